What follows belongs to an exercise in optimizing a design on an open flow for small area; a production flow would make more cautious choices. Where RTL was checked, it was by simulation tests only, not by an equivalence proof against the original. The runs stand in the order in which they began. Some may have run side by side, so a run need not build on the results above it, and the first need not be the original design. Some runs may be left out. An edit can pass the tests and still lose a function that they never use. The RTL of runs 1 and 2 was laid out without a check of its function.

===== flow/design.v =====
`timescale 1ns / 1ps
module UART_RX(
    input clk,
    input reset,
    input rx,
    output reg [7:0] rx_data,
    output reg rx_valid
    );
   reg rx_synch1;
   reg rx_synch2;
   always @(posedge clk)
    begin
        rx_synch1 <= rx;
        rx_synch2<= rx_synch1;
    end
    parameter BAUDRATE= 115200*16;
    parameter CLK_FREQ=50000000;
    parameter CYCLES=CLK_FREQ/BAUDRATE;  
    wire baud_tick;
    reg [4:0] counter;
    always @(posedge clk)
    begin
    if(!reset)
        counter <= 5'b0;
    else
        if(counter == CYCLES-1)  
            counter <=5'd0;
        else
            counter <= counter +1;
    end
    assign baud_tick = (counter == CYCLES-1)?1'b1:1'b0;
    parameter
    IDLE =3'b000, 
    START=3'b001, 
    DATA=3'b010, 
    STOP=3'b011, 
    DONE=3'b100;  
    reg [2:0] state;
    reg [2:0] next_state;
    reg [7:0] bit_time;
    reg [2:0] pos;
    reg [3:0] read_count;
   always @(posedge clk)
        if(!reset)
            state<=IDLE;
        else
            state<=next_state;
    always @(*)
     begin
        next_state =state;  
        case(state)
            IDLE:
                if(!rx_synch2)
                    next_state=START;
            START:
                if(baud_tick && bit_time==7)  
                    begin
                       if(!rx_synch2)
                          next_state=DATA;
                       else
                          next_state=IDLE;
                    end
                else
                    next_state=START;
            DATA:
                if(baud_tick && read_count==8)
                    next_state=STOP;
                else
                    next_state=DATA;
            STOP:
                if(baud_tick && bit_time==15 && rx_synch2)
                    next_state=DONE;
                else
                    next_state=STOP;
            DONE:
                next_state=IDLE;
        endcase
     end
   always @(posedge clk)
    begin
        if(!reset)
            begin
            read_count<=0;
            pos<=0;
            bit_time<=0;
            rx_valid<=0;
            end
        else
            begin
            if(baud_tick)
                bit_time<=bit_time+1;
            case(state)
                IDLE:
                    begin
                      read_count<=0;
                      pos<=0;
                      bit_time<=0;
                      rx_valid<=0;  
                    end
                START:
                    if(baud_tick && bit_time==7)
                        bit_time<=0;
                DATA:
                    if(baud_tick && bit_time==15)
                        begin
                            rx_data[pos] <= rx_synch2;
                            pos<=pos+1;
                            read_count<=read_count +1;
                            bit_time<=0;
                        end
                STOP:
                    if(baud_tick && bit_time == 15)
                        bit_time<=0;
                DONE:
                    rx_valid<=1;          
            endcase
            end
    end
endmodule
`timescale 1ns / 1ps
module UART_TX(
    input clk,
    input reset,
    input TX_start,
    input [7:0] TX_data,
    output q_busy,
    output TX
    );
    parameter BAUDRATE= 5000000;
    parameter CLK_FREQ=50000000;
    parameter CYCLES=CLK_FREQ/BAUDRATE;
    wire enable;
    time_base_generation #(.CYCLES(CYCLES)) baud_generation(.clk(clk), .reset(reset), .q(enable));
    parameter RESET=3'b000,
              IDLE =3'b001,
              START=3'b010,
              SEND =3'b011,
              DONE =3'b100;
    reg [2:0] state, next_state;
    parameter UART_FRAME_SIZE=10;
    reg [1:0] syn_reg;
    wire start_request;
    always @(posedge clk)
        if(!reset)
            syn_reg<=2'b00;
        else
            syn_reg<={syn_reg[0], TX_start};
    assign start_request = (syn_reg == 2'b01) ? 1'b1 : 1'b0;
    reg start_request_detected;
    always @(posedge clk)
        if(!reset)
            start_request_detected <=0;
        else if(state == DONE || state == SEND)
            start_request_detected <=0;
        else if(state ==IDLE && ~start_request_detected)
            start_request_detected <= start_request;
     function [7:0] uart_bit_swap (
		 input [7:0] data
		);
		integer i;
		begin
			for (i=0; i < 8; i=i+1) begin : reverse_bits
				uart_bit_swap[7-i] = data[i]; 	
			end
		end
	endfunction
    wire STOP_BIT; assign STOP_BIT  = 1'b1;
    wire START_BIT; assign START_BIT = 1'b0;
    wire [7:0] TXD_DATA; assign TXD_DATA = uart_bit_swap(TX_data);
    wire txd_shift_reg_en; wire txd_shift_reg_init;
    assign txd_shift_reg_en = (state == SEND) & enable;
    assign txd_shift_reg_init = start_request & ~start_request_detected;
    reg [9:0] txd_shift_reg;
    always @(posedge clk)
        if(!reset)
            txd_shift_reg <=10'b1111111111;
        else if(txd_shift_reg_init)
            txd_shift_reg <= {STOP_BIT, START_BIT, TXD_DATA};
        else if(txd_shift_reg_en)
            txd_shift_reg <= {txd_shift_reg[8:0], STOP_BIT};
    assign TX = txd_shift_reg[9];
    always @(posedge clk)
        if(!reset)
            state <= RESET;
        else if(enable)
            state <= next_state;
	reg [3:0] bits_transmitted;
	always @(posedge clk)
		if(!reset)
			bits_transmitted <= 0;
		else if(enable)
			begin
				if(state == SEND)
					bits_transmitted <= bits_transmitted + 1'b1;
				else
					bits_transmitted <= 0;
			end
    always @(*)
    begin
        next_state = state;  
        case(state)
            RESET: begin
                next_state=IDLE;
                end
            IDLE: begin
                if(start_request_detected)
                    next_state = SEND;
                  end
            SEND: begin
                if(bits_transmitted != (UART_FRAME_SIZE - 1))
                    next_state = SEND;
                else
                    next_state = DONE;
                   end
            DONE:
                next_state = IDLE;
        endcase         
    end 
    assign q_busy = (state == IDLE || state == RESET) ? 1'b0 : 1'b1;
endmodule
module time_base_generation #(parameter CYCLES=50000)(
            input clk,
            input reset,
            output q);
  localparam BITWIDTH = $clog2(CYCLES);
  reg [BITWIDTH-1:0] time_base_counter;
  always @(posedge clk)
    if(!reset)
        time_base_counter <='d0;
    else 
    begin
        if(time_base_counter == CYCLES -1)
            time_base_counter <='d0;
        else
             time_base_counter<=time_base_counter +1;
    end
  assign q=(time_base_counter==(CYCLES -1))?1'b1:1'b0;
endmodule
`timescale 1ns / 1ps
module cmd_parser(
    input clk,
    input reset,
    input rx_valid,
    input [7:0] rx_data,
    output reg reg_we,
    output reg reg_re,
    output reg [5:0] r_addr,
    output reg [5:0] w_addr,
    output reg [7:0] w_data
    );
    parameter 
            IDLE = 3'b000,
            CMD_BYTE =3'b001,
            ADDR_BYTE = 3'b010,
            DATA_BYTE = 3'b011,
            EXECUTE = 3'b100,
            RESP_TX = 3'b101;
   reg [2:0] state, next_state;
   reg [7:0] cmd;  
   always @(posedge clk) begin
        if(!reset)
            state <= IDLE;
        else
            state <= next_state;
   end
   always @(*) begin
        next_state = state;  
        case(state)
            IDLE: begin
                if(rx_valid)
                    next_state = CMD_BYTE;
                else
                    next_state = IDLE;
            end
            CMD_BYTE: begin
                if(rx_valid)
                    next_state = ADDR_BYTE;
                else
                    next_state = CMD_BYTE;
            end
            ADDR_BYTE: begin  
                if(cmd[7]) begin
                    if(rx_valid)
                        next_state = DATA_BYTE;
                    else
                        next_state = ADDR_BYTE;
                end
               else
                   next_state = EXECUTE;
            end
            DATA_BYTE: begin
                 next_state = EXECUTE;
            end
            EXECUTE: 
            begin
                 if(reg_we==1 || reg_re==1)
                    next_state = RESP_TX;
                 else
                    next_state = EXECUTE;
            end
            RESP_TX: begin
                next_state = IDLE;
            end
        endcase
   end
    reg [1:0] counter;
    always @(posedge clk) begin
        if(!reset) begin
           cmd <= 0;
           w_addr <= 0;
           r_addr <= 0;
           w_data <= 0;
           reg_we <= 0;
           reg_re <= 0; 
           counter <=0;   
        end
        else 
        begin
            reg_we <= 0;
            reg_re <= 0;
            case(state)
                IDLE: begin
                   cmd <= 0;
                   w_addr <= 0;
                   r_addr <= 0;
                   w_data <= 0;
                   reg_we <= 0;
                   reg_re <= 0; 
                   counter <=0;  
                end
                CMD_BYTE: begin
                     if(counter == 0) begin
                        cmd <= rx_data; 
                        counter <= counter +1; 
                       end
                 end
                 ADDR_BYTE: begin
                    if(counter == 1) begin
                        w_addr <= rx_data[5:0];
                        r_addr <= rx_data[5:0];
                        counter <= counter +1;
                      end      
                 end  
                 DATA_BYTE: begin
                        if(counter == 2) begin
                            w_data <= rx_data;
                            counter <= counter +1;
                        end
                 end
                 EXECUTE: 
                 begin
                    if(cmd[7])
                        reg_we <= 1;  
                    else
                        reg_re <= 1'b1;  
                 end 
            endcase
        end
    end
endmodule
`timescale 1ns / 1ps
module register_file(
    input clk,
    input reset,
    input we,
    input re,
    input  [7:0] w_data,
    input  [7:0] w_addr,
    input  [7:0] r_addr,
    output reg [7:0] r_data,
    output reg adress_status,
    output  TX_start
    );
    reg start;
    reg status;
    reg [7:0] ram[0:63];
    integer i;
    reg [5:0] addr;
    reg [7:0] data;
    always @(posedge clk) begin
        if(!reset) begin
            for( i = 0; i < 64; i = i+1)
              ram[i] <= 8'b0;
           r_data <= 8'b0;
           adress_status <= 1'b0;
           start <=0;
           addr <=0;
           data <=0;
        end
        else begin
            adress_status <= 1'b0;
            if( we ) 
            begin
                addr <= w_addr;
                data <= w_data;
                if( addr < 'd64 ) 
                begin
                   ram[addr] <= data;
                   adress_status <= 1'b1;
                end
                else
                   adress_status <= 1'b0;
            end
            if( re ) 
            begin
             addr <= r_addr;
                if(addr < 'd64 )
                 begin
                    r_data <= ram[addr];
                    adress_status <= 1'b1;
                    start <= 1'b1;
                 end
                else 
                begin
                   adress_status <= 1'b0;
                   start <= 1'b0;
                 end
           end
           else
             start <= 1'b0;
        end     
    end
       assign  TX_start = start;
endmodule
`timescale 1ns / 1ps
module uart_parser_register_TOP(
    input clk,
    input reset,
    input RX,
    output TX,
    output busy
    );
    wire  [7:0] rx_data;
    wire rx_valid;
    UART_RX uart_rx(
                    .clk(clk),
                    .reset(reset),
                    .rx(RX),
                    .rx_valid(rx_valid),
                    .rx_data(rx_data));
   wire reg_we; wire reg_re; 
   wire [5:0] r_addr; wire [5:0] w_addr; 
   wire [7:0] w_data;
   cmd_parser parser(
                    .clk(clk),
                    .reset(reset),
                    .rx_valid(rx_valid),
                    .rx_data(rx_data),
                    .reg_we(reg_we),
                    .reg_re(reg_re),
                    .r_addr(r_addr),
                    .w_addr(w_addr),
                    .w_data(w_data));
    wire [7:0] r_data; 
    wire status;  
    wire TX_start;         
    register_file reg_file(
                     .clk(clk),
                     .reset(reset),
                     .we(reg_we),
                     .re(reg_re),
                     .w_addr(w_addr),
                     .r_addr(r_addr),
                     .w_data(w_data),
                     .r_data(r_data),
                     .adress_status(status),
                     .TX_start(TX_start)
                     );   
    UART_TX uart_tx(
                    .clk(clk),
                    .reset(reset),
                    .TX_start(TX_start),
                    .TX_data(r_data),
                    .TX(TX),
                    .q_busy(busy)
                    );
endmodule

===== flow/run.sh =====
#!/bin/bash
# synth_recipe.tcl (not shown) runs the flow's synth.tcl, then flattens the netlist and writes it again
# the make line also repeats each setting of config.mk as NAME=value (left out here)
make -C /OpenROAD-flow-scripts/flow DESIGN_CONFIG=/design/flow/config.mk WORK_HOME=/design/flow/orfs CLKGATE_MAP_FILE= SYNTH_SCRIPT=/design/flow/synth_recipe.tcl finish

===== flow/config.mk =====
export PLATFORM = sky130hd
export DESIGN_NAME = uart_parser_register_TOP
export DESIGN_NICKNAME = uart_parser_register_TOP
export VERILOG_FILES = /design/flow/design.v
export SDC_FILE = /design/flow/constraint.sdc
export NUM_CORES = 4
export LEC_CHECK = 0
export CAP_MARGIN = 20
export CORE_MARGIN = 2
export CORE_UTILIZATION = 40
export PLACE_DENSITY = 0.6
export SLEW_MARGIN = 20

===== flow/constraint.sdc =====
create_clock -name core_clock -period 10.0 [get_ports {clk}]
set_input_delay 2.0000 -clock core_clock [delete_from_list [all_inputs] [get_ports {clk}]]
set_output_delay 2.0000 -clock core_clock [all_outputs]
set_load 0.01 [all_outputs]

==> results of run 1 <==
-- Yosys cell counts, types with 10 or more instances --
cell and n:
and2_1 525, edfxtp_1 520, nor2_1 137, o21ai_0 135, clkbuf_1 118, dfxtp_1 95
mux2i_1 86, nand2_1 78, a21oi_1 48, nand3_1 47, a221oi_1 41, a22oi_1 36
mux2_2 36, mux4_2 32, buf_2 30, nor2b_1 29, a21boi_0 28, o22ai_1 19
a22o_1 18, buf_4 18, inv_1 17, ha_1 16, a31oi_1 14, nor3_1 12
a211oi_1 11, xor2_1 11, and3_1 10, buf_6 10
-- path summary, 6_finish.rpt --
check,startpoint,to,slack [ps]
min,uart_rx.rx_synch1,uart_rx.rx_synch2,330
max reg2reg,reg_file.addr[0],reg_file.ram[10][0],5620
max,reset,reg_file.ram[4][6],4910
min reg2reg,uart_rx.rx_synch1,uart_rx.rx_synch2,330
-- kinds of logic (layout without fill, tap and decap cells) --
| family | Yosys count | in the layout | synth area share |
|---|---|---|---|
| XOR/XNOR | 18 | 18 | 0.00554 |
| adder cells (fa/ha/maj) | 16 | 16 | 0.00704 |
| flip-flops | 615 | 615 | 0.616 |
| AND/OR/NAND/NOR | 875 | 875 | 0.172 |
| multiplexers | 158 | 158 | 0.0716 |
| AO/OA/AOI/OAI | 406 | 406 | 0.0951 |
| buffers and inverters | 198 | 163 | 0.0331 |
-- layer usage --
layer  wire length (µm)  vias up
met1              32900     8986
met5                  0        -
met4               3030        0
li1                   -     8154
met2              36300      822
met3               6380      178
-- critical path: cells and delay by family --
family | cells | cell delay [ps]
AND/OR/NAND/NOR | 2 | 1320
AO/OA/AOI/OAI | 1 | 1260
buffers and inverters | 1 | 620
-- metrics by stage --
stage / hold WS [ps] / util / instance area, µm²
after floorplan: 310 / - / 28400
after global placement: 314 / 0.413 / 29000
after detailed placement: 318 / 0.413 / 29000
after CTS: 332 / 0.441 / 31000
after global routing: 343 / 0.442 / 31100
final: 327 / 0.442 / 31100
-- placed cells by master (no fill, tap or decap), types with 12 or more instances in the layout --
| cell | instances |
|---|---|
| buf_4 | 26 |
| nor3_1 | 12 |
| o21ai_1 | 38 |
| o21ai_0 | 98 |
| a31oi_1 | 14 |
| a21oi_1 | 48 |
| nand3_1 | 45 |
| a22oi_1 | 36 |
| clkbuf_1 | 16 |
| nor2b_1 | 26 |
| dfxtp_1 | 84 |
| nand2_1 | 78 |
| mux2i_1 | 86 |
| clkbuf_16 | 69 |
| inv_1 | 17 |
| ha_1 | 16 |
| and2_1 | 526 |
| o22ai_1 | 19 |
| mux4_2 | 32 |
| a221oi_1 | 41 |
| a21boi_0 | 28 |
| a22o_1 | 18 |
| edfxtp_1 | 520 |
| nor2_1 | 136 |
| mux2_2 | 36 |
-- layout make-up --
cell class	count	share of cell area
sequential	615	0.565
multi-input combinational	1473	0.322
clock buffer	88	0.0589
tap	940	0.0379
timing repair buffer	32	0.00806
clock inverter	25	0.00512
inverter	18	0.00226
==> run notes, run 1 <==
layout cells sized above 1 0.0946; pin count of the biggest net entering global routing 76; Inserted Clock Buffers 66; max reg flops 512; final worst-path cycle share 0.509; Die X 271 µm; CTS root buffer clkbuf_16; syn nets 2305; final RePlAce weighted congestion 0.836; DR iter-0 viols 1973; RSZ-0062 raised after global routing no; Fmax 196 MHz; Mapped Cells 2286; routed vias/inst 5.68; final setup vio count 0; filler cell count 6297; # hold bufs at CTS 0; top post-synthesis cells by area edfxtp_1 55%, and2_1 12%, dfxtp_1 6.7%; leading area contributor after synthesis edfxtp_1; Least-Margin Pin Slew 1160 ps; CTS clk-pin slew, worst paths 60 ps; starting density of the core 0.405; CP endpoint kind register; most used routing layer in global routing met2; M1 GR Usage 0.285; hold path cells 0; fraction of registers with async set/reset 0; worst hold-check path type register to register; critical path peak fanout 66; total core area 70300 µm²; CTS tree built; Vias 18140; # Post-CTS Setup Buffers 0; die height 271 µm; number of synthesized flops with an enable pin 520; Critical Path Slowest Stage Cell o21ai_0; crit start category input pin; signal arrival time at the worst endpoint 5290 ps; met2 Track Usage GR 0.338; met3 Use GR 0.0384; area grow syn2layout 9.16%; cts repair resizes 0; global-route wire length before repair 116 mm; required time of the worst setup path 10200 ps; post-synth top area share 0.549; port buffer count 4; Clock Skew 30.0 ps; Congestion Overflow GR 0; # DRC 0; HPWL Detailed 47.4 mm; Tot GR Track Use 0.212; FP Rows 97; Post-Syn Area per Cell 12.4 µm²; Worst path max stage delay 1260 ps; dominant register cell in the synthesized netlist edfxtp_1; drt first pass iters 5; final hold viol count 0; Setup TNS 0 ps; Ys Warns 7; mapped cell area 28400 µm²; htree depth 3; worst reg-to-reg path cell count 4; Finished Layout Cells 3191; Unique masters post-synth 73; dpl cells 3075; clk buf depth 3; status timing/DRC/antenna clean; Max Cap Violations 0; Synth Register Bits 615; CTS sink count 615; worst skew pair latency 600 ps; vias in the first global route 18054; Routed Antenna Nets 0; Tmin final 5090 ps; pre-CTS WS 4340 ps; slew margin rel. 0.222; Routed WL 78.6 mm; critical-path cell list buf_4 -> and2_1 -> nand3_1 -> o21ai_0; crit path kind input pin to register; die area 73300 µm²; area of the multi-input gates 10000 µm²; sequential share of the synthesized area 0.616; Final WS setup 4910 ps; initial antenna violation count 0; Final Slew Violations 0; register area 17600 µm²; final net count 2225; n_diodes 0; number of I/O pins 5; Wirelength per Cell 24.6 µm
Power of run 1 is not shown: the default activity estimate is doubtful for this run.
==> inputs of run 2 (changes only) <==
==> flow/design.v (replaced) <==
module UART_RX(
    input clk,
    input reset,
    input rx,
    output rxd,           
    output smp,           
    output [2:0] pos,     
    output in_data,       
    output done,          
    output cnt6           
    );
    reg rx_synch1, rx_synch2;
    always @(posedge clk) begin
        rx_synch1 <= rx;
        rx_synch2 <= rx_synch1;
    end
    assign rxd = rx_synch2;
    reg [4:0] counter;
    wire tick = (counter == 5'd26);
    always @(posedge clk)
        if (!reset || tick) counter <= 5'd0;
        else counter <= counter + 5'd1;
    assign cnt6 = (counter == 5'd6);
    localparam DATA8 = 4'd0, IDLE = 4'd1, START = 4'd2, STOP = 4'd3, DONE = 4'd4, DATA0 = 4'd8;
    reg [3:0] state;
    reg [3:0] bt;
    always @(posedge clk) begin
        if (!reset) begin
            state <= IDLE;
        end else begin
            case (state)
                IDLE:  if (!rx_synch2) state <= START;
                START: if (tick && bt == 4'd7) state <= rx_synch2 ? IDLE : DATA0;
                DATA8: if (tick) state <= STOP;
                STOP:  if (tick && bt == 4'd15 && rx_synch2) state <= DONE;
                DONE:  state <= IDLE;
                default: if (state[3] && tick && bt == 4'd15) state <= state + 4'd1;
            endcase
        end
    end
    always @(posedge clk) begin
        if (state == IDLE || (state == START && tick && bt == 4'd7))
            bt <= 4'd0;
        else if (tick)
            bt <= bt + 4'd1;
    end
    assign in_data = state[3];
    assign pos = state[2:0];
    assign smp = state[3] && tick && bt == 4'd15;
    assign done = (state == DONE);
endmodule
module UART_TX(
    input clk,
    input reset,
    input start,
    input [7:0] tap,
    input hit,
    output busy,
    output TX
    );
    reg [3:0] tbc;
    wire enable = (tbc == 4'd9);
    always @(posedge clk)
        if (!reset || enable) tbc <= 4'd0;
        else tbc <= tbc + 4'd1;
    localparam IDLE = 4'd0, PEND = 4'd1, DONE = 4'd2, S0 = 4'd6, S1 = 4'd7;
    reg [3:0] state;
    always @(posedge clk) begin
        if (!reset) state <= IDLE;
        else if (state == IDLE) begin
            if (start) state <= PEND;
        end else if (enable) begin
            case (state)
                PEND: state <= S0;
                DONE: state <= IDLE;
                4'd15: state <= DONE;
                default: state <= state + 4'd1;
            endcase
        end
    end
    reg [7:0] buf_q;
    wire idle = (state == IDLE || state == PEND);
    always @(posedge clk)
        if (idle && hit) buf_q <= tap;
    assign busy = !idle;
    assign TX = state[3] ? buf_q[state[2:0]] : (state != S1);
endmodule
module cmd_parser(
    input clk,
    input reset,
    input rxd,
    input smp,
    input [2:0] pos,
    input in_data,
    input done,
    input cnt6,
    output wen,
    output reg [5:0] addr,
    output reg [7:0] data,
    output start
    );
    localparam CMD_R = 3'd0, CMD_W = 3'd1, ADDR_R = 3'd2, ADDR_W = 3'd3, DATA = 3'd5, RWAIT = 3'd4, RDW = 3'd6;
    reg [2:0] state;
    reg wv;  
    wire last = smp && pos == 3'd7;
    always @(posedge clk) begin
        if (!reset) begin
            state <= CMD_R;
            wv <= 1'b0;
        end else begin
            case (state)
                CMD_R, CMD_W: if (last) state <= rxd ? ADDR_W : ADDR_R;
                ADDR_W: if (last) state <= DATA;
                ADDR_R: if (last) state <= RWAIT;
                RWAIT: if (done) state <= RDW;
                DATA: if (last) begin state <= CMD_W; wv <= 1'b1; end
                RDW: if (cnt6) state <= CMD_R;
                default: state <= CMD_R;
            endcase
        end
    end
    always @(posedge clk)
        if ((state == ADDR_R || state == ADDR_W) && smp && !(pos[2] && pos[1]))
            addr <= {rxd, addr[5:1]};
    always @(posedge clk)
        if (state == DATA && smp)
            data <= {rxd, data[7:1]};
    assign wen = wv && (state == CMD_W || state == ADDR_W) && !in_data;
    assign start = (state == RDW) && cnt6;
endmodule
module register_file(
    input clk,
    input reset,
    input wen,
    input [5:0] addr,
    input [7:0] data,
    output [7:0] tap,
    output hit
    );
    reg [511:0] ring;
    reg [5:0] ptr;
    reg clr;
    wire fb = ptr[5] ^ ptr[4] ^ (ptr[4:0] == 5'd0);
    wire ptr_last = (ptr == 6'b100000);
    always @(posedge clk) begin
        if (!reset) ptr <= 6'd0;
        else ptr <= {ptr[4:0], fb};
    end
    always @(posedge clk)
        clr <= !reset || (clr && !ptr_last);
    assign tap = ring[7:0];
    assign hit = (ptr == addr);
    wire [7:0] ins = clr ? 8'd0 : (wen && hit) ? data : tap;
    always @(posedge clk)
        ring <= {ins, ring[511:8]};
endmodule
module uart_parser_register_TOP(
    input clk,
    input reset,
    input RX,
    output TX,
    output busy
    );
    wire rxd, smp, in_data, done, cnt6;
    wire [2:0] pos;
    UART_RX uart_rx(.clk(clk), .reset(reset), .rx(RX), .rxd(rxd), .smp(smp), .pos(pos),
                    .in_data(in_data), .done(done), .cnt6(cnt6));
    wire wen, start;
    wire [5:0] addr;
    wire [7:0] data;
    cmd_parser parser(.clk(clk), .reset(reset), .rxd(rxd), .smp(smp), .pos(pos),
                      .in_data(in_data), .done(done), .cnt6(cnt6), .wen(wen),
                      .addr(addr), .data(data), .start(start));
    wire [7:0] tap;
    wire hit;
    register_file reg_file(.clk(clk), .reset(reset), .wen(wen), .addr(addr), .data(data),
                           .tap(tap), .hit(hit));
    UART_TX uart_tx(.clk(clk), .reset(reset), .start(start), .tap(tap), .hit(hit),
                    .busy(busy), .TX(TX));
endmodule
==> run 2 against run 1 <==
Net effect: clock skew down 14 ps; clock-buffer cell count down 20; wire length down 82%; register-to-register slack better by 2200 ps; worst setup slack better by 770 ps; flip-flop and latch count down 47; final cell count down 59%; sequential share of layout area up 19 points; worst hold slack worse by 17 ps; global-route usage down 12 points; highest routed layer unchanged.
==> run notes, run 2 <==
commonest non-fill, non-tap cell in the layout dfxtp_1; Critical Path Slowest Stage Cell mux4_2; Synth Register Bits 568 (-7.6%); RSZ-0062 raised after global routing no; final net count 848 (-62%); signal arrival time at the worst endpoint 2320 ps (-2970 ps); worst hold-check path type register to register; htree depth 2 (-1); Ys Warns 4 (-3); CP endpoint kind output pin; leading area contributor after synthesis dfxtp_1; # DRC 0 (unchanged); top-count cell post-synth dfxtp_1; area of the multi-input gates 1320 µm² (-87%); Fmax 231 MHz (+18%); Post-Syn Area per Cell 16.6 µm² (+33%); Final Slew Violations 0 (unchanged); Final WS setup 5680 ps (+769 ps); pre-CTS WS 6250 ps (+1910 ps); final hold viol count 0 (unchanged); mapped cell area 13000 µm² (-54%); Mapped Cells 784 (-66%); Wirelength per Cell 11.1 µm (-55%); worst skew pair latency 560 ps (-40 ps); final RePlAce weighted congestion 0.800 (-4.3%); Congestion Overflow GR 0 (unchanged); slew margin rel. 0.442 (+0.220); top post-synthesis cells by area dfxtp_1 84%, edfxtp_1 5.1%, ha_1 1.4%; layout cells sized above 1 0.107 (+0.0126); clk buf depth 3 (unchanged); Largest Register reg_file.ring; FP Rows 66 (-32%); Tmin final 4320 ps (-769 ps); status timing/DRC/antenna clean; CTS tree built; required time of the worst setup path 8000 ps (-2200 ps); fraction of registers with async set/reset 0 (unchanged); n_diodes 0 (unchanged); Unique masters post-synth 52 (-29%); Worst path max stage delay 530 ps (-730 ps); sequential share of the synthesized area 0.890 (+0.275); Inserted Clock Buffers 50 (-24%); Max Cap Violations 0 (unchanged); drt first pass iters 4 (-1); Die X 184 µm (-32%); filler cell count 2745 (-56%); Routed WL 14.5 mm (-82%); initial antenna violation count 0 (unchanged); DR iter-0 viols 214 (-89%); # Post-CTS Setup Buffers 0 (unchanged); area grow syn2layout 17.8%; crit path kind register to output pin; register area 11600 µm² (-34%); die area 34000 µm² (-54%); Vias 5193 (-71%); HPWL Detailed 7.34 mm (-85%); pin count of the biggest net entering global routing 27 (-64%); final worst-path cycle share 0.432 (-0.0769); die height 184 µm (-32%); dominant register cell in the synthesized netlist dfxtp_1; Tot GR Track Use 0.0898 (-0.122); total core area 32300 µm² (-54%); final setup vio count 0 (unchanged); crit start category register; CTS sink count 568 (-7.6%); routed vias/inst 3.97 (-30%); CTS root buffer clkbuf_16; # hold bufs at CTS 0 (unchanged); most frequent cells in the layout 546 x dfxtp_1, 51 x clkbuf_16, 35 x nor2_1, 22 x edfxtp_1, 19 x nand2_1; critical-path cell list mux4_2 -> mux2i_1 -> a21oi_1 -> clkdlybuf4s50_1; Least-Margin Pin Slew 834 ps (-330 ps); max reg flops 512 (unchanged); Routed Antenna Nets 0 (unchanged); cts repair resizes 0 (unchanged); Clock Skew 15.7 ps (-14.3 ps); number of synthesized flops with an enable pin 22 (-96%); post-synth top area share 0.840 (+0.291); starting density of the core 0.403 (-0.00166); syn nets 802 (-65%); CTS clk-pin slew, worst paths 70 ps (about the same); critical path peak fanout 7 (-89%); global-route wire length before repair 24.8 mm (-79%); port buffer count 4 (unchanged); top post-synthesis cells by count 546 x dfxtp_1, 35 x nor2_1, 22 x edfxtp_1, 19 x nand2_1, 15 x ha_1; vias in the first global route 5103 (-72%); number of I/O pins 5 (unchanged); Setup TNS 0 ps (unchanged)
[run 2: cell count changes in the layout (fill, tap and decap cells not counted), moves of 76 or more]
cell / previous run / this run
mux2i_1: 86 / 10
dfxtp_1: 84 / 546
and2_1: 526 / 6
nor2_1: 136 / 35
edfxtp_1: 520 / 22
o21ai_0: 98 / 11
[run 2: logic make-up (layout without fill, tap and decap cells)]
| logic type | after synthesis | count (layout) | synth area share |
|---|---|---|---|
| flops | 568 | 568 | 0.890 |
| xor+xnor | 14 | 14 | 0.00942 |
| fa+ha+maj | 15 | 15 | 0.0144 |
| buf+inv | 25 | 108 | 0.00817 |
| compound gates | 51 | 51 | 0.0265 |
| mux | 13 | 13 | 0.0120 |
| simple gates | 98 | 98 | 0.0390 |
[run 2: per-stage QoR]
stage,utilization,instances,hold slack [ps],cell area [µm²]
2_1_floorplan,-,784,310,13000
3_3_place_gp,0.420,1220,310,13600
3_5_place_dp,0.420,1220,312,13600
4_1_cts,0.475,1309,303,15300
5_1_grt,0.475,1309,316,15300
6_report,0.475,1309,310,15300
[run 2: final timing paths]
check             cells past startpoint  slack [ps]                 end          startpoint
setup / recovery                      4        5680                  TX    uart_tx.state[0]
setup reg to reg                      6        7850      parser.addr[0]  uart_rx.counter[0]
hold / removal                        0         310  reg_file.ring[125]  reg_file.ring[133]
hold reg to reg                       0         310  reg_file.ring[125]  reg_file.ring[133]
[run 2: area by class of cell]
cell class / instances / area share
flip-flops and latches: 568 / 0.756
multi-input cells: 191 / 0.0862
well taps: 442 / 0.0361
clock buffers: 68 / 0.0933
inverters: 13 / 0.00318
clock inverters: 21 / 0.0219
repair buffers: 6 / 0.00359
[run 2: critical path: cells and delay by family, from the launching register on]
kind                   cells  cell delay (ps)
muxes                      2              680
buffers and inverters      1              500
DFF                        1              480
AOI/OAI and AO/OA          1              100
[run 2: per-layer routing]
layer | part of all wire | vias to the layer above | track usage
met1 | 0.55 | 2420 | 0.134
met4 | 0.035 | 0 | 0.0470
met3 | 0.043 | 43 | 0.0259
li1 | - | 2657 | -
met2 | 0.38 | 73 | 0.116
met5 | 0 | - | 0
Power of run 2 is not shown: the default activity estimate is doubtful for this run.
==> inputs of run 3 (changes only) <==
--- a/flow/design.v
+++ b/flow/design.v
@@ -94,6 +94,7 @@
     input in_data,
     input done,
     input cnt6,
+    output reg wv,       
     output wen,
     output reg [5:0] addr,
     output reg [7:0] data,
@@ -101,7 +102,6 @@
     );
     localparam CMD_R = 3'd0, CMD_W = 3'd1, ADDR_R = 3'd2, ADDR_W = 3'd3, DATA = 3'd5, RWAIT = 3'd4, RDW = 3'd6;
     reg [2:0] state;
-    reg wv;  
     wire last = smp && pos == 3'd7;
     always @(posedge clk) begin
         if (!reset) begin
@@ -125,12 +125,13 @@
     always @(posedge clk)
         if (state == DATA && smp)
             data <= {rxd, data[7:1]};
-    assign wen = wv && (state == CMD_W || state == ADDR_W) && !in_data;
+    assign wen = state == CMD_W || (state == ADDR_W && !in_data);
     assign start = (state == RDW) && cnt6;
 endmodule
 module register_file(
     input clk,
     input reset,
+    input wv,
     input wen,
     input [5:0] addr,
     input [7:0] data,
@@ -139,18 +140,14 @@
     );
     reg [511:0] ring;
     reg [5:0] ptr;
-    reg clr;
     wire fb = ptr[5] ^ ptr[4] ^ (ptr[4:0] == 5'd0);
-    wire ptr_last = (ptr == 6'b100000);
     always @(posedge clk) begin
         if (!reset) ptr <= 6'd0;
         else ptr <= {ptr[4:0], fb};
     end
-    always @(posedge clk)
-        clr <= !reset || (clr && !ptr_last);
     assign tap = ring[7:0];
     assign hit = (ptr == addr);
-    wire [7:0] ins = clr ? 8'd0 : (wen && hit) ? data : tap;
+    wire [7:0] ins = !wv ? 8'd0 : (wen && hit) ? data : tap;
     always @(posedge clk)
         ring <= {ins, ring[511:8]};
 endmodule
@@ -165,15 +162,15 @@
     wire [2:0] pos;
     UART_RX uart_rx(.clk(clk), .reset(reset), .rx(RX), .rxd(rxd), .smp(smp), .pos(pos),
                     .in_data(in_data), .done(done), .cnt6(cnt6));
-    wire wen, start;
+    wire wv, wen, start;
     wire [5:0] addr;
     wire [7:0] data;
     cmd_parser parser(.clk(clk), .reset(reset), .rxd(rxd), .smp(smp), .pos(pos),
-                      .in_data(in_data), .done(done), .cnt6(cnt6), .wen(wen),
+                      .in_data(in_data), .done(done), .cnt6(cnt6), .wv(wv), .wen(wen),
                       .addr(addr), .data(data), .start(start));
     wire [7:0] tap;
     wire hit;
-    register_file reg_file(.clk(clk), .reset(reset), .wen(wen), .addr(addr), .data(data),
+    register_file reg_file(.clk(clk), .reset(reset), .wv(wv), .wen(wen), .addr(addr), .data(data),
                            .tap(tap), .hit(hit));
     UART_TX uart_tx(.clk(clk), .reset(reset), .start(start), .tap(tap), .hit(hit),
                     .busy(busy), .TX(TX));
--- a/flow/config.mk
+++ b/flow/config.mk
@@ -8,5 +8,8 @@
 export CAP_MARGIN = 20
 export CORE_MARGIN = 2
 export CORE_UTILIZATION = 40
+export CTS_BUF_LIST = sky130_fd_sc_hd__clkbuf_16
+export CTS_CLUSTER_DIAMETER = 80
+export CTS_CLUSTER_SIZE = 32
 export PLACE_DENSITY = 0.6
 export SLEW_MARGIN = 20
==> run 3 against run 2 <==
Net effect: still clean on timing, DRC and antenna; synthesized cell count shrank 0.89%; worst setup slack gained 25 ps; final cell count shrank 4.8%; global-route usage shrank 0.64 points; maximum frequency grew 0.58%; sequential share of layout area grew 5.9 points; flip-flop and latch count shrank 1; non-clock buffer count is the same; clock-buffer cell count shrank 45; critical endpoint unchanged; highest routed layer unchanged.
==> run notes, run 3 <==
Largest Register reg_file.ring; final net count 815 (-3.9%); CP startpoint uart_tx.state[0]; worst skew pair latency 540 ps (-20 ps); worst reg2reg setup slack 7820 ps (-30 ps); signal arrival time at the worst endpoint 2300 ps (-20 ps); Vias 4922 (-5.2%); Mapped Cells 777 (-0.89%); cts repair resizes 0 (unchanged); final hold viol count 0 (unchanged); CTS tree built; CTS clk-pin slew, worst paths 110 ps (+40 ps); drt first pass iters 5 (+1); crit start category register; Ys Warns 4 (unchanged); initial antenna violation count 0 (unchanged); die height 184 µm (about the same); starting density of the core 0.403 (-0.000543); area grow syn2layout 9.28%; # Post-CTS Setup Buffers 0 (unchanged); reg2reg start uart_rx.counter[0]; total core area 32300 µm² (unchanged); CTS root buffer clkbuf_16; most frequent cells in the layout 545 x dfxtp_1, 24 x nor2_1, 23 x clkbuf_16, 22 x edfxtp_1, 19 x nand2_1; # DRC 0 (unchanged); final worst-path cycle share 0.430 (-0.00247); leading area contributor after synthesis dfxtp_1; vias in the first global route 4644 (-9.0%); fraction of registers with async set/reset 0 (unchanged); slew margin rel. 0.559 (+0.117); RR Endpoint parser.addr[3]; number of synthesized flops with an enable pin 22 (unchanged); Post-Syn Area per Cell 16.7 µm² (+0.77%); CTS sink count 567 (-0.18%); Fmax 233 MHz (+0.58%); Congestion Overflow GR 0 (unchanged); pin count of the biggest net entering global routing 34 (+26%); # hold bufs at CTS 0 (unchanged); layout cells sized above 1 0.0498 (-0.0575); worst reg-to-reg path cell count 6 (unchanged); Wirelength per Cell 10.9 µm (-1.7%); status timing/DRC/antenna clean; top post-synthesis cells by count 545 x dfxtp_1, 24 x nor2_1, 22 x edfxtp_1, 19 x nand2_1, 14 x ha_1; clk buf depth 3 (unchanged); Die X 184 µm (about the same); port buffer count 4 (unchanged); sequential share of the synthesized area 0.890 (about the same); crit path kind register to output pin; Unique masters post-synth 56 (+7.7%); top post-synthesis cells by area dfxtp_1 84%, edfxtp_1 5.1%, ha_1 1.3%; n_diodes 0 (unchanged); post-synth top area share 0.839 (about the same); Final Slew Violations 0 (unchanged); commonest non-fill, non-tap cell in the layout dfxtp_1; Setup TNS 0 ps (unchanged); Clock Skew 20.2 ps (+4.47 ps); worst hold-check path type register to register; routed vias/inst 3.95 (-0.43%); htree depth 1 (-1); die area 34000 µm² (-0.14%); Least-Margin Pin Slew 659 ps (-175 ps); DR iter-0 viols 223 (+4.2%); final RePlAce weighted congestion 0.750 (-6.1%); RSZ-0062 raised after global routing no; max reg flops 512 (unchanged); dominant register cell in the synthesized netlist dfxtp_1; final setup vio count 0 (unchanged); Tmin final 4300 ps (-24.7 ps); Synth Register Bits 567 (-0.18%); Routed WL 13.6 mm (-6.4%); Inserted Clock Buffers 22 (-56%); FP Rows 66 (unchanged); Max Cap Violations 0 (unchanged); syn nets 794 (-1.0%); HPWL Detailed 7.34 mm (about the same); global-route wire length before repair 23.3 mm (-6.1%); critical path peak fanout 7 (unchanged); CP endpoint kind output pin; filler cell count 2814 (+2.5%); top-count cell post-synth dfxtp_1; Tot GR Track Use 0.0834 (-0.00641); Routed Antenna Nets 0 (unchanged); number of I/O pins 5 (unchanged); critical path endpoint TX; required time of the worst setup path 8000 ps (about the same); mapped cell area 13000 µm² (-0.13%)
run 3: layer usage:
metal / track usage / wire length [µm]
met3: 0.0172 / 456
met5: 0 / 0
met2: 0.107 / 4830
met1: 0.135 / 7940
met4: 0.0291 / 381
run 3: logic make-up (layout without fill, tap and decap cells):
| logic type | Yosys count | in the layout | share of synthesized area |
|---|---|---|---|
| multiplexers | 14 | 14 | 0.0128 |
| buffers and inverters | 20 | 47 | 0.00645 |
| AO/OA/AOI/OAI | 46 | 46 | 0.0247 |
| XOR/XNOR | 14 | 14 | 0.00943 |
| adder cells (fa/ha/maj) | 14 | 14 | 0.0135 |
| AND/OR/NAND/NOR | 102 | 102 | 0.0430 |
| flip-flops | 567 | 567 | 0.890 |
run 3: worst min-delay path by stage:
| stage | from | cells after the start | slack (ps) | to |
|---|---|---|---|---|
| final | reg_file.ring[86] | 0 | 320 | reg_file.ring[78] |
| after detailed placement | reg_file.ring[311] | 0 | 310 | reg_file.ring[303] |
| after global routing | reg_file.ring[339] | 0 | 320 | reg_file.ring[331] |
| after global placement | reg_file.ring[30] | 0 | 310 | reg_file.ring[22] |
| after floorplan | reg_file.ring[8] | 0 | 310 | reg_file.ring[0] |
| after CTS | reg_file.ring[501] | 0 | 320 | reg_file.ring[493] |
run 3: critical path, cell delays in order (launching register included):
cell and delay (ps):
dfxtp_1 520, mux4_2 540, mux2i_1 140, a21oi_1 80, clkdlybuf4s50_1 490
run 3: area by class of cell:
class	instances	area, µm²	area share
inverter	11	41.3	0.00291
timing repair buffer	6	55.1	0.00388
sequential	567	11600	0.815
multi-input combinational	190	1350	0.0948
clock buffer	23	576	0.0405
tap	442	553	0.0389
clock inverter	7	63.8	0.00449
run 3: per-stage QoR:
step / cells / worst slack [ps] / cell area (µm²) / utilization / hold WS (ps)
floorplan: 777 / 6790 / 13000 / - / 310
global placement: 1216 / 6240 / 13600 / 0.420 / 310
detailed placement: 1216 / 6240 / 13600 / 0.420 / 312
CTS: 1246 / 5650 / 14200 / 0.440 / 317
global route: 1246 / 5570 / 14200 / 0.440 / 317
finish: 1246 / 5700 / 14200 / 0.440 / 319
Power of run 3 is not shown: the default activity estimate is doubtful for this run.
==> inputs of run 4 (changes only) <==
--- a/flow/config.mk
+++ b/flow/config.mk
@@ -8,8 +8,8 @@
 export CAP_MARGIN = 20
 export CORE_MARGIN = 2
 export CORE_UTILIZATION = 40
-export CTS_BUF_LIST = sky130_fd_sc_hd__clkbuf_16
-export CTS_CLUSTER_DIAMETER = 80
-export CTS_CLUSTER_SIZE = 32
+export CTS_BUF_LIST = sky130_fd_sc_hd__clkbuf_8
+export CTS_CLUSTER_DIAMETER = 60
+export CTS_CLUSTER_SIZE = 18
 export PLACE_DENSITY = 0.6
 export SLEW_MARGIN = 20
==> run 4 against run 3 <==
Net effect: critical path depth stayed put; global-route usage is 0.33 points higher; highest routed layer unchanged; register-to-register slack better by 20 ps; still clean on timing, DRC and antenna; critical path type unchanged; largest cell class unchanged; maximum frequency is 0.47% lower; area after synthesis stayed put; worst hold slack worse by 7.0 ps.
==> run notes, run 4 <==
Die X 184 µm (unchanged); CP endpoint kind output pin; # Post-CTS Setup Buffers 0 (unchanged); Wirelength per Cell 11.0 µm (+0.50%); initial antenna violation count 0 (unchanged); Util after Layout 0.439 (-0.000504); hold path cells 0 (unchanged); Fmax 232 MHz (-0.47%); CTS sink count 567 (unchanged); Max Cap Violations 0 (unchanged); number of synthesized flops with an enable pin 22 (unchanged); CTS clk-pin slew, worst paths 100 ps (about the same); worst hold-check path type register to register; crit start category register; signal arrival time at the worst endpoint 2320 ps (+20 ps); Vias 4997 (+1.5%); Unique masters post-synth 56 (unchanged); max reg flops 512 (unchanged); fraction of registers with async set/reset 0 (unchanged); Least-Margin Pin Slew 647 ps (-11.7 ps); number of I/O pins 5 (unchanged); die height 184 µm (unchanged); vias in the first global route 4867 (+4.8%); CTS root buffer clkbuf_8; leading area contributor after synthesis dfxtp_1; commonest non-fill, non-tap cell in the layout dfxtp_1; worst skew pair latency 560 ps (+20 ps); cts repair resizes 0 (unchanged); dominant register cell in the synthesized netlist dfxtp_1; Synth Register Bits 567 (unchanged); worst reg-to-reg path cell count 6 (unchanged); Mapped Cells 777 (unchanged); n_diodes 0 (unchanged); area grow syn2layout 9.15%; critical path peak fanout 7 (unchanged); post-synth top area share 0.839 (unchanged); port buffer count 4 (unchanged); layout cells sized above 1 0.0717 (+0.0219); RSZ-0062 raised after global routing no; status timing/DRC/antenna clean; crit path kind register to output pin; most frequent cells in the layout 545 x dfxtp_1, 38 x clkbuf_8, 24 x nor2_1, 22 x edfxtp_1, 19 x nand2_1; Tmin final 4320 ps (+20.2 ps); mapped cell area 13000 µm² (unchanged); Routed Antenna Nets 0 (unchanged); top post-synthesis cells by area dfxtp_1 84%, edfxtp_1 5.1%, ha_1 1.3%; top-count cell post-synth dfxtp_1; # hold bufs at CTS 0 (unchanged); final worst-path cycle share 0.432 (+0.00202); final net count 831 (+2.0%); worst reg2reg setup slack 7840 ps (+20 ps); Tot GR Track Use 0.0867 (+0.00327); Largest Register reg_file.ring; Inserted Clock Buffers 38 (+73%); Setup TNS 0 ps (unchanged); Routed WL 13.9 mm (+2.0%); Clock Skew 29.4 ps (+9.23 ps); # DRC 0 (unchanged); sequential share of the synthesized area 0.890 (unchanged); routed vias/inst 3.95 (about the same); Post-Syn Area per Cell 16.7 µm² (unchanged); HPWL Detailed 7.34 mm (unchanged); Congestion Overflow GR 0 (unchanged); starting density of the core 0.403 (unchanged); required time of the worst setup path 8000 ps (about the same); total core area 32300 µm² (unchanged); pin count of the biggest net entering global routing 20 (-41%); final setup vio count 0 (unchanged); DR iter-0 viols 262 (+17%); drt first pass iters 4 (-1); die area 34000 µm² (unchanged); slew margin rel. 0.567 (+0.00780); Ys Warns 4 (unchanged); CTS tree built; top post-synthesis cells by count 545 x dfxtp_1, 24 x nor2_1, 22 x edfxtp_1, 19 x nand2_1, 14 x ha_1; Final Slew Violations 0 (unchanged); FP Rows 66 (unchanged); htree depth 2 (+1); syn nets 794 (unchanged); final RePlAce weighted congestion 0.750 (unchanged); final hold viol count 0 (unchanged); clk buf depth 3 (unchanged); global-route wire length before repair 24.0 mm (+2.9%)
[run 4: per-layer routing]
metal,track usage,share of wire
met4,0.0387,0.027
met1,0.135,0.57
met3,0.0239,0.041
met5,0,0
met2,0.109,0.36
[run 4: stage by stage]
step / instance area [µm²] / std cells / hold slack [ps] / worst slack [ps]
floorplan: 13000 / 777 / 310 / 6790
global placement: 13600 / 1216 / 310 / 6240
detailed placement: 13600 / 1216 / 312 / 6240
CTS: 14200 / 1265 / 311 / 5630
global route: 14200 / 1265 / 337 / 5560
finish: 14200 / 1265 / 312 / 5680
[run 4: area by class of cell]
class,count,area (µm²)
Inverter,11,41.3
Multi-Input combinational cell,190,1350
Tap cell,442,553
Fill cell,2822,18100
Clock inverter,11,100
Sequential cell,567,11600
Timing Repair Buffer,6,55.1
Clock buffer,38,523
[run 4: cells by family (layout without fill, tap and decap cells)]
kind of cell    count (synthesis)  count (layout)  share of synthesized area
compound gates                 46              46                     0.0247
xor+xnor                       14              14                    0.00943
fa+ha+maj                      14              14                     0.0135
buf+inv                        20              66                    0.00645
flops                         567             567                      0.890
mux                            14              14                     0.0128
simple gates                  102             102                     0.0430
[run 4: path summary, 6_finish.rpt]
path / start / end
hold reg to reg: reg_file.ring[501] / reg_file.ring[493]
setup / recovery: uart_tx.state[0] / TX
setup reg to reg: uart_rx.counter[0] / parser.addr[1]
hold / removal: reg_file.ring[501] / reg_file.ring[493]
[run 4: critical path: stages, from the launching register on]
cell             delay [ps]
dfxtp_1                 520
mux4_2                  540
mux2i_1                 140
a21oi_1                  80
clkdlybuf4s50_1         490
Power of run 4 is not shown: the default activity estimate is doubtful for this run.
==> inputs of run 5 (changes only) <==
--- a/flow/design.v
+++ b/flow/design.v
@@ -16,37 +16,39 @@
     end
     assign rxd = rx_synch2;
     reg [4:0] counter;
-    wire tick = (counter == 5'd26);
+    wire fa = !(counter[3] || (counter[2] && counter[1]));
+    wire fb = counter[4] ? fa : !((counter[2] || counter[1]) && fa);
     always @(posedge clk)
-        if (!reset || tick) counter <= 5'd0;
-        else counter <= counter + 5'd1;
-    assign cnt6 = (counter == 5'd6);
-    localparam DATA8 = 4'd0, IDLE = 4'd1, START = 4'd2, STOP = 4'd3, DONE = 4'd4, DATA0 = 4'd8;
+        if (!reset) counter <= 5'b00001;
+        else counter <= {counter[3:0], fb};
+    wire tick = !(counter[3] || counter[2] || counter[1] || counter[0]);
+    assign cnt6 = !(counter[4] || counter[1] || counter[0]);
+    localparam STOP = 4'd0, IDLE = 4'd1, START = 4'd2, DONE = 4'd3, DATA0 = 4'd8;
     reg [3:0] state;
     reg [3:0] bt;
+    wire t15 = tick && bt == 4'd15;
     always @(posedge clk) begin
         if (!reset) begin
             state <= IDLE;
         end else begin
             case (state)
                 IDLE:  if (!rx_synch2) state <= START;
-                START: if (tick && bt == 4'd7) state <= rx_synch2 ? IDLE : DATA0;
-                DATA8: if (tick) state <= STOP;
-                STOP:  if (tick && bt == 4'd15 && rx_synch2) state <= DONE;
+                START: if (t15) state <= rx_synch2 ? IDLE : DATA0;
+                STOP:  if (t15 && rx_synch2) state <= DONE;
                 DONE:  state <= IDLE;
-                default: if (state[3] && tick && bt == 4'd15) state <= state + 4'd1;
+                default: if (t15) state <= state + 4'd1;
             endcase
         end
     end
     always @(posedge clk) begin
-        if (state == IDLE || (state == START && tick && bt == 4'd7))
-            bt <= 4'd0;
+        if (state == IDLE)
+            bt <= 4'd8;
         else if (tick)
             bt <= bt + 4'd1;
     end
     assign in_data = state[3];
     assign pos = state[2:0];
-    assign smp = state[3] && tick && bt == 4'd15;
+    assign smp = state[3] && t15;
     assign done = (state == DONE);
 endmodule
 module UART_TX(
@@ -59,11 +61,11 @@
     output TX
     );
     reg [3:0] tbc;
-    wire enable = (tbc == 4'd9);
+    wire enable = tbc[3] && tbc[0];    
     always @(posedge clk)
         if (!reset || enable) tbc <= 4'd0;
         else tbc <= tbc + 4'd1;
-    localparam IDLE = 4'd0, PEND = 4'd1, DONE = 4'd2, S0 = 4'd6, S1 = 4'd7;
+    localparam IDLE = 4'd2, PEND = 4'd3, DONE = 4'd0, S0 = 4'd6, S1 = 4'd7;
     reg [3:0] state;
     always @(posedge clk) begin
         if (!reset) state <= IDLE;
@@ -72,6 +74,8 @@
         end else if (enable) begin
             case (state)
                 PEND: state <= S0;
+                S0: state <= S1;
+                S1: state <= 4'd8;
                 DONE: state <= IDLE;
                 4'd15: state <= DONE;
                 default: state <= state + 4'd1;
@@ -147,7 +151,9 @@
     end
     assign tap = ring[7:0];
     assign hit = (ptr == addr);
-    wire [7:0] ins = !wv ? 8'd0 : (wen && hit) ? data : tap;
+    wire wr = wv && wen && hit;
+    wire keep = wv && !(wen && hit);
+    wire [7:0] ins = ({8{wr}} & data) | ({8{keep}} & tap);
     always @(posedge clk)
         ring <= {ins, ring[511:8]};
 endmodule
--- a/flow/config.mk
+++ b/flow/config.mk
@@ -7,9 +7,9 @@
 export LEC_CHECK = 0
 export CAP_MARGIN = 20
 export CORE_MARGIN = 2
-export CORE_UTILIZATION = 40
+export CORE_UTILIZATION = 70
 export CTS_BUF_LIST = sky130_fd_sc_hd__clkbuf_8
 export CTS_CLUSTER_DIAMETER = 60
 export CTS_CLUSTER_SIZE = 18
-export PLACE_DENSITY = 0.6
+export PLACE_DENSITY = 0.85
 export SLEW_MARGIN = 20
==> run 5 against run 4 <==
Net effect: area after synthesis decreased by 1.1%; still clean on timing, DRC and antenna; final cell count shrank 19%; global-route usage up 8.4 points; worst setup slack worse by 180 ps; worst hold slack gained 4.5 ps; synthesized cell count shrank 2.4%.
==> run notes, run 5 <==
HPWL Detailed 9.35 mm (+27%); Final Slew Violations 0 (unchanged); Tmin final 4500 ps (+181 ps); n_diodes 0 (unchanged); commonest non-fill, non-tap cell in the layout dfxtp_1; port buffer count 4 (unchanged); layout cells sized above 1 0.0676 (-0.00410); critical-path cell list inv_1 -> ha_1 -> o21ai_0 -> clkdlybuf4s50_1; CP startpoint uart_tx.state[0]; area grow syn2layout 6.74%; Least-Margin Pin Slew 991 ps (+343 ps); Die X 140 µm (-24%); fraction of registers with async set/reset 0 (unchanged); routed vias/inst 4.85 (+23%); post-synth top area share 0.848 (+0.00906); Ys Warns 4 (unchanged); clk buf depth 3 (unchanged); Worst path max stage delay 600 ps (+60 ps); Post-Syn Area per Cell 17.0 µm² (+1.4%); leading area contributor after synthesis dfxtp_1; die area 19500 µm² (-43%); global-route wire length before repair 26.6 mm (+11%); CTS tree built; final setup vio count 0 (unchanged); sequential share of the synthesized area 0.900 (+0.00961); area of the multi-input gates 1210 µm² (-9.8%); Clock Skew 14.4 ps (-15.0 ps); xor and xnor area share after synthesis 0.00817 (-0.00126); dpl cells 981 (-19%); Synth Area in Compound Gates 0.0200 (-0.00469); mapped cell area 12900 µm² (-1.1%); starting density of the core 0.714 (+0.311); Setup TNS 0 ps (unchanged); # DRC 0 (unchanged); CTS clk-pin slew, worst paths 100 ps (about the same); most frequent cells in the layout 545 x dfxtp_1, 37 x clkbuf_8, 29 x nand2_1, 22 x edfxtp_1; Inserted Clock Buffers 37 (-2.6%); cts repair resizes 0 (unchanged); Synth Area in Adders 0.00973 (-0.00375); mux share of post-synthesis cell area 0.0157 (+0.00286); Vias 4987 (-0.20%); pin count of the biggest net entering global routing 26 (+30%); top-count cell post-synth dfxtp_1; vias in the first global route 5212 (+7.1%); Synth Register Bits 567 (unchanged); largest family of logic cells by synthesized area simple AND/OR/NAND/NOR gates; htree depth 2 (unchanged); final RePlAce weighted congestion 0.797 (+6.2%); drt first pass iters 4 (unchanged); Mapped Cells 758 (-2.4%); crit start category register; required time of the worst setup path 8000 ps (about the same); CTS root buffer clkbuf_8; final hold viol count 0 (unchanged); # Post-CTS Setup Buffers 0 (unchanged); signal arrival time at the worst endpoint 2500 ps (+180 ps); max reg flops 512 (unchanged); Min Hold Slack 316 ps (+4.51 ps); RSZ-0062 raised after global routing no; Buf/Inv on CP 2 (+1); slew margin rel. 0.334 (-0.232); Routed WL 15.8 mm (+14%); worst hold-check path type register to register; final net count 804 (-3.2%); final worst-path cycle share 0.450 (+0.0181); initial antenna violation count 0 (unchanged); total core area 18000 µm² (-44%); Unique masters post-synth 55 (-1.8%); top post-synthesis cells by count 545 x dfxtp_1, 29 x nand2_1, 22 x edfxtp_1, 15 x nor2_1, 13 x mux2i_1; # hold bufs at CTS 0 (unchanged); die height 140 µm (-24%); Finished Layout Cells 1028 (-19%); Max Cap Violations 0 (unchanged); number of synthesized flops with an enable pin 22 (unchanged); reg2reg start uart_tx.state[0]; status timing/DRC/antenna clean; syn nets 771 (-2.9%); FP Rows 49 (-26%); Congestion Overflow GR 0 (unchanged); Largest Register reg_file.ring; crit path kind register to output pin; Tot GR Track Use 0.171 (+0.0843); top post-synthesis cells by area dfxtp_1 85%, edfxtp_1 5.1%, mux2i_1 1.0%; simple-gate share of the synthesized area 0.0404 (-0.00265); Wirelength per Cell 15.4 µm (+40%); CP delay by family, top buffers and inverters; DR iter-0 viols 338 (+29%); dominant register cell in the synthesized netlist dfxtp_1; worst skew pair latency 560 ps (about the same); register area 11600 µm² (unchanged); Fmax 222 MHz (-4.0%); critical path peak fanout 7 (unchanged); CTS sink count 567 (unchanged); filler cell count 980 (-65%); number of I/O pins 5 (unchanged); Hold Startpoint reg_file.ring[294]; Routed Antenna Nets 0 (unchanged); CP endpoint kind output pin; Critical Path Slowest Stage Cell clkdlybuf4s50_1
## run 5: cells by family (layout without fill, tap and decap cells)
family | Yosys count | count (layout)
buf+inv | 21 | 62
fa+ha+maj | 10 | 10
xor+xnor | 12 | 12
flops | 567 | 567
mux | 17 | 17
compound gates | 36 | 36
simple gates | 95 | 95
## run 5: layer usage
| metal | GRT usage | part of all wire |
|---|---|---|
| met4 | 0.0611 | 0.022 |
| met3 | 0.0365 | 0.043 |
| met5 | 0 | 0 |
| met1 | 0.238 | 0.47 |
| met2 | 0.271 | 0.46 |
## run 5: final cells by class
cell class / instances / area share
sequential: 567 / 0.843
multi-input combinational: 170 / 0.0885
clock buffer: 37 / 0.0371
tap: 229 / 0.0209
clock inverter: 10 / 0.00419
timing repair buffer: 6 / 0.00401
inverter: 9 / 0.00246
## run 5: per-stage QoR
stage	setup WS, ps	utilization	instance area [µm²]
after floorplan	6810	-	12900
after global placement	6050	0.730	13200
after detailed placement	5950	0.730	13200
after CTS	5540	0.761	13700
after global routing	5370	0.762	13700
final	5500	0.762	13700
## run 5: worst paths after layout
kind	endpoint	slack (ps)	cells after the start
min reg2reg	reg_file.ring[286]	320	0
max reg2reg	uart_tx.buf_q[3]	7700	3
min	reg_file.ring[286]	320	0
max	busy	5500	4
Power of run 5 is not shown: the default activity estimate is doubtful for this run.
==> inputs of run 6 (changes only) <==
==> flow/flow/run.sh (new file) <==
#!/bin/bash
# The standard layout (standard.sh), with two changes: clock tree synthesis
# without dummy load cells, and plain buf_1 cells as the port buffers.
# make's full output goes to standard.log; each tool's log is under orfs/logs.
set -euo pipefail
export CTS_ARGS="-sink_clustering_enable -repair_clock_nets -dont_use_dummy_load -buf_list sky130_fd_sc_hd__clkbuf_8 -sink_clustering_size 18 -sink_clustering_max_diameter 60"
export BUFFER_PORTS_ARGS="-buffer_cell sky130_fd_sc_hd__buf_1"
bash standard.sh > standard.log 2>&1
==> flow/standard.sh (new file) <==
#!/bin/bash
# synth_recipe.tcl (not shown) runs the flow's synth.tcl, then flattens the netlist and writes it again
# the make line also repeats each setting of config.mk as NAME=value (left out here)
make -C /OpenROAD-flow-scripts/flow DESIGN_CONFIG=/design/flow/config.mk WORK_HOME=/design/flow/orfs CLKGATE_MAP_FILE= SYNTH_SCRIPT=/design/flow/synth_recipe.tcl "${@:-finish}"
--- a/flow/config.mk
+++ b/flow/config.mk
@@ -7,9 +7,9 @@
 export LEC_CHECK = 0
 export CAP_MARGIN = 20
 export CORE_MARGIN = 2
-export CORE_UTILIZATION = 70
+export CORE_UTILIZATION = 40
 export CTS_BUF_LIST = sky130_fd_sc_hd__clkbuf_8
 export CTS_CLUSTER_DIAMETER = 60
 export CTS_CLUSTER_SIZE = 18
-export PLACE_DENSITY = 0.85
+export PLACE_DENSITY = 0.6
 export SLEW_MARGIN = 20
removed: flow/run.sh
==> run 6 against run 5 <==
Net effect: still clean on timing, DRC and antenna; clock skew is 12 ps higher; cell area is 1.1% higher; non-clock buffer count is 2 higher; wire length is 14% lower; final cell count is 16% higher; sequential share of layout area is 0.89 points lower; via count is 2.7% lower; critical path type unchanged; critical endpoint is now TX.
==> run notes, run 6 <==
status timing/DRC/antenna clean; top post-synthesis cells by area dfxtp_1 85%, edfxtp_1 5.1%, mux2i_1 1.0%; Vias 4854 (-2.7%); Tmin final 3940 ps (-554 ps); Ys Warns 4 (unchanged); Min Hold Slack 309 ps (-6.99 ps); required time of the worst setup path 8000 ps (about the same); mapped cell area 12900 µm² (unchanged); critical-path cell list mux4_2 -> mux2i_1 -> a21oi_1 -> buf_1; Die X 183 µm (+31%); final RePlAce weighted congestion 0.752 (-5.6%); n_diodes 0 (unchanged); max reg flops 512 (unchanged); Largest Register reg_file.ring; Mapped Cells 758 (unchanged); signal arrival time at the worst endpoint 1940 ps (-560 ps); slew margin rel. 0.480 (+0.146); Finished Cell Area 13900 µm² (+1.1%); CTS sink count 567 (unchanged); DR iter-0 viols 266 (-21%); crit path kind register to output pin; # DRC 0 (unchanged); worst hold-check path type register to register; syn nets 771 (unchanged); # hold bufs at CTS 0 (unchanged); htree depth 2 (unchanged); layout cells sized above 1 0.0657 (-0.00184); starting density of the core 0.407 (-0.307); cts repair resizes 0 (unchanged); pin count of the biggest net entering global routing 26 (unchanged); Congestion Overflow GR 0 (unchanged); top-count cell post-synth dfxtp_1; initial antenna violation count 0 (unchanged); port buffer count 4 (unchanged); critical path peak fanout 7 (unchanged); Worst path max stage delay 540 ps (-60 ps); RSZ-0062 raised after global routing no; Critical Path Stages 4 (unchanged); leading area contributor after synthesis dfxtp_1; CTS root buffer clkbuf_8; CP delay by family, top multiplexers; number of synthesized flops with an enable pin 22 (unchanged); crit start category register; final setup vio count 0 (unchanged); area grow syn2layout 7.88%; commonest non-fill, non-tap cell in the layout dfxtp_1; post-synth top area share 0.848 (unchanged); # Post-CTS Setup Buffers 0 (unchanged); total core area 31600 µm² (+76%); Final Slew Violations 0 (unchanged); Routed Antenna Nets 0 (unchanged); die height 183 µm (+31%); Post-Syn Area per Cell 17.0 µm² (unchanged); Buf/Inv on CP 1 (-1); Critical Path Slowest Stage Cell mux4_2; dominant register cell in the synthesized netlist dfxtp_1; Wirelength per Cell 11.4 µm (-26%); die area 33600 µm² (+73%); fraction of registers with async set/reset 0 (unchanged); hold path cells 0 (unchanged); Unique masters post-synth 55 (unchanged); final worst-path cycle share 0.394 (-0.0554); drt first pass iters 4 (unchanged); Clock Skew 26.7 ps (+12.3 ps); vias in the first global route 4697 (-9.9%); Routed WL 13.6 mm (-14%); Tot GR Track Use 0.0847 (-0.0863); most frequent cells in the layout 545 x dfxtp_1, 37 x clkbuf_8, 29 x nand2_1, 22 x edfxtp_1, 15 x nor2_1; Least-Margin Pin Slew 769 ps (-222 ps); HPWL Detailed 7.23 mm (-23%); worst reg-to-reg path cell count 4 (+1); top post-synthesis cells by count 545 x dfxtp_1, 29 x nand2_1, 22 x edfxtp_1, 15 x nor2_1, 13 x mux2i_1; FP Rows 65 (+33%); routed vias/inst 4.07 (-16%); Max Cap Violations 0 (unchanged); placed instance area 13400 µm² (+1.5%); CTS tree built; final hold viol count 0 (unchanged); number of I/O pins 5 (unchanged); clk buf depth 3 (unchanged); global-route wire length before repair 23.1 mm (-13%); Synth Register Bits 567 (unchanged); final net count 806 (+0.25%); CTS clk-pin slew, worst paths 100 ps (about the same); CP endpoint kind output pin; worst skew pair latency 530 ps (-30 ps); Inserted Clock Buffers 37 (unchanged); Setup TNS 0 ps (unchanged); sequential share of the synthesized area 0.900 (unchanged); Fmax 254 MHz (+14%)
==> run 6: kinds of logic (layout without fill, tap and decap cells) <==
kind of cell,Yosys count,after routing,synth area share
multiplexers,17,17,0.0157
XOR/XNOR,12,12,0.00817
AO/OA/AOI/OAI,36,36,0.0200
flip-flops,567,567,0.900
AND/OR/NAND/NOR,95,95,0.0404
buffers and inverters,21,54,0.00632
adder cells (fa/ha/maj),10,10,0.00973
==> run 6: per-layer routing <==
metal / global-route usage / part of all wire / routed length [µm]
met1: 0.130 / 0.56 / 7630
met2: 0.109 / 0.36 / 4920
met3: 0.0240 / 0.044 / 594
met4: 0.0378 / 0.035 / 470
met5: 0 / 0 / 0
==> run 6: worst paths after layout <==
kind                      startpoint  slack, ps           endpoint
setup / recovery    uart_tx.state[0]       6060                 TX
hold / removal    reg_file.ring[107]        310  reg_file.ring[99]
setup reg to reg  uart_rx.counter[3]       7880     parser.data[4]
hold reg to reg   reg_file.ring[107]        310  reg_file.ring[99]
==> run 6: through the flow <==
stage / setup WS [ps] / utilization / std cells
after floorplan: 6810 / - / 758
after global placement: 6610 / 0.422 / 1155
after detailed placement: 6630 / 0.422 / 1156
after CTS: 6020 / 0.438 / 1193
after global routing: 5850 / 0.439 / 1193
final: 6060 / 0.439 / 1193
==> run 6: cell type report <==
type / count / area, µm²
clock buffers: 37 / 509
fillers: 2780 / 17800
inverters: 9 / 33.8
multi-input cells: 170 / 1210
flip-flops and latches: 567 / 11600
well taps: 402 / 503
repair buffers: 8 / 42.5
Power of run 6 is not shown: the default activity estimate is doubtful for this run.
==> inputs of run 7 (changes only) <==
==> flow/run.sh (new file) <==
#!/bin/bash
# synth_recipe.tcl (not shown) runs the flow's synth.tcl, then flattens the netlist and writes it again
# the make line also repeats each setting of config.mk as NAME=value (left out here)
make -C /OpenROAD-flow-scripts/flow DESIGN_CONFIG=/design/flow/config.mk WORK_HOME=/design/flow/orfs CLKGATE_MAP_FILE= SYNTH_SCRIPT=/design/flow/synth_recipe.tcl finish
removed: flow/flow/run.sh
removed: flow/standard.sh
==> run 7 against run 6 <==
Net effect: global-route usage up 0.13 points; core utilization up 0.24 points; critical path depth unchanged; sequential share of layout area down 0.45 points; final cell count up 0.84%; critical path type unchanged; worst setup slack worse by 440 ps; clock skew down 2.1 ps; highest routed layer unchanged; die area unchanged; wire length up 2.0%; register-to-register slack better by 30 ps; synthesized cell count unchanged.
==> run notes, run 7 <==
Setup TNS 0 ps (unchanged); final worst-path cycle share 0.438 (+0.0437); Final Slew Violations 0 (unchanged); worst skew pair latency 540 ps (about the same); cts repair resizes 0 (unchanged); sequential share of the synthesized area 0.900 (unchanged); vias in the first global route 4766 (+1.5%); Buf/Inv on CP 2 (+1); critical path peak fanout 7 (unchanged); # Post-CTS Setup Buffers 0 (unchanged); area grow syn2layout 8.46%; Tmin final 4380 ps (+437 ps); final setup vio count 0 (unchanged); slew margin rel. 0.502 (+0.0216); Unique masters post-synth 55 (unchanged); Fmax 228 MHz (-10%); CTS tree built; final hold viol count 0 (unchanged); critical-path cell list inv_1 -> ha_1 -> o21ai_0 -> clkdlybuf4s50_1; most frequent cells in the layout 545 x dfxtp_1, 37 x clkbuf_8, 29 x nand2_1, 22 x edfxtp_1; top-count cell post-synth dfxtp_1; Critical Path Slowest Stage Cell clkdlybuf4s50_1; mapped cell area 12900 µm² (unchanged); met2 Track Usage GR 0.112 (+0.00318); post-synth top area share 0.848 (unchanged); met3 Use GR 0.0254 (+0.00139); Routed WL 13.9 mm (+2.0%); final RePlAce weighted congestion 0.758 (+0.74%); Least-Margin Pin Slew 737 ps (-32.0 ps); CTS clk-pin slew, worst paths 100 ps (about the same); Congestion Overflow GR 0 (unchanged); FP Rows 65 (unchanged); worst hold-check path type register to register; Largest Register reg_file.ring; drt first pass iters 5 (+1); M1 GR Usage 0.132 (+0.00199); Clock Skew 24.6 ps (-2.14 ps); CTS root buffer clkbuf_8; routed vias/inst 4.06 (-0.30%); leading area contributor after synthesis dfxtp_1; final net count 806 (unchanged); Post-Syn Area per Cell 17.0 µm² (unchanged); die area 33600 µm² (unchanged); Finished Cell Area 13900 µm² (+0.54%); Die X 183 µm (unchanged); CP endpoint kind output pin; fraction of registers with async set/reset 0 (unchanged); top post-synthesis cells by count 545 x dfxtp_1, 29 x nand2_1, 22 x edfxtp_1, 15 x nor2_1, 13 x mux2i_1; CTS sink count 567 (unchanged); RSZ-0062 raised after global routing no; global-route wire length before repair 23.7 mm (+2.5%); dominant register cell in the synthesized netlist dfxtp_1; total core area 31600 µm² (unchanged); Routed Antenna Nets 0 (unchanged); Max Cap Violations 0 (unchanged); Synth Register Bits 567 (unchanged); HPWL Detailed 7.20 mm (-0.44%); CP delay by family, top buffers and inverters; # hold bufs at CTS 0 (unchanged); Wirelength per Cell 11.6 µm (+1.2%); crit start category register; signal arrival time at the worst endpoint 2380 ps (+440 ps); Vias 4880 (+0.54%); clk buf depth 3 (unchanged); commonest non-fill, non-tap cell in the layout dfxtp_1; htree depth 2 (unchanged); crit path kind register to output pin; Worst path max stage delay 600 ps (+60 ps); n_diodes 0 (unchanged); Ys Warns 4 (unchanged); top post-synthesis cells by area dfxtp_1 85%, edfxtp_1 5.1%, mux2i_1 1.0%; required time of the worst setup path 8000 ps (about the same); # DRC 0 (unchanged); initial antenna violation count 0 (unchanged); port buffer count 4 (unchanged); status timing/DRC/antenna clean; Inserted Clock Buffers 37 (unchanged); layout cells sized above 1 0.0699 (+0.00417); max reg flops 512 (unchanged); number of I/O pins 5 (unchanged); most used routing layer in global routing met1; pin count of the biggest net entering global routing 26 (unchanged); DR iter-0 viols 252 (-5.3%); filler cell count 2748 (-1.2%); starting density of the core 0.407 (unchanged); Mapped Cells 758 (unchanged); Tot GR Track Use 0.0860 (+0.00126); syn nets 771 (unchanged); number of synthesized flops with an enable pin 22 (unchanged); placed instance area 13400 µm² (+0.19%); die height 183 µm (unchanged)
[run 7: cell counts after synthesis]
Identical to the previous run, type by type.
[run 7: cell type report]
cell class                 instances  area [µm²]  area share
clock buffer                      37         509      0.0365
clock inverter                    10        50.0     0.00359
inverter                           9        33.8     0.00242
multi-input combinational        170        1210      0.0871
sequential                       567       11600       0.829
tap                              402         503      0.0361
timing repair buffer               8        67.6     0.00484
[run 7: cells by family (layout without fill, tap and decap cells)]
logic type | after synthesis | in the layout | share of synthesized area
buffers and inverters | 21 | 64 | 0.00632
xor gates and xnor gates | 12 | 12 | 0.00817
AOI/OAI and AO/OA | 36 | 36 | 0.0200
and+or+nand+nor | 95 | 95 | 0.0404
adders and majority gates | 10 | 10 | 0.00973
muxes | 17 | 17 | 0.0157
DFF | 567 | 567 | 0.900
[run 7: layer usage]
layer / share of wire / up-vias
met2: 0.36 / 57
met1: 0.57 / 2288
li1: - / 2501
met3: 0.045 / 34
met4: 0.027 / 0
met5: 0 / -
[run 7: metrics by stage]
step | instances | hold WS [ps] | setup slack (ps) | utilization
floorplan | 758 | 310 | 6810 | -
global placement | 1155 | 310 | 6280 | 0.423
detailed placement | 1156 | 312 | 6240 | 0.423
CTS | 1203 | 308 | 5610 | 0.441
global route | 1203 | 324 | 5420 | 0.441
finish | 1203 | 316 | 5620 | 0.441
[run 7: final timing paths]
check	startpoint	endpoint	slack (ps)	cells after the start
setup / recovery	uart_tx.state[0]	busy	5620	4
hold / removal	reg_file.ring[98]	reg_file.ring[90]	320	0
setup reg to reg	uart_rx.counter[2]	parser.data[4]	7910	4
hold reg to reg	reg_file.ring[98]	reg_file.ring[90]	320	0
[run 7: worst reg2reg max path: cells and delay by family, from the launching register on]
family	cells	cell delay [ps]
simple gates	3	1130
buf+inv	1	290
flops	1	380
Power of run 7 is not shown: the default activity estimate is doubtful for this run.
==> inputs of run 8 (changes only) <==
==> flow/flow/run.sh (new file) <==
#!/bin/bash
# The standard layout (standard.sh), with two changes: clock tree synthesis
# without dummy load cells, and plain buf_1 cells as the port buffers.
# make's full output goes to standard.log; each tool's log is under orfs/logs.
set -euo pipefail
export CTS_ARGS="-sink_clustering_enable -repair_clock_nets -dont_use_dummy_load -buf_list sky130_fd_sc_hd__clkbuf_8 -sink_clustering_size 22 -sink_clustering_max_diameter 60"
export BUFFER_PORTS_ARGS="-buffer_cell sky130_fd_sc_hd__buf_1"
bash standard.sh > standard.log 2>&1
==> flow/standard.sh (new file) <==
#!/bin/bash
# synth_recipe.tcl (not shown) runs the flow's synth.tcl, then flattens the netlist and writes it again
# the make line also repeats each setting of config.mk as NAME=value (left out here)
make -C /OpenROAD-flow-scripts/flow DESIGN_CONFIG=/design/flow/config.mk WORK_HOME=/design/flow/orfs CLKGATE_MAP_FILE= SYNTH_SCRIPT=/design/flow/synth_recipe.tcl "${@:-finish}"
removed: flow/run.sh
==> run 8 against run 7 <==
Net effect: wire length down 1.9%; sequential share of layout area up 0.95 points; maximum frequency up 10%; final cell count down 1.3%; via count down 1.4%; die area unchanged; critical path type unchanged; largest cell class unchanged.
==> run notes, run 8 <==
vias in the first global route 4671 (-2.0%); Unique masters post-synth 55 (unchanged); Clock Skew 76.0 ps (+51.4 ps); Tmin final 3980 ps (-402 ps); n_diodes 0 (unchanged); Vias 4812 (-1.4%); slew margin rel. 0.480 (-0.0219); # DRC 0 (unchanged); Congestion Overflow GR 0 (unchanged); area grow syn2layout 7.24%; Least-Margin Pin Slew 769 ps (+32.3 ps); top post-synthesis cells by area dfxtp_1 85%, edfxtp_1 5.1%, mux2i_1 1.0%; final setup vio count 0 (unchanged); top post-synthesis cells by count 545 x dfxtp_1, 29 x nand2_1, 22 x edfxtp_1, 15 x nor2_1, 13 x mux2i_1; Routed Antenna Nets 0 (unchanged); Setup TNS 0 ps (unchanged); simple-gate share of the synthesized area 0.0404 (unchanged); CTS clk-pin slew, worst paths 120 ps (+20 ps); RSZ-0062 raised after global routing no; sequential share of the synthesized area 0.900 (unchanged); cts repair resizes 0 (unchanged); xor and xnor area share after synthesis 0.00817 (unchanged); CP delay by family, top multiplexers; post-synth top area share 0.848 (unchanged); largest family of logic cells by synthesized area simple AND/OR/NAND/NOR gates; global-route wire length before repair 23.1 mm (-2.4%); Wirelength per Cell 11.5 µm (-0.61%); DR iter-0 viols 267 (+6.0%); Fmax 251 MHz (+10%); mapped cell area 12900 µm² (unchanged); Ys Warns 4 (unchanged); required time of the worst setup path 8000 ps (about the same); Tot GR Track Use 0.0831 (-0.00290); crit start category register; CP endpoint kind output pin; number of I/O pins 5 (unchanged); die height 183 µm (unchanged); total core area 31600 µm² (unchanged); CTS sink count 567 (unchanged); routed vias/inst 4.05 (about the same); Inserted Clock Buffers 31 (-16%); htree depth 1 (-1); leading area contributor after synthesis dfxtp_1; Max Cap Violations 0 (unchanged); number of synthesized flops with an enable pin 22 (unchanged); Post-Syn Area per Cell 17.0 µm² (unchanged); Synth Register Bits 567 (unchanged); final worst-path cycle share 0.398 (-0.0402); Final Slew Violations 0 (unchanged); fraction of registers with async set/reset 0 (unchanged); critical path peak fanout 7 (unchanged); Worst path max stage delay 540 ps (-60 ps); final net count 800 (-0.74%); die area 33600 µm² (unchanged); most frequent cells in the layout 545 x dfxtp_1, 31 x clkbuf_8, 29 x nand2_1, 22 x edfxtp_1, 15 x nor2_1; drt first pass iters 4 (-1); status timing/DRC/antenna clean; Mapped Cells 758 (unchanged); worst skew pair latency 570 ps (+30 ps); worst hold-check path type register to register; Buf/Inv on CP 1 (-1); signal arrival time at the worst endpoint 1980 ps (-400 ps); dominant register cell in the synthesized netlist dfxtp_1; commonest non-fill, non-tap cell in the layout dfxtp_1; pin count of the biggest net entering global routing 26 (unchanged); final RePlAce weighted congestion 0.752 (-0.74%); mux share of post-synthesis cell area 0.0157 (unchanged); clk buf depth 3 (unchanged); FP Rows 65 (unchanged); crit path kind register to output pin; critical-path cell list mux4_2 -> mux2i_1 -> a21oi_1 -> buf_1; HPWL Detailed 7.23 mm (+0.44%); Routed WL 13.6 mm (-1.9%); CTS tree built; syn nets 771 (unchanged); port buffer count 4 (unchanged); starting density of the core 0.407 (unchanged); Die X 183 µm (unchanged); Synth Area in Compound Gates 0.0200 (unchanged); top-count cell post-synth dfxtp_1; layout cells sized above 1 0.0586 (-0.0113); initial antenna violation count 0 (unchanged); Synth Area in Adders 0.00973 (unchanged); filler cell count 2785 (+1.3%); Largest Register reg_file.ring; # Post-CTS Setup Buffers 0 (unchanged); # hold bufs at CTS 0 (unchanged); Critical Path Slowest Stage Cell mux4_2; max reg flops 512 (unchanged); final hold viol count 0 (unchanged); CTS root buffer clkbuf_8
[run 8: metal layers]
layer / up-vias / track usage / wire length (µm)
met5: - / 0 / 0
met4: 0 / 0.0294 / 377
met3: 38 / 0.0199 / 530
met2: 47 / 0.108 / 4840
met1: 2247 / 0.132 / 7880
li1: 2480 / - / -
[run 8: final cells by class]
type / count / area [µm²] / share of cell area
clock buffers: 31 / 427 / 0.0309
inverters: 9 / 33.8 / 0.00245
multi-input cells: 170 / 1210 / 0.0881
flip-flops and latches: 567 / 11600 / 0.839
well taps: 402 / 503 / 0.0365
repair buffers: 8 / 42.5 / 0.00308
[run 8: cells by family (layout without fill, tap and decap cells)]
kind of cell    Yosys count  after routing
flops                   567            567
simple gates             95             95
compound gates           36             36
buf+inv                  21             48
mux                      17             17
xor+xnor                 12             12
fa+ha+maj                10             10
[run 8: through the flow]
step / util / setup slack (ps) / cells / hold WS (ps) / cell area, µm²
2_1_floorplan: - / 6810 / 758 / 310 / 12900
3_3_place_gp: 0.422 / 6610 / 1155 / 310 / 13400
3_5_place_dp: 0.422 / 6630 / 1156 / 312 / 13400
4_1_cts: 0.436 / 5970 / 1187 / 248 / 13800
5_1_grt: 0.436 / 5830 / 1187 / 246 / 13800
6_report: 0.436 / 6020 / 1187 / 248 / 13800
[run 8: final timing paths]
check | depth (start not counted) | endpoint | slack (ps) | startpoint
hold / removal | 0 | reg_file.ring[318] | 250 | reg_file.ring[326]
setup / recovery | 4 | TX | 6020 | uart_tx.state[0]
hold reg to reg | 0 | reg_file.ring[318] | 250 | reg_file.ring[326]
setup reg to reg | 4 | parser.data[2] | 7900 | uart_rx.counter[3]
Power of run 8 is not shown: the default activity estimate is doubtful for this run.
==> inputs of run 9 (changes only) <==
==> flow/flow/run.sh (replaced) <==
#!/bin/bash
# The standard layout (standard.sh), with two changes: clock tree synthesis
# without dummy load cells, and plain buf_1 cells as the port buffers.
# make's full output goes to standard.log; each tool's log is under orfs/logs.
set -euo pipefail
export CTS_ARGS="-sink_clustering_enable -repair_clock_nets -dont_use_dummy_load -buf_list sky130_fd_sc_hd__clkbuf_8 -sink_clustering_size 20 -sink_clustering_max_diameter 50"
export BUFFER_PORTS_ARGS="-buffer_cell sky130_fd_sc_hd__buf_1"
bash standard.sh > standard.log 2>&1
--- a/flow/config.mk
+++ b/flow/config.mk
@@ -7,9 +7,9 @@
 export LEC_CHECK = 0
 export CAP_MARGIN = 20
 export CORE_MARGIN = 2
-export CORE_UTILIZATION = 40
+export CORE_UTILIZATION = 70
 export CTS_BUF_LIST = sky130_fd_sc_hd__clkbuf_8
-export CTS_CLUSTER_DIAMETER = 60
-export CTS_CLUSTER_SIZE = 18
-export PLACE_DENSITY = 0.6
+export CTS_CLUSTER_DIAMETER = 50
+export CTS_CLUSTER_SIZE = 20
+export PLACE_DENSITY = 0.85
 export SLEW_MARGIN = 20
==> run 9 against run 8 <==
Net effect: still clean on timing, DRC and antenna; synthesized cell count stayed put; clock skew fell by 17 ps; sequential share of layout area grew 0.95 points; critical path type unchanged.
==> run notes, run 9 <==
status timing/DRC/antenna clean; syn nets 771 (unchanged); FP Rows 49 (-25%); pin count of the biggest net entering global routing 26 (unchanged); RSZ-0062 raised after global routing no; layout cells sized above 1 0.0635 (+0.00485); total core area 18000 µm² (-43%); cts repair resizes 0 (unchanged); final worst-path cycle share 0.400 (+0.00218); Worst path max stage delay 550 ps (about the same); top post-synthesis cells by count 545 x dfxtp_1, 29 x nand2_1, 22 x edfxtp_1, 15 x nor2_1, 13 x mux2i_1; slew margin rel. 0.362 (-0.118); filler cell count 992 (-64%); critical path peak fanout 7 (unchanged); Finished Layout Cells 1017 (-14%); required time of the worst setup path 8000 ps (about the same); post-synth top area share 0.848 (unchanged); worst reg2reg setup slack 7860 ps (-40 ps); critical-path cell list mux4_2 -> mux2i_1 -> a21oi_1 -> buf_1; Routed Antenna Nets 0 (unchanged); routed vias/inst 4.93 (+22%); n_diodes 0 (unchanged); Synth Register Bits 567 (unchanged); Critical Path Slowest Stage Cell mux4_2; Final Slew Violations 0 (unchanged); Clock Skew 59.4 ps (-16.6 ps); final RePlAce weighted congestion 0.768 (+2.1%); vias in the first global route 5184 (+11%); crit start category register; CTS root buffer clkbuf_8; Unique masters post-synth 55 (unchanged); sequential share of the synthesized area 0.900 (unchanged); Least-Margin Pin Slew 957 ps (+188 ps); fraction of registers with async set/reset 0 (unchanged); Ys Warns 4 (unchanged); dpl cells 981 (-15%); crit path kind register to output pin; Routed WL 15.7 mm (+15%); Die X 140 µm (-24%); global-route wire length before repair 25.9 mm (+12%); # Post-CTS Setup Buffers 0 (unchanged); top-count cell post-synth dfxtp_1; Tot GR Track Use 0.168 (+0.0848); Post-Syn Area per Cell 17.0 µm² (unchanged); CTS clk-pin slew, worst paths 100 ps (-20 ps); Max Cap Violations 0 (unchanged); Vias 5015 (+4.2%); CTS sink count 567 (unchanged); signal arrival time at the worst endpoint 2000 ps (+20 ps); commonest non-fill, non-tap cell in the layout dfxtp_1; CP endpoint kind output pin; Setup TNS 0 ps (unchanged); final setup vio count 0 (unchanged); port buffer count 4 (unchanged); CTS tree built; most frequent cells in the layout 545 x dfxtp_1, 36 x clkbuf_8, 29 x nand2_1, 22 x edfxtp_1, 15 x nor2_1; Congestion Overflow GR 0 (unchanged); final hold viol count 0 (unchanged); mapped cell area 12900 µm² (unchanged); Wirelength per Cell 15.4 µm (+34%); # hold bufs at CTS 0 (unchanged); Mapped Cells 758 (unchanged); worst skew pair latency 540 ps (-30 ps); worst hold-check path type register to register; Largest Register reg_file.ring; max reg flops 512 (unchanged); number of synthesized flops with an enable pin 22 (unchanged); number of I/O pins 5 (unchanged); initial antenna violation count 0 (unchanged); HPWL Detailed 9.18 mm (+27%); htree depth 2 (+1); Fmax 250 MHz (-0.54%); # DRC 0 (unchanged); drt first pass iters 4 (unchanged); leading area contributor after synthesis dfxtp_1; Tmin final 4000 ps (+21.8 ps); clk buf depth 3 (unchanged); DR iter-0 viols 283 (+6.0%); die height 140 µm (-24%); starting density of the core 0.714 (+0.307); final net count 803 (+0.38%); die area 19500 µm² (-42%); Inserted Clock Buffers 36 (+16%); dominant register cell in the synthesized netlist dfxtp_1; top post-synthesis cells by area dfxtp_1 85%, edfxtp_1 5.1%, mux2i_1 1.0%; area grow syn2layout 6.03%
-- run 9: cell counts after synthesis --
Identical to the previous run, type by type.
-- run 9: cell families (layout without fill, tap and decap cells) --
kind of cell	count (synthesis)	after routing	synth area share
XOR/XNOR	12	12	0.00817
buffers and inverters	21	51	0.00632
flip-flops	567	567	0.900
AO/OA/AOI/OAI	36	36	0.0200
AND/OR/NAND/NOR	95	95	0.0404
multiplexers	17	17	0.0157
adder cells (fa/ha/maj)	10	10	0.00973
-- run 9: layer usage --
layer  share of wire  GRT usage  vias to the layer above
li1                -          -                     2489
met4           0.031     0.0716                        0
met1            0.48      0.230                     2378
met5               0          0                        -
met3           0.036     0.0348                       39
met2            0.46      0.265                      109
-- run 9: worst paths after layout --
path	startpoint	to	cells past startpoint
worst max-delay path	uart_tx.state[0]	TX	4
worst min-delay path	reg_file.ring[40]	reg_file.ring[32]	0
worst max register to register	uart_rx.counter[3]	parser.addr[5]	4
worst min register to register	reg_file.ring[40]	reg_file.ring[32]	0
-- run 9: worst max-delay path, delay by kind of cell, from the launching register on --
kind,cells,cell delay [ps]
buffers and inverters,1,140
AOI/OAI and AO/OA,1,100
muxes,2,740
DFF,1,500
-- run 9: metrics by stage --
step / setup slack (ps) / hold WS, ps / area, µm² / utilization
floorplan: 6810 / 310 / 12900 / -
global placement: 6330 / 310 / 13100 / 0.729
detailed placement: 6240 / 312 / 13100 / 0.729
CTS: 5960 / 278 / 13600 / 0.756
global route: 5860 / 274 / 13600 / 0.757
finish: 6000 / 275 / 13600 / 0.757
-- run 9: final cells by class --
class	count	area [µm²]	area share
sequential	567	11600	0.849
inverter	9	33.8	0.00248
clock buffer	36	495	0.0363
multi-input combinational	170	1220	0.0895
timing repair buffer	6	30.0	0.00220
tap	229	287	0.0210
Power of run 9 is not shown: the default activity estimate is doubtful for this run.
==> inputs of run 10 (changes only) <==
--- a/flow/design.v
+++ b/flow/design.v
@@ -104,33 +104,32 @@
     output reg [7:0] data,
     output start
     );
-    localparam CMD_R = 3'd0, CMD_W = 3'd1, ADDR_R = 3'd2, ADDR_W = 3'd3, DATA = 3'd5, RWAIT = 3'd4, RDW = 3'd6;
-    reg [2:0] state;
+    reg w;
+    reg [1:0] phase;
     wire last = smp && pos == 3'd7;
     always @(posedge clk) begin
         if (!reset) begin
-            state <= CMD_R;
+            w <= 1'b0;
+            phase <= 2'd0;
             wv <= 1'b0;
         end else begin
-            case (state)
-                CMD_R, CMD_W: if (last) state <= rxd ? ADDR_W : ADDR_R;
-                ADDR_W: if (last) state <= DATA;
-                ADDR_R: if (last) state <= RWAIT;
-                RWAIT: if (done) state <= RDW;
-                DATA: if (last) begin state <= CMD_W; wv <= 1'b1; end
-                RDW: if (cnt6) state <= CMD_R;
-                default: state <= CMD_R;
+            case (phase)
+                2'd0: if (last) begin phase <= 2'd1; w <= rxd; end
+                2'd1: if (last) phase <= 2'd2;
+                2'd2: if (last) begin phase <= 2'd0; wv <= 1'b1; end
+                      else if (done && !w) phase <= 2'd3;
+                2'd3: if (cnt6) phase <= 2'd0;
             endcase
         end
     end
     always @(posedge clk)
-        if ((state == ADDR_R || state == ADDR_W) && smp && !(pos[2] && pos[1]))
+        if (phase == 2'd1 && smp && !(pos[2] && pos[1]))
             addr <= {rxd, addr[5:1]};
     always @(posedge clk)
-        if (state == DATA && smp)
+        if (phase == 2'd2 && smp)
             data <= {rxd, data[7:1]};
-    assign wen = state == CMD_W || (state == ADDR_W && !in_data);
-    assign start = (state == RDW) && cnt6;
+    assign wen = w && !in_data;
+    assign start = (phase == 2'd3) && cnt6;
 endmodule
 module register_file(
     input clk,
==> flow/flow/run.sh (replaced) <==
#!/bin/bash
# The standard layout (standard.sh), with two changes: clock tree synthesis
# without dummy load cells, and plain buf_1 cells as the port buffers.
# make's full output goes to standard.log; each tool's log is under orfs/logs.
set -euo pipefail
export CTS_ARGS="-sink_clustering_enable -repair_clock_nets -dont_use_dummy_load -buf_list sky130_fd_sc_hd__clkbuf_8 -sink_clustering_size 22 -sink_clustering_max_diameter 60"
export BUFFER_PORTS_ARGS="-buffer_cell sky130_fd_sc_hd__buf_1"
bash standard.sh > standard.log 2>&1
--- a/flow/config.mk
+++ b/flow/config.mk
@@ -7,9 +7,9 @@
 export LEC_CHECK = 0
 export CAP_MARGIN = 20
 export CORE_MARGIN = 2
-export CORE_UTILIZATION = 70
+export CORE_UTILIZATION = 40
 export CTS_BUF_LIST = sky130_fd_sc_hd__clkbuf_8
-export CTS_CLUSTER_DIAMETER = 50
-export CTS_CLUSTER_SIZE = 20
-export PLACE_DENSITY = 0.85
+export CTS_CLUSTER_DIAMETER = 60
+export CTS_CLUSTER_SIZE = 18
+export PLACE_DENSITY = 0.6
 export SLEW_MARGIN = 20
==> run 10 against run 9 <==
Net effect: die area increased by 72%; core utilization decreased by 32 points; flip-flop and latch count unchanged; largest cell class unchanged; critical path depth unchanged; critical path type unchanged; sequential share of layout area decreased by 0.61 points; final cell count increased by 17%; still clean on timing, DRC and antenna; wire length decreased by 16%; worst hold slack got worse by 3.0 ps; synthesized cell count decreased by 0.26%.
==> run notes, run 10 <==
final RePlAce weighted congestion 0.768 (about the same); Die X 183 µm (+31%); Worst path max stage delay 450 ps (-100 ps); CTS clk-pin slew, worst paths 120 ps (+20 ps); CP delay by family, top flip-flops; number of synthesized flops with an enable pin 22 (unchanged); Vias 4817 (-3.9%); number of I/O pins 5 (unchanged); vias in the first global route 4541 (-12%); most frequent cells in the layout 545 x dfxtp_1, 31 x clkbuf_8, 22 x nand2_1, 22 x edfxtp_1; CTS sink count 567 (unchanged); FP Rows 65 (+33%); Clock Skew 58.9 ps (-0.454 ps); Congestion Overflow GR 0 (unchanged); CTS root buffer clkbuf_8; Routed WL 13.2 mm (-16%); final setup vio count 0 (unchanged); final net count 805 (+0.25%); area grow syn2layout 7.19%; Unique masters post-synth 44 (-20%); RSZ-0062 raised after global routing no; CP endpoint kind output pin; worst skew pair latency 610 ps (+70 ps); status timing/DRC/antenna clean; Setup TNS 0 ps (unchanged); signal arrival time at the worst endpoint 1930 ps (-70 ps); crit start category register; syn nets 774 (+0.39%); Ys Warns 4 (unchanged); Tot GR Track Use 0.0818 (-0.0860); Least-Margin Pin Slew 882 ps (-74.8 ps); # Post-CTS Setup Buffers 0 (unchanged); top post-synthesis cells by count 545 x dfxtp_1, 22 x edfxtp_1, 22 x nand2_1, 19 x nor2_1, 19 x o21ai_0; top post-synthesis cells by area dfxtp_1 85%, edfxtp_1 5.2%, ha_1 1.5%; drt first pass iters 4 (unchanged); htree depth 1 (-1); Max Cap Violations 0 (unchanged); reg2reg start parser.addr[3]; critical path peak fanout 7 (unchanged); Final Slew Violations 0 (unchanged); worst hold-check path type register to register; CP startpoint uart_tx.state[0]; critical-path cell list inv_1 -> ha_1 -> o21ai_0 -> buf_1; fraction of registers with async set/reset 0 (unchanged); slew margin rel. 0.412 (+0.0499); placed instance area 13300 µm² (+1.4%); dominant register cell in the synthesized netlist dfxtp_1; die area 33500 µm² (+72%); DR iter-0 viols 234 (-17%); Post-Syn Area per Cell 17.0 µm² (about the same); Fmax 254 MHz (+1.8%); die height 183 µm (+31%); # DRC 0 (unchanged); mapped cell area 12800 µm² (-0.36%); max reg flops 512 (unchanged); Mapped Cells 756 (-0.26%); global-route wire length before repair 22.6 mm (-13%); initial antenna violation count 0 (unchanged); required time of the worst setup path 8000 ps (about the same); crit path kind register to output pin; Finished Cell Area 13700 µm² (+0.73%); n_diodes 0 (unchanged); Synth Register Bits 567 (unchanged); final worst-path cycle share 0.393 (-0.00696); final hold viol count 0 (unchanged); HPWL Detailed 6.95 mm (-24%); Routed Antenna Nets 0 (unchanged); post-synth top area share 0.851 (+0.00306); leading area contributor after synthesis dfxtp_1; Inserted Clock Buffers 31 (-14%); sequential share of the synthesized area 0.903 (+0.00325); starting density of the core 0.406 (-0.307); port buffer count 4 (unchanged); pin count of the biggest net entering global routing 24 (-7.7%); Wirelength per Cell 11.1 µm (-28%); total core area 31600 µm² (+75%); layout cells sized above 1 0.0497 (-0.0138); cts repair resizes 0 (unchanged); commonest non-fill, non-tap cell in the layout dfxtp_1; Hold Startpoint reg_file.ring[426]; Tmin final 3930 ps (-69.6 ps); Buf/Inv on CP 2 (+1); top-count cell post-synth dfxtp_1; routed vias/inst 4.06 (-18%); Critical Path Slowest Stage Cell dfxtp_1; clk buf depth 3 (unchanged); # hold bufs at CTS 0 (unchanged); CTS tree built; Largest Register reg_file.ring
run 10: changes by cell type after synthesis, sizes merged, moves of 4 or more:
cell	before	now
a21oi	5	12
xnor2	8	2
nor2	15	19
clkbuf	11	5
mux2i	13	4
nor3	7	2
ha	10	15
nand2	29	22
xor2	4	11
o21ai	8	19
nand3	6	11
run 10: layer usage:
| layer | vias up | share of wire | GRT usage | wire, µm |
|---|---|---|---|---|
| met5 | - | 0 | 0 | 0 |
| met4 | 0 | 0.034 | 0.0323 | 447 |
| met3 | 36 | 0.039 | 0.0207 | 517 |
| met2 | 57 | 0.35 | 0.104 | 4640 |
| met1 | 2256 | 0.58 | 0.130 | 7620 |
| li1 | 2468 | - | - | - |
run 10: final cells by class:
type                            count  area, µm²
Clock buffer                       31        427
Sequential cell                   567      11600
Inverter                           10       37.5
Tap cell                          402        503
Multi-Input combinational cell    173       1180
Fill cell                        2801      17800
Timing Repair Buffer                4       15.0
run 10: worst reg2reg max path: stages, from the launching register on:
cell,delay [ps]
edfxtp_1,410
xor2_1,180
nor4_1,440
nand4_1,570
o21ai_0,570
run 10: cell families (layout without fill, tap and decap cells):
kind of cell               Yosys count  after routing  synth area share
DFF                                567            567             0.903
and+or+nand+nor                     89             89            0.0365
AOI/OAI and AO/OA                   50             50            0.0256
buffers and inverters               16             45           0.00478
adders and majority gates           15             15            0.0146
xor gates and xnor gates            13             13           0.00889
muxes                                6              6           0.00664
run 10: worst paths after layout:
path                                           end  slack [ps]  cells past startpoint
worst max-delay path                          busy        6070                      4
worst min-delay path            reg_file.ring[418]         270                      0
worst max register to register  reg_file.ring[506]        7700                      4
worst min register to register  reg_file.ring[418]         270                      0
run 10: metrics by stage:
step           utilization  worst slack, ps  instances  hold WS [ps]
6_report             0.435             6070       1187           272
5_1_grt              0.435             5890       1187           265
4_1_cts              0.435             6000       1187           258
3_5_place_dp         0.422             6670       1156           312
3_3_place_gp         0.422             6670       1156           309
2_1_floorplan            -             6850        756           310
Power of run 10 is not shown: the default activity estimate is doubtful for this run.
==> inputs of run 11 (changes only) <==
--- a/flow/design.v
+++ b/flow/design.v
@@ -25,7 +25,7 @@
     assign cnt6 = !(counter[4] || counter[1] || counter[0]);
     localparam STOP = 4'd0, IDLE = 4'd1, START = 4'd2, DONE = 4'd3, DATA0 = 4'd8;
     reg [3:0] state;
-    reg [3:0] bt;
+    reg [3:0] bt;    
     wire t15 = tick && bt == 4'd15;
     always @(posedge clk) begin
         if (!reset) begin
@@ -36,7 +36,7 @@
                 START: if (t15) state <= rx_synch2 ? IDLE : DATA0;
                 STOP:  if (t15 && rx_synch2) state <= DONE;
                 DONE:  state <= IDLE;
-                default: if (t15) state <= state + 4'd1;
+                default: if (t15) state <= {!(state[2] && state[1] && state[0]), state[2] ^ (state[1] && state[0]), state[1] ^ state[0], !state[0]};
             endcase
         end
     end
@@ -44,7 +44,7 @@
         if (state == IDLE)
             bt <= 4'd8;
         else if (tick)
-            bt <= bt + 4'd1;
+            bt <= {bt[3] ^ (bt[2] && bt[1] && bt[0]), bt[2] ^ (bt[1] && bt[0]), bt[1] ^ bt[0], !bt[0]};
     end
     assign in_data = state[3];
     assign pos = state[2:0];
@@ -64,7 +64,7 @@
     wire enable = tbc[3] && tbc[0];    
     always @(posedge clk)
         if (!reset || enable) tbc <= 4'd0;
-        else tbc <= tbc + 4'd1;
+        else tbc <= {tbc[3] ^ (tbc[2] && tbc[1] && tbc[0]), tbc[2] ^ (tbc[1] && tbc[0]), tbc[1] ^ tbc[0], !tbc[0]};
     localparam IDLE = 4'd2, PEND = 4'd3, DONE = 4'd0, S0 = 4'd6, S1 = 4'd7;
     reg [3:0] state;
     always @(posedge clk) begin
@@ -78,7 +78,7 @@
                 S1: state <= 4'd8;
                 DONE: state <= IDLE;
                 4'd15: state <= DONE;
-                default: state <= state + 4'd1;
+                default: state <= {state[3] ^ (state[2] && state[1] && state[0]), state[2] ^ (state[1] && state[0]), state[1] ^ state[0], !state[0]};
             endcase
         end
     end
==> flow/flow/run.sh (replaced) <==
#!/bin/bash
# The standard layout (standard.sh) with these changes:
#  - synthesis: the standard synthesis script, but without the adder-extraction
#    step (ADDER_MAP_FILE empty) and with an area-oriented ABC script
#    (flow/abc_area.script, used in place of ORFS's abc_speed.script through a
#    copy of ORFS's scripts folder). Registers are mapped before ABC runs, so
#    they are the same as the standard synthesis's.
#  - clock tree synthesis without dummy load cells, with clkbuf_8 and clusters
#    of up to 22 sinks;
#  - plain buf_1 cells as the port buffers.
# make's full output goes to synth.log and standard.log; each tool's own log is
# under orfs/logs.
set -euo pipefail
here=$(pwd)
rm -rf "$here/scripts_area"
cp -r "$FLOW_HOME/scripts" "$here/scripts_area"
cp "$here/flow/abc_area.script" "$here/scripts_area/abc_speed.script"
ADDER_MAP_FILE= SCRIPTS_DIR="$here/scripts_area" bash standard.sh synth > synth.log 2>&1
export CTS_ARGS="-sink_clustering_enable -repair_clock_nets -dont_use_dummy_load -buf_list sky130_fd_sc_hd__clkbuf_8 -sink_clustering_size 22 -sink_clustering_max_diameter 60"
export BUFFER_PORTS_ARGS="-buffer_cell sky130_fd_sc_hd__buf_1"
bash standard.sh > standard.log 2>&1
==> flow/flow/abc_area.script (new file) <==
&get -n
&st
&syn2
&dch -f
&nf -R 1000
&st
&syn2
&dch -f
&nf -R 1000
&st
&synch2
&nf -R 1000
&put
==> run 11 against run 10 <==
Net effect: sequential share of layout area grew 2.7 points; worst hold slack gained 14 ps; final cell count shrank 4.5%; clock-buffer cell count shrank 1; area after synthesis shrank 3.5%; maximum frequency shrank 2.5%; global-route usage shrank 0.24 points; cell area shrank 3.1%; register-to-register slack lost 100 ps; critical path depth is the same; flip-flop and latch count is the same; die area shrank 3.5%.
==> run notes, run 11 <==
clk buf depth 3 (unchanged); Vias 4487 (-6.9%); worst reg2reg setup slack 7600 ps (-100 ps); number of I/O pins 5 (unchanged); final net count 742 (-7.8%); Tot GR Track Use 0.0794 (-0.00243); worst hold-check path type register to register; htree depth 1 (unchanged); final worst-path cycle share 0.403 (+0.0101); # hold bufs at CTS 0 (unchanged); leading area contributor after synthesis dfxtp_1; post-synth top area share 0.883 (+0.0312); RSZ-0062 raised after global routing no; top post-synthesis cells by count 545 x dfxtp_1, 22 x edfxtp_1, 19 x nor2_1, 15 x a21oi_1, 13 x and2_0; signal arrival time at the worst endpoint 2030 ps (+100 ps); starting density of the core 0.405 (-0.000923); routed vias/inst 3.96 (-2.4%); HPWL Detailed 6.43 mm (-7.6%); number of synthesized flops with an enable pin 22 (unchanged); global-route wire length before repair 21.6 mm (-4.5%); Routed WL 12.5 mm (-5.1%); slew margin rel. 0.449 (+0.0373); DR iter-0 viols 198 (-15%); area grow syn2layout 7.65%; commonest non-fill, non-tap cell in the layout dfxtp_1; Worst Hold End reg_file.ring[190]; CTS sink count 567 (unchanged); critical path peak fanout 9 (+2); cts repair resizes 0 (unchanged); n_diodes 0 (unchanged); die area 32300 µm² (-3.5%); vias in the first global route 4415 (-2.8%); reg2reg start uart_rx.counter[2]; filler cell count 2637 (-5.9%); Max Cap Violations 0 (unchanged); final hold viol count 0 (unchanged); most frequent cells in the layout 545 x dfxtp_1, 30 x clkbuf_8, 22 x edfxtp_1, 19 x nor2_1, 15 x a21oi_1; Hold Startpoint reg_file.ring[198]; sequential share of the synthesized area 0.936 (+0.0331); syn nets 703 (-9.2%); layout cells sized above 1 0.0461 (-0.00355); Ys Warns 4 (unchanged); mapped cell area 12400 µm² (-3.5%); final setup vio count 0 (unchanged); worst reg-to-reg path cell count 8 (+4); crit path kind register to output pin; RR Endpoint uart_rx.state[1]; CTS tree built; total core area 30500 µm² (-3.3%); # DRC 0 (unchanged); Largest Register reg_file.ring; Die X 180 µm (-1.7%); top post-synthesis cells by area dfxtp_1 88%, edfxtp_1 5.3%, and2_0 0.66%; top-count cell post-synth dfxtp_1; worst skew pair latency 610 ps (about the same); initial antenna violation count 0 (unchanged); max reg flops 512 (unchanged); dominant register cell in the synthesized netlist dfxtp_1; FP Rows 64 (-1.5%); pin count of the biggest net entering global routing 23 (-4.2%); required time of the worst setup path 8000 ps (about the same); Inserted Clock Buffers 30 (-3.2%); hold path cells 0 (unchanged); crit start category register; port buffer count 4 (unchanged); drt first pass iters 4 (unchanged); Setup TNS 0 ps (unchanged); die height 180 µm (-1.7%); Final Slew Violations 0 (unchanged); Tmin final 4030 ps (+101 ps); Clock Skew 40.6 ps (-18.3 ps); Synth Register Bits 567 (unchanged); Wirelength per Cell 11.1 µm (-0.59%); Least-Margin Pin Slew 820 ps (-62.3 ps); Congestion Overflow GR 0 (unchanged); Unique masters post-synth 28 (-36%); Fmax 248 MHz (-2.5%); final RePlAce weighted congestion 0.715 (-7.0%); # Post-CTS Setup Buffers 0 (unchanged); Routed Antenna Nets 0 (unchanged); status timing/DRC/antenna clean; Mapped Cells 700 (-7.4%); fraction of registers with async set/reset 0 (unchanged); CP endpoint kind output pin; CTS root buffer clkbuf_8; Post-Syn Area per Cell 17.7 µm² (+4.2%); CTS clk-pin slew, worst paths 110 ps (about the same)
-- run 11: cell count changes in the layout (fill, tap and decap cells not counted), moves of 6 or more --
cell / change
a22o_1: +9
inv_1: -10
clkinv_1: +6
nand2_1: -12
ha_1: -15
o21ai_0: -9
nand3_1: -7
and2_0: +13
and2_1: -12
nor3_1: +7
xor2_1: -8
-- run 11: cells by family (layout without fill, tap and decap cells) --
| logic type | count (synthesis) | in the layout | synth area share |
|---|---|---|---|
| muxes | 5 | 5 | 0.00506 |
| DFF | 567 | 567 | 0.936 |
| xor gates and xnor gates | 9 | 9 | 0.00638 |
| buffers and inverters | 6 | 43 | 0.00182 |
| AOI/OAI and AO/OA | 45 | 45 | 0.0231 |
| and+or+nand+nor | 68 | 68 | 0.0276 |
-- run 11: worst max path at each step --
stage | cells past startpoint | endpoint | from | slack [ps]
after global placement | 4 | TX | uart_tx.state[0] | 6560
after detailed placement | 4 | TX | uart_tx.state[0] | 6600
final | 4 | TX | uart_tx.state[0] | 5970
after CTS | 4 | TX | uart_tx.state[0] | 5910
after floorplan | 3 | TX | uart_tx.state[0] | 6800
after global routing | 4 | TX | uart_tx.state[0] | 5790
-- run 11: layout make-up --
class	instances	area, µm²	area share
sequential	567	11600	0.869
timing repair buffer	7	37.5	0.00282
multi-input combinational	127	768	0.0577
tap	396	495	0.0372
inverter	6	22.5	0.00169
clock buffer	30	413	0.0310
-- run 11: stage by stage --
stage                     worst slack (ps)   util  std cells  cell area (µm²)  hold WS (ps)
final                                 5970  0.436       1133            13300           286
after global routing                  5790  0.436       1133            13300           285
after CTS                             5910  0.436       1133            13300           288
after detailed placement              6600  0.423       1103            12900           312
after global placement                6560  0.423       1103            12900           311
after floorplan                       6800      -        700            12400           310
-- run 11: per-layer routing --
metal / wire length (µm) / GRT usage / share of wire
met5: 0 / 0 / 0
met4: 440 / 0.0312 / 0.035
met3: 483 / 0.0217 / 0.038
met2: 4380 / 0.0996 / 0.35
met1: 7240 / 0.126 / 0.58
-- run 11: worst max-delay path, cell delays in order, from the launching register on --
cell and delay, ps:
dfxtp_1 500, mux4_2 530, o21ai_0 180, a21oi_1 100, buf_1 130
Power of run 11 is not shown: the default activity estimate is doubtful for this run.
==> inputs of run 12 (changes only) <==
--- a/flow/flow/run.sh
+++ b/flow/flow/run.sh
@@ -16,6 +16,6 @@
 cp -r "$FLOW_HOME/scripts" "$here/scripts_area"
 cp "$here/flow/abc_area.script" "$here/scripts_area/abc_speed.script"
 ADDER_MAP_FILE= SCRIPTS_DIR="$here/scripts_area" bash standard.sh synth > synth.log 2>&1
-export CTS_ARGS="-sink_clustering_enable -repair_clock_nets -dont_use_dummy_load -buf_list sky130_fd_sc_hd__clkbuf_8 -sink_clustering_size 22 -sink_clustering_max_diameter 60"
+export CTS_ARGS="-sink_clustering_enable -repair_clock_nets -dont_use_dummy_load -buf_list sky130_fd_sc_hd__clkbuf_8 -sink_clustering_size 22 -sink_clustering_max_diameter 45"
 export BUFFER_PORTS_ARGS="-buffer_cell sky130_fd_sc_hd__buf_1"
 bash standard.sh > standard.log 2>&1
==> flow/config.mk (replaced) <==
export PLATFORM = sky130hd
export DESIGN_NAME = uart_parser_register_TOP
export DESIGN_NICKNAME = uart_parser_register_TOP
export VERILOG_FILES = /design/flow/design.v
export SDC_FILE = /design/flow/constraint.sdc
export NUM_CORES = 4
export LEC_CHECK = 0
export CAP_MARGIN = 20
export CORE_MARGIN = 2
export CORE_UTILIZATION = 70
export PLACE_DENSITY = 0.9
export SLEW_MARGIN = 20
==> run 12 against run 11 <==
Net effect: critical path type unchanged; cell area shrank 1.1%; synthesized cell count unchanged; critical path depth did not move; maximum frequency fell by 3.3%; core utilization up 33 points; wire length rose by 23%; worst setup slack got worse by 140 ps; die area decreased by 42%; largest cell class unchanged; final cell count shrank 15%; worst hold slack improved by 27 ps; non-clock buffer count shrank 2.
==> run notes, run 12 <==
Worst path max stage delay 560 ps (+30 ps); worst hold-check path type register to register; Ys Warns 4 (unchanged); pre-CTS WS 6400 ps (-202 ps); n_diodes 0 (unchanged); slew margin rel. 0.375 (-0.0745); syn nets 703 (unchanged); Unique masters post-synth 28 (unchanged); routed vias/inst 4.77 (+20%); CP endpoint kind output pin; cts repair resizes 0 (unchanged); final RePlAce weighted congestion 0.775 (+8.4%); pin count of the biggest net entering global routing 23 (unchanged); final worst-path cycle share 0.417 (+0.0139); DR iter-0 viols 208 (+5.1%); port buffer count 4 (unchanged); required time of the worst setup path 8000 ps (about the same); starting density of the core 0.715 (+0.310); top-count cell post-synth dfxtp_1; crit path kind register to output pin; critical path peak fanout 9 (unchanged); HPWL Detailed 9.14 mm (+42%); critical-path cell list mux4_2 -> o21ai_0 -> a21oi_1 -> buf_1; Fmax 240 MHz (-3.3%); RR Endpoint parser.addr[0]; mapped cell area 12400 µm² (unchanged); Post-Syn Area per Cell 17.7 µm² (unchanged); CP startpoint uart_tx.state[0]; layout cells sized above 1 0.0526 (+0.00650); vias in the first global route 4830 (+9.4%); CTS tree built; critical path endpoint TX; commonest non-fill, non-tap cell in the layout dfxtp_1; max reg flops 512 (unchanged); total core area 17300 µm² (-43%); Vias 4609 (+2.7%); dominant register cell in the synthesized netlist dfxtp_1; leading area contributor after synthesis dfxtp_1; # Post-CTS Setup Buffers 0 (unchanged); Min Hold Slack 313 ps (+27.4 ps); signal arrival time at the worst endpoint 2170 ps (+140 ps); Tmin final 4170 ps (+139 ps); Final WS setup 5830 ps (-139 ps); Final Slew Violations 0 (unchanged); most used routing layer in global routing met2; Die X 137 µm (-24%); reg2reg start uart_rx.counter[2]; initial antenna violation count 2 (+2); worst reg2reg setup slack 7510 ps (-90 ps); Largest Register reg_file.ring; Routed WL 15.5 mm (+23%); number of I/O pins 5 (unchanged); Critical Path Slowest Stage Cell mux4_2; final net count 746 (+0.54%); worst skew pair latency 550 ps (-60 ps); met3 Use GR 0.0400 (+0.0183); CTS root buffer clkbuf_8; Congestion Overflow GR 0 (unchanged); FP Rows 48 (-25%); Synth Register Bits 567 (unchanged); fraction of registers with async set/reset 0 (unchanged); Setup TNS 0 ps (unchanged); top post-synthesis cells by count 545 x dfxtp_1, 22 x edfxtp_1, 19 x nor2_1, 15 x a21oi_1, 13 x and2_0; met2 Track Usage GR 0.295 (+0.195); # DRC 0 (unchanged); area grow syn2layout 6.51%; clk buf depth 3 (unchanged); RSZ-0062 raised after global routing no; Inserted Clock Buffers 36 (+20%); die height 137 µm (-24%); Clock Skew 40.1 ps (-0.461 ps); # hold bufs at CTS 0 (unchanged); final hold viol count 0 (unchanged); final setup vio count 0 (unchanged); htree depth 2 (+1); Routed Antenna Nets 0 (unchanged); filler cell count 968 (-63%); worst reg-to-reg path cell count 5 (-3); Mapped Cells 700 (unchanged); Util after Layout 0.761 (+0.325); sequential share of the synthesized area 0.936 (unchanged); drt first pass iters 4 (unchanged); global-route wire length before repair 24.7 mm (+14%); M1 GR Usage 0.227 (+0.100); CTS clk-pin slew, worst paths 100 ps (about the same); number of synthesized flops with an enable pin 22 (unchanged); top post-synthesis cells by area dfxtp_1 88%, edfxtp_1 5.3%, and2_0 0.66%; most frequent cells in the layout 545 x dfxtp_1, 36 x clkbuf_8, 22 x edfxtp_1, 19 x nor2_1, 15 x a21oi_1; crit start category register; post-synth top area share 0.883 (unchanged); CTS sink count 567 (unchanged); Tot GR Track Use 0.176 (+0.0968); die area 18700 µm² (-42%); Max Cap Violations 0 (unchanged); Least-Margin Pin Slew 931 ps (+111 ps); status timing/DRC/antenna clean; Wirelength per Cell 16.0 µm (+45%)
-- run 12: cell families after synthesis --
kind of cell,count (synthesis),share of synthesized area
compound gates,45,0.0231
xor+xnor,9,0.00638
buf+inv,6,0.00182
flops,567,0.936
mux,5,0.00506
simple gates,68,0.0276
-- run 12: per-layer routing --
metal / routed length [µm] / share of wire
met4: 303 / 0.020
met2: 7370 / 0.48
met1: 7200 / 0.46
met5: 0 / 0
met3: 615 / 0.040
-- run 12: critical path: cells and delay by family, from the launching register on --
family | cells | cell delay, ps
multiplexers | 1 | 560
AO/OA/AOI/OAI | 2 | 440
buffers and inverters | 1 | 140
flip-flops | 1 | 510
-- run 12: worst min-delay path by stage --
stage | from | endpoint | slack [ps] | cells after the start
floorplan | reg_file.ring[8] | reg_file.ring[0] | 310 | 0
global placement | reg_file.ring[70] | reg_file.ring[62] | 310 | 0
detailed placement | reg_file.ring[145] | reg_file.ring[137] | 310 | 0
CTS | reg_file.ring[476] | reg_file.ring[468] | 310 | 0
global route | reg_file.ring[476] | reg_file.ring[468] | 320 | 0
finish | reg_file.ring[476] | reg_file.ring[468] | 310 | 0
-- run 12: layout make-up --
type / count / area (µm²) / area share
sequential: 567 / 11600 / 0.879
multi-input combinational: 127 / 773 / 0.0587
clock buffer: 36 / 495 / 0.0376
tap: 225 / 282 / 0.0214
timing repair buffer: 5 / 22.5 / 0.00171
inverter: 6 / 22.5 / 0.00171
-- run 12: per-stage QoR --
step                area, µm²  instances
floorplan               12400        700
global placement        12700        930
detailed placement      12700        930
CTS                     13200        966
global route            13200        966
finish                  13200        966
Power of run 12 is not shown: the default activity estimate is doubtful for this run.
==> inputs of run 13 (changes only) <==
==> flow/flow/run.sh (replaced) <==
#!/bin/bash
# The standard layout (standard.sh) with these changes:
#  - synthesis: the standard synthesis script, but without the adder-extraction
#    step (ADDER_MAP_FILE empty) and with an area-oriented ABC script
#    (flow/abc_area.script: a seeded, iteration-bounded &deepsyn, so it gives
#    the same netlist every run; used in place of ORFS's abc_speed.script through a
#    copy of ORFS's scripts folder). Registers are mapped before ABC runs, so
#    they are the same as the standard synthesis's.
#  - clock tree synthesis without dummy load cells, with clkbuf_8 and clusters
#    of up to 22 sinks;
#  - plain buf_1 cells as the port buffers.
# make's full output goes to synth.log and standard.log; each tool's own log is
# under orfs/logs.
set -euo pipefail
here=$(pwd)
rm -rf "$here/scripts_area"
cp -r "$FLOW_HOME/scripts" "$here/scripts_area"
cp "$here/flow/abc_area.script" "$here/scripts_area/abc_speed.script"
ADDER_MAP_FILE= SCRIPTS_DIR="$here/scripts_area" bash standard.sh synth > synth.log 2>&1
export CTS_ARGS="-sink_clustering_enable -repair_clock_nets -dont_use_dummy_load -buf_list sky130_fd_sc_hd__clkbuf_8 -sink_clustering_size 22 -sink_clustering_max_diameter 60"
export BUFFER_PORTS_ARGS="-buffer_cell sky130_fd_sc_hd__buf_1"
bash standard.sh > standard.log 2>&1
==> flow/flow/abc_area.script (replaced) <==
&get -n
&st
&deepsyn -I 200 -J 10 -S 1
&dch -f
&nf -R 1000
&put
--- a/flow/config.mk
+++ b/flow/config.mk
@@ -7,6 +7,9 @@
 export LEC_CHECK = 0
 export CAP_MARGIN = 20
 export CORE_MARGIN = 2
-export CORE_UTILIZATION = 70
-export PLACE_DENSITY = 0.9
+export CORE_UTILIZATION = 40
+export CTS_BUF_LIST = sky130_fd_sc_hd__clkbuf_8
+export CTS_CLUSTER_DIAMETER = 60
+export CTS_CLUSTER_SIZE = 18
+export PLACE_DENSITY = 0.6
 export SLEW_MARGIN = 20
==> run 13 against run 12 <==
Net effect: still clean; critical path depth grew 1; area after synthesis shrank 0.30%; core utilization shrank 33 points; via count shrank 4.0%; register-to-register slack lost 140 ps; worst setup slack gained 300 ps; final cell count grew 16%; clock-buffer cell count shrank 5; flip-flop and latch count is the same; global-route usage shrank 9.7 points; highest routed layer unchanged.
==> run notes, run 13 <==
Ys Warns 4 (unchanged); CTS clk-pin slew, worst paths 120 ps (+20 ps); syn nets 697 (-0.85%); Fmax 258 MHz (+7.8%); crit start category register; fraction of registers with async set/reset 0 (unchanged); Final Slew Violations 0 (unchanged); sequential share of the synthesized area 0.939 (+0.00285); critical path peak fanout 8 (-1); final hold viol count 0 (unchanged); initial antenna violation count 0 (-2); top post-synthesis cells by count 545 x dfxtp_1, 22 x edfxtp_1, 20 x nor2_1, 14 x a21oi_1, 12 x and2_0; starting density of the core 0.405 (-0.310); worst skew pair latency 620 ps (+70 ps); Least-Margin Pin Slew 898 ps (-33.4 ps); n_diodes 0 (unchanged); worst hold-check path type register to register; Unique masters post-synth 37 (+32%); post-synth top area share 0.885 (+0.00269); Mapped Cells 694 (-0.86%); final setup vio count 0 (unchanged); Setup TNS 0 ps (unchanged); Max Cap Violations 0 (unchanged); layout cells sized above 1 0.0425 (-0.0101); crit path kind register to output pin; leading area contributor after synthesis dfxtp_1; port buffer count 4 (unchanged); Tot GR Track Use 0.0789 (-0.0973); # DRC 0 (unchanged); max reg flops 512 (unchanged); DR iter-0 viols 325 (+56%); area grow syn2layout 7.60%; CP endpoint kind output pin; mapped cell area 12300 µm² (-0.30%); CTS tree built; cts repair resizes 0 (unchanged); Die X 180 µm (+31%); dominant register cell in the synthesized netlist dfxtp_1; Synth Register Bits 567 (unchanged); final RePlAce weighted congestion 0.693 (-11%); Routed Antenna Nets 0 (unchanged); Largest Register reg_file.ring; signal arrival time at the worst endpoint 1870 ps (-300 ps); clk buf depth 3 (unchanged); RSZ-0062 raised after global routing no; CTS sink count 567 (unchanged); die area 32200 µm² (+72%); top post-synthesis cells by area dfxtp_1 89%, edfxtp_1 5.4%, and2_0 0.61%; Inserted Clock Buffers 31 (-14%); HPWL Detailed 6.32 mm (-31%); top-count cell post-synth dfxtp_1; most frequent cells in the layout 545 x dfxtp_1, 31 x clkbuf_8, 22 x edfxtp_1, 20 x nor2_1, 14 x a21oi_1; slew margin rel. 0.402 (+0.0271); Vias 4425 (-4.0%); die height 180 µm (+31%); Clock Skew 45.5 ps (+5.37 ps); vias in the first global route 4401 (-8.9%); CTS root buffer clkbuf_8; commonest non-fill, non-tap cell in the layout dfxtp_1; # Post-CTS Setup Buffers 0 (unchanged); reg2reg start uart_rx.counter[0]; CP startpoint uart_tx.state[1]; global-route wire length before repair 21.5 mm (-13%); status timing/DRC/antenna clean; pin count of the biggest net entering global routing 26 (+13%); Routed WL 12.5 mm (-19%); number of synthesized flops with an enable pin 22 (unchanged); Wirelength per Cell 11.1 µm (-31%); drt first pass iters 4 (unchanged); routed vias/inst 3.93 (-18%); Hold Startpoint reg_file.ring[301]; total core area 30400 µm² (+76%); FP Rows 64 (+33%); final worst-path cycle share 0.387 (-0.0301); Congestion Overflow GR 0 (unchanged); number of I/O pins 5 (unchanged); Tmin final 3870 ps (-301 ps); # hold bufs at CTS 0 (unchanged); required time of the worst setup path 8000 ps (about the same); Post-Syn Area per Cell 17.8 µm² (+0.56%); final net count 734 (-1.6%); htree depth 1 (-1)
[run 13: stage by stage]
step / worst slack, ps / instance area [µm²] / hold slack [ps] / instances / util
floorplan: 6890 / 12300 / 310 / 694 / -
global placement: 6600 / 12800 / 311 / 1094 / 0.422
detailed placement: 6580 / 12800 / 312 / 1094 / 0.422
CTS: 6090 / 13300 / 298 / 1125 / 0.436
global route: 5960 / 13300 / 303 / 1125 / 0.436
finish: 6130 / 13300 / 299 / 1125 / 0.436
[run 13: worst max-delay path: stages (launching register included)]
cell and delay [ps]:
dfxtp_1 490, mux2i_1 120, a211oi_1 230, o21ai_0 120
a31oi_1 170, buf_1 170
[run 13: metal layers]
| metal | GRT usage | vias to the layer above | routed length [µm] |
|---|---|---|---|
| met5 | 0 | - | 0 |
| met4 | 0.0354 | 0 | 496 |
| met3 | 0.0215 | 38 | 512 |
| met2 | 0.0973 | 50 | 4200 |
| met1 | 0.126 | 2055 | 7330 |
| li1 | - | 2282 | - |
[run 13: worst paths after layout]
check             slack [ps]                 end  cells past startpoint
setup reg to reg        7370     parser.phase[0]                      9
hold reg to reg          300  reg_file.ring[293]                      0
hold / removal           300  reg_file.ring[293]                      0
setup / recovery        6130                  TX                      5
[run 13: cell type report]
cell class	instances	area, µm²
timing repair buffer	4	15.0
clock buffer	31	427
sequential	567	11600
multi-input combinational	123	738
fill	2687	17200
tap	396	495
inverter	4	15.0
[run 13: logic make-up (layout without fill, tap and decap cells)]
kind of cell	after synthesis	count (layout)	share of synthesized area
AO/OA/AOI/OAI	47	47	0.0259
XOR/XNOR	6	6	0.00426
buffers and inverters	4	39	0.00122
flip-flops	567	567	0.939
multiplexers	2	2	0.00162
AND/OR/NAND/NOR	68	68	0.0281
Power of run 13 is not shown: the default activity estimate is doubtful for this run.
==> inputs of run 14 (changes only) <==
--- a/flow/flow/run.sh
+++ b/flow/flow/run.sh
@@ -7,7 +7,7 @@
 #    copy of ORFS's scripts folder). Registers are mapped before ABC runs, so
 #    they are the same as the standard synthesis's.
 #  - clock tree synthesis without dummy load cells, with clkbuf_8 and clusters
-#    of up to 22 sinks;
+#    of up to 20 sinks;
 #  - plain buf_1 cells as the port buffers.
 # make's full output goes to synth.log and standard.log; each tool's own log is
 # under orfs/logs.
@@ -17,6 +17,6 @@
 cp -r "$FLOW_HOME/scripts" "$here/scripts_area"
 cp "$here/flow/abc_area.script" "$here/scripts_area/abc_speed.script"
 ADDER_MAP_FILE= SCRIPTS_DIR="$here/scripts_area" bash standard.sh synth > synth.log 2>&1
-export CTS_ARGS="-sink_clustering_enable -repair_clock_nets -dont_use_dummy_load -buf_list sky130_fd_sc_hd__clkbuf_8 -sink_clustering_size 22 -sink_clustering_max_diameter 60"
+export CTS_ARGS="-sink_clustering_enable -repair_clock_nets -dont_use_dummy_load -buf_list sky130_fd_sc_hd__clkbuf_8 -sink_clustering_size 20 -sink_clustering_max_diameter 60"
 export BUFFER_PORTS_ARGS="-buffer_cell sky130_fd_sc_hd__buf_1"
 bash standard.sh > standard.log 2>&1
==> run 14 against run 13 <==
Net effect: worst setup slack better by 65 ps; core utilization up 0.14 points; clock-buffer cell count up 3; critical path type unchanged.
==> run notes, run 14 <==
status timing/DRC/antenna clean; dominant register cell in the synthesized netlist dfxtp_1; Wirelength per Cell 11.1 µm (-0.43%); FP Rows 64 (unchanged); Clock Skew 47.3 ps (+1.82 ps); # DRC 0 (unchanged); Routed Antenna Nets 0 (unchanged); Fmax 263 MHz (+1.7%); drt first pass iters 4 (unchanged); number of synthesized flops with an enable pin 22 (unchanged); total core area 30400 µm² (unchanged); Mapped Cells 694 (unchanged); top-count cell post-synth dfxtp_1; mapped cell area 12300 µm² (unchanged); starting density of the core 0.405 (unchanged); port buffer count 4 (unchanged); clk buf depth 3 (unchanged); CP endpoint kind output pin; n_diodes 0 (unchanged); final setup vio count 0 (unchanged); Ys Warns 4 (unchanged); crit path kind register to output pin; Inserted Clock Buffers 34 (+9.7%); final net count 737 (+0.41%); Min Hold Slack 289 ps (-9.65 ps); initial antenna violation count 0 (unchanged); final hold viol count 0 (unchanged); die area 32200 µm² (unchanged); CTS root buffer clkbuf_8; # hold bufs at CTS 0 (unchanged); signal arrival time at the worst endpoint 1810 ps (-60 ps); placed instance area 12800 µm² (unchanged); CTS sink count 567 (unchanged); syn nets 697 (unchanged); Finished Layout Cells 1128 (+0.27%); CTS clk-pin slew, worst paths 110 ps (about the same); htree depth 2 (+1); worst hold-check path type register to register; required time of the worst setup path 8000 ps (about the same); fraction of registers with async set/reset 0 (unchanged); slew margin rel. 0.426 (+0.0240); Largest Register reg_file.ring; post-synth top area share 0.885 (unchanged); Tmin final 3810 ps (-64.5 ps); Least-Margin Pin Slew 862 ps (-36.1 ps); number of I/O pins 5 (unchanged); vias in the first global route 4474 (+1.7%); pin count of the biggest net entering global routing 26 (unchanged); commonest non-fill, non-tap cell in the layout dfxtp_1; Final Slew Violations 0 (unchanged); Die X 180 µm (unchanged); Routed WL 12.5 mm (-0.16%); Congestion Overflow GR 0 (unchanged); Setup TNS 0 ps (unchanged); final worst-path cycle share 0.381 (-0.00645); HPWL Detailed 6.32 mm (unchanged); die height 180 µm (unchanged); top post-synthesis cells by count 545 x dfxtp_1, 22 x edfxtp_1, 20 x nor2_1, 14 x a21oi_1, 12 x and2_0; global-route wire length before repair 21.7 mm (+0.77%); most frequent cells in the layout 545 x dfxtp_1, 34 x clkbuf_8, 22 x edfxtp_1, 20 x nor2_1, 14 x a21oi_1; leading area contributor after synthesis dfxtp_1; layout cells sized above 1 0.0464 (+0.00392); top post-synthesis cells by area dfxtp_1 89%, edfxtp_1 5.4%, and2_0 0.61%; Vias 4467 (+0.95%); Finished Cell Area 13300 µm² (+0.31%); dpl cells 1094 (unchanged); sequential share of the synthesized area 0.939 (unchanged); area grow syn2layout 7.94%; final RePlAce weighted congestion 0.693 (unchanged); Synth Register Bits 567 (unchanged); Post-Syn Area per Cell 17.8 µm² (unchanged); Unique masters post-synth 37 (unchanged); worst skew pair latency 550 ps (-70 ps); max reg flops 512 (unchanged); cts repair resizes 0 (unchanged); Tot GR Track Use 0.0806 (+0.00164); critical path peak fanout 8 (unchanged); # Post-CTS Setup Buffers 0 (unchanged); routed vias/inst 3.96 (+0.68%); Max Cap Violations 0 (unchanged); CTS tree built; DR iter-0 viols 243 (-25%); crit start category register; RSZ-0062 raised after global routing no
==> run 14: cell counts after synthesis <==
No cell type changed its count.
==> run 14: logic make-up (layout without fill, tap and decap cells) <==
kind of cell	count (synthesis)	after routing	share of synthesized area
XOR/XNOR	6	6	0.00426
AO/OA/AOI/OAI	47	47	0.0259
buffers and inverters	4	42	0.00122
flip-flops	567	567	0.939
AND/OR/NAND/NOR	68	68	0.0281
multiplexers	2	2	0.00162
==> run 14: per-layer routing <==
layer / up-vias / track usage / wire [µm]
met5: - / 0 / 0
met4: 0 / 0.0416 / 521
met3: 43 / 0.0221 / 479
met2: 54 / 0.0982 / 4270
met1: 2074 / 0.127 / 7240
li1: 2296 / - / -
==> run 14: final cells by class <==
cell class | instances | area, µm²
flip-flops and latches | 567 | 11600
multi-input cells | 123 | 738
repair buffers | 4 | 15.0
inverters | 4 | 15.0
well taps | 396 | 495
fillers | 2687 | 17100
clock buffers | 34 | 468
==> run 14: critical path, stage by stage, from the launching register on <==
cell      delay, ps
dfxtp_1         490
mux2i_1         120
a211oi_1        230
o21ai_0         120
a31oi_1         170
buf_1           170
==> run 14: stage by stage <==
stage / setup WS (ps) / util
after floorplan: 6890 / -
after global placement: 6600 / 0.422
after detailed placement: 6580 / 0.422
after CTS: 6160 / 0.437
after global routing: 6030 / 0.437
final: 6190 / 0.437
==> run 14: worst paths after layout <==
| kind | startpoint | endpoint | slack, ps | cells after the start |
|---|---|---|---|---|
| setup / recovery | uart_tx.state[1] | TX | 6190 | 5 |
| hold / removal | reg_file.ring[98] | reg_file.ring[90] | 290 | 0 |
| setup reg to reg | uart_rx.counter[1] | parser.phase[0] | 7360 | 9 |
| hold reg to reg | reg_file.ring[98] | reg_file.ring[90] | 290 | 0 |
Power of run 14 is not shown: the default activity estimate is doubtful for this run.
==> inputs of run 15 (changes only) <==
--- a/flow/flow/run.sh
+++ b/flow/flow/run.sh
@@ -7,7 +7,7 @@
 #    copy of ORFS's scripts folder). Registers are mapped before ABC runs, so
 #    they are the same as the standard synthesis's.
 #  - clock tree synthesis without dummy load cells, with clkbuf_8 and clusters
-#    of up to 20 sinks;
+#    of up to 22 sinks;
 #  - plain buf_1 cells as the port buffers.
 # make's full output goes to synth.log and standard.log; each tool's own log is
 # under orfs/logs.
@@ -17,6 +17,6 @@
 cp -r "$FLOW_HOME/scripts" "$here/scripts_area"
 cp "$here/flow/abc_area.script" "$here/scripts_area/abc_speed.script"
 ADDER_MAP_FILE= SCRIPTS_DIR="$here/scripts_area" bash standard.sh synth > synth.log 2>&1
-export CTS_ARGS="-sink_clustering_enable -repair_clock_nets -dont_use_dummy_load -buf_list sky130_fd_sc_hd__clkbuf_8 -sink_clustering_size 20 -sink_clustering_max_diameter 60"
+export CTS_ARGS="-sink_clustering_enable -repair_clock_nets -dont_use_dummy_load -buf_list sky130_fd_sc_hd__clkbuf_8 -sink_clustering_size 24 -sink_clustering_max_diameter 40"
 export BUFFER_PORTS_ARGS="-buffer_cell sky130_fd_sc_hd__buf_1"
 bash standard.sh > standard.log 2>&1
==> run 15 against run 14 <==
Net effect: still clean; via count rose by 0.18%; maximum frequency fell by 1.2%; cell area rose by 0.83%; non-clock buffer count did not move; clock-buffer cell count rose by 8; final cell count rose by 0.71%; worst setup slack got worse by 47 ps; worst hold slack got worse by 15 ps; core utilization rose by 0.36 points; synthesized cell count did not move; critical endpoint unchanged; largest cell class unchanged.
==> run notes, run 15 <==
final worst-path cycle share 0.385 (+0.00466); area of the multi-input gates 738 µm² (unchanged); CTS sink count 567 (unchanged); critical-path cell list mux2i_1 -> a211oi_1 -> o21ai_0 -> a31oi_1 -> buf_1; worst hold-check path type register to register; pre-CTS WS 6580 ps (unchanged); worst skew pair latency 590 ps (+40 ps); n_diodes 0 (unchanged); Worst path max stage delay 490 ps (about the same); Min Hold Slack 274 ps (-15.4 ps); Wirelength per Cell 11.1 µm (-0.27%); Tot GR Track Use 0.0808 (+0.000264); drt first pass iters 4 (unchanged); cts repair resizes 0 (unchanged); CP endpoint kind output pin; layout cells sized above 1 0.0568 (+0.0103); status timing/DRC/antenna clean; Inserted Clock Buffers 42 (+24%); commonest non-fill, non-tap cell in the layout dfxtp_1; Final WS setup 6150 ps (-46.6 ps); Max Cap Violations 0 (unchanged); CTS clk-pin slew, worst paths 110 ps (about the same); die height 180 µm (unchanged); pin count of the biggest net entering global routing 26 (unchanged); initial antenna violation count 0 (unchanged); dominant register cell in the synthesized netlist dfxtp_1; Mapped Cells 694 (unchanged); Least-Margin Pin Slew 911 ps (+49.4 ps); post-synth top area share 0.885 (unchanged); most frequent cells in the layout 545 x dfxtp_1, 42 x clkbuf_8, 22 x edfxtp_1, 20 x nor2_1, 14 x a21oi_1; Congestion Overflow GR 0 (unchanged); number of I/O pins 5 (unchanged); Vias 4475 (+0.18%); Die X 180 µm (unchanged); RR Endpoint parser.phase[0]; Synth Register Bits 567 (unchanged); FP Rows 64 (unchanged); final RePlAce weighted congestion 0.693 (unchanged); register area 11600 µm² (unchanged); reg2reg start uart_rx.counter[1]; Post-Syn Area per Cell 17.8 µm² (unchanged); CTS tree built; global-route wire length before repair 21.7 mm (+0.23%); critical path peak fanout 8 (unchanged); final hold viol count 0 (unchanged); syn nets 697 (unchanged); Tmin final 3850 ps (+46.6 ps); top-count cell post-synth dfxtp_1; leading area contributor after synthesis dfxtp_1; signal arrival time at the worst endpoint 1850 ps (+40 ps); starting density of the core 0.405 (unchanged); max reg flops 512 (unchanged); critical path endpoint TX; required time of the worst setup path 8000 ps (about the same); die area 32200 µm² (unchanged); fraction of registers with async set/reset 0 (unchanged); # Post-CTS Setup Buffers 0 (unchanged); vias in the first global route 4528 (+1.2%); top post-synthesis cells by count 545 x dfxtp_1, 22 x edfxtp_1, 20 x nor2_1, 14 x a21oi_1, 12 x and2_0; final setup vio count 0 (unchanged); CTS root buffer clkbuf_8; port buffer count 4 (unchanged); routed vias/inst 3.94 (-0.53%); Unique masters post-synth 37 (unchanged); number of synthesized flops with an enable pin 22 (unchanged); placed instance area 12800 µm² (unchanged); Fmax 260 MHz (-1.2%); clk buf depth 3 (unchanged); CP startpoint uart_tx.state[1]; filler cell count 2681 (-0.22%); Routed WL 12.6 mm (+0.44%); sequential share of the synthesized area 0.939 (unchanged); Finished Cell Area 13400 µm² (+0.83%); Largest Register reg_file.ring; worst reg2reg setup slack 7310 ps (-50 ps); crit path kind register to output pin; Clock Skew 69.0 ps (+21.6 ps); RSZ-0062 raised after global routing no; slew margin rel. 0.393 (-0.0330); total core area 30400 µm² (unchanged); Setup TNS 0 ps (unchanged); Final Slew Violations 0 (unchanged); crit start category register; worst reg-to-reg path cell count 9 (unchanged); mapped cell area 12300 µm² (unchanged); final net count 745 (+1.1%); Critical Path Slowest Stage Cell dfxtp_1; Routed Antenna Nets 0 (unchanged); DR iter-0 viols 231 (-4.9%); # DRC 0 (unchanged); Ys Warns 4 (unchanged); htree depth 2 (unchanged); top post-synthesis cells by area dfxtp_1 89%, edfxtp_1 5.4%, and2_0 0.61%; HPWL Detailed 6.32 mm (unchanged); # hold bufs at CTS 0 (unchanged); area grow syn2layout 8.83%
run 15: cell counts after synthesis:
Identical to the previous run, type by type.
run 15: worst max-delay path: cells and delay by family (launching register included):
kind	cells	cell delay (ps)
muxes	1	120
DFF	1	490
AOI/OAI and AO/OA	3	520
buffers and inverters	1	170
run 15: per-layer routing:
| layer | up-vias | share of wire | track usage |
|---|---|---|---|
| met5 | - | 0 | 0 |
| li1 | 2304 | - | - |
| met3 | 40 | 0.051 | 0.0265 |
| met1 | 2070 | 0.57 | 0.125 |
| met2 | 61 | 0.34 | 0.0972 |
| met4 | 0 | 0.039 | 0.0433 |
run 15: metrics by stage:
stage	std cells	util
after floorplan	694	-
after global routing	1136	0.441
after global placement	1094	0.422
after detailed placement	1094	0.422
after CTS	1136	0.441
final	1136	0.441
run 15: final cells by class:
cell class,instances,area share
repair buffers,4,0.00112
multi-input cells,123,0.0550
clock buffers,42,0.0431
well taps,396,0.0369
inverters,4,0.00112
flip-flops and latches,567,0.863
run 15: cells by family after synthesis:
family                 after synthesis  synth area share
AO/OA/AOI/OAI                       47            0.0259
flip-flops                         567             0.939
multiplexers                         2           0.00162
XOR/XNOR                             6           0.00426
AND/OR/NAND/NOR                     68            0.0281
buffers and inverters                4           0.00122
run 15: worst min-delay path by stage:
stage                            start                 end  slack (ps)  depth (start not counted)
finish              reg_file.ring[285]  reg_file.ring[277]         270                          0
global route        reg_file.ring[280]  reg_file.ring[272]         280                          0
CTS                 reg_file.ring[285]  reg_file.ring[277]         280                          0
detailed placement  reg_file.ring[160]  reg_file.ring[152]         310                          0
global placement     reg_file.ring[98]   reg_file.ring[90]         310                          0
floorplan             reg_file.ring[8]    reg_file.ring[0]         310                          0
Power of run 15 is not shown: the default activity estimate is doubtful for this run.
==> inputs of run 16 (changes only) <==
--- a/flow/flow/run.sh
+++ b/flow/flow/run.sh
@@ -17,6 +17,6 @@
 cp -r "$FLOW_HOME/scripts" "$here/scripts_area"
 cp "$here/flow/abc_area.script" "$here/scripts_area/abc_speed.script"
 ADDER_MAP_FILE= SCRIPTS_DIR="$here/scripts_area" bash standard.sh synth > synth.log 2>&1
-export CTS_ARGS="-sink_clustering_enable -repair_clock_nets -dont_use_dummy_load -buf_list sky130_fd_sc_hd__clkbuf_8 -sink_clustering_size 24 -sink_clustering_max_diameter 40"
+export CTS_ARGS="-sink_clustering_enable -repair_clock_nets -dont_use_dummy_load -buf_list sky130_fd_sc_hd__clkbuf_8 -sink_clustering_size 23 -sink_clustering_max_diameter 50"
 export BUFFER_PORTS_ARGS="-buffer_cell sky130_fd_sc_hd__buf_1"
 bash standard.sh > standard.log 2>&1
==> run 16 against run 15 <==
Net effect: still clean; flip-flop and latch count unchanged; area after synthesis stayed put; core utilization down 0.32 points; critical path depth did not move.
==> run notes, run 16 <==
syn nets 697 (unchanged); leading area contributor after synthesis dfxtp_1; top post-synthesis cells by count 545 x dfxtp_1, 22 x edfxtp_1, 20 x nor2_1, 14 x a21oi_1, 12 x and2_0; top post-synthesis cells by area dfxtp_1 89%, edfxtp_1 5.4%, and2_0 0.61%; reg2reg start uart_rx.counter[1]; Least-Margin Pin Slew 898 ps (-13.0 ps); worst hold-check path type register to register; Worst path max stage delay 490 ps (about the same); Routed WL 12.4 mm (-1.2%); starting density of the core 0.405 (unchanged); worst skew pair latency 550 ps (-40 ps); Unique masters post-synth 37 (unchanged); crit path kind register to output pin; Clock Skew 57.4 ps (-11.6 ps); signal arrival time at the worst endpoint 1800 ps (-50 ps); final setup vio count 0 (unchanged); CP endpoint kind output pin; critical-path cell list mux2i_1 -> a211oi_1 -> o21ai_0 -> a31oi_1 -> buf_1; vias in the first global route 4494 (-0.75%); CTS clk-pin slew, worst paths 120 ps (about the same); initial antenna violation count 0 (unchanged); Fmax 263 MHz (+1.4%); worst reg2reg setup slack 7320 ps (about the same); status timing/DRC/antenna clean; Util after Layout 0.438 (-0.00317); dpl cells 1094 (unchanged); cts repair resizes 0 (unchanged); CTS root buffer clkbuf_8; n_diodes 0 (unchanged); FP Rows 64 (unchanged); final net count 738 (-0.94%); critical path peak fanout 8 (unchanged); commonest non-fill, non-tap cell in the layout dfxtp_1; crit start category register; clk buf depth 3 (unchanged); Congestion Overflow GR 0 (unchanged); CTS tree built; final hold viol count 0 (unchanged); Vias 4458 (-0.38%); top-count cell post-synth dfxtp_1; final RePlAce weighted congestion 0.693 (unchanged); pin count of the biggest net entering global routing 26 (unchanged); # Post-CTS Setup Buffers 0 (unchanged); required time of the worst setup path 8000 ps (about the same); global-route wire length before repair 21.7 mm (-0.16%); CP startpoint uart_tx.state[1]; Min Hold Slack 275 ps (+1.24 ps); fraction of registers with async set/reset 0 (unchanged); dominant register cell in the synthesized netlist dfxtp_1; critical path endpoint TX; max reg flops 512 (unchanged); Synth Register Bits 567 (unchanged); sequential share of the synthesized area 0.939 (unchanged); slew margin rel. 0.401 (+0.00864); HPWL Detailed 6.32 mm (unchanged); # DRC 0 (unchanged); Largest Register reg_file.ring; die height 180 µm (unchanged); RSZ-0062 raised after global routing no; die area 32200 µm² (unchanged); mapped cell area 12300 µm² (unchanged); total core area 30400 µm² (unchanged); Setup TNS 0 ps (unchanged); Final Slew Violations 0 (unchanged); Inserted Clock Buffers 35 (-17%); # hold bufs at CTS 0 (unchanged); routed vias/inst 3.95 (+0.24%); area grow syn2layout 8.05%; number of I/O pins 5 (unchanged); Routed Antenna Nets 0 (unchanged); worst reg-to-reg path cell count 9 (unchanged); Max Cap Violations 0 (unchanged); layout cells sized above 1 0.0477 (-0.00901); Ys Warns 4 (unchanged); number of synthesized flops with an enable pin 22 (unchanged); Wirelength per Cell 11.0 µm (-0.60%); htree depth 2 (unchanged); drt first pass iters 4 (unchanged); Tmin final 3800 ps (-52.6 ps); final worst-path cycle share 0.380 (-0.00526); most frequent cells in the layout 545 x dfxtp_1, 35 x clkbuf_8, 22 x edfxtp_1, 20 x nor2_1, 14 x a21oi_1; DR iter-0 viols 216 (-6.5%); Die X 180 µm (unchanged); Mapped Cells 694 (unchanged); Post-Syn Area per Cell 17.8 µm² (unchanged); RR Endpoint parser.phase[0]; CTS sink count 567 (unchanged); post-synth top area share 0.885 (unchanged); port buffer count 4 (unchanged); Finished Layout Cells 1129 (-0.62%); Tot GR Track Use 0.0803 (-0.000572); Critical Path Slowest Stage Cell dfxtp_1
-- run 16: changes by cell type in the layout (fill, tap and decap cells not counted) --
cell      delta
clkbuf_8     -7
-- run 16: worst min path at each step --
stage                       start                  to  slack [ps]  depth (start not counted)
5_1_grt        reg_file.ring[418]  reg_file.ring[410]         290                          0
3_3_place_gp    reg_file.ring[98]   reg_file.ring[90]         310                          0
4_1_cts        reg_file.ring[418]  reg_file.ring[410]         280                          0
2_1_floorplan    reg_file.ring[8]    reg_file.ring[0]         310                          0
3_5_place_dp   reg_file.ring[160]  reg_file.ring[152]         310                          0
6_report       reg_file.ring[418]  reg_file.ring[410]         270                          0
-- run 16: logic make-up (layout without fill, tap and decap cells) --
family                 count (synthesis)  in the layout  synth area share
multiplexers                           2              2           0.00162
buffers and inverters                  4             43           0.00122
flip-flops                           567            567             0.939
AND/OR/NAND/NOR                       68             68            0.0281
AO/OA/AOI/OAI                         47             47            0.0259
XOR/XNOR                               6              6           0.00426
-- run 16: per-layer routing --
metal,wire (µm),up-vias,GRT usage
li1,-,2289,-
met1,7120,2074,0.125
met2,4290,58,0.0985
met3,591,37,0.0251
met4,416,0,0.0387
met5,0,-,0
-- run 16: metrics by stage --
stage | instance area (µm²) | worst slack, ps
floorplan | 12300 | 6890
detailed placement | 12800 | 6580
CTS | 13300 | 6170
global placement | 12800 | 6600
finish | 13300 | 6200
global route | 13300 | 6040
-- run 16: worst max-delay path: cells and delay by family (launching register included) --
family	cells	cell delay, ps
muxes	1	120
AOI/OAI and AO/OA	3	520
buffers and inverters	1	170
DFF	1	490
-- run 16: layout make-up --
class / instances / area [µm²]
inverters: 4 / 15.0
repair buffers: 4 / 15.0
well taps: 396 / 495
flip-flops and latches: 567 / 11600
multi-input cells: 123 / 738
clock buffers: 35 / 482
fillers: 2683 / 17100
Power of run 16 is not shown: the default activity estimate is doubtful for this run.
==> inputs of run 17 (changes only) <==
--- a/flow/flow/run.sh
+++ b/flow/flow/run.sh
@@ -17,6 +17,6 @@
 cp -r "$FLOW_HOME/scripts" "$here/scripts_area"
 cp "$here/flow/abc_area.script" "$here/scripts_area/abc_speed.script"
 ADDER_MAP_FILE= SCRIPTS_DIR="$here/scripts_area" bash standard.sh synth > synth.log 2>&1
-export CTS_ARGS="-sink_clustering_enable -repair_clock_nets -dont_use_dummy_load -buf_list sky130_fd_sc_hd__clkbuf_8 -sink_clustering_size 23 -sink_clustering_max_diameter 50"
+export CTS_ARGS="-sink_clustering_enable -repair_clock_nets -dont_use_dummy_load -buf_list sky130_fd_sc_hd__clkbuf_8 -sink_clustering_size 22 -sink_clustering_max_diameter 60"
 export BUFFER_PORTS_ARGS="-buffer_cell sky130_fd_sc_hd__buf_1"
 bash standard.sh > standard.log 2>&1
--- a/flow/config.mk
+++ b/flow/config.mk
@@ -8,8 +8,5 @@
 export CAP_MARGIN = 20
 export CORE_MARGIN = 2
 export CORE_UTILIZATION = 40
-export CTS_BUF_LIST = sky130_fd_sc_hd__clkbuf_8
-export CTS_CLUSTER_DIAMETER = 60
-export CTS_CLUSTER_SIZE = 18
-export PLACE_DENSITY = 0.6
+export PLACE_DENSITY = 0.5
 export SLEW_MARGIN = 20
==> run 17 against run 16 <==
Net effect: clock skew shrank 10 ps; cell area is 0.10% lower; clock-buffer cell count is 1 lower; synthesized cell count did not move; sequential share of layout area is 0.089 points higher; final cell count about the same; maximum frequency fell by 5.1%; non-clock buffer count did not move; worst setup slack worse by 210 ps; global-route usage up 0.59 points; critical path depth unchanged; area after synthesis did not move; largest cell class unchanged; highest routed layer unchanged.
==> run notes, run 17 <==
final net count 737 (-0.14%); CP endpoint kind output pin; worst reg2reg setup slack 7310 ps (about the same); Tmin final 4010 ps (+206 ps); hold path cells 0 (unchanged); Vias 4542 (+1.9%); drt first pass iters 4 (unchanged); CTS sink count 567 (unchanged); cts repair resizes 0 (unchanged); Tot GR Track Use 0.0861 (+0.00585); # Post-CTS Setup Buffers 0 (unchanged); top post-synthesis cells by count 545 x dfxtp_1, 22 x edfxtp_1, 20 x nor2_1, 14 x a21oi_1, 12 x and2_0; crit start category register; number of synthesized flops with an enable pin 22 (unchanged); post-synth top area share 0.885 (unchanged); final hold viol count 0 (unchanged); die area 32200 µm² (unchanged); status timing/DRC/antenna clean; Unique masters post-synth 37 (unchanged); final worst-path cycle share 0.400 (+0.0206); worst skew pair latency 550 ps (about the same); Setup TNS 0 ps (unchanged); Post-Syn Area per Cell 17.8 µm² (unchanged); Final Slew Violations 0 (unchanged); HPWL Detailed 6.94 mm (+9.7%); signal arrival time at the worst endpoint 2000 ps (+200 ps); top post-synthesis cells by area dfxtp_1 89%, edfxtp_1 5.4%, and2_0 0.61%; initial antenna violation count 0 (unchanged); Congestion Overflow GR 0 (unchanged); Inserted Clock Buffers 34 (-2.9%); n_diodes 0 (unchanged); vias in the first global route 4689 (+4.3%); Fmax 250 MHz (-5.1%); routed vias/inst 4.03 (+2.0%); commonest non-fill, non-tap cell in the layout dfxtp_1; CTS tree built; layout cells sized above 1 0.0464 (-0.00130); required time of the worst setup path 8000 ps (about the same); Mapped Cells 694 (unchanged); most frequent cells in the layout 545 x dfxtp_1, 34 x clkbuf_8, 22 x edfxtp_1, 20 x nor2_1, 14 x a21oi_1; number of I/O pins 5 (unchanged); Routed WL 13.3 mm (+6.9%); # DRC 0 (unchanged); area grow syn2layout 7.94%; top-count cell post-synth dfxtp_1; Least-Margin Pin Slew 884 ps (-14.2 ps); final setup vio count 0 (unchanged); Clock Skew 47.1 ps (-10.3 ps); mapped cell area 12300 µm² (unchanged); leading area contributor after synthesis dfxtp_1; Die X 180 µm (unchanged); max reg flops 512 (unchanged); Routed Antenna Nets 0 (unchanged); Finished Cell Area 13300 µm² (-0.10%); port buffer count 4 (unchanged); # hold bufs at CTS 0 (unchanged); clk buf depth 3 (unchanged); DR iter-0 viols 255 (+18%); Largest Register reg_file.ring; dominant register cell in the synthesized netlist dfxtp_1; slew margin rel. 0.411 (+0.00949); Ys Warns 4 (unchanged); Wirelength per Cell 11.8 µm (+7.0%); htree depth 2 (unchanged); fraction of registers with async set/reset 0 (unchanged); starting density of the core 0.405 (unchanged); final RePlAce weighted congestion 0.666 (-3.8%); filler cell count 2619 (-2.4%); syn nets 697 (unchanged); pin count of the biggest net entering global routing 26 (unchanged); CTS clk-pin slew, worst paths 120 ps (about the same); worst reg-to-reg path cell count 9 (unchanged); global-route wire length before repair 23.1 mm (+6.4%); die height 180 µm (unchanged); CTS root buffer clkbuf_8; total core area 30400 µm² (unchanged); Synth Register Bits 567 (unchanged); Max Cap Violations 0 (unchanged); FP Rows 64 (unchanged); worst hold-check path type register to register; RSZ-0062 raised after global routing no; placed instance area 12800 µm² (unchanged); sequential share of the synthesized area 0.939 (unchanged); critical path peak fanout 8 (unchanged); crit path kind register to output pin
-- run 17: cell count changes in the layout (fill, tap and decap cells not counted) --
cell / change
clkbuf_8: -1
-- run 17: cell families (layout without fill, tap and decap cells) --
family | count (synthesis) | count (layout) | synth area share
AOI/OAI and AO/OA | 47 | 47 | 0.0259
xor gates and xnor gates | 6 | 6 | 0.00426
buffers and inverters | 4 | 42 | 0.00122
DFF | 567 | 567 | 0.939
muxes | 2 | 2 | 0.00162
and+or+nand+nor | 68 | 68 | 0.0281
-- run 17: path summary, 6_finish.rpt --
path | startpoint | endpoint
setup / recovery | uart_tx.state[1] | TX
hold / removal | reg_file.ring[220] | reg_file.ring[212]
setup reg to reg | uart_rx.counter[1] | parser.phase[0]
hold reg to reg | reg_file.ring[220] | reg_file.ring[212]
-- run 17: area by class of cell --
type / count / area, µm² / area share
repair buffers: 4 / 15.0 / 0.00113
well taps: 396 / 495 / 0.0372
clock buffers: 34 / 468 / 0.0352
flip-flops and latches: 567 / 11600 / 0.870
inverters: 4 / 15.0 / 0.00113
multi-input cells: 123 / 738 / 0.0555
-- run 17: stage by stage --
stage,cells,utilization,setup WS [ps],hold WS [ps]
6_report,1128,0.437,6000,281
5_1_grt,1128,0.437,5800,274
4_1_cts,1128,0.437,5940,283
3_5_place_dp,1094,0.422,6550,312
3_3_place_gp,1094,0.422,6710,311
2_1_floorplan,694,-,6890,310
-- run 17: worst max-delay path, stage by stage, from the launching register on --
cell      delay [ps]
dfxtp_1          520
mux2i_1          140
a211oi_1         260
o21ai_0          160
a31oi_1          210
buf_1            170
-- run 17: metal layers --
layer / GRT usage / up-vias / wire, µm
met5: 0 / - / 0
met4: 0.0449 / 0 / 493
met3: 0.0265 / 42 / 652
met2: 0.115 / 72 / 5070
met1: 0.125 / 2134 / 7060
li1: - / 2294 / -
Power of run 17 is not shown: the default activity estimate is doubtful for this run.
==> inputs of run 18 (changes only) <==
--- a/flow/config.mk
+++ b/flow/config.mk
@@ -7,6 +7,6 @@
 export LEC_CHECK = 0
 export CAP_MARGIN = 20
 export CORE_MARGIN = 2
-export CORE_UTILIZATION = 40
-export PLACE_DENSITY = 0.5
+export CORE_UTILIZATION = 50
+export PLACE_DENSITY = 0.65
 export SLEW_MARGIN = 20
==> run 18 against run 17 <==
Net effect: non-clock buffer count did not move; wire length rose by 0.96%; cell area fell by 1.1%; highest routed layer unchanged.
==> run notes, run 18 <==
area grow syn2layout 6.76%; Clock Skew 33.3 ps (-13.8 ps); port buffer count 4 (unchanged); cts repair resizes 0 (unchanged); RR Endpoint parser.w; CTS clk-pin slew, worst paths 110 ps (about the same); signal arrival time at the worst endpoint 1880 ps (-120 ps); register area 11600 µm² (unchanged); reg2reg start uart_rx.counter[1]; # hold bufs at CTS 0 (unchanged); final hold viol count 0 (unchanged); Final Slew Violations 0 (unchanged); n_diodes 0 (unchanged); clk buf depth 3 (unchanged); RSZ-0062 raised after global routing no; Wirelength per Cell 12.7 µm (+8.3%); pin count of the biggest net entering global routing 26 (unchanged); # Post-CTS Setup Buffers 0 (unchanged); Vias 4545 (+0.066%); die height 161 µm (-10%); area of the multi-input gates 738 µm² (unchanged); final RePlAce weighted congestion 0.718 (+7.8%); worst reg-to-reg path cell count 11 (+2); drt first pass iters 4 (unchanged); post-synth top area share 0.885 (unchanged); status timing/DRC/antenna clean; sequential share of the synthesized area 0.939 (unchanged); most frequent cells in the layout 545 x dfxtp_1, 30 x clkbuf_8, 22 x edfxtp_1, 20 x nor2_1, 14 x a21oi_1; FP Rows 57 (-11%); dominant register cell in the synthesized netlist dfxtp_1; initial antenna violation count 0 (unchanged); mapped cell area 12300 µm² (unchanged); htree depth 1 (-1); slew margin rel. 0.387 (-0.0238); worst reg2reg setup slack 7310 ps (about the same); commonest non-fill, non-tap cell in the layout dfxtp_1; Largest Register reg_file.ring; global-route wire length before repair 22.8 mm (-1.2%); CTS root buffer clkbuf_8; final worst-path cycle share 0.388 (-0.0125); top post-synthesis cells by area dfxtp_1 89%, edfxtp_1 5.4%, and2_0 0.61%; critical path peak fanout 8 (unchanged); final setup vio count 0 (unchanged); Unique masters post-synth 37 (unchanged); max reg flops 512 (unchanged); DR iter-0 viols 282 (+11%); CP endpoint kind output pin; vias in the first global route 4692 (+0.064%); Routed WL 13.4 mm (+0.96%); leading area contributor after synthesis dfxtp_1; Routed Antenna Nets 0 (unchanged); required time of the worst setup path 8000 ps (about the same); filler cell count 1889 (-28%); Congestion Overflow GR 0 (unchanged); Mapped Cells 694 (unchanged); layout cells sized above 1 0.0412 (-0.00524); critical path endpoint TX; HPWL Detailed 7.35 mm (+5.9%); CTS sink count 567 (unchanged); routed vias/inst 4.32 (+7.3%); number of I/O pins 5 (unchanged); # DRC 0 (unchanged); number of synthesized flops with an enable pin 22 (unchanged); Fmax 258 MHz (+3.2%); top-count cell post-synth dfxtp_1; Tmin final 3880 ps (-125 ps); Setup TNS 0 ps (unchanged); worst hold-check path type register to register; starting density of the core 0.508 (+0.103); fraction of registers with async set/reset 0 (unchanged); Min Hold Slack 315 ps (+34.1 ps); crit start category register; final net count 733 (-0.54%); CTS tree built; crit path kind register to output pin; Ys Warns 4 (unchanged); total core area 24200 µm² (-20%); Least-Margin Pin Slew 919 ps (+35.7 ps); top post-synthesis cells by count 545 x dfxtp_1, 22 x edfxtp_1, 20 x nor2_1, 14 x a21oi_1, 12 x and2_0; Post-Syn Area per Cell 17.8 µm² (unchanged); CP startpoint uart_tx.state[1]; Synth Register Bits 567 (unchanged); Max Cap Violations 0 (unchanged); worst skew pair latency 590 ps (+40 ps); Tot GR Track Use 0.107 (+0.0209); Inserted Clock Buffers 30 (-12%); Die X 161 µm (-10%); syn nets 697 (unchanged); die area 25900 µm² (-20%)
==> run 18: per-stage QoR <==
stage               instance area (µm²)  setup slack, ps  instances  utilization
global placement                  12700             6710       1022        0.526
CTS                               13200             6070       1052        0.543
global route                      13200             5970       1052        0.543
floorplan                         12300             6890        694            -
detailed placement                12700             6550       1022        0.526
finish                            13200             6120       1052        0.543
==> run 18: critical path, stage by stage, from the launching register on <==
cell      delay [ps]
dfxtp_1          510
mux2i_1          120
a211oi_1         220
o21ai_0          110
a31oi_1          180
buf_1            160
==> run 18: cell type report <==
type                    instances  area share
clock buffers                  30      0.0314
inverters                       4     0.00114
multi-input cells             123      0.0561
flip-flops and latches        567       0.879
well taps                     324      0.0308
repair buffers                  4     0.00114
==> run 18: metal layers <==
| layer | routed length (µm) | track usage |
|---|---|---|
| met1 | 6850 | 0.153 |
| met3 | 664 | 0.0270 |
| met2 | 5460 | 0.155 |
| met4 | 432 | 0.0487 |
| met5 | 0 | 0 |
==> run 18: cell families after synthesis <==
kind of cell              Yosys count  share of synthesized area
DFF                               567                      0.939
muxes                               2                    0.00162
AOI/OAI and AO/OA                  47                     0.0259
buffers and inverters               4                    0.00122
xor gates and xnor gates            6                    0.00426
and+or+nand+nor                    68                     0.0281
==> run 18: how the worst min path moves through the flow <==
stage | startpoint | endpoint | depth (start not counted) | slack, ps
floorplan | reg_file.ring[8] | reg_file.ring[0] | 0 | 310
global placement | reg_file.ring[12] | reg_file.ring[4] | 0 | 310
detailed placement | reg_file.ring[152] | reg_file.ring[144] | 0 | 310
CTS | reg_file.ring[230] | reg_file.ring[222] | 0 | 310
global route | reg_file.ring[16] | reg_file.ring[8] | 0 | 300
finish | reg_file.ring[230] | reg_file.ring[222] | 0 | 320
Power of run 18 is not shown: the default activity estimate is doubtful for this run.

## afterwards: timing with drivers on the ports
The results above use ideal ports. As a check the final layouts listed here were re-extracted and re-timed, cells and wires unchanged. Step 1 (the two cells are an assumption about what drives the block):
set clk [get_ports {clk}]
set_driving_cell -lib_cell sky130_fd_sc_hd__clkbuf_16 $clk
set_driving_cell -lib_cell sky130_fd_sc_hd__buf_2 [delete_from_list [all_inputs] $clk]
Step 2 moves the port delays by t, midway between the first and last clock arrival at a register: inputs arrive t later, outputs are due t later. That takes back most of the time a late clock gives input paths. Three values: no drivers, after step 1, after step 2; two values: the first two.
| run | shift t [ns] | slack for setup (ns) | hold WS [ns] |
|---|---|---|---|
| run 1 | 0.653 | 4.910 / 4.943 / 4.290 | 0.327 / 0.327 / 0.327 |
| run 2 | 0.597 | 5.679 / 5.631 / 6.228 | 0.310 / 0.310 / 0.310 |
| run 3 | 0.569 | 5.704 / 5.658 / 6.227 | 0.319 / 0.319 / 0.319 |
| run 4 | 0.587 | 5.684 / 5.643 / 6.229 | 0.312 / 0.312 / 0.312 |
| run 5 | 0.589 | 5.503 / 5.463 / 5.943 | 0.316 / 0.316 / 0.316 |
| run 6 | 0.561 | 6.057 / 6.015 / 6.576 | 0.309 / 0.309 / 0.309 |
| run 7 | 0.572 | 5.620 / 5.579 / 6.151 | 0.316 / 0.316 / 0.316 |
| run 8 | 0.598 | 6.022 / 5.982 / 6.579 | 0.248 / 0.248 / 0.248 |
| run 9 | 0.556 | 6.000 / 5.960 / 6.182 | 0.275 / 0.275 / 0.275 |
| run 10 | 0.625 | 6.069 / 6.028 / 6.653 | 0.272 / 0.272 / 0.272 |
| run 11 | 0.611 | 5.968 / 5.929 / 6.540 | 0.286 / 0.286 / 0.286 |
| run 12 | 0.564 | 5.829 / 5.792 / 6.356 | 0.313 / 0.313 / 0.313 |
| run 13 | 0.625 | 6.130 / 6.088 / 6.533 | 0.299 / 0.299 / 0.299 |
| run 14 | 0.561 | 6.195 / 6.156 / 6.581 | 0.289 / 0.289 / 0.289 |
| run 15 | 0.587 | 6.148 / 6.108 / 6.552 | 0.274 / 0.274 / 0.274 |
| run 16 | 0.558 | 6.201 / 6.162 / 6.549 | 0.275 / 0.275 / 0.275 |
| run 17 | 0.570 | 5.995 / 5.951 / 6.521 | 0.281 / 0.281 / 0.281 |
| run 18 | 0.617 | 6.120 / 6.076 / 6.461 | 0.315 / 0.315 / 0.315 |
After both steps every run listed still meets setup and hold. For run 1, which loses most, drivers alone change the setup slack by +0.033 ns; drivers and shift together by -0.620 ns.
